This design comes from an exercise in tuning for small area and a short achievable clock period on the open sky130 flow, not from production work.
Where RTL was checked, it was by simulation tests only, not by an equivalence proof against the original.
Runs are listed by start time; runs that overlapped did not see each other's results, and the first one shown may already differ from the original design.
The series may have gaps, and a smaller design here may also do less where the tests do not look.
No functional check of the RTL was part of run 4.

File: design.v
`timescale 1ns/1ps
module DW01_csa(a, b, c, ci, carry, sum, co);
parameter width = 8;
input [width-1:0] a, b, c;
input ci;
output [width-1:0] carry, sum;
output co;
wire [width-1:0] maj;
assign sum = a ^ b ^ c;
assign maj = (a & b) | (a & c) | (b & c);
assign carry = {maj[width-2:0], ci};
assign co = maj[width-1];
endmodule
`timescale 1ns/1ps
module Dadda_tree(
    inst_a, inst_b, 
    part_prod1, part_prod2
);
input [23:0] inst_a, inst_b;
output [49:0] part_prod1, part_prod2;
wire [47:0] prod;
assign prod = inst_a * inst_b;                       
assign part_prod1 = {2'b0, prod};
assign part_prod2 = 50'b0;
endmodule
`timescale 1ns/1ps
module DP4_pipe_stage1(
    mode, clk, reset,
    a, b, c, d, e, f, g, h,
    part_prod0_0_reg, part_prod0_1_reg, 
    part_prod1_0_reg, part_prod1_1_reg, 
    part_prod2_0_reg, part_prod2_1_reg, 
    part_prod3_0_reg, part_prod3_1_reg,
    sign_ab_reg, sign_cd_reg, sign_ef_reg, sign_gh_reg,
    exp_DP4_reg, shift_ab_reg, shift_cd_reg, shift_ef_reg, shift_gh_reg
) ;
input mode, clk, reset;
input [31:0] a, b, c, d, e, f, g, h;
output reg sign_ab_reg, sign_cd_reg, sign_ef_reg, sign_gh_reg;
output reg [7:0] exp_DP4_reg, shift_ab_reg, shift_cd_reg, shift_ef_reg, shift_gh_reg;
output reg signed [49:0] part_prod0_0_reg, part_prod0_1_reg, part_prod1_0_reg, part_prod1_1_reg, part_prod2_0_reg, part_prod2_1_reg, part_prod3_0_reg, part_prod3_1_reg;
wire sign_ab, sign_cd, sign_ef, sign_gh;
reg [7:0] _exp_DP4, shift_ab, shift_cd, shift_ef, shift_gh;
wire signed [49:0] part_prod0_0, part_prod0_1, part_prod1_0, part_prod1_1, part_prod2_0, part_prod2_1, part_prod3_0, part_prod3_1;
wire [1:0] uns0_0, uns0_1, uns1_0, uns1_1, uns2_0, uns2_1, uns3_0, uns3_1;
wire [7:0] exp_ab, exp_cd, exp_ef, exp_gh;
wire [7:0] diff_ab_cd, diff_cd_ef, diff_ef_gh, diff_gh_ab, diff_ab_ef, diff_cd_gh;
wire signed [7:0] _diff_ab_cd, _diff_cd_ef, _diff_ef_gh, _diff_gh_ab, _diff_ab_ef, _diff_cd_gh;
wire signed [7:0] diff_ab_cd_, diff_cd_ef_, diff_ef_gh_, diff_gh_ab_, diff_ab_ef_, diff_cd_gh_;
wire [23:0] mantissa_A, mantissa_B, mantissa_C, mantissa_D, mantissa_E, mantissa_F, mantissa_G, mantissa_H;
wire [7:0] exp_DP4, _exp_DP4_;
assign mantissa_A = (mode) ? {1'b1, a[22:0]} : {1'b1, a[9:0], 13'b0};       
assign mantissa_B = (mode) ? {1'b1, b[22:0]} : {1'b1, b[9:0], 13'b0};
assign mantissa_C = (mode) ? {1'b1, c[22:0]} : {1'b1, c[9:0], 13'b0};
assign mantissa_D = (mode) ? {1'b1, d[22:0]} : {1'b1, d[9:0], 13'b0};
assign mantissa_E = (mode) ? {1'b1, e[22:0]} : {1'b1, e[9:0], 13'b0};
assign mantissa_F = (mode) ? {1'b1, f[22:0]} : {1'b1, f[9:0], 13'b0};
assign mantissa_G = (mode) ? {1'b1, g[22:0]} : {1'b1, g[9:0], 13'b0};
assign mantissa_H = (mode) ? {1'b1, h[22:0]} : {1'b1, h[9:0], 13'b0};
Dadda_tree D0(
    mantissa_A, mantissa_B, 
    part_prod0_0, part_prod0_1
);
Dadda_tree D1(
    mantissa_C, mantissa_D, 
    part_prod1_0, part_prod1_1
);
Dadda_tree D2(
    mantissa_E, mantissa_F, 
    part_prod2_0, part_prod2_1
);
Dadda_tree D3(
    mantissa_G, mantissa_H, 
    part_prod3_0, part_prod3_1
);
assign sign_ab = (mode) ? (a[31] ^ b[31]) : (a[15] ^ b[15]);
assign sign_cd = (mode) ? (c[31] ^ d[31]) : (c[15] ^ d[15]);
assign sign_ef = (mode) ? (e[31] ^ f[31]) : (e[15] ^ f[15]);
assign sign_gh = (mode) ? (g[31] ^ h[31]) : (g[15] ^ h[15]);
assign exp_ab = (mode) ? (a[30:23] + b[30:23] - 127) : (a[14:10] + b[14:10] - 15);
assign exp_cd = (mode) ? (c[30:23] + d[30:23] - 127) : (c[14:10] + d[14:10] - 15);
assign exp_ef = (mode) ? (e[30:23] + f[30:23] - 127) : (e[14:10] + f[14:10] - 15);
assign exp_gh = (mode) ? (g[30:23] + h[30:23] - 127) : (g[14:10] + h[14:10] - 15);
assign _diff_ab_cd = exp_ab - exp_cd;
assign diff_ab_cd_ = exp_cd - exp_ab;
assign _diff_cd_ef = exp_cd - exp_ef;
assign diff_cd_ef_ = exp_ef - exp_cd;
assign _diff_ef_gh = exp_ef - exp_gh;
assign diff_ef_gh_ = exp_gh - exp_ef;
assign _diff_gh_ab = exp_gh - exp_ab;
assign diff_gh_ab_ = exp_ab - exp_gh;
assign _diff_ab_ef = exp_ab - exp_ef;
assign diff_ab_ef_ = exp_ef - exp_ab;
assign _diff_cd_gh = exp_cd - exp_gh;
assign diff_cd_gh_ = exp_gh - exp_cd;
assign diff_ab_cd = (_diff_ab_cd[7]) ? diff_ab_cd_ : _diff_ab_cd;
assign diff_cd_ef = (_diff_cd_ef[7]) ? diff_cd_ef_ : _diff_cd_ef;
assign diff_ef_gh = (_diff_ef_gh[7]) ? diff_ef_gh_ : _diff_ef_gh;
assign diff_gh_ab = (_diff_gh_ab[7]) ? diff_gh_ab_ : _diff_gh_ab;
assign diff_ab_ef = (_diff_ab_ef[7]) ? diff_ab_ef_ : _diff_ab_ef;
assign diff_cd_gh = (_diff_cd_gh[7]) ? diff_cd_gh_ : _diff_cd_gh;
assign comp_ab_cd = (_diff_ab_cd >= 0) ? 1 : 0;
assign comp_cd_ef = (_diff_cd_ef >= 0) ? 1 : 0;
assign comp_ef_gh = (_diff_ef_gh >= 0) ? 1 : 0;
assign comp_gh_ab = (_diff_gh_ab >= 0) ? 1 : 0;
assign comp_ab_ef = (_diff_ab_ef >= 0) ? 1 : 0;
assign comp_cd_gh = (_diff_cd_gh >= 0) ? 1 : 0;
always @(*) begin
    casex({comp_ab_cd, comp_cd_ef, comp_ef_gh, comp_gh_ab, comp_ab_ef, comp_cd_gh})
        6'b0001_xx: _exp_DP4 <= exp_gh;
        6'b0010_xx: _exp_DP4 <= exp_ef;
        6'b0011_xx: _exp_DP4 <= exp_ef;
        6'b0100_xx: _exp_DP4 <= exp_cd;
        6'b0101_x0: _exp_DP4 <= exp_gh;
        6'b0101_x1: _exp_DP4 <= exp_cd;
        6'b0110_xx: _exp_DP4 <= exp_cd;
        6'b0111_xx: _exp_DP4 <= exp_cd;
        6'b1000_xx: _exp_DP4 <= exp_ab;
        6'b1001_xx: _exp_DP4 <= exp_gh;
        6'b1010_0x: _exp_DP4 <= exp_ef;
        6'b1010_1x: _exp_DP4 <= exp_ab;
        6'b1011_xx: _exp_DP4 <= exp_ef;
        6'b1100_xx: _exp_DP4 <= exp_ab;
        6'b1101_xx: _exp_DP4 <= exp_gh;
        6'b1110_xx: _exp_DP4 <= exp_ab;
        default: _exp_DP4 <= exp_ab;
    endcase
end
assign exp_DP4 = (mode) ? _exp_DP4 : {3'b0, _exp_DP4[4:0]};
always @(*) begin
    casex({comp_ab_cd, comp_cd_ef, comp_ef_gh, comp_gh_ab, comp_ab_ef, comp_cd_gh})
        6'b0001_xx: shift_ab <= diff_gh_ab;
        6'b0010_xx: shift_ab <= diff_ab_ef;
        6'b0011_xx: shift_ab <= diff_ab_ef;
        6'b0100_xx: shift_ab <= diff_ab_cd;
        6'b0101_x0: shift_ab <= diff_gh_ab;
        6'b0101_x1: shift_ab <= diff_ab_cd;
        6'b0110_xx: shift_ab <= diff_ab_cd;
        6'b0111_xx: shift_ab <= diff_ab_cd;
        6'b1000_xx: shift_ab <= 0;
        6'b1001_xx: shift_ab <= diff_gh_ab;
        6'b1010_0x: shift_ab <= diff_ab_ef;
        6'b1010_1x: shift_ab <= 0;
        6'b1011_xx: shift_ab <= diff_ab_ef;
        6'b1100_xx: shift_ab <= 0;
        6'b1101_xx: shift_ab <= diff_gh_ab;
        6'b1110_xx: shift_ab <= 0;
        default: shift_ab <= 0;
    endcase
end
always @(*) begin
    casex({comp_ab_cd, comp_cd_ef, comp_ef_gh, comp_gh_ab, comp_ab_ef, comp_cd_gh})
        6'b0001_xx: shift_cd <= diff_cd_gh;
        6'b0010_xx: shift_cd <= diff_cd_ef;
        6'b0011_xx: shift_cd <= diff_cd_ef;
        6'b0100_xx: shift_cd <= 0;
        6'b0101_x0: shift_cd <= diff_cd_gh;
        6'b0101_x1: shift_cd <= 0;
        6'b0110_xx: shift_cd <= 0;
        6'b0111_xx: shift_cd <= 0;
        6'b1000_xx: shift_cd <= diff_ab_cd;
        6'b1001_xx: shift_cd <= diff_cd_gh;
        6'b1010_0x: shift_cd <= diff_cd_ef;
        6'b1010_1x: shift_cd <= diff_ab_cd;
        6'b1011_xx: shift_cd <= diff_cd_ef;
        6'b1100_xx: shift_cd <= diff_ab_cd;
        6'b1101_xx: shift_cd <= diff_cd_gh;
        6'b1110_xx: shift_cd <= diff_ab_cd;
        default: shift_cd <= 0;
    endcase
end
always @(*) begin
    casex({comp_ab_cd, comp_cd_ef, comp_ef_gh, comp_gh_ab, comp_ab_ef, comp_cd_gh})
        6'b0001_xx: shift_ef <= diff_ef_gh;
        6'b0010_xx: shift_ef <= 0;
        6'b0011_xx: shift_ef <= 0;
        6'b0100_xx: shift_ef <= diff_cd_ef;
        6'b0101_x0: shift_ef <= diff_ef_gh;
        6'b0101_x1: shift_ef <= diff_cd_ef;
        6'b0110_xx: shift_ef <= diff_cd_ef;
        6'b0111_xx: shift_ef <= diff_cd_ef;
        6'b1000_xx: shift_ef <= diff_ab_ef;
        6'b1001_xx: shift_ef <= diff_ef_gh;
        6'b1010_0x: shift_ef <= 0;
        6'b1010_1x: shift_ef <= diff_ab_ef;
        6'b1011_xx: shift_ef <= 0;
        6'b1100_xx: shift_ef <= diff_ab_ef;
        6'b1101_xx: shift_ef <= diff_ef_gh;
        6'b1110_xx: shift_ef <= diff_ab_ef;
        default: shift_ef <= 0;
    endcase
end
always @(*) begin
    casex({comp_ab_cd, comp_cd_ef, comp_ef_gh, comp_gh_ab, comp_ab_ef, comp_cd_gh})
        6'b0001_xx: shift_gh <= 0;
        6'b0010_xx: shift_gh <= diff_ef_gh;
        6'b0011_xx: shift_gh <= diff_ef_gh;
        6'b0100_xx: shift_gh <= diff_cd_gh;
        6'b0101_x0: shift_gh <= 0;
        6'b0101_x1: shift_gh <= diff_cd_gh;
        6'b0110_xx: shift_gh <= diff_cd_gh;
        6'b0111_xx: shift_gh <= diff_cd_gh;
        6'b1000_xx: shift_gh <= diff_gh_ab;
        6'b1001_xx: shift_gh <= 0;
        6'b1010_0x: shift_gh <= diff_ef_gh;
        6'b1010_1x: shift_gh <= diff_gh_ab;
        6'b1011_xx: shift_gh <= diff_ef_gh;
        6'b1100_xx: shift_gh <= diff_gh_ab;
        6'b1101_xx: shift_gh <= 0;
        6'b1110_xx: shift_gh <= diff_gh_ab;
        default: shift_gh <= 0;
    endcase
end
always @(posedge clk or posedge reset) begin
    if(reset) begin
        exp_DP4_reg[7:5] <= 0;
        shift_ab_reg[7:5] <= 0;
        shift_cd_reg[7:5] <= 0;
        shift_ef_reg[7:5] <= 0;
        shift_gh_reg[7:5] <= 0;
        part_prod0_0_reg[24:0] <= 0;
        part_prod0_1_reg[24:0] <= 0;
        part_prod1_0_reg[24:0] <= 0;
        part_prod1_1_reg[24:0] <= 0;
        part_prod2_0_reg[24:0] <= 0;
        part_prod2_1_reg[24:0] <= 0;
        part_prod3_0_reg[24:0] <= 0;
        part_prod3_1_reg[24:0] <= 0;
    end
    else begin     
        exp_DP4_reg[7:5] <= exp_DP4[7:5];
        shift_ab_reg[7:5] <= shift_ab[7:5];
        shift_cd_reg[7:5] <= shift_cd[7:5];
        shift_ef_reg[7:5] <= shift_ef[7:5];
        shift_gh_reg[7:5] <= shift_gh[7:5];
        part_prod0_0_reg[24:0] <= part_prod0_0[24:0];
        part_prod0_1_reg[24:0] <= part_prod0_1[24:0];
        part_prod1_0_reg[24:0] <= part_prod1_0[24:0];
        part_prod1_1_reg[24:0] <= part_prod1_1[24:0];
        part_prod2_0_reg[24:0] <= part_prod2_0[24:0];
        part_prod2_1_reg[24:0] <= part_prod2_1[24:0];
        part_prod3_0_reg[24:0] <= part_prod3_0[24:0];
        part_prod3_1_reg[24:0] <= part_prod3_1[24:0];
    end
end
always @(posedge clk or posedge reset) begin
    if(reset) begin
        sign_ab_reg <= 0;
        sign_cd_reg <= 0;
        sign_ef_reg <= 0;
        sign_gh_reg <= 0;
        exp_DP4_reg[4:0] <= 0;
        shift_ab_reg[4:0] <= 0;
        shift_cd_reg[4:0] <= 0;
        shift_ef_reg[4:0] <= 0;
        shift_gh_reg[4:0] <= 0;
        part_prod0_0_reg[49:25] <= 0;
        part_prod0_1_reg[49:25] <= 0;
        part_prod1_0_reg[49:25] <= 0;
        part_prod1_1_reg[49:25] <= 0;
        part_prod2_0_reg[49:25] <= 0;
        part_prod2_1_reg[49:25] <= 0;
        part_prod3_0_reg[49:25] <= 0;
        part_prod3_1_reg[49:25] <= 0;
    end
    else begin
        sign_ab_reg <= sign_ab;
        sign_cd_reg <= sign_cd;
        sign_ef_reg <= sign_ef;
        sign_gh_reg <= sign_gh;
        exp_DP4_reg[4:0] <= exp_DP4[4:0];
        shift_ab_reg[4:0] <= shift_ab[4:0];
        shift_cd_reg[4:0] <= shift_cd[4:0];
        shift_ef_reg[4:0] <= shift_ef[4:0];
        shift_gh_reg[4:0] <= shift_gh[4:0];
        part_prod0_0_reg[49:25] <= part_prod0_0[49:25];
        part_prod0_1_reg[49:25] <= part_prod0_1[49:25];
        part_prod1_0_reg[49:25] <= part_prod1_0[49:25];
        part_prod1_1_reg[49:25] <= part_prod1_1[49:25];
        part_prod2_0_reg[49:25] <= part_prod2_0[49:25];
        part_prod2_1_reg[49:25] <= part_prod2_1[49:25];
        part_prod3_0_reg[49:25] <= part_prod3_0[49:25];
        part_prod3_1_reg[49:25] <= part_prod3_1[49:25];
    end
end
endmodule
`timescale 1ns/1ps
module DP4_pipe_stage2(
    mode, clk, reset,
    part_prod0_0_reg, part_prod0_1_reg, 
    part_prod1_0_reg, part_prod1_1_reg, 
    part_prod2_0_reg, part_prod2_1_reg, 
    part_prod3_0_reg, part_prod3_1_reg,
    sign_ab_reg, sign_cd_reg, sign_ef_reg, sign_gh_reg,
    exp_DP4_reg, shift_ab_reg, shift_cd_reg, shift_ef_reg, shift_gh_reg,
    exp_DP4_2_reg,
    carry1_1_reg, carry_pos_reg, sum_pos_reg, carry_Neg0_reg, sum_Neg0_reg, carry_Neg1_reg, sum_Neg1_reg
);
input mode, clk, reset;
input sign_ab_reg, sign_cd_reg, sign_ef_reg, sign_gh_reg;
input [7:0] exp_DP4_reg, shift_ab_reg, shift_cd_reg, shift_ef_reg, shift_gh_reg;
input signed [49:0] part_prod0_0_reg, part_prod0_1_reg, part_prod1_0_reg, part_prod1_1_reg, part_prod2_0_reg, part_prod2_1_reg, part_prod3_0_reg, part_prod3_1_reg;
output reg[7:0] exp_DP4_2_reg;
output reg signed [51:0] carry1_1_reg, carry_pos_reg, sum_pos_reg, carry_Neg0_reg, sum_Neg0_reg, carry_Neg1_reg, sum_Neg1_reg;
wire [7:0] exp_DP4_2;
wire signed [51:0] carry1_1, carry_pos, sum_pos, carry_Neg0, sum_Neg0, carry_Neg1, sum_Neg1;
wire signed [49:0] part_prodAB_0, part_prodAB_1, part_prodCD_0, part_prodCD_1, part_prodEF_0, part_prodEF_1, part_prodGH_0, part_prodGH_1;
wire signed [51:0] part_prod0, part_prod1, part_prod2, part_prod3, part_prod4, part_prod5, part_prod6, part_prod7;
wire signed [51:0] carry0_0, sum0_0, carry0_1, sum0_1, carry0_2, sum0_2, carry1_0, sum1_0, sum1_1;
assign exp_DP4_2 = exp_DP4_reg;
assign part_prodAB_0 = part_prod0_0_reg >>> shift_ab_reg;
assign part_prodAB_1 = part_prod0_1_reg >>> shift_ab_reg;
assign part_prodCD_0 = part_prod1_0_reg >>> shift_cd_reg;
assign part_prodCD_1 = part_prod1_1_reg >>> shift_cd_reg;
assign part_prodEF_0 = part_prod2_0_reg >>> shift_ef_reg;
assign part_prodEF_1 = part_prod2_1_reg >>> shift_ef_reg;
assign part_prodGH_0 = part_prod3_0_reg >>> shift_gh_reg;
assign part_prodGH_1 = part_prod3_1_reg >>> shift_gh_reg;
assign part_prod0 = {52{sign_ab_reg}} ^ {{2{part_prodAB_0[49]}}, part_prodAB_0};     
assign part_prod1 = {52{sign_ab_reg}} ^ {{2{part_prodAB_1[49]}}, part_prodAB_1};
assign part_prod2 = {52{sign_cd_reg}} ^ {{2{part_prodCD_0[49]}}, part_prodCD_0};
assign part_prod3 = {52{sign_cd_reg}} ^ {{2{part_prodCD_1[49]}}, part_prodCD_1};
assign part_prod4 = {52{sign_ef_reg}} ^ {{2{part_prodEF_0[49]}}, part_prodEF_0};
assign part_prod5 = {52{sign_ef_reg}} ^ {{2{part_prodEF_1[49]}}, part_prodEF_1};
assign part_prod6 = {52{sign_gh_reg}} ^ {{2{part_prodGH_0[49]}}, part_prodGH_0};
assign part_prod7 = {52{sign_gh_reg}} ^ {{2{part_prodGH_1[49]}}, part_prodGH_1};
DW01_csa #(52) U0_0(                                                   
    .a(part_prod0), .b(part_prod1), .c(part_prod2), .ci(sign_ab_reg),      
    .carry(carry0_0), .sum(sum0_0), .co(cout00)                        
);                                                                     
DW01_csa #(52) U0_1(
    .a(part_prod3), .b(part_prod4), .c(part_prod5), .ci(sign_ab_reg), 
    .carry(carry0_1), .sum(sum0_1), .co(cout01)
);
DW01_csa #(52) U0_2(
    .a(part_prod6), .b(part_prod7), .c({50'b0, sign_cd_reg, 1'b0}), .ci(sign_ef_reg), 
    .carry(carry0_2), .sum(sum0_2), .co(cout02)
);
DW01_csa #(52) U1_0(
    .a(carry0_0), .b(sum0_0), .c(sum0_1), .ci(sign_ef_reg), 
    .carry(carry1_0), .sum(sum1_0), .co(cout10)
);
DW01_csa #(52) U1_1(
    .a(sum0_2), .b(carry0_1), .c(carry0_2), .ci(sign_gh_reg), 
    .carry(carry1_1), .sum(sum1_1), .co(cout11)
);
DW01_csa #(52) C0(
    .a(sum1_0), .b(carry1_0), .c(sum1_1), .ci(sign_gh_reg),
    .carry(carry_pos), .sum(sum_pos), .co(cout_pos)
);
DW01_csa #(52) Neg0_0(
    .a(~carry1_0), .b(~sum1_0), .c(~sum1_1), .ci(~sign_gh_reg),
    .carry(carry_Neg0), .sum(sum_Neg0), .co(_cout_Neg)
);
DW01_csa #(52) Neg0_1(
    .a(~carry1_1), .b(52'd4), .c(52'b0), .ci(1'b0),
    .carry(carry_Neg1), .sum(sum_Neg1), .co(cout_Neg1)
);
always @(posedge clk or posedge reset) begin
    if(reset) begin
        exp_DP4_2_reg[7:5] <= 0;
        carry1_1_reg[24:0] <= 0;
        carry_pos_reg[24:0] <= 0;
        sum_pos_reg[24:0] <= 0;
        carry_Neg0_reg[24:0] <= 0;
        sum_Neg0_reg[24:0] <= 0;
        carry_Neg1_reg[24:0] <= 0;
        sum_Neg1_reg[24:0] <= 0;
    end
    else begin     
        exp_DP4_2_reg[7:5] <= exp_DP4_2[7:5];
        carry1_1_reg[24:0] <= carry1_1[24:0];
        carry_pos_reg[24:0] <= carry_pos[24:0];
        sum_pos_reg[24:0] <= sum_pos[24:0];
        carry_Neg0_reg[24:0] <= carry_Neg0[24:0];
        sum_Neg0_reg[24:0] <= sum_Neg0[24:0];
        carry_Neg1_reg[24:0] <= carry_Neg1[24:0];
        sum_Neg1_reg[24:0] <= sum_Neg1[24:0];
    end
end
always @(posedge clk or posedge reset) begin
    if(reset) begin
        exp_DP4_2_reg[4:0] <= 0;
        carry1_1_reg[51:25] <= 0;
        carry_pos_reg[51:25] <= 0;
        sum_pos_reg[51:25] <= 0;
        carry_Neg0_reg[51:25] <= 0;
        sum_Neg0_reg[51:25] <= 0;
        carry_Neg1_reg[51:25] <= 0;
        sum_Neg1_reg[51:25] <= 0;
    end
    else begin
        exp_DP4_2_reg[4:0] <= exp_DP4_2[4:0];
        carry1_1_reg[51:25] <= carry1_1[51:25];
        carry_pos_reg[51:25] <= carry_pos[51:25];
        sum_pos_reg[51:25] <= sum_pos[51:25];
        carry_Neg0_reg[51:25] <= carry_Neg0[51:25];
        sum_Neg0_reg[51:25] <= sum_Neg0[51:25];
        carry_Neg1_reg[51:25] <= carry_Neg1[51:25];
        sum_Neg1_reg[51:25] <= sum_Neg1[51:25];
    end
end
endmodule
`timescale 1ns/1ps
module DP4_pipe_stage3(
    mode, clk, reset,
    exp_DP4_2_reg,
    carry1_1_reg, carry_pos_reg, sum_pos_reg, carry_Neg0_reg, sum_Neg0_reg, carry_Neg1_reg, sum_Neg1_reg,
    sign_DP4_reg,
    exp_DP4_3_reg,
    mantissa_DP4_reg, 
    LOD_reg
);
input mode, clk, reset;
input [7:0] exp_DP4_2_reg;
input signed [51:0] carry1_1_reg, carry_pos_reg, sum_pos_reg, carry_Neg0_reg, sum_Neg0_reg, carry_Neg1_reg, sum_Neg1_reg;
output reg sign_DP4_reg;
output reg [7:0] exp_DP4_3_reg;
output reg [7:0] LOD_reg;
output reg [51:0] mantissa_DP4_reg;
wire [7:0] exp_DP4_3;
wire [7:0] LOD;
wire [51:0] mantissa_DP4;
wire signed [51:0] carry_f_pos, sum_f_pos, carry_Neg2, sum_Neg2, carry_f_Neg, sum_f_Neg, mantissa_DP4_pos, mantissa_DP4_neg;
integer i, j;
reg [7:0] LOD_pos, LOD_neg;
assign exp_DP4_3 = exp_DP4_2_reg;
DW01_csa #(52) C1(
    .a(carry1_1_reg), .b(carry_pos_reg), .c(sum_pos_reg), .ci(1'b0),
    .carry(carry_f_pos), .sum(sum_f_pos), .co(cout_f_pos)
);
DW01_csa #(52) Neg1_0(
    .a(carry_Neg0_reg), .b(sum_Neg0_reg), .c(carry_Neg1_reg), .ci(1'b0),
    .carry(carry_Neg2), .sum(sum_Neg2), .co(cout_Neg2)
);
DW01_csa #(52) Neg2(
    .a(sum_Neg1_reg), .b(carry_Neg2), .c(sum_Neg2), .ci(1'b0),
    .carry(carry_f_Neg), .sum(sum_f_Neg), .co(cout_f_Neg)
);
assign mantissa_DP4_pos = carry_f_pos + sum_f_pos;
assign mantissa_DP4_neg = carry_f_Neg + sum_f_Neg;
assign sign_DP4 = mantissa_DP4_pos[51];
assign mantissa_DP4 = (sign_DP4) ? mantissa_DP4_neg : mantissa_DP4_pos;
always @(*) begin
    LOD_pos = 51;
    for(i = 0; i <= 51; i = i + 1) begin
        if(mantissa_DP4_pos[i])
            LOD_pos = 51 - i;
    end
end
always @(*) begin
    LOD_neg = 51;
    for(j = 0; j <= 51; j = j + 1) begin
        if(mantissa_DP4_neg[j])
            LOD_neg = 51 - j;
    end
end
assign LOD = (sign_DP4) ? LOD_neg : LOD_pos;
always @(posedge clk or posedge reset) begin
    if(reset) begin
        exp_DP4_3_reg[7:5] <= 0;
        mantissa_DP4_reg[24:0] <= 0;
    end
    else begin     
        exp_DP4_3_reg[7:5] <= exp_DP4_3[7:5];
        mantissa_DP4_reg[24:0] <= mantissa_DP4[24:0];
    end
end
always @(posedge clk or posedge reset) begin
    if(reset) begin
        sign_DP4_reg <= 0;
        exp_DP4_3_reg[4:0] <= 0;
        mantissa_DP4_reg[51:25] <= 0;
        LOD_reg <= 0;
    end
    else begin
        sign_DP4_reg <= sign_DP4;
        exp_DP4_3_reg[4:0] <= exp_DP4_3[4:0];
        mantissa_DP4_reg[51:25] <= mantissa_DP4[51:25];
        LOD_reg <= LOD;
    end
end
endmodule
`timescale 1ns/1ps
module DP4_pipe_stage4(
    mode, clk, reset,
    sign_DP4_reg,
    exp_DP4_3_reg, LOD_reg,
    mantissa_DP4_reg, 
    DP4
);
input mode, clk, reset;
input sign_DP4_reg;
input [7:0] exp_DP4_3_reg, LOD_reg;
input [51:0] mantissa_DP4_reg;
output reg [31:0] DP4;
reg [7:0] exp_DP4_4;
reg [51:0] mantissa_DP4_1;
wire [7:0] LOD, exp_DP4_5;
wire [15:0] DP4_16;
wire [22:0] mantissa_DP4_4;
wire [23:0] mantissa_DP4_2;
wire [24:0] mantissa_DP4_round, mantissa_DP4_3;
wire [31:0] DP4_32;
wire [51:0] mantissa_DP4;
wire [4:0] exp_DP4_16;
wire [9:0] mantissa_DP4_16_3;
wire [10:0] mantissa_DP4_16_1;
wire [11:0] mantissa_DP4_round_16, mantissa_DP4_16_2;
always @(*) begin
    if(LOD_reg < 5) begin
        mantissa_DP4_1 <= mantissa_DP4_reg >> (5 - LOD_reg);
        exp_DP4_4 <= exp_DP4_3_reg + (5 - LOD_reg);
    end
    else begin
        mantissa_DP4_1 <= mantissa_DP4_reg << (LOD_reg - 5);
        exp_DP4_4 <= exp_DP4_3_reg - (LOD_reg - 5);
    end
end
assign mantissa_DP4_2 = mantissa_DP4_1[46:23];               
assign Guard_DP4 = mantissa_DP4_1[22];
assign Round_DP4 = mantissa_DP4_1[21];
assign Sticky_DP4 = |mantissa_DP4_1[20:0];
assign carry_DP4 = ( Guard_DP4 & (Round_DP4 | mantissa_DP4_1[23] | Sticky_DP4) );
assign mantissa_DP4_round = {1'b0, mantissa_DP4_2} + {24'b0, carry_DP4};           
assign mantissa_DP4_3 = (mantissa_DP4_reg[51] | mantissa_DP4_reg[50] | mantissa_DP4_reg[49] | mantissa_DP4_reg[48] | mantissa_DP4_reg[47]) ? mantissa_DP4_round : {1'b0, mantissa_DP4_2};
assign mantissa_DP4_4 = (mantissa_DP4_3[24]) ? (mantissa_DP4_3[23:1]) : mantissa_DP4_3[22:0];
assign exp_DP4_5 = exp_DP4_4 + {7'b0, mantissa_DP4_3[24]};
assign DP4_32 = {sign_DP4_reg, exp_DP4_5, mantissa_DP4_4};
assign mantissa_DP4_16_1 = mantissa_DP4_1[46:36];     
assign Guard_DP4_16 = mantissa_DP4_1[35];
assign Round_DP4_16 = mantissa_DP4_1[34];
assign Sticky_DP4_16 = |mantissa_DP4_1[33:25];           
assign carry_DP4_16 = Guard_DP4_16 & (Round_DP4_16 | mantissa_DP4_1[36] | Sticky_DP4_16);
assign mantissa_DP4_round_16 = {1'b0, mantissa_DP4_16_1} + {11'b0, carry_DP4_16};           
assign mantissa_DP4_16_2 = (mantissa_DP4_reg[51] | mantissa_DP4_reg[50] | mantissa_DP4_reg[49] | mantissa_DP4_reg[48] | mantissa_DP4_reg[47]) ? mantissa_DP4_round_16 : {1'b0, mantissa_DP4_16_1};
assign mantissa_DP4_16_3 = (mantissa_DP4_16_2[11]) ? (mantissa_DP4_16_2[10:1]) : mantissa_DP4_16_2[9:0];
assign exp_DP4_16 = exp_DP4_4[4:0] + {4'b0, mantissa_DP4_16_2[11]};
assign DP4_16 = {sign_DP4_reg, exp_DP4_16, mantissa_DP4_16_3};
always @(posedge clk or posedge reset) begin
    if(reset)
        DP4[31:16] <= 0;
    else if(mode)     
        DP4[31:16] <= DP4_32[31:16];
end
always @(posedge clk or posedge reset) begin
    if(reset)
        DP4[15:0] <= 0;
    else
        DP4[15:0] <= (mode) ? DP4_32[15:0] : DP4_16;
end
endmodule
`timescale 1ns/1ps
module DP4_pipe(
    mode, clk, reset,
    a, b, c, d, e, f, g, h,
    DP4
);
input mode, clk, reset;
input [31:0] a, b, c, d, e, f, g, h;
output [31:0] DP4;
wire sign_ab_reg, sign_cd_reg, sign_ef_reg, sign_gh_reg;
wire [7:0] exp_DP4_reg, shift_ab_reg, shift_cd_reg, shift_ef_reg, shift_gh_reg;
wire signed [49:0] part_prod0_0_reg, part_prod0_1_reg, part_prod1_0_reg, part_prod1_1_reg;
wire signed [49:0] part_prod2_0_reg, part_prod2_1_reg, part_prod3_0_reg, part_prod3_1_reg;
wire [7:0] exp_DP4_2_reg;
wire signed [51:0] carry1_1_reg, carry_pos_reg, sum_pos_reg, carry_Neg0_reg, sum_Neg0_reg, carry_Neg1_reg, sum_Neg1_reg;
wire sign_DP4_reg;
wire [7:0] exp_DP4_3_reg, LOD_reg;
wire [51:0] mantissa_DP4_reg;
DP4_pipe_stage1 S1(
    mode, clk, reset,
    a, b, c, d, e, f, g, h,
    part_prod0_0_reg, part_prod0_1_reg,
    part_prod1_0_reg, part_prod1_1_reg,
    part_prod2_0_reg, part_prod2_1_reg,
    part_prod3_0_reg, part_prod3_1_reg,
    sign_ab_reg, sign_cd_reg, sign_ef_reg, sign_gh_reg,
    exp_DP4_reg, shift_ab_reg, shift_cd_reg, shift_ef_reg, shift_gh_reg
);
DP4_pipe_stage2 S2(
    mode, clk, reset,
    part_prod0_0_reg, part_prod0_1_reg,
    part_prod1_0_reg, part_prod1_1_reg,
    part_prod2_0_reg, part_prod2_1_reg,
    part_prod3_0_reg, part_prod3_1_reg,
    sign_ab_reg, sign_cd_reg, sign_ef_reg, sign_gh_reg,
    exp_DP4_reg, shift_ab_reg, shift_cd_reg, shift_ef_reg, shift_gh_reg,
    exp_DP4_2_reg,
    carry1_1_reg, carry_pos_reg, sum_pos_reg, carry_Neg0_reg, sum_Neg0_reg, carry_Neg1_reg, sum_Neg1_reg
);
DP4_pipe_stage3 S3(
    mode, clk, reset,
    exp_DP4_2_reg,
    carry1_1_reg, carry_pos_reg, sum_pos_reg, carry_Neg0_reg, sum_Neg0_reg, carry_Neg1_reg, sum_Neg1_reg,
    sign_DP4_reg,
    exp_DP4_3_reg,
    mantissa_DP4_reg,
    LOD_reg
);
DP4_pipe_stage4 S4(
    mode, clk, reset,
    sign_DP4_reg,
    exp_DP4_3_reg, LOD_reg,
    mantissa_DP4_reg,
    DP4
);
endmodule
File: run.sh
#!/bin/bash
# synth_recipe.tcl (not shown) runs the flow's synth.tcl, then flattens the netlist and writes it again
# the make line also repeats each setting of config.mk as NAME=value (left out here)
make -C /OpenROAD-flow-scripts/flow DESIGN_CONFIG=/design/flow/config.mk WORK_HOME=/design/flow/orfs CLKGATE_MAP_FILE= SYNTH_SCRIPT=/design/flow/synth_recipe.tcl finish
File: config.mk
export PLATFORM = sky130hd
export DESIGN_NAME = DP4_pipe
export DESIGN_NICKNAME = DP4_pipe
export VERILOG_FILES = /design/flow/design.v
export SDC_FILE = /design/flow/constraint.sdc
export NUM_CORES = 4
export LEC_CHECK = 0
export CAP_MARGIN = 20
export CORE_MARGIN = 2
export CORE_UTILIZATION = 40
export PLACE_DENSITY = 0.6
export SLEW_MARGIN = 20
File: constraint.sdc
create_clock -name core_clock -period 8.8 [get_ports {clk}]
set_input_delay 1.7600 -clock core_clock [delete_from_list [all_inputs] [get_ports {clk}]]
set_output_delay 1.7600 -clock core_clock [all_outputs]
set_load 0.01 [all_outputs]
==> flow_summary.yaml, run 1 <==
sta:
  finalClockSkew_ns: 0.0671
  hold_ws_ns: 0.342
  period_share_pct: 97.3
  setup_viol_count_final: 0
  relSlewSlack_pct: 28.3
  fmax_mhz: 117
  slew_violations: 0
  setup_ws_ns: 0.237
  min_period_ns: 8.56
  tightest_slew_ns: 1.07
  hold_viol_final: 0
  final.setup.tns_ns: 0
yosys:
  ys_async_sr_fraction_pct: 100
  synth.distinct_cells: 111
  avgSynthCellArea_sq_um: 9.05
  synth_enable_flop_cells: 0
  synth_area_sq_um: 135000
  yosys_register_bits: 649
  synth_area_leaders: "fa_1 (33%), dfrtp_1 (12%), ha_1 (9.9%), inv_1 (8.0%), nand2_1 (5.0%)"
  synth_top_area_share_pct: 33.4
  synth_warnings: 30
  syn_inst: 14900
  yosysSeqAreaShare_pct: 12.0
  yosysTopAreaCell: "fa_1"
  ys.flop_type: "dfrtp_1"
grt:
  grt_pass1_wl_um: 683000
  grt_max_degree: 137
  grt_usage_pct: 26.3
  globalRouteOverflowTotal: 0
  grt_pass1_vias: 110000
  antenna_found_initial: 40
setup_path:
  cp_slowest_cell: "fa_1"
  critical_path.most_common_cell: "fa_1"
  worstSetupPathType: "input port to flop"
  critPathMaxStageDelay_ns: 0.56
  crit_fanout: 12
  end_kind: "flop"
  crit_arrival_ns: 9.10
  worstPathRequired_ns: 9.34
  worstSetupStartpointType: "input port"
worst_hold_path:
  min_path_type: "flop to flop"
die:
  fp.dieArea_sq_um: 342000
  ios: 291
  core_sq_um: 336000
  initial_core_util_pct: 40.1
  num_rows: 213
  die_h_um: 585
  die_w_um: 585
detailed_routing:
  met3WireLength_um: 33300
  drt_iter0_drc: 8871
  wl_per_cell_um: 22.0
  m1WireLength_um: 200000
  highest-signal-layer: "met5"
  vias: 108000
  drt_pass1_iterations: 8
  avgViaCountPerCell: 5.28
  wl_um: 450000
  drcViolationCount: 0
  postRouteAntennaNets: 0
  route.met2.wl_um: 200000
final_layout:
  largest_reg_flops: 52
  fill_cells: 32500
  layout.nets: 19400
  syn_to_final_growth_pct: 14.7
  drive_gt1_share_pct: 11.9
  layout_commonest_cell: "inv_1"
  final_cell_mix: "inv_1 (2865), fa_1 (2248), nand2_1 (1805)"
cts:
  clk_latency_ns: 0.72
  tritoncts: "built"
  path_clk_slew_ns: 0.06
  cts_inserted_buffers: 77
  clock_sinks: 649
  clk_path_buf_depth: 3
  cts_hold_buf: 0
  root_buffer: "clkbuf_16"
  cts_max_level: 3
placed_design:
  dp_slack_ns: -0.705
  gp_congestion: 1.01
  portBuffers: 290
  dp_hpwl_um: 384000
run:
  max_cap_violations: 0
run_status:
  status: "complete, no violations"
==> path summary, 6_finish.rpt <==
check | startpoint | endpoint | cells past startpoint | slack [ns]
worst max register to register | S3.LOD_reg[0] | S4.DP4[14] | 21 | 2.17
worst min register to register | S1.exp_DP4_reg[5] | S2.exp_DP4_2_reg[5] | 0 | 0.34
min in group asynchronous | reset | S3.mantissa_DP4_reg[35] | 2 | 1.52
worst min-delay path | S1.exp_DP4_reg[5] | S2.exp_DP4_2_reg[5] | 0 | 0.34
worst max-delay path | b[0] | S1.part_prod0_0_reg[46] | 31 | 0.24
max in group asynchronous | reset | S1.shift_ab_reg[7] | 4 | 5.67
==> what timing repair did <==
| action | CTS | global route |
|---|---|---|
| buffers inserted | 0 | 5 |
| gates resized for setup | 1 | 73 |
| endpoints found under the setup margin | 1 | 39 |
| cloned | 0 | 5 |
| pin swaps | 0 | 12 |
==> through the flow <==
stage / instance area, sq um / instances / utilization, %
floorplan: 135000 / 14900 / -
global placement: 152000 / 20200 / 45.1
detailed placement: 152000 / 20200 / 45.1
CTS: 154000 / 20400 / 45.9
global route: 155000 / 20400 / 46.0
finish: 155000 / 20400 / 46.0
==> cells by family (layout without fill, tap and decap cells) <==
logic type / count (synthesis) / after routing / share of synthesized area, %
simple gates: 4141 / 4141 / 14.4
flops: 649 / 649 / 12.0
compound gates: 1856 / 1856 / 8.90
other cells: 0 / 26 / 0
buf+inv: 3644 / 4608 / 10.3
xor+xnor: 595 / 595 / 3.94
mux: 708 / 708 / 7.12
fa+ha+maj: 3321 / 3321 / 43.3
==> worst max-delay path, delay by kind of cell <==
family / cells / cell delay, ns
fa+ha+maj: 8 / 3.49
simple gates: 2 / 0.39
xor+xnor: 1 / 0.15
compound gates: 11 / 1.95
buf+inv: 9 / 1.35
==> cell type report <==
class	count	area [sq um]	area share, %
diodes	26	65.1	0.0420
clock buffers	91	2080	1.34
clock inverters	46	639	0.413
inverters	2877	10800	6.98
multi-input cells	10600	105000	67.9
flip-flops and latches	649	16300	10.5
well taps	4515	5650	3.65
repair buffers	1594	14100	9.14
==> synth_stat cells (20+ instances only) <==
master	n
a21o_1	149
nor2_1	741
a22oi_1	30
o22a_1	45
o21ai_1	22
o21bai_1	62
xnor2_1	444
a31oi_1	55
clkbuf_1	636
o211ai_1	38
buf_2	27
fa_1	2249
nand3_1	130
o31ai_1	22
o22ai_1	62
a21oi_1	527
o21a_1	61
ha_1	1072
a211o_1	29
mux2_2	103
a211oi_1	104
nor4_1	21
buf_1	75
xor2_1	143
nand2_1	1807
and3_1	734
o21ai_0	405
inv_1	2866
nand2b_1	211
mux2i_1	412
dfrtp_1	649
nor3_1	121
or3_1	41
a21boi_0	20
mux4_2	190
and2_1	141
nor2b_1	66
==> per-layer routing <==
layer | vias to the layer above | global-route usage [%]
met4 | 10 | 8.01
met5 | - | 0.350
met2 | 3839 | 41.0
met1 | 54100 | 37.3
li1 | 49200 | -
met3 | 646 | 4.31
Power of run 1 is not shown: default switching activity piles up to over one toggle a cycle in this logic, so the estimate is an artifact.
## Run 2: large edit since run 1, in outline
design.v: 608 -> 1929 lines; modules unchanged: 0
  DP4_pipe: edited, 55 -> 188 lines
  MUL: new, 332 lines, not shown
  SUM4: new, 164 lines
  ADD48: new, 592 lines, not shown
  ADD52: new, 640 lines, shown in part
  FA: new, 6 lines
  HA: new, 6 lines
  removed: DW01_csa, Dadda_tree, DP4_pipe_stage1, DP4_pipe_stage2, DP4_pipe_stage3, DP4_pipe_stage4
  code outside the modules changed too, not shown
==> module DP4_pipe as of run 2 <==
module DP4_pipe(
    mode, clk, reset,
    a, b, c, d, e, f, g, h,
    DP4
);
input mode, clk, reset;
input [31:0] a, b, c, d, e, f, g, h;
output [31:0] DP4;
function [22:0] man;                  
    input m;
    input [31:0] x;
    man = m ? x[22:0] : {x[9:0], 13'b0};
endfunction
function [7:0] pexp;                  
    input m;
    input [31:0] x, y;
    pexp = m ? (x[30:23] + y[30:23] - 8'd127) : ({3'b0, x[14:10]} + {3'b0, y[14:10]} - 8'd15);
endfunction
function [35:0] booth;                
    input [22:0] y;
    reg [24:0] z;
    integer i;
    begin
        z = {1'b1, y, 1'b0};          
        for (i = 0; i < 12; i = i + 1) begin
            booth[24 + i] = z[2*i+2];
            booth[12 + i] = (z[2*i+2] & ~z[2*i+1] & ~z[2*i]) | (~z[2*i+2] & z[2*i+1] & z[2*i]);
            booth[i]      = z[2*i+1] ^ z[2*i];
        end
    end
endfunction
reg        m1;
reg [22:0] xa1, xc1, xe1, xg1;
reg [35:0] yb1, yd1, yf1, yh1;
reg [7:0]  eab1, ecd1, eef1, egh1;
reg [3:0]  sg1;
always @(posedge clk) begin
    m1 <= mode;
    xa1 <= man(mode, a); yb1 <= booth(man(mode, b));
    xc1 <= man(mode, c); yd1 <= booth(man(mode, d));
    xe1 <= man(mode, e); yf1 <= booth(man(mode, f));
    xg1 <= man(mode, g); yh1 <= booth(man(mode, h));
    eab1 <= pexp(mode, a, b); ecd1 <= pexp(mode, c, d);
    eef1 <= pexp(mode, e, f); egh1 <= pexp(mode, g, h);
    sg1 <= mode ? {a[31]^b[31], c[31]^d[31], e[31]^f[31], g[31]^h[31]}
                : {a[15]^b[15], c[15]^d[15], e[15]^f[15], g[15]^h[15]};
end
wire [47:0] pab, pcd, pef, pgh;
MUL u_mab(xa1, yb1[11:0], yb1[23:12], yb1[35:24], pab);
MUL u_mcd(xc1, yd1[11:0], yd1[23:12], yd1[35:24], pcd);
MUL u_mef(xe1, yf1[11:0], yf1[23:12], yf1[35:24], pef);
MUL u_mgh(xg1, yh1[11:0], yh1[23:12], yh1[35:24], pgh);
wire [7:0] d_ab_cd = eab1 - ecd1, d_cd_ab = ecd1 - eab1;
wire [7:0] d_cd_ef = ecd1 - eef1, d_ef_cd = eef1 - ecd1;
wire [7:0] d_ef_gh = eef1 - egh1, d_gh_ef = egh1 - eef1;
wire [7:0] d_gh_ab = egh1 - eab1, d_ab_gh = eab1 - egh1;
wire [7:0] d_ab_ef = eab1 - eef1, d_ef_ab = eef1 - eab1;
wire [7:0] d_cd_gh = ecd1 - egh1, d_gh_cd = egh1 - ecd1;
wire [7:0] x_ab_cd = d_ab_cd[7] ? d_cd_ab : d_ab_cd;
wire [7:0] x_cd_ef = d_cd_ef[7] ? d_ef_cd : d_cd_ef;
wire [7:0] x_ef_gh = d_ef_gh[7] ? d_gh_ef : d_ef_gh;
wire [7:0] x_gh_ab = d_gh_ab[7] ? d_ab_gh : d_gh_ab;
wire [7:0] x_ab_ef = d_ab_ef[7] ? d_ef_ab : d_ab_ef;
wire [7:0] x_cd_gh = d_cd_gh[7] ? d_gh_cd : d_cd_gh;
wire [5:0] cmp = {~d_ab_cd[7], ~d_cd_ef[7], ~d_ef_gh[7], ~d_gh_ab[7], ~d_ab_ef[7], ~d_cd_gh[7]};
reg [7:0] emax, s_ab, s_cd, s_ef, s_gh;
always @(*) begin
    casex (cmp)
        6'b0001_xx: begin emax = egh1; s_ab = x_gh_ab; s_cd = x_cd_gh; s_ef = x_ef_gh; s_gh = 0; end
        6'b0010_xx: begin emax = eef1; s_ab = x_ab_ef; s_cd = x_cd_ef; s_ef = 0; s_gh = x_ef_gh; end
        6'b0011_xx: begin emax = eef1; s_ab = x_ab_ef; s_cd = x_cd_ef; s_ef = 0; s_gh = x_ef_gh; end
        6'b0100_xx: begin emax = ecd1; s_ab = x_ab_cd; s_cd = 0; s_ef = x_cd_ef; s_gh = x_cd_gh; end
        6'b0101_x0: begin emax = egh1; s_ab = x_gh_ab; s_cd = x_cd_gh; s_ef = x_ef_gh; s_gh = 0; end
        6'b0101_x1: begin emax = ecd1; s_ab = x_ab_cd; s_cd = 0; s_ef = x_cd_ef; s_gh = x_cd_gh; end
        6'b0110_xx: begin emax = ecd1; s_ab = x_ab_cd; s_cd = 0; s_ef = x_cd_ef; s_gh = x_cd_gh; end
        6'b0111_xx: begin emax = ecd1; s_ab = x_ab_cd; s_cd = 0; s_ef = x_cd_ef; s_gh = x_cd_gh; end
        6'b1000_xx: begin emax = eab1; s_ab = 0; s_cd = x_ab_cd; s_ef = x_ab_ef; s_gh = x_gh_ab; end
        6'b1001_xx: begin emax = egh1; s_ab = x_gh_ab; s_cd = x_cd_gh; s_ef = x_ef_gh; s_gh = 0; end
        6'b1010_0x: begin emax = eef1; s_ab = x_ab_ef; s_cd = x_cd_ef; s_ef = 0; s_gh = x_ef_gh; end
        6'b1010_1x: begin emax = eab1; s_ab = 0; s_cd = x_ab_cd; s_ef = x_ab_ef; s_gh = x_gh_ab; end
        6'b1011_xx: begin emax = eef1; s_ab = x_ab_ef; s_cd = x_cd_ef; s_ef = 0; s_gh = x_ef_gh; end
        6'b1100_xx: begin emax = eab1; s_ab = 0; s_cd = x_ab_cd; s_ef = x_ab_ef; s_gh = x_gh_ab; end
        6'b1101_xx: begin emax = egh1; s_ab = x_gh_ab; s_cd = x_cd_gh; s_ef = x_ef_gh; s_gh = 0; end
        6'b1110_xx: begin emax = eab1; s_ab = 0; s_cd = x_ab_cd; s_ef = x_ab_ef; s_gh = x_gh_ab; end
        default:    begin emax = eab1; s_ab = 0; s_cd = 0; s_ef = 0; s_gh = 0; end
    endcase
end
function [5:0] clamp;
    input [7:0] s;
    clamp = (s[7:6] != 2'b0) ? 6'h3f : s[5:0];
endfunction
reg        m2;
reg [47:0] pab2, pcd2, pef2, pgh2;
reg [5:0]  sab2, scd2, sef2, sgh2;
reg [7:0]  e2;
reg [3:0]  sg2;
always @(posedge clk) begin
    m2 <= m1;
    pab2 <= pab; pcd2 <= pcd; pef2 <= pef; pgh2 <= pgh;
    sab2 <= clamp(s_ab); scd2 <= clamp(s_cd); sef2 <= clamp(s_ef); sgh2 <= clamp(s_gh);
    e2 <= m1 ? emax : {3'b0, emax[4:0]};
    sg2 <= sg1;
end
function [47:0] rsh48;                
    input [47:0] v;
    input [5:0] s;
    reg [47:0] t;
    begin
        t = s[5] ? {32'b0, v[47:32]} : v;
        t = s[4] ? {16'b0, t[47:16]} : t;
        t = s[3] ? { 8'b0, t[47:8]}  : t;
        t = s[2] ? { 4'b0, t[47:4]}  : t;
        t = s[1] ? { 2'b0, t[47:2]}  : t;
        rsh48 = s[0] ? { 1'b0, t[47:1]}  : t;
    end
endfunction
wire [51:0] tab = {52{sg2[3]}} ^ {4'b0, rsh48(pab2, sab2)};
wire [51:0] tcd = {52{sg2[2]}} ^ {4'b0, rsh48(pcd2, scd2)};
wire [51:0] tef = {52{sg2[1]}} ^ {4'b0, rsh48(pef2, sef2)};
wire [51:0] tgh = {52{sg2[0]}} ^ {4'b0, rsh48(pgh2, sgh2)};
wire [51:0] sx, sy, ssum;
SUM4  u_sum(tab, tcd, tef, tgh, sg2, sx, sy);
ADD52 u_add(sx, sy, 1'b0, ssum);
reg        m3;
reg [51:0] s3;
reg [7:0]  e3;
always @(posedge clk) begin
    m3 <= m2;
    s3 <= ssum;
    e3 <= e2;
end
wire        neg = s3[51];
wire [49:0] u   = s3[49:0] ^ {50{neg}};
wire [49:0] mg  = u + {48'b0, neg, 1'b0};
wire        rsh = |mg[49:47];
wire [1:0]  k   = mg[49] ? 2'd3 : (mg[48] ? 2'd2 : 2'd1);
wire [23:0] mr  = mg[49] ? mg[49:26] : (mg[48] ? mg[48:25] : mg[47:24]);
wire        g32 = mg[49] ? mg[25] : (mg[48] ? mg[24] : mg[23]);
wire        r32 = mg[49] ? mg[24] : (mg[48] ? mg[23] : mg[22]);
wire        t32 = mg[49] ? |mg[23:3] : (mg[48] ? |mg[22:2] : |mg[21:1]);
wire        g16 = mg[49] ? mg[38] : (mg[48] ? mg[37] : mg[36]);
wire        r16 = mg[49] ? mg[37] : (mg[48] ? mg[36] : mg[35]);
wire        t16 = mg[49] ? |mg[36:28] : (mg[48] ? |mg[35:27] : |mg[34:26]);
wire        c32 = g32 & (r32 | mr[0] | t32);
wire        c16 = g16 & (r16 | mr[13] | t16);
reg  [5:0]  lz;
integer i;
always @(*) begin
    lz = 6'd46;
    for (i = 0; i <= 46; i = i + 1)
        if (mg[i]) lz = 6'd46 - i;
end
function [46:0] lsh47;                
    input [46:0] v;
    input [5:0] s;
    reg [46:0] t;
    begin
        t = s[5] ? {v[14:0], 32'b0} : v;
        t = s[4] ? {t[30:0], 16'b0} : t;
        t = s[3] ? {t[38:0],  8'b0} : t;
        t = s[2] ? {t[42:0],  4'b0} : t;
        t = s[1] ? {t[44:0],  2'b0} : t;
        lsh47 = s[0] ? {t[45:0],  1'b0} : t;
    end
endfunction
wire [46:0] ml = lsh47(mg[46:0], lz);
reg        m4, sgn4, up4;
reg [23:0] n4;
reg [7:0]  e4;
always @(posedge clk or posedge reset) begin
    if (reset) begin
        m4 <= 1'b0; sgn4 <= 1'b0; up4 <= 1'b0; n4 <= 24'b0; e4 <= 8'b0;
    end else begin
        m4 <= m3;
        sgn4 <= neg;
        up4 <= rsh & (m3 ? c32 : c16);
        n4 <= rsh ? mr : ml[46:23];
        e4 <= rsh ? e3 + {6'b0, k} : e3 - {2'b0, lz};
    end
end
wire [24:0] r32v = {1'b0, n4} + {24'b0, up4};
wire [22:0] f32  = r32v[24] ? r32v[23:1] : r32v[22:0];
wire [7:0]  x32  = e4 + {7'b0, r32v[24]};
wire [11:0] r16v = {1'b0, n4[23:13]} + {11'b0, up4};
wire [9:0]  f16  = r16v[11] ? r16v[10:1] : r16v[9:0];
wire [4:0]  x16  = e4[4:0] + {4'b0, r16v[11]};
assign DP4 = m4 ? {sgn4, x32, f32} : {16'b0, sgn4, x16, f16};
endmodule
==> module SUM4 as of run 2 <==
module SUM4(t0, t1, t2, t3, ng, x, y);
input [51:0] t0, t1, t2, t3;
input [3:0] ng;
output [51:0] x, y;
wire qs1, qc2; FA u_qs1(t0[0], t1[0], t2[0], qs1, qc2);
wire qs3, qc4; FA u_qs3(t3[0], ng[0], ng[1], qs3, qc4);
wire qs5, qc6; FA u_qs5(t0[1], t1[1], t2[1], qs5, qc6);
wire qs7, qc8; HA u_qs7(t0[2], t1[2], qs7, qc8);
wire qs9, qc10; HA u_qs9(t0[3], t1[3], qs9, qc10);
wire qs11, qc12; HA u_qs11(t0[4], t1[4], qs11, qc12);
wire qs13, qc14; HA u_qs13(t0[5], t1[5], qs13, qc14);
wire qs15, qc16; HA u_qs15(t0[6], t1[6], qs15, qc16);
wire qs17, qc18; HA u_qs17(t0[7], t1[7], qs17, qc18);
wire qs19, qc20; HA u_qs19(t0[8], t1[8], qs19, qc20);
wire qs21, qc22; HA u_qs21(t0[9], t1[9], qs21, qc22);
wire qs23, qc24; HA u_qs23(t0[10], t1[10], qs23, qc24);
wire qs25, qc26; HA u_qs25(t0[11], t1[11], qs25, qc26);
wire qs27, qc28; HA u_qs27(t0[12], t1[12], qs27, qc28);
wire qs29, qc30; HA u_qs29(t0[13], t1[13], qs29, qc30);
wire qs31, qc32; HA u_qs31(t0[14], t1[14], qs31, qc32);
wire qs33, qc34; HA u_qs33(t0[15], t1[15], qs33, qc34);
wire qs35, qc36; HA u_qs35(t0[16], t1[16], qs35, qc36);
wire qs37, qc38; HA u_qs37(t0[17], t1[17], qs37, qc38);
wire qs39, qc40; HA u_qs39(t0[18], t1[18], qs39, qc40);
wire qs41, qc42; HA u_qs41(t0[19], t1[19], qs41, qc42);
wire qs43, qc44; HA u_qs43(t0[20], t1[20], qs43, qc44);
wire qs45, qc46; HA u_qs45(t0[21], t1[21], qs45, qc46);
wire qs47, qc48; HA u_qs47(t0[22], t1[22], qs47, qc48);
wire qs49, qc50; HA u_qs49(t0[23], t1[23], qs49, qc50);
wire qs51, qc52; HA u_qs51(t0[24], t1[24], qs51, qc52);
wire qs53, qc54; HA u_qs53(t0[25], t1[25], qs53, qc54);
wire qs55, qc56; HA u_qs55(t0[26], t1[26], qs55, qc56);
wire qs57, qc58; HA u_qs57(t0[27], t1[27], qs57, qc58);
wire qs59, qc60; HA u_qs59(t0[28], t1[28], qs59, qc60);
wire qs61, qc62; HA u_qs61(t0[29], t1[29], qs61, qc62);
wire qs63, qc64; HA u_qs63(t0[30], t1[30], qs63, qc64);
wire qs65, qc66; HA u_qs65(t0[31], t1[31], qs65, qc66);
wire qs67, qc68; HA u_qs67(t0[32], t1[32], qs67, qc68);
wire qs69, qc70; HA u_qs69(t0[33], t1[33], qs69, qc70);
wire qs71, qc72; HA u_qs71(t0[34], t1[34], qs71, qc72);
wire qs73, qc74; HA u_qs73(t0[35], t1[35], qs73, qc74);
wire qs75, qc76; HA u_qs75(t0[36], t1[36], qs75, qc76);
wire qs77, qc78; HA u_qs77(t0[37], t1[37], qs77, qc78);
wire qs79, qc80; HA u_qs79(t0[38], t1[38], qs79, qc80);
wire qs81, qc82; HA u_qs81(t0[39], t1[39], qs81, qc82);
wire qs83, qc84; HA u_qs83(t0[40], t1[40], qs83, qc84);
wire qs85, qc86; HA u_qs85(t0[41], t1[41], qs85, qc86);
wire qs87, qc88; HA u_qs87(t0[42], t1[42], qs87, qc88);
wire qs89, qc90; HA u_qs89(t0[43], t1[43], qs89, qc90);
wire qs91, qc92; HA u_qs91(t0[44], t1[44], qs91, qc92);
wire qs93, qc94; HA u_qs93(t0[45], t1[45], qs93, qc94);
wire qs95, qc96; HA u_qs95(t0[46], t1[46], qs95, qc96);
wire qs97, qc98; HA u_qs97(t0[47], t1[47], qs97, qc98);
wire qs99, qc100; HA u_qs99(t0[48], t1[48], qs99, qc100);
wire qs101, qc102; HA u_qs101(t0[49], t1[49], qs101, qc102);
wire qs103, qc104; HA u_qs103(t0[50], t1[50], qs103, qc104);
wire qs105, qc106; HA u_qs105(t0[51], t1[51], qs105, qc106);
wire qs107, qc108; HA u_qs107(ng[2], ng[3], qs107, qc108);
wire qs109, qc110; FA u_qs109(t3[1], qc2, qc4, qs109, qc110);
wire qs111, qc112; FA u_qs111(t2[2], t3[2], qc6, qs111, qc112);
wire qs113, qc114; FA u_qs113(t2[3], t3[3], qc8, qs113, qc114);
wire qs115, qc116; FA u_qs115(t2[4], t3[4], qc10, qs115, qc116);
wire qs117, qc118; FA u_qs117(t2[5], t3[5], qc12, qs117, qc118);
wire qs119, qc120; FA u_qs119(t2[6], t3[6], qc14, qs119, qc120);
wire qs121, qc122; FA u_qs121(t2[7], t3[7], qc16, qs121, qc122);
wire qs123, qc124; FA u_qs123(t2[8], t3[8], qc18, qs123, qc124);
wire qs125, qc126; FA u_qs125(t2[9], t3[9], qc20, qs125, qc126);
wire qs127, qc128; FA u_qs127(t2[10], t3[10], qc22, qs127, qc128);
wire qs129, qc130; FA u_qs129(t2[11], t3[11], qc24, qs129, qc130);
wire qs131, qc132; FA u_qs131(t2[12], t3[12], qc26, qs131, qc132);
wire qs133, qc134; FA u_qs133(t2[13], t3[13], qc28, qs133, qc134);
wire qs135, qc136; FA u_qs135(t2[14], t3[14], qc30, qs135, qc136);
wire qs137, qc138; FA u_qs137(t2[15], t3[15], qc32, qs137, qc138);
wire qs139, qc140; FA u_qs139(t2[16], t3[16], qc34, qs139, qc140);
wire qs141, qc142; FA u_qs141(t2[17], t3[17], qc36, qs141, qc142);
wire qs143, qc144; FA u_qs143(t2[18], t3[18], qc38, qs143, qc144);
wire qs145, qc146; FA u_qs145(t2[19], t3[19], qc40, qs145, qc146);
wire qs147, qc148; FA u_qs147(t2[20], t3[20], qc42, qs147, qc148);
wire qs149, qc150; FA u_qs149(t2[21], t3[21], qc44, qs149, qc150);
wire qs151, qc152; FA u_qs151(t2[22], t3[22], qc46, qs151, qc152);
wire qs153, qc154; FA u_qs153(t2[23], t3[23], qc48, qs153, qc154);
wire qs155, qc156; FA u_qs155(t2[24], t3[24], qc50, qs155, qc156);
wire qs157, qc158; FA u_qs157(t2[25], t3[25], qc52, qs157, qc158);
wire qs159, qc160; FA u_qs159(t2[26], t3[26], qc54, qs159, qc160);
wire qs161, qc162; FA u_qs161(t2[27], t3[27], qc56, qs161, qc162);
wire qs163, qc164; FA u_qs163(t2[28], t3[28], qc58, qs163, qc164);
wire qs165, qc166; FA u_qs165(t2[29], t3[29], qc60, qs165, qc166);
wire qs167, qc168; FA u_qs167(t2[30], t3[30], qc62, qs167, qc168);
wire qs169, qc170; FA u_qs169(t2[31], t3[31], qc64, qs169, qc170);
wire qs171, qc172; FA u_qs171(t2[32], t3[32], qc66, qs171, qc172);
wire qs173, qc174; FA u_qs173(t2[33], t3[33], qc68, qs173, qc174);
wire qs175, qc176; FA u_qs175(t2[34], t3[34], qc70, qs175, qc176);
wire qs177, qc178; FA u_qs177(t2[35], t3[35], qc72, qs177, qc178);
wire qs179, qc180; FA u_qs179(t2[36], t3[36], qc74, qs179, qc180);
wire qs181, qc182; FA u_qs181(t2[37], t3[37], qc76, qs181, qc182);
wire qs183, qc184; FA u_qs183(t2[38], t3[38], qc78, qs183, qc184);
wire qs185, qc186; FA u_qs185(t2[39], t3[39], qc80, qs185, qc186);
wire qs187, qc188; FA u_qs187(t2[40], t3[40], qc82, qs187, qc188);
wire qs189, qc190; FA u_qs189(t2[41], t3[41], qc84, qs189, qc190);
wire qs191, qc192; FA u_qs191(t2[42], t3[42], qc86, qs191, qc192);
wire qs193, qc194; FA u_qs193(t2[43], t3[43], qc88, qs193, qc194);
wire qs195, qc196; FA u_qs195(t2[44], t3[44], qc90, qs195, qc196);
wire qs197, qc198; FA u_qs197(t2[45], t3[45], qc92, qs197, qc198);
wire qs199, qc200; FA u_qs199(t2[46], t3[46], qc94, qs199, qc200);
wire qs201, qc202; FA u_qs201(t2[47], t3[47], qc96, qs201, qc202);
wire qs203, qc204; FA u_qs203(t2[48], t3[48], qc98, qs203, qc204);
wire qs205, qc206; FA u_qs205(t2[49], t3[49], qc100, qs205, qc206);
wire qs207, qc208; FA u_qs207(t2[50], t3[50], qc102, qs207, qc208);
wire qs209, qc210; FA u_qs209(t2[51], t3[51], qc104, qs209, qc210);
wire qs211, qc212; HA u_qs211(qs1, qs3, qs211, qc212);
wire qs213, qc214; FA u_qs213(qs5, qc108, qs109, qs213, qc214);
wire qs215, qc216; FA u_qs215(qs7, qc110, qs111, qs215, qc216);
wire qs217, qc218; FA u_qs217(qs9, qc112, qs113, qs217, qc218);
wire qs219, qc220; FA u_qs219(qs11, qc114, qs115, qs219, qc220);
wire qs221, qc222; FA u_qs221(qs13, qc116, qs117, qs221, qc222);
wire qs223, qc224; FA u_qs223(qs15, qc118, qs119, qs223, qc224);
wire qs225, qc226; FA u_qs225(qs17, qc120, qs121, qs225, qc226);
wire qs227, qc228; FA u_qs227(qs19, qc122, qs123, qs227, qc228);
wire qs229, qc230; FA u_qs229(qs21, qc124, qs125, qs229, qc230);
wire qs231, qc232; FA u_qs231(qs23, qc126, qs127, qs231, qc232);
wire qs233, qc234; FA u_qs233(qs25, qc128, qs129, qs233, qc234);
wire qs235, qc236; FA u_qs235(qs27, qc130, qs131, qs235, qc236);
wire qs237, qc238; FA u_qs237(qs29, qc132, qs133, qs237, qc238);
wire qs239, qc240; FA u_qs239(qs31, qc134, qs135, qs239, qc240);
wire qs241, qc242; FA u_qs241(qs33, qc136, qs137, qs241, qc242);
wire qs243, qc244; FA u_qs243(qs35, qc138, qs139, qs243, qc244);
wire qs245, qc246; FA u_qs245(qs37, qc140, qs141, qs245, qc246);
wire qs247, qc248; FA u_qs247(qs39, qc142, qs143, qs247, qc248);
wire qs249, qc250; FA u_qs249(qs41, qc144, qs145, qs249, qc250);
wire qs251, qc252; FA u_qs251(qs43, qc146, qs147, qs251, qc252);
wire qs253, qc254; FA u_qs253(qs45, qc148, qs149, qs253, qc254);
wire qs255, qc256; FA u_qs255(qs47, qc150, qs151, qs255, qc256);
wire qs257, qc258; FA u_qs257(qs49, qc152, qs153, qs257, qc258);
wire qs259, qc260; FA u_qs259(qs51, qc154, qs155, qs259, qc260);
wire qs261, qc262; FA u_qs261(qs53, qc156, qs157, qs261, qc262);
wire qs263, qc264; FA u_qs263(qs55, qc158, qs159, qs263, qc264);
wire qs265, qc266; FA u_qs265(qs57, qc160, qs161, qs265, qc266);
wire qs267, qc268; FA u_qs267(qs59, qc162, qs163, qs267, qc268);
wire qs269, qc270; FA u_qs269(qs61, qc164, qs165, qs269, qc270);
wire qs271, qc272; FA u_qs271(qs63, qc166, qs167, qs271, qc272);
wire qs273, qc274; FA u_qs273(qs65, qc168, qs169, qs273, qc274);
wire qs275, qc276; FA u_qs275(qs67, qc170, qs171, qs275, qc276);
wire qs277, qc278; FA u_qs277(qs69, qc172, qs173, qs277, qc278);
wire qs279, qc280; FA u_qs279(qs71, qc174, qs175, qs279, qc280);
wire qs281, qc282; FA u_qs281(qs73, qc176, qs177, qs281, qc282);
wire qs283, qc284; FA u_qs283(qs75, qc178, qs179, qs283, qc284);
wire qs285, qc286; FA u_qs285(qs77, qc180, qs181, qs285, qc286);
wire qs287, qc288; FA u_qs287(qs79, qc182, qs183, qs287, qc288);
wire qs289, qc290; FA u_qs289(qs81, qc184, qs185, qs289, qc290);
wire qs291, qc292; FA u_qs291(qs83, qc186, qs187, qs291, qc292);
wire qs293, qc294; FA u_qs293(qs85, qc188, qs189, qs293, qc294);
wire qs295, qc296; FA u_qs295(qs87, qc190, qs191, qs295, qc296);
wire qs297, qc298; FA u_qs297(qs89, qc192, qs193, qs297, qc298);
wire qs299, qc300; FA u_qs299(qs91, qc194, qs195, qs299, qc300);
wire qs301, qc302; FA u_qs301(qs93, qc196, qs197, qs301, qc302);
wire qs303, qc304; FA u_qs303(qs95, qc198, qs199, qs303, qc304);
wire qs305, qc306; FA u_qs305(qs97, qc200, qs201, qs305, qc306);
wire qs307, qc308; FA u_qs307(qs99, qc202, qs203, qs307, qc308);
wire qs309, qc310; FA u_qs309(qs101, qc204, qs205, qs309, qc310);
wire qs311, qc312; FA u_qs311(qs103, qc206, qs207, qs311, qc312);
wire qs313, qc314; FA u_qs313(qs105, qc208, qs209, qs313, qc314);
assign x = {qc312, qc310, qc308, qc306, qc304, qc302, qc300, qc298, qc296, qc294, qc292, qc290, qc288, qc286, qc284, qc282, qc280, qc278, qc276, qc274, qc272, qc270, qc268, qc266, qc264, qc262, qc260, qc258, qc256, qc254, qc252, qc250, qc248, qc246, qc244, qc242, qc240, qc238, qc236, qc234, qc232, qc230, qc228, qc226, qc224, qc222, qc220, qc218, qc216, qc214, qc212, qs107};
assign y = {qs313, qs311, qs309, qs307, qs305, qs303, qs301, qs299, qs297, qs295, qs293, qs291, qs289, qs287, qs285, qs283, qs281, qs279, qs277, qs275, qs273, qs271, qs269, qs267, qs265, qs263, qs261, qs259, qs257, qs255, qs253, qs251, qs249, qs247, qs245, qs243, qs241, qs239, qs237, qs235, qs233, qs231, qs229, qs227, qs225, qs223, qs221, qs219, qs217, qs215, qs213, qs211};
endmodule
==> module ADD52 as of run 2, first 52 of 640 lines <==
module ADD52(a, b, ci, y);
input [51:0] a, b;
input ci;
output [51:0] y;
wire [51:0] p = a ^ b;
wire [51:0] g0 = a & b;
wire [51:0] G0 = {g0[51:1], g0[0] | (p[0] & ci)};
wire [51:0] P0 = p;
wire [51:0] G1, P1;
assign G1[0] = G0[0];
assign P1[0] = P0[0];
assign G1[1] = G0[1] | (P0[1] & G0[0]);
assign P1[1] = P0[1] & P0[0];
assign G1[2] = G0[2] | (P0[2] & G0[1]);
assign P1[2] = P0[2] & P0[1];
assign G1[3] = G0[3] | (P0[3] & G0[2]);
assign P1[3] = P0[3] & P0[2];
assign G1[4] = G0[4] | (P0[4] & G0[3]);
assign P1[4] = P0[4] & P0[3];
assign G1[5] = G0[5] | (P0[5] & G0[4]);
assign P1[5] = P0[5] & P0[4];
assign G1[6] = G0[6] | (P0[6] & G0[5]);
assign P1[6] = P0[6] & P0[5];
assign G1[7] = G0[7] | (P0[7] & G0[6]);
assign P1[7] = P0[7] & P0[6];
assign G1[8] = G0[8] | (P0[8] & G0[7]);
assign P1[8] = P0[8] & P0[7];
assign G1[9] = G0[9] | (P0[9] & G0[8]);
assign P1[9] = P0[9] & P0[8];
assign G1[10] = G0[10] | (P0[10] & G0[9]);
assign P1[10] = P0[10] & P0[9];
assign G1[11] = G0[11] | (P0[11] & G0[10]);
assign P1[11] = P0[11] & P0[10];
assign G1[12] = G0[12] | (P0[12] & G0[11]);
assign P1[12] = P0[12] & P0[11];
assign G1[13] = G0[13] | (P0[13] & G0[12]);
assign P1[13] = P0[13] & P0[12];
assign G1[14] = G0[14] | (P0[14] & G0[13]);
assign P1[14] = P0[14] & P0[13];
assign G1[15] = G0[15] | (P0[15] & G0[14]);
assign P1[15] = P0[15] & P0[14];
assign G1[16] = G0[16] | (P0[16] & G0[15]);
assign P1[16] = P0[16] & P0[15];
assign G1[17] = G0[17] | (P0[17] & G0[16]);
assign P1[17] = P0[17] & P0[16];
assign G1[18] = G0[18] | (P0[18] & G0[17]);
assign P1[18] = P0[18] & P0[17];
assign G1[19] = G0[19] | (P0[19] & G0[18]);
assign P1[19] = P0[19] & P0[18];
assign G1[20] = G0[20] | (P0[20] & G0[19]);
assign P1[20] = P0[20] & P0[19];
assign G1[21] = G0[21] | (P0[21] & G0[20]);
==> module FA as of run 2 <==
module FA(a, b, c, s, co);
input a, b, c;
output s, co;
assign s = a ^ b ^ c;
assign co = (a & b) | (a & c) | (b & c);
endmodule
==> module HA as of run 2 <==
module HA(a, b, s, co);
input a, b;
output s, co;
assign s = a ^ b;
assign co = a & b;
endmodule
--- a/config.mk
+++ b/config.mk
@@ -11,2 +11,4 @@
 export PLACE_DENSITY = 0.6
 export SLEW_MARGIN = 20
+export SYNTH_HIERARCHICAL = 1
+export SYNTH_MINIMUM_KEEP_SIZE = 0
==> run 2 against run 1 <==
Largest cell class unchanged. Die area is 22% lower. Fmax up 18%. Still clean on timing, DRC and antenna. Highest routed layer unchanged. Count of clock-buffer cells in the layout rose by 4. Final cell count is 29% lower. Sequential cell count down 56. First-iteration DRC count grew 8.7%. Clock skew decreased by 0.025 ns.
==> flow_summary.yaml, run 2 <==
detailed_routing:
  met3WireLength_um: 32500
  drcViolationCount: 0
  highest-signal-layer: "met5"
  wl_per_cell_um: 25.5
  route.met2.wl_um: 165000
  drt_iter0_drc: 9641
  wl_um: 369000
  m1WireLength_um: 157000
  avgViaCountPerCell: 6.09
  drt_pass1_iterations: 10
  vias: 88300
  postRouteAntennaNets: 0
setup_path:
  path_cells: "buf_4 > nor3b_1 > nand3b_1 > a2111oi_1 > nand3_1 > xnor2_1 > o21ai_0 > a21o_1 > a21o_1 > a2111oi_0 > or2_2 > inv_1 > ha_1 > a21o_1 > ha_1 > a21o_1 > a21oi_1 > o21bai_1 > a21oi_1 > o21bai_1 > a21oi_1 > xor2_1 > xnor2_1"
  end_kind: "flop"
  worstSetupStartpointType: "flop"
  worstSetupPathType: "flop to flop"
  crit_arrival_ns: 7.85
  rr_worst_depth: 23
  worstPathRequired_ns: 9.41
  critPathMaxStageDelay_ns: 0.89
  critical_path.most_common_cell: "a21o_1"
  crit_fanout: 49
  cp_slowest_cell: "a2111oi_1"
sta:
  fmax_mhz: 138
  min_period_ns: 7.25
  setup_viol_count_final: 0
  hold_ws_ns: 0.326
  hold_viol_final: 0
  finalClockSkew_ns: 0.0421
  rsz0062_at_grt: "no"
  tightest_slew_ns: 1.23
  slew_violations: 0
  final.setup.tns_ns: 0
  period_share_pct: 82.4
  relSlewSlack_pct: 17.7
die:
  core_sq_um: 260000
  num_rows: 187
  ios: 291
  fp.dieArea_sq_um: 266000
  die_h_um: 516
  initial_core_util_pct: 40.3
  die_w_um: 516
yosys:
  avgSynthCellArea_sq_um: 9.34
  synth_area_sq_um: 105000
  syn_inst: 11200
  synth_warnings: 7
worst_hold_path:
  min_path_type: "flop to flop"
  whs_path_depth: 0
final_layout:
  layout_commonest_cell: "xnor2_1"
  final_cell_mix: "xnor2_1 (1470), fa_1 (1192), a22oi_1 (1077)"
  fill_cells: 25400
  largest_reg_flops: 51
  drive_gt1_share_pct: 6.55
  layout.nets: 13000
  syn_to_final_growth_pct: 6.00
grt:
  grt_usage_pct: 26.8
  grt_max_degree: 106
  grt_pass1_vias: 90300
  antenna_found_initial: 15
  globalRouteOverflowTotal: 0
  grt_pass1_wl_um: 557000
cts:
  tritoncts: "built"
  cts-resized-gates: 0
  cts_max_level: 3
  clk_latency_ns: 0.73
  cts_inserted_buffers: 72
  post_cts.repair.setup_buffers: 0
  root_buffer: "clkbuf_16"
  cts_hold_buf: 0
  path_clk_slew_ns: 0.06
  clk_path_buf_depth: 3
  clock_sinks: 593
placed_design:
  gp_congestion: 0.944
  portBuffers: 290
  dp_hpwl_um: 276000
run:
  max_cap_violations: 0
run_status:
  status: "complete, no violations"
==> run 2: through the flow <==
step	cell area [sq um]	utilization (%)	cells	worst slack [ns]
5_1_grt	111000	42.7	14500	0.959
6_report	111000	42.7	14500	1.55
2_1_floorplan	105000	-	11300	1.37
3_3_place_gp	109000	41.8	14400	1.65
3_5_place_dp	109000	41.8	14400	1.60
4_1_cts	111000	42.7	14500	1.59
==> run 2: worst paths after layout <==
check / from / slack, ns / endpoint
setup / recovery: s3[51] / 1.55 / e4[7]
hold / removal: sg1[0] / 0.33 / sg2[0]
setup reg to reg: s3[51] / 1.55 / e4[7]
hold reg to reg: sg1[0] / 0.33 / sg2[0]
max in group asynchronous: reset / 6.94 / e4[6]
min in group asynchronous: reset / 1.49 / n4[23]
==> run 2: layer usage <==
layer / up-vias / GRT usage (%)
li1: 38900 / -
met1: 43900 / 36.5
met2: 4533 / 42.1
met3: 934 / 5.00
met4: 8 / 10.0
met5: - / 0
==> run 2: critical path: cells and delay by family (launching register included) <==
kind	cells	cell delay (ns)
compound gates	12	3.11
simple gates	4	1.15
xor+xnor	3	1.12
flops	1	0.66
fa+ha+maj	2	0.57
buf+inv	2	0.49
==> run 2: cell type report <==
class	count	area, sq um	share of cell area [%]
Multi-Input combinational cell	9397	86000	77.4
Sequential cell	593	12100	10.9
Timing Repair Buffer	578	5070	4.56
Tap cell	3496	4370	3.93
Clock buffer	95	2010	1.81
Inverter	295	1110	0.996
Clock inverter	36	488	0.439
Antenna cell	3	7.51	0.00675
Power of run 2 is left out for the same reason.
--- run 3: outline of the changes from run 2 ---
design.v: 1929 -> 2011 lines; modules unchanged: 2
  DP4_pipe: edited, 188 -> 192 lines
  MUL: edited, 332 -> 330 lines, shown in part
  SUM4: edited, 164 -> 113 lines
  ADD48: edited, 592 -> 592 lines, not shown
  ADD52: edited, 640 -> 640 lines, not shown
  LZC64: new, 131 lines
==> module DP4_pipe, changes in run 3 <==
@@ -120,17 +120,19 @@
 wire [51:0] tgh = {52{sg2[0]}} ^ {4'b0, rsh48(pgh2, sgh2)};
 wire [51:0] sx, sy, ssum;
-SUM4  u_sum(tab, tcd, tef, tgh, sg2, sx, sy);
-ADD52 u_add(sx, sy, 1'b0, ssum);
-reg        m3;
+SUM4  u_sum(tab, tcd, tef, tgh, sg2[3:2], sx, sy);
+ADD52 u_add(sx, sy, sg2[1], ssum);
+reg        m3, c3;
 reg [51:0] s3;
 reg [7:0]  e3;
 always @(posedge clk) begin
     m3 <= m2;
+    c3 <= sg2[0];
     s3 <= ssum;
     e3 <= e2;
 end
 wire        neg = s3[51];
+wire        zfix = c3 & (&s3);
 wire [49:0] u   = s3[49:0] ^ {50{neg}};
-wire [49:0] mg  = u + {48'b0, neg, 1'b0};
+wire [49:0] mg  = u + {48'b0, neg & ~c3, c3};
 wire        rsh = |mg[49:47];
 wire [1:0]  k   = mg[49] ? 2'd3 : (mg[48] ? 2'd2 : 2'd1);
@@ -144,11 +146,6 @@
 wire        c32 = g32 & (r32 | mr[0] | t32);
 wire        c16 = g16 & (r16 | mr[13] | t16);
-reg  [5:0]  lz;
-integer i;
-always @(*) begin
-    lz = 6'd46;
-    for (i = 0; i <= 46; i = i + 1)
-        if (mg[i]) lz = 6'd46 - i;
-end
+wire [5:0]  lz;                       
+LZC64 u_lzc({mg[46:1], 1'b1, 17'b0}, lz);
 function [46:0] lsh47;                
     input [46:0] v;
@@ -165,24 +162,31 @@
 endfunction
 wire [46:0] ml = lsh47(mg[46:0], lz);
-reg        m4, sgn4, up4;
+reg        m4, sgn4, up4, rsh4;
 reg [23:0] n4;
 reg [7:0]  e4;
+reg [5:0]  lz4;
+reg [1:0]  k4;
 always @(posedge clk or posedge reset) begin
     if (reset) begin
-        m4 <= 1'b0; sgn4 <= 1'b0; up4 <= 1'b0; n4 <= 24'b0; e4 <= 8'b0;
+        m4 <= 1'b0; sgn4 <= 1'b0; up4 <= 1'b0; rsh4 <= 1'b0;
+        n4 <= 24'b0; e4 <= 8'b0; lz4 <= 6'b0; k4 <= 2'b0;
     end else begin
         m4 <= m3;
-        sgn4 <= neg;
-        up4 <= rsh & (m3 ? c32 : c16);
-        n4 <= rsh ? mr : ml[46:23];
-        e4 <= rsh ? e3 + {6'b0, k} : e3 - {2'b0, lz};
+        e4 <= e3;
+        sgn4 <= neg & ~zfix;
+        up4 <= rsh & ~zfix & (m3 ? c32 : c16);
+        rsh4 <= rsh & ~zfix;
+        k4 <= k;
+        lz4 <= zfix ? 6'd46 : lz;
+        n4 <= zfix ? 24'b0 : (rsh ? mr : ml[46:23]);
     end
 end
+wire [7:0]  ex  = rsh4 ? e4 + {6'b0, k4} : e4 - {2'b0, lz4};
 wire [24:0] r32v = {1'b0, n4} + {24'b0, up4};
 wire [22:0] f32  = r32v[24] ? r32v[23:1] : r32v[22:0];
-wire [7:0]  x32  = e4 + {7'b0, r32v[24]};
+wire [7:0]  x32  = ex + {7'b0, r32v[24]};
 wire [11:0] r16v = {1'b0, n4[23:13]} + {11'b0, up4};
 wire [9:0]  f16  = r16v[11] ? r16v[10:1] : r16v[9:0];
-wire [4:0]  x16  = e4[4:0] + {4'b0, r16v[11]};
+wire [4:0]  x16  = ex[4:0] + {4'b0, r16v[11]};
 assign DP4 = m4 ? {sgn4, x32, f32} : {16'b0, sgn4, x16, f16};
 endmodule
==> module MUL as of run 3, first 36 of 330 lines <==
module MUL(x, one, two, neg, p);
input [22:0] x;
input [11:0] one, two, neg;
output [47:0] p;
wire [24:0] xx = {1'b0, 1'b1, x};
wire [25:0] xs = {xx, 1'b0};    
wire [24:0] pp0 = ((xx & {25{one[0]}}) | (xs[24:0] & {25{two[0]}})) ^ {25{neg[0]}};
wire sn0 = ~neg[0];
wire [24:0] pp1 = ((xx & {25{one[1]}}) | (xs[24:0] & {25{two[1]}})) ^ {25{neg[1]}};
wire sn1 = ~neg[1];
wire [24:0] pp2 = ((xx & {25{one[2]}}) | (xs[24:0] & {25{two[2]}})) ^ {25{neg[2]}};
wire sn2 = ~neg[2];
wire [24:0] pp3 = ((xx & {25{one[3]}}) | (xs[24:0] & {25{two[3]}})) ^ {25{neg[3]}};
wire sn3 = ~neg[3];
wire [24:0] pp4 = ((xx & {25{one[4]}}) | (xs[24:0] & {25{two[4]}})) ^ {25{neg[4]}};
wire sn4 = ~neg[4];
wire [24:0] pp5 = ((xx & {25{one[5]}}) | (xs[24:0] & {25{two[5]}})) ^ {25{neg[5]}};
wire sn5 = ~neg[5];
wire [24:0] pp6 = ((xx & {25{one[6]}}) | (xs[24:0] & {25{two[6]}})) ^ {25{neg[6]}};
wire sn6 = ~neg[6];
wire [24:0] pp7 = ((xx & {25{one[7]}}) | (xs[24:0] & {25{two[7]}})) ^ {25{neg[7]}};
wire sn7 = ~neg[7];
wire [24:0] pp8 = ((xx & {25{one[8]}}) | (xs[24:0] & {25{two[8]}})) ^ {25{neg[8]}};
wire sn8 = ~neg[8];
wire [24:0] pp9 = ((xx & {25{one[9]}}) | (xs[24:0] & {25{two[9]}})) ^ {25{neg[9]}};
wire sn9 = ~neg[9];
wire [24:0] pp10 = ((xx & {25{one[10]}}) | (xs[24:0] & {25{two[10]}})) ^ {25{neg[10]}};
wire sn10 = ~neg[10];
wire [24:0] pp11 = ((xx & {25{one[11]}}) | (xs[24:0] & {25{two[11]}})) ^ {25{neg[11]}};
wire sn11 = ~neg[11];
wire ms1, mc2; HA u_ms1(pp0[16], pp1[14], ms1, mc2);
wire ms3, mc4; HA u_ms3(pp0[17], pp1[15], ms3, mc4);
wire ms5, mc6; FA u_ms5(pp0[18], pp1[16], pp2[14], ms5, mc6);
wire ms7, mc8; HA u_ms7(pp3[12], pp4[10], ms7, mc8);
wire ms9, mc10; FA u_ms9(pp0[19], pp1[17], pp2[15], ms9, mc10);
wire ms11, mc12; HA u_ms11(pp3[13], pp4[11], ms11, mc12);
==> module SUM4 as of run 3 <==
module SUM4(t0, t1, t2, t3, ng, x, y);
input [51:0] t0, t1, t2, t3;
input [1:0] ng;
output [51:0] x, y;
wire [51:0] a; wire [52:0] b; wire [52:0] c;
assign b[0] = ng[1];
assign c[0] = ng[0];
FA u1_0(t0[0], t1[0], t2[0], a[0], b[1]);
FA u1_1(t0[1], t1[1], t2[1], a[1], b[2]);
FA u1_2(t0[2], t1[2], t2[2], a[2], b[3]);
FA u1_3(t0[3], t1[3], t2[3], a[3], b[4]);
FA u1_4(t0[4], t1[4], t2[4], a[4], b[5]);
FA u1_5(t0[5], t1[5], t2[5], a[5], b[6]);
FA u1_6(t0[6], t1[6], t2[6], a[6], b[7]);
FA u1_7(t0[7], t1[7], t2[7], a[7], b[8]);
FA u1_8(t0[8], t1[8], t2[8], a[8], b[9]);
FA u1_9(t0[9], t1[9], t2[9], a[9], b[10]);
FA u1_10(t0[10], t1[10], t2[10], a[10], b[11]);
FA u1_11(t0[11], t1[11], t2[11], a[11], b[12]);
FA u1_12(t0[12], t1[12], t2[12], a[12], b[13]);
FA u1_13(t0[13], t1[13], t2[13], a[13], b[14]);
FA u1_14(t0[14], t1[14], t2[14], a[14], b[15]);
FA u1_15(t0[15], t1[15], t2[15], a[15], b[16]);
FA u1_16(t0[16], t1[16], t2[16], a[16], b[17]);
FA u1_17(t0[17], t1[17], t2[17], a[17], b[18]);
FA u1_18(t0[18], t1[18], t2[18], a[18], b[19]);
FA u1_19(t0[19], t1[19], t2[19], a[19], b[20]);
FA u1_20(t0[20], t1[20], t2[20], a[20], b[21]);
FA u1_21(t0[21], t1[21], t2[21], a[21], b[22]);
FA u1_22(t0[22], t1[22], t2[22], a[22], b[23]);
FA u1_23(t0[23], t1[23], t2[23], a[23], b[24]);
FA u1_24(t0[24], t1[24], t2[24], a[24], b[25]);
FA u1_25(t0[25], t1[25], t2[25], a[25], b[26]);
FA u1_26(t0[26], t1[26], t2[26], a[26], b[27]);
FA u1_27(t0[27], t1[27], t2[27], a[27], b[28]);
FA u1_28(t0[28], t1[28], t2[28], a[28], b[29]);
FA u1_29(t0[29], t1[29], t2[29], a[29], b[30]);
FA u1_30(t0[30], t1[30], t2[30], a[30], b[31]);
FA u1_31(t0[31], t1[31], t2[31], a[31], b[32]);
FA u1_32(t0[32], t1[32], t2[32], a[32], b[33]);
FA u1_33(t0[33], t1[33], t2[33], a[33], b[34]);
FA u1_34(t0[34], t1[34], t2[34], a[34], b[35]);
FA u1_35(t0[35], t1[35], t2[35], a[35], b[36]);
FA u1_36(t0[36], t1[36], t2[36], a[36], b[37]);
FA u1_37(t0[37], t1[37], t2[37], a[37], b[38]);
FA u1_38(t0[38], t1[38], t2[38], a[38], b[39]);
FA u1_39(t0[39], t1[39], t2[39], a[39], b[40]);
FA u1_40(t0[40], t1[40], t2[40], a[40], b[41]);
FA u1_41(t0[41], t1[41], t2[41], a[41], b[42]);
FA u1_42(t0[42], t1[42], t2[42], a[42], b[43]);
FA u1_43(t0[43], t1[43], t2[43], a[43], b[44]);
FA u1_44(t0[44], t1[44], t2[44], a[44], b[45]);
FA u1_45(t0[45], t1[45], t2[45], a[45], b[46]);
FA u1_46(t0[46], t1[46], t2[46], a[46], b[47]);
FA u1_47(t0[47], t1[47], t2[47], a[47], b[48]);
FA u1_48(t0[48], t1[48], t2[48], a[48], b[49]);
FA u1_49(t0[49], t1[49], t2[49], a[49], b[50]);
FA u1_50(t0[50], t1[50], t2[50], a[50], b[51]);
FA u1_51(t0[51], t1[51], t2[51], a[51], b[52]);
FA u2_0(a[0], b[0], t3[0], x[0], c[1]);
FA u2_1(a[1], b[1], t3[1], x[1], c[2]);
FA u2_2(a[2], b[2], t3[2], x[2], c[3]);
FA u2_3(a[3], b[3], t3[3], x[3], c[4]);
FA u2_4(a[4], b[4], t3[4], x[4], c[5]);
FA u2_5(a[5], b[5], t3[5], x[5], c[6]);
FA u2_6(a[6], b[6], t3[6], x[6], c[7]);
FA u2_7(a[7], b[7], t3[7], x[7], c[8]);
FA u2_8(a[8], b[8], t3[8], x[8], c[9]);
FA u2_9(a[9], b[9], t3[9], x[9], c[10]);
FA u2_10(a[10], b[10], t3[10], x[10], c[11]);
FA u2_11(a[11], b[11], t3[11], x[11], c[12]);
FA u2_12(a[12], b[12], t3[12], x[12], c[13]);
FA u2_13(a[13], b[13], t3[13], x[13], c[14]);
FA u2_14(a[14], b[14], t3[14], x[14], c[15]);
FA u2_15(a[15], b[15], t3[15], x[15], c[16]);
FA u2_16(a[16], b[16], t3[16], x[16], c[17]);
FA u2_17(a[17], b[17], t3[17], x[17], c[18]);
FA u2_18(a[18], b[18], t3[18], x[18], c[19]);
FA u2_19(a[19], b[19], t3[19], x[19], c[20]);
FA u2_20(a[20], b[20], t3[20], x[20], c[21]);
FA u2_21(a[21], b[21], t3[21], x[21], c[22]);
FA u2_22(a[22], b[22], t3[22], x[22], c[23]);
FA u2_23(a[23], b[23], t3[23], x[23], c[24]);
FA u2_24(a[24], b[24], t3[24], x[24], c[25]);
FA u2_25(a[25], b[25], t3[25], x[25], c[26]);
FA u2_26(a[26], b[26], t3[26], x[26], c[27]);
FA u2_27(a[27], b[27], t3[27], x[27], c[28]);
FA u2_28(a[28], b[28], t3[28], x[28], c[29]);
FA u2_29(a[29], b[29], t3[29], x[29], c[30]);
FA u2_30(a[30], b[30], t3[30], x[30], c[31]);
FA u2_31(a[31], b[31], t3[31], x[31], c[32]);
FA u2_32(a[32], b[32], t3[32], x[32], c[33]);
FA u2_33(a[33], b[33], t3[33], x[33], c[34]);
FA u2_34(a[34], b[34], t3[34], x[34], c[35]);
FA u2_35(a[35], b[35], t3[35], x[35], c[36]);
FA u2_36(a[36], b[36], t3[36], x[36], c[37]);
FA u2_37(a[37], b[37], t3[37], x[37], c[38]);
FA u2_38(a[38], b[38], t3[38], x[38], c[39]);
FA u2_39(a[39], b[39], t3[39], x[39], c[40]);
FA u2_40(a[40], b[40], t3[40], x[40], c[41]);
FA u2_41(a[41], b[41], t3[41], x[41], c[42]);
FA u2_42(a[42], b[42], t3[42], x[42], c[43]);
FA u2_43(a[43], b[43], t3[43], x[43], c[44]);
FA u2_44(a[44], b[44], t3[44], x[44], c[45]);
FA u2_45(a[45], b[45], t3[45], x[45], c[46]);
FA u2_46(a[46], b[46], t3[46], x[46], c[47]);
FA u2_47(a[47], b[47], t3[47], x[47], c[48]);
FA u2_48(a[48], b[48], t3[48], x[48], c[49]);
FA u2_49(a[49], b[49], t3[49], x[49], c[50]);
FA u2_50(a[50], b[50], t3[50], x[50], c[51]);
FA u2_51(a[51], b[51], t3[51], x[51], c[52]);
assign y = c[51:0];
endmodule
==> module LZC64 as of run 3 <==
module LZC64(x, z);
input [63:0] x;
output [5:0] z;
wire v0_0 = x[1] | x[0];
wire [0:0] c0_0 = ~x[1];
wire v0_1 = x[3] | x[2];
wire [0:0] c0_1 = ~x[3];
wire v0_2 = x[5] | x[4];
wire [0:0] c0_2 = ~x[5];
wire v0_3 = x[7] | x[6];
wire [0:0] c0_3 = ~x[7];
wire v0_4 = x[9] | x[8];
wire [0:0] c0_4 = ~x[9];
wire v0_5 = x[11] | x[10];
wire [0:0] c0_5 = ~x[11];
wire v0_6 = x[13] | x[12];
wire [0:0] c0_6 = ~x[13];
wire v0_7 = x[15] | x[14];
wire [0:0] c0_7 = ~x[15];
wire v0_8 = x[17] | x[16];
wire [0:0] c0_8 = ~x[17];
wire v0_9 = x[19] | x[18];
wire [0:0] c0_9 = ~x[19];
wire v0_10 = x[21] | x[20];
wire [0:0] c0_10 = ~x[21];
wire v0_11 = x[23] | x[22];
wire [0:0] c0_11 = ~x[23];
wire v0_12 = x[25] | x[24];
wire [0:0] c0_12 = ~x[25];
wire v0_13 = x[27] | x[26];
wire [0:0] c0_13 = ~x[27];
wire v0_14 = x[29] | x[28];
wire [0:0] c0_14 = ~x[29];
wire v0_15 = x[31] | x[30];
wire [0:0] c0_15 = ~x[31];
wire v0_16 = x[33] | x[32];
wire [0:0] c0_16 = ~x[33];
wire v0_17 = x[35] | x[34];
wire [0:0] c0_17 = ~x[35];
wire v0_18 = x[37] | x[36];
wire [0:0] c0_18 = ~x[37];
wire v0_19 = x[39] | x[38];
wire [0:0] c0_19 = ~x[39];
wire v0_20 = x[41] | x[40];
wire [0:0] c0_20 = ~x[41];
wire v0_21 = x[43] | x[42];
wire [0:0] c0_21 = ~x[43];
wire v0_22 = x[45] | x[44];
wire [0:0] c0_22 = ~x[45];
wire v0_23 = x[47] | x[46];
wire [0:0] c0_23 = ~x[47];
wire v0_24 = x[49] | x[48];
wire [0:0] c0_24 = ~x[49];
wire v0_25 = x[51] | x[50];
wire [0:0] c0_25 = ~x[51];
wire v0_26 = x[53] | x[52];
wire [0:0] c0_26 = ~x[53];
wire v0_27 = x[55] | x[54];
wire [0:0] c0_27 = ~x[55];
wire v0_28 = x[57] | x[56];
wire [0:0] c0_28 = ~x[57];
wire v0_29 = x[59] | x[58];
wire [0:0] c0_29 = ~x[59];
wire v0_30 = x[61] | x[60];
wire [0:0] c0_30 = ~x[61];
wire v0_31 = x[63] | x[62];
wire [0:0] c0_31 = ~x[63];
wire v1_0 = v0_1 | v0_0;
wire [1:0] c1_0 = v0_1 ? {1'b0, c0_1} : {1'b1, c0_0};
wire v1_1 = v0_3 | v0_2;
wire [1:0] c1_1 = v0_3 ? {1'b0, c0_3} : {1'b1, c0_2};
wire v1_2 = v0_5 | v0_4;
wire [1:0] c1_2 = v0_5 ? {1'b0, c0_5} : {1'b1, c0_4};
wire v1_3 = v0_7 | v0_6;
wire [1:0] c1_3 = v0_7 ? {1'b0, c0_7} : {1'b1, c0_6};
wire v1_4 = v0_9 | v0_8;
wire [1:0] c1_4 = v0_9 ? {1'b0, c0_9} : {1'b1, c0_8};
wire v1_5 = v0_11 | v0_10;
wire [1:0] c1_5 = v0_11 ? {1'b0, c0_11} : {1'b1, c0_10};
wire v1_6 = v0_13 | v0_12;
wire [1:0] c1_6 = v0_13 ? {1'b0, c0_13} : {1'b1, c0_12};
wire v1_7 = v0_15 | v0_14;
wire [1:0] c1_7 = v0_15 ? {1'b0, c0_15} : {1'b1, c0_14};
wire v1_8 = v0_17 | v0_16;
wire [1:0] c1_8 = v0_17 ? {1'b0, c0_17} : {1'b1, c0_16};
wire v1_9 = v0_19 | v0_18;
wire [1:0] c1_9 = v0_19 ? {1'b0, c0_19} : {1'b1, c0_18};
wire v1_10 = v0_21 | v0_20;
wire [1:0] c1_10 = v0_21 ? {1'b0, c0_21} : {1'b1, c0_20};
wire v1_11 = v0_23 | v0_22;
wire [1:0] c1_11 = v0_23 ? {1'b0, c0_23} : {1'b1, c0_22};
wire v1_12 = v0_25 | v0_24;
wire [1:0] c1_12 = v0_25 ? {1'b0, c0_25} : {1'b1, c0_24};
wire v1_13 = v0_27 | v0_26;
wire [1:0] c1_13 = v0_27 ? {1'b0, c0_27} : {1'b1, c0_26};
wire v1_14 = v0_29 | v0_28;
wire [1:0] c1_14 = v0_29 ? {1'b0, c0_29} : {1'b1, c0_28};
wire v1_15 = v0_31 | v0_30;
wire [1:0] c1_15 = v0_31 ? {1'b0, c0_31} : {1'b1, c0_30};
wire v2_0 = v1_1 | v1_0;
wire [2:0] c2_0 = v1_1 ? {1'b0, c1_1} : {1'b1, c1_0};
wire v2_1 = v1_3 | v1_2;
wire [2:0] c2_1 = v1_3 ? {1'b0, c1_3} : {1'b1, c1_2};
wire v2_2 = v1_5 | v1_4;
wire [2:0] c2_2 = v1_5 ? {1'b0, c1_5} : {1'b1, c1_4};
wire v2_3 = v1_7 | v1_6;
wire [2:0] c2_3 = v1_7 ? {1'b0, c1_7} : {1'b1, c1_6};
wire v2_4 = v1_9 | v1_8;
wire [2:0] c2_4 = v1_9 ? {1'b0, c1_9} : {1'b1, c1_8};
wire v2_5 = v1_11 | v1_10;
wire [2:0] c2_5 = v1_11 ? {1'b0, c1_11} : {1'b1, c1_10};
wire v2_6 = v1_13 | v1_12;
wire [2:0] c2_6 = v1_13 ? {1'b0, c1_13} : {1'b1, c1_12};
wire v2_7 = v1_15 | v1_14;
wire [2:0] c2_7 = v1_15 ? {1'b0, c1_15} : {1'b1, c1_14};
wire v3_0 = v2_1 | v2_0;
wire [3:0] c3_0 = v2_1 ? {1'b0, c2_1} : {1'b1, c2_0};
wire v3_1 = v2_3 | v2_2;
wire [3:0] c3_1 = v2_3 ? {1'b0, c2_3} : {1'b1, c2_2};
wire v3_2 = v2_5 | v2_4;
wire [3:0] c3_2 = v2_5 ? {1'b0, c2_5} : {1'b1, c2_4};
wire v3_3 = v2_7 | v2_6;
wire [3:0] c3_3 = v2_7 ? {1'b0, c2_7} : {1'b1, c2_6};
wire v4_0 = v3_1 | v3_0;
wire [4:0] c4_0 = v3_1 ? {1'b0, c3_1} : {1'b1, c3_0};
wire v4_1 = v3_3 | v3_2;
wire [4:0] c4_1 = v3_3 ? {1'b0, c3_3} : {1'b1, c3_2};
wire v5_0 = v4_1 | v4_0;
wire [5:0] c5_0 = v4_1 ? {1'b0, c4_1} : {1'b1, c4_0};
assign z = c5_0;
endmodule
--- a/config.mk
+++ b/config.mk
@@ -10,4 +10,5 @@
 export CORE_UTILIZATION = 40
 export PLACE_DENSITY = 0.6
+export SETUP_SLACK_MARGIN = 5.0
 export SLEW_MARGIN = 20
 export SYNTH_HIERARCHICAL = 1
==> run 3 against run 2 <==
Still clean. First-iteration DRC count up 4.2%. Global-route usage up 4.2 points. Clock skew up 0.0045 ns. Synthesized area down 3.0%. Via count up 5.4%. Core utilization up 9.8 points. Setup slack better by 1.7 ns. Critical path depth down 5. Register-to-register slack better by 1.7 ns. Sequential cell count up 11. Wire length up 13%. Non-clock buffer count up 1093. Critical endpoint is now pab2[38].
==> flow_summary.yaml, run 3 <==
yosys:
  syn_inst: 10700
  avgSynthCellArea_sq_um: 9.48
  synth_commonest_cells: "xnor2_1 (1471), fa_1 (1217), a22oi_1 (1078)"
  yosysMostFrequentCell: "xnor2_1"
  synth_enable_flop_cells: 0
  synth_area_sq_um: 102000
  synth_warnings: 7
  synth.distinct_cells: 135
  synth_area_leaders: "fa_1 (24%), xnor2_1 (13%), dfxtp_1 (11%), a22oi_1 (8.0%), ha_1 (6.8%)"
  yosysTopAreaCell: "fa_1"
  synth_top_area_share_pct: 24.0
  ys_async_sr_fraction_pct: 7.28
  ys.flop_type: "dfxtp_1"
  yosysSeqAreaShare_pct: 12.1
  yosys_register_bits: 604
setup_path:
  worstPathRequired_ns: 9.44
  end_kind: "flop"
  crit_fanout: 12
  crit_arrival_ns: 6.16
  worstSetupStartpointType: "flop"
  worstSetupPathType: "flop to flop"
detailed_routing:
  avgViaCountPerCell: 6.16
  wl_um: 418000
  postRouteAntennaNets: 0
  drcViolationCount: 0
  drt_iter0_drc: 10000
  drt_pass1_iterations: 10
  vias: 93100
  wl_per_cell_um: 27.7
die:
  fp.dieArea_sq_um: 258000
  core_sq_um: 253000
  die_h_um: 508
  initial_core_util_pct: 40.1
  num_rows: 185
  die_w_um: 508
  ios: 291
worst_hold_path:
  min_path_type: "flop to flop"
final_layout:
  layout.nets: 13700
  seqCellArea_sq_um: 13100
  multi_input_comb_area_sq_um: 93100
  layout_commonest_cell: "xnor2_1"
  fill_cells: 22100
  largest_reg_flops: 52
  syn_to_final_growth_pct: 31.0
  drive_gt1_share_pct: 30.5
  final_cell_mix: "xnor2_1 (1275), fa_1 (1011), a22oi_1 (833)"
grt:
  grt_usage_pct: 31.0
  grt_pass1_vias: 94800
  grt_pass1_wl_um: 610000
  grt_max_degree: 131
  globalRouteOverflowTotal: 0
  antenna_found_initial: 24
cts:
  clock_sinks: 604
  tritoncts: "built"
  path_clk_slew_ns: 0.07
  clk_latency_ns: 0.77
  cts_inserted_buffers: 79
  clk_path_buf_depth: 3
  root_buffer: "clkbuf_16"
  cts_max_level: 3
sta:
  setup_viol_count_final: 0
  slew_violations: 0
  setup_ws_ns: 3.29
  fmax_mhz: 181
  hold_viol_final: 0
  relSlewSlack_pct: 23.2
  final.setup.tns_ns: 0
  rsz0062_at_grt: "yes"
  tightest_slew_ns: 1.15
  finalClockSkew_ns: 0.0466
  period_share_pct: 62.7
  min_period_ns: 5.51
placed_design:
  gp_congestion: 0.952
  portBuffers: 290
  dp_slack_ns: 1.74
  dp_hpwl_um: 259000
run:
  max_cap_violations: 0
run_status:
  status: "complete, no violations"
## run 3: what timing repair did
| action | in CTS | in global routing |
|---|---|---|
| resized for setup | 1582 | 623 |
| buffers inserted | 876 | 275 |
| gates cloned | 47 | 4 |
| endpoints found under the setup margin | 312 | 300 |
| hold buffers | 0 | 0 |
| endpoints found under the hold margin | 0 | 0 |
| pin swaps | 520 | 468 |
## run 3: critical path, stage by stage, from the launching register on
cell and delay [ns]:
dfxtp_4 0.38, buf_12 0.16, a22oi_2 0.34, xnor2_2 0.19, fa_1 0.48, fa_2 0.38, fa_1 0.48, fa_1 0.52
fa_2 0.49, ha_4 0.30, and4_4 0.23, and4_1 0.20, inv_2 0.06, a2111oi_4 0.26, buf_4 0.20, nor2_4 0.07
o31ai_4 0.33, a31oi_1 0.17, xnor2_1 0.16
## run 3: stage by stage
stage	area, sq um	cells	hold WS (ns)	utilization [%]
finish	133000	15100	0.329	52.6
global route	133000	15100	0.339	52.6
CTS	128000	14800	0.329	50.4
detailed placement	109000	13700	0.313	42.9
global placement	109000	13700	0.318	42.9
floorplan	108000	10800	0.310	-
## run 3: cell type report
| cell class | instances | share of cell area, % |
|---|---|---|
| Multi-Input combinational cell | 8934 | 69.9 |
| Timing Repair Buffer | 1671 | 14.0 |
| Sequential cell | 604 | 9.84 |
| Tap cell | 3366 | 3.16 |
| Clock buffer | 95 | 1.59 |
| Inverter | 366 | 1.09 |
| Clock inverter | 46 | 0.387 |
| Antenna cell | 28 | 0.0526 |
## run 3: worst paths after layout
kind                       endpoint  slack (ns)    from  depth (start not counted)
setup / recovery           pab2[38]        3.29  yb1[6]                         18
hold / removal                   m3        0.33      m2                          0
setup reg to reg           pab2[38]        3.29  yb1[6]                         18
hold reg to reg                  m3        0.33      m2                          0
max in group asynchronous        m4        6.90   reset                          3
min in group asynchronous     n4[8]        1.47   reset                          3
## run 3: logic make-up after synthesis
family,after synthesis,synth area share [%]
buffers and inverters,1291,6.71
other,10,0.0369
adders and majority gates,1768,30.7
muxes,673,7.07
and+or+nand+nor,1916,9.36
AOI/OAI and AO/OA,2674,18.5
xor gates and xnor gates,1791,15.5
DFF,604,12.1
## run 3: modules after synthesis, one instance, submodules excluded
module    copies in the design  flops+latches
DP4_pipe                     1            604
MUL                          4              0
ADD52                        1              0
ADD48                        4              0
LZC64                        1              0
SUM4                         1              0
FA                        1160              0
HA                         128              0
## run 3: per-layer routing
layer  routed length (um)  track usage (%)  up-vias
li1                     -                -    39500
met1               162000             39.1    46300
met2               187000             48.7     5618
met3                41500             7.91     1585
met4                27200             16.2       22
met5                  275                0        -
Power of run 3 is left out for the same reason.
==> inputs of run 4 (changes only) <==
--- a/design.v
+++ b/design.v
@@ -149,20 +149,18 @@
 wire [5:0]  lz;                       
 LZC64 u_lzc({mg[46:1], 1'b1, 17'b0}, lz);
-function [46:0] lsh47;                
+function [46:0] lsh47h;
     input [46:0] v;
-    input [5:0] s;
+    input [2:0] s;
     reg [46:0] t;
     begin
-        t = s[5] ? {v[14:0], 32'b0} : v;
-        t = s[4] ? {t[30:0], 16'b0} : t;
-        t = s[3] ? {t[38:0],  8'b0} : t;
-        t = s[2] ? {t[42:0],  4'b0} : t;
-        t = s[1] ? {t[44:0],  2'b0} : t;
-        lsh47 = s[0] ? {t[45:0],  1'b0} : t;
+        t = s[2] ? {v[14:0], 32'b0} : v;
+        t = s[1] ? {t[30:0], 16'b0} : t;
+        lsh47h = s[0] ? {t[38:0],  8'b0} : t;
     end
 endfunction
-wire [46:0] ml = lsh47(mg[46:0], lz);
+wire [46:0] mh = lsh47h(mg[46:0], lz[5:3]);
 reg        m4, sgn4, up4, rsh4;
-reg [23:0] n4;
+reg [30:0] h4;                        
+reg [2:0]  lzl4;
 reg [7:0]  e4;
 reg [5:0]  lz4;
@@ -171,5 +169,5 @@
     if (reset) begin
         m4 <= 1'b0; sgn4 <= 1'b0; up4 <= 1'b0; rsh4 <= 1'b0;
-        n4 <= 24'b0; e4 <= 8'b0; lz4 <= 6'b0; k4 <= 2'b0;
+        h4 <= 31'b0; lzl4 <= 3'b0; e4 <= 8'b0; lz4 <= 6'b0; k4 <= 2'b0;
     end else begin
         m4 <= m3;
@@ -180,7 +178,20 @@
         k4 <= k;
         lz4 <= zfix ? 6'd46 : lz;
-        n4 <= zfix ? 24'b0 : (rsh ? mr : ml[46:23]);
+        lzl4 <= (rsh | zfix) ? 3'b0 : lz[2:0];
+        h4 <= zfix ? 31'b0 : (rsh ? {mr, 7'b0} : mh[46:16]);
     end
 end
+function [23:0] lsh31l;               
+    input [30:0] v;
+    input [2:0] s;
+    reg [30:0] t;
+    begin
+        t = s[2] ? {v[26:0], 4'b0} : v;
+        t = s[1] ? {t[28:0], 2'b0} : t;
+        t = s[0] ? {t[29:0], 1'b0} : t;
+        lsh31l = t[30:7];
+    end
+endfunction
+wire [23:0] n4  = lsh31l(h4, lzl4);
 wire [7:0]  ex  = rsh4 ? e4 + {6'b0, k4} : e4 - {2'b0, lz4};
 wire [24:0] r32v = {1'b0, n4} + {24'b0, up4};
==> run 4 against run 3 <==
Still clean. Fmax decreased by 3.5%. Core utilization decreased by 0.30 points. Worst hold slack got worse by 0.0042 ns. Critical path depth unchanged. Synthesized area decreased by 0.63%. Non-clock buffer count decreased by 117. Critical endpoint is now DP4[29].
==> flow_summary.yaml, run 4 <==
cts:
  root_buffer: "clkbuf_16"
  tritoncts: "built"
  clk_latency_ns: 0.76
  clk_path_buf_depth: 3
  clock_sinks: 614
  cts_inserted_buffers: 76
  cts_hold_buf: 0
  path_clk_slew_ns: 0.07
  cts_max_level: 3
setup_path:
  critPathMaxStageDelay_ns: 0.47
  critical_path.most_common_cell: "buf_4"
  crit_fanout: 6
  cp_top_family: "buffers and inverters"
  cp_slowest_cell: "dfrtp_2"
  worstSetupStartpointType: "flop"
  worstPathRequired_ns: 7.04
  path_cells: "buf_12 > buf_4 > buf_4 > buf_4 > mux2i_4 > a21oi_4 > nand3_1 > a21oi_4 > buf_4 > nand4_1 > inv_2 > ha_4 > buf_4 > ha_4 > nand4_1 > xnor2_1 > and2_1 > buf_2"
  crit_arrival_ns: 3.95
  end_kind: "primary output"
  worstSetupPathType: "flop to primary output"
  crit_buf_inv: 8
yosys:
  synth.distinct_cells: 117
  ys_async_sr_fraction_pct: 8.79
  synth_warnings: 7
  yosysTopAreaCell: "fa_1"
  synth_top_area_share_pct: 24.1
  yosysMostFrequentCell: "xnor2_1"
  yosysSeqAreaShare_pct: 12.4
  ys.flop_type: "dfxtp_1"
  syn_inst: 10600
  avgSynthCellArea_sq_um: 9.50
  synth_area_sq_um: 101000
  synth_area_leaders: "fa_1 (24%), xnor2_1 (13%), dfxtp_1 (11%), a22oi_1 (8.0%), ha_1 (6.8%)"
  yosys_register_bits: 614
  synth_commonest_cells: "xnor2_1 (1474), fa_1 (1217), a22oi_1 (1074)"
  synth_enable_flop_cells: 0
detailed_routing:
  vias: 91500
  postRouteAntennaNets: 0
  drt_iter0_drc: 10100
  drt_pass1_iterations: 10
  drcViolationCount: 0
  wl_um: 417000
  avgViaCountPerCell: 6.15
  wl_per_cell_um: 28.0
sta:
  slew_violations: 0
  final.setup.tns_ns: 0
  relSlewSlack_pct: 26.8
  fmax_mhz: 175
  rsz0062_at_grt: "yes"
  finalClockSkew_ns: 0.0648
  setup_ws_ns: 3.09
  min_period_ns: 5.71
  hold_viol_final: 0
  setup_viol_count_final: 0
  period_share_pct: 64.9
  tightest_slew_ns: 1.10
final_layout:
  fill_cells: 22000
  syn_to_final_growth_pct: 30.0
  final_cell_mix: "xnor2_1 (1278), fa_1 (1007), a22oi_1 (826)"
  layout_commonest_cell: "xnor2_1"
  drive_gt1_share_pct: 30.0
  largest_reg_flops: 52
  layout.nets: 13500
  seqCellArea_sq_um: 13300
  fin_util_pct: 52.3
  multi_input_comb_area_sq_um: 92000
die:
  ios: 291
  fp.dieArea_sq_um: 257000
  initial_core_util_pct: 40.2
  num_rows: 184
  die_h_um: 507
  die_w_um: 507
  core_sq_um: 251000
run:
  max_cap_violations: 0
grt:
  grt_pass1_vias: 93000
  grt_usage_pct: 30.9
  grt_pass1_wl_um: 605000
  antenna_found_initial: 14
  grt_max_degree: 131
  globalRouteOverflowTotal: 0
run_status:
  status: "complete, no violations"
placed_design:
  dp_slack_ns: 1.98
  dp_hpwl_um: 260000
  portBuffers: 290
  gp_congestion: 0.955
worst_hold_path:
  min_path_type: "flop to flop"
[run 4: changes by cell type in the layout (fill, tap and decap cells not counted), sizes merged, moves of 13 or more]
cell / previous run / this run
nor3: 100 / 85
buf: 1371 / 1260
bufbuf: 37 / 22
nand2: 517 / 553
a21oi: 496 / 528
nand3: 181 / 161
clkinv: 29 / 13
diode: 28 / 3
inv: 363 / 376
clkbuf: 100 / 117
a222oi: 16 / 0
[run 4: layout make-up]
type,instances,share of cell area [%]
repair inverters,1,0.00381
well taps,3348,3.19
clock buffers,103,1.66
inverters,377,1.14
multi-input cells,8851,70.0
flip-flops and latches,614,10.1
repair buffers,1554,13.6
diodes,3,0.00571
clock inverters,31,0.316
[run 4: repair_timing]
action	4_1_cts	5_1_grt
setup endpoints to repair	325	316
gates resized for setup	1438	679
pin swaps	500	450
buffers inserted	793	242
cloned	43	12
[run 4: logic make-up after synthesis]
family | count (synthesis) | share of synthesized area, %
compound gates | 2606 | 17.9
xor+xnor | 1795 | 15.6
fa+ha+maj | 1768 | 30.9
buf+inv | 1280 | 6.73
flops | 614 | 12.4
mux | 688 | 7.39
other cells | 10 | 0.0371
simple gates | 1883 | 9.04
[run 4: Yosys stat by module, one instance, submodules excluded, a selection]
module    cell area (sq um)  times used  flops+latches
SUM4                    390           1              0
ADD52                  2530           1              0
MUL                    5680           4              0
DP4_pipe              41700           1            614
HA                     12.5         128              0
LZC64                   698           1              0
FA                     20.0        1160              0
[run 4: worst paths after layout]
check	startpoint	end	slack, ns	cells after the start
max in group asynchronous	reset	lzl4[0]	6.72	3
worst max register to register	xg1[8]	pgh2[27]	3.30	16
worst min register to register	sg1[3]	sg2[3]	0.32	0
min in group asynchronous	reset	h4[12]	1.54	3
worst min-delay path	sg1[3]	sg2[3]	0.32	0
worst max-delay path	lzl4[1]	DP4[29]	3.09	18
[run 4: through the flow]
step,instance area [sq um],hold slack [ns],instances
after floorplan,107000,0.310,10700
after global placement,108000,0.317,13700
after detailed placement,108000,0.315,13700
after CTS,126000,0.327,14600
after global routing,131000,0.328,14900
final,131000,0.324,14900
[run 4: layer usage]
layer | vias to the layer above | GRT usage [%] | wire length (um) | part of all wire, %
li1 | 38700 | - | - | -
met1 | 45600 | 40.6 | 166000 | 40
met2 | 5647 | 47.2 | 183000 | 44
met3 | 1458 | 8.31 | 44500 | 11
met4 | 4 | 14.3 | 23100 | 5.5
met5 | - | 0 | 25 | 0.0060
Power of run 4 is left out for the same reason.
==> inputs of run 5 (changes only) <==
--- a/design.v
+++ b/design.v
@@ -149,18 +149,20 @@
 wire [5:0]  lz;                       
 LZC64 u_lzc({mg[46:1], 1'b1, 17'b0}, lz);
-function [46:0] lsh47h;
+function [46:0] lsh47;                
     input [46:0] v;
-    input [2:0] s;
+    input [5:0] s;
     reg [46:0] t;
     begin
-        t = s[2] ? {v[14:0], 32'b0} : v;
-        t = s[1] ? {t[30:0], 16'b0} : t;
-        lsh47h = s[0] ? {t[38:0],  8'b0} : t;
+        t = s[5] ? {v[14:0], 32'b0} : v;
+        t = s[4] ? {t[30:0], 16'b0} : t;
+        t = s[3] ? {t[38:0],  8'b0} : t;
+        t = s[2] ? {t[42:0],  4'b0} : t;
+        t = s[1] ? {t[44:0],  2'b0} : t;
+        lsh47 = s[0] ? {t[45:0],  1'b0} : t;
     end
 endfunction
-wire [46:0] mh = lsh47h(mg[46:0], lz[5:3]);
+wire [46:0] ml = lsh47(mg[46:0], lz);
 reg        m4, sgn4, up4, rsh4;
-reg [30:0] h4;                        
-reg [2:0]  lzl4;
+reg [23:0] n4;
 reg [7:0]  e4;
 reg [5:0]  lz4;
@@ -169,5 +171,5 @@
     if (reset) begin
         m4 <= 1'b0; sgn4 <= 1'b0; up4 <= 1'b0; rsh4 <= 1'b0;
-        h4 <= 31'b0; lzl4 <= 3'b0; e4 <= 8'b0; lz4 <= 6'b0; k4 <= 2'b0;
+        n4 <= 24'b0; e4 <= 8'b0; lz4 <= 6'b0; k4 <= 2'b0;
     end else begin
         m4 <= m3;
@@ -178,20 +180,7 @@
         k4 <= k;
         lz4 <= zfix ? 6'd46 : lz;
-        lzl4 <= (rsh | zfix) ? 3'b0 : lz[2:0];
-        h4 <= zfix ? 31'b0 : (rsh ? {mr, 7'b0} : mh[46:16]);
+        n4 <= zfix ? 24'b0 : (rsh ? mr : ml[46:23]);
     end
 end
-function [23:0] lsh31l;               
-    input [30:0] v;
-    input [2:0] s;
-    reg [30:0] t;
-    begin
-        t = s[2] ? {v[26:0], 4'b0} : v;
-        t = s[1] ? {t[28:0], 2'b0} : t;
-        t = s[0] ? {t[29:0], 1'b0} : t;
-        lsh31l = t[30:7];
-    end
-endfunction
-wire [23:0] n4  = lsh31l(h4, lzl4);
 wire [7:0]  ex  = rsh4 ? e4 + {6'b0, k4} : e4 - {2'b0, lz4};
 wire [24:0] r32v = {1'b0, n4} + {24'b0, up4};
--- a/config.mk
+++ b/config.mk
@@ -10,5 +10,5 @@
 export CORE_UTILIZATION = 40
 export PLACE_DENSITY = 0.6
-export SETUP_SLACK_MARGIN = 5.0
+export SETUP_SLACK_MARGIN = 3.5
 export SLEW_MARGIN = 20
 export SYNTH_HIERARCHICAL = 1
==> run 5 against run 4 <==
Count of clock-buffer cells in the layout shrank 11. Still clean on timing, DRC and antenna. Setup slack gained 0.086 ns. Fmax grew 1.5%. Sequential share of layout area is essentially flat. Clock skew shrank 0.019 ns. Non-clock buffer count shrank 182. Final cell count shrank 0.48%. Wire length shrank 4.7%. Core utilization shrank 1.7 points.
==> flow_summary.yaml, run 5 <==
setup_path:
  crit_arrival_ns: 6.26
  worstSetupStartpointType: "flop"
  r2r-end: "pab2[27]"
  rr_startpoint: "yb1[17]"
  r2r_slack_ns: 3.17
  rr_worst_depth: 19
  crit_start: "yb1[17]"
  crit_fanout: 11
  cp_slowest_cell: "fa_1"
  cp_top_family: "adder cells"
  critical_path.most_common_cell: "fa_1"
  end_kind: "flop"
  critical_path.endpoint: "pab2[27]"
  critPathMaxStageDelay_ns: 0.56
  worstPathRequired_ns: 9.44
  cp_num_cells: 19
  path_cells: "buf_8 > a22oi_2 > xnor2_1 > fa_1 > fa_2 > fa_2 > fa_1 > fa_1 > ha_4 > and4_4 > and4_1 > inv_2 > buf_4 > buf_6 > a211oi_4 > o21a_1 > o21a_1 > or4b_4 > o2111ai_4"
  crit_buf_inv: 4
  worstSetupPathType: "flop to flop"
run:
  max_cap_violations: 0
cts:
  path_clk_slew_ns: 0.06
  root_buffer: "clkbuf_16"
  clock_sinks: 604
  cts_inserted_buffers: 77
  clk_path_buf_depth: 3
  clk_latency_ns: 0.76
  cts_max_level: 3
  tritoncts: "built"
die:
  num_rows: 185
  die_h_um: 508
  die_w_um: 508
  ios: 291
  fp.dieArea_sq_um: 258000
  initial_core_util_pct: 40.1
  core_sq_um: 253000
final_layout:
  largest_reg_flops: 52
  final_cells: 14800
  syn_to_final_growth_pct: 25.9
  fin_util_pct: 50.5
  layout.nets: 13400
  layout_commonest_cell: "xnor2_1"
  drive_gt1_share_pct: 24.9
  final_cell_mix: "xnor2_1 (1361), fa_1 (1023), a22oi_1 (842)"
yosys:
  synth_enable_flop_cells: 0
  ys.flop_type: "dfxtp_1"
  yosysSeqAreaShare_pct: 12.1
  avgSynthCellArea_sq_um: 9.48
  synth_commonest_cells: "xnor2_1 (1471), fa_1 (1217), a22oi_1 (1078)"
  yosysTopAreaCell: "fa_1"
  synth.distinct_cells: 135
  synth_area_sq_um: 102000
  syn_inst: 10700
  ys_async_sr_fraction_pct: 7.28
  yosysMostFrequentCell: "xnor2_1"
  synth_warnings: 7
  synth_area_leaders: "fa_1 (24%), xnor2_1 (13%), dfxtp_1 (11%), a22oi_1 (8.0%), ha_1 (6.8%)"
  synth_top_area_share_pct: 24.0
  yosys_register_bits: 604
sta:
  final.setup.tns_ns: 0
  period_share_pct: 64.0
  hold_viol_final: 0
  finalClockSkew_ns: 0.0460
  relSlewSlack_pct: 4.77
  tightest_slew_ns: 1.39
  min_period_ns: 5.63
  rsz0062_at_grt: "yes"
  slew_violations: 0
  fmax_mhz: 178
  setup_viol_count_final: 0
  hold_ws_ns: 0.324
grt:
  globalRouteOverflowTotal: 0
  grt_max_degree: 124
  antenna_found_initial: 11
  grt_pass1_vias: 91600
  grt_usage_pct: 28.8
  grt_pass1_wl_um: 576000
placed_design:
  gp_congestion: 0.983
  dp_hpwl_um: 262000
  dpl.cell_count: 13900
  portBuffers: 290
detailed_routing:
  wl_per_cell_um: 26.8
  postRouteAntennaNets: 0
  drcViolationCount: 0
  drt_pass1_iterations: 7
  drt_iter0_drc: 10100
  wl_um: 398000
  vias: 90800
  avgViaCountPerCell: 6.13
run_status:
  status: "complete, no violations"
worst_hold_path:
  min_path_type: "flop to flop"
-- run 5: cell count changes after synthesis, moves of 10 or more --
cell      previous run  this run
a21oi_1            524       494
a222oi_1             0        16
clkbuf_1           229       256
dfrtp_1             54        44
inv_1              366       354
mux4_2              36        26
nand2_1            549       515
nand3_1            160       178
nor2_1             527       517
nor3_1              79        90
-- run 5: worst min-delay path by stage --
stage,startpoint,slack [ns],end,depth (start not counted)
2_1_floorplan,e2[0],0.31,e3[0],0
3_3_place_gp,e2[5],0.31,e3[5],0
3_5_place_dp,sg1[3],0.31,sg2[3],0
4_1_cts,sg1[3],0.33,sg2[3],0
5_1_grt,e3[3],0.33,e4[3],0
6_report,sg1[3],0.32,sg2[3],0
-- run 5: final cells by class --
cell class              count  area, sq um
diodes                     28         70.1
clock buffers              92         2070
clock inverters            49          669
fillers                 22500       125000
inverters                 366         1450
multi-input cells        8933        90100
flip-flops and latches    604        13000
well taps                3366         4210
repair buffers           1372        16500
repair inverters            1         7.51
-- run 5: repair_timing --
action,in CTS,in global routing
hold buffers,0,0
endpoints found under the hold margin,0,0
buffers inserted,448,235
gates resized for setup,1454,932
endpoints found under the setup margin,239,193
pin swaps,486,506
cloned,63,40
-- run 5: Yosys stat by module (local to each module, per instance) --
| module | area (sq um) | flops+latches | copies in the design |
|---|---|---|---|
| ADD48 | 2050 | 0 | 4 |
| ADD52 | 2530 | 0 | 1 |
| DP4_pipe | 42300 | 604 | 1 |
| FA | 20.0 | 0 | 1160 |
| HA | 12.5 | 0 | 128 |
| LZC64 | 698 | 0 | 1 |
| MUL | 5680 | 0 | 4 |
| SUM4 | 390 | 0 | 1 |
-- run 5: kinds of logic (layout without fill, tap and decap cells) --
group                      Yosys count  in the layout  synth area share [%]
AOI/OAI and AO/OA                 2674           2674                  18.5
and+or+nand+nor                   1916           1918                  9.36
xor gates and xnor gates          1791           1791                  15.5
adders and majority gates         1768           1768                  30.7
buffers and inverters             1291           1880                  6.71
muxes                              673            673                  7.07
DFF                                604            604                  12.1
other                               10            137                0.0369
-- run 5: metal layers --
layer	GRT usage, %	wire length [um]	vias to the layer above
li1	-	-	38900
met1	37.4	156000	44900
met2	44.9	176000	5489
met3	6.66	40700	1416
met4	14.7	24700	4
met5	0	30	-
-- run 5: stage by stage --
step / setup WS, ns / cell area, sq um
finish: 3.17 / 128000
global route: 3.04 / 128000
CTS: 3.33 / 121000
detailed placement: 1.84 / 106000
global placement: 1.91 / 106000
floorplan: 3.09 / 102000
Power of run 5 is left out for the same reason.
==> inputs of run 6 (changes only) <==
--- a/design.v
+++ b/design.v
@@ -122,18 +122,22 @@
 wire [51:0] sx, sy, ssum;
 SUM4  u_sum(tab, tcd, tef, tgh, sg2[3:2], sx, sy);
-ADD52 u_add(sx, sy, sg2[1], ssum);
-reg        m3, c3;
+ADD52 u_add(sx, sy, ssum);
+reg        m3;
+reg [1:0]  c3;
 reg [51:0] s3;
 reg [7:0]  e3;
 always @(posedge clk) begin
     m3 <= m2;
-    c3 <= sg2[0];
+    c3 <= {sg2[1] & sg2[0], sg2[1] ^ sg2[0]};
     s3 <= ssum;
     e3 <= e2;
 end
 wire        neg = s3[51];
-wire        zfix = c3 & (&s3);
+wire        all1 = &s3[51:1];
+wire        zfix = all1 & (s3[0] ? (c3 != 2'd0) : c3[1]);    
+wire        tone = all1 & s3[0] & c3[1];                      
 wire [49:0] u   = s3[49:0] ^ {50{neg}};
-wire [49:0] mg  = u + {48'b0, neg & ~c3, c3};
+wire [1:0]  inc = neg ? (2'd2 - c3) : c3;
+wire [49:0] mg  = u + {48'b0, inc};
 wire        rsh = |mg[49:47];
 wire [1:0]  k   = mg[49] ? 2'd3 : (mg[48] ? 2'd2 : 2'd1);
@@ -149,20 +153,18 @@
 wire [5:0]  lz;                       
 LZC64 u_lzc({mg[46:1], 1'b1, 17'b0}, lz);
-function [46:0] lsh47;                
+function [46:0] lsh47h;
     input [46:0] v;
-    input [5:0] s;
+    input [2:0] s;
     reg [46:0] t;
     begin
-        t = s[5] ? {v[14:0], 32'b0} : v;
-        t = s[4] ? {t[30:0], 16'b0} : t;
-        t = s[3] ? {t[38:0],  8'b0} : t;
-        t = s[2] ? {t[42:0],  4'b0} : t;
-        t = s[1] ? {t[44:0],  2'b0} : t;
-        lsh47 = s[0] ? {t[45:0],  1'b0} : t;
+        t = s[2] ? {v[14:0], 32'b0} : v;
+        t = s[1] ? {t[30:0], 16'b0} : t;
+        lsh47h = s[0] ? {t[38:0],  8'b0} : t;
     end
 endfunction
-wire [46:0] ml = lsh47(mg[46:0], lz);
+wire [46:0] mh = lsh47h(mg[46:0], lz[5:3]);
 reg        m4, sgn4, up4, rsh4;
-reg [23:0] n4;
+reg [30:0] h4;                        
+reg [2:0]  lzl4;
 reg [7:0]  e4;
 reg [5:0]  lz4;
@@ -171,5 +173,5 @@
     if (reset) begin
         m4 <= 1'b0; sgn4 <= 1'b0; up4 <= 1'b0; rsh4 <= 1'b0;
-        n4 <= 24'b0; e4 <= 8'b0; lz4 <= 6'b0; k4 <= 2'b0;
+        h4 <= 31'b0; lzl4 <= 3'b0; e4 <= 8'b0; lz4 <= 6'b0; k4 <= 2'b0;
     end else begin
         m4 <= m3;
@@ -180,7 +182,20 @@
         k4 <= k;
         lz4 <= zfix ? 6'd46 : lz;
-        n4 <= zfix ? 24'b0 : (rsh ? mr : ml[46:23]);
+        lzl4 <= (rsh | zfix) ? 3'b0 : lz[2:0];
+        h4 <= zfix ? {tone, 30'b0} : (rsh ? {mr, 7'b0} : mh[46:16]);
     end
 end
+function [23:0] lsh31l;               
+    input [30:0] v;
+    input [2:0] s;
+    reg [30:0] t;
+    begin
+        t = s[2] ? {v[26:0], 4'b0} : v;
+        t = s[1] ? {t[28:0], 2'b0} : t;
+        t = s[0] ? {t[29:0], 1'b0} : t;
+        lsh31l = t[30:7];
+    end
+endfunction
+wire [23:0] n4  = lsh31l(h4, lzl4);
 wire [7:0]  ex  = rsh4 ? e4 + {6'b0, k4} : e4 - {2'b0, lz4};
 wire [24:0] r32v = {1'b0, n4} + {24'b0, up4};
@@ -520,5 +535,5 @@
 wire [47:0] r0 = {mc590, mc588, mc586, mc584, mc582, mc580, mc578, mc576, mc574, mc572, mc570, mc568, mc566, mc564, mc562, mc560, mc558, mc556, mc554, mc552, mc550, mc548, mc546, mc544, mc542, mc540, mc538, mc536, mc534, mc532, mc530, mc528, mc526, mc524, mc522, mc520, mc518, mc516, mc514, mc512, mc510, mc508, mc506, mc504, mc502, neg[1], pp0[1], pp0[0]};
 wire [47:0] r1 = {ms591, ms589, ms587, ms585, ms583, ms581, ms579, ms577, ms575, ms573, ms571, ms569, ms567, ms565, ms563, ms561, ms559, ms557, ms555, ms553, ms551, ms549, ms547, ms545, ms543, ms541, ms539, ms537, ms535, ms533, ms531, ms529, ms527, ms525, ms523, ms521, ms519, ms517, ms515, ms513, ms511, ms509, ms507, ms505, ms503, ms501, 1'b0, neg[0]};
-ADD48 u_add(r0, r1, 1'b0, p);
+ADD48 u_add(r0, r1, p);
 endmodule
 module SUM4(t0, t1, t2, t3, ng, x, y);
@@ -635,11 +650,10 @@
 assign y = c[51:0];
 endmodule
-module ADD48(a, b, ci, y);
+module ADD48(a, b, y);
 input [47:0] a, b;
-input ci;
 output [47:0] y;
 wire [47:0] p = a ^ b;
 wire [47:0] g0 = a & b;
-wire [47:0] G0 = {g0[47:1], g0[0] | (p[0] & ci)};
+wire [47:0] G0 = g0;
 wire [47:0] P0 = p;
 wire [47:0] G1, P1;
@@ -1225,13 +1239,12 @@
 assign G6[47] = G5[47] | (P5[47] & G5[31]);
 assign P6[47] = P5[47] & P5[31];
-assign y = p ^ {G6[46:0], ci};
+assign y = p ^ {G6[46:0], 1'b0};
 endmodule
-module ADD52(a, b, ci, y);
+module ADD52(a, b, y);
 input [51:0] a, b;
-input ci;
 output [51:0] y;
 wire [51:0] p = a ^ b;
 wire [51:0] g0 = a & b;
-wire [51:0] G0 = {g0[51:1], g0[0] | (p[0] & ci)};
+wire [51:0] G0 = g0;
 wire [51:0] P0 = p;
 wire [51:0] G1, P1;
@@ -1865,5 +1878,5 @@
 assign G6[51] = G5[51] | (P5[51] & G5[31]);
 assign P6[51] = P5[51] & P5[31];
-assign y = p ^ {G6[50:0], ci};
+assign y = p ^ {G6[50:0], 1'b0};
 endmodule
 module FA(a, b, c, s, co);
--- a/config.mk
+++ b/config.mk
@@ -8,7 +8,7 @@
 export CAP_MARGIN = 20
 export CORE_MARGIN = 2
-export CORE_UTILIZATION = 40
-export PLACE_DENSITY = 0.6
-export SETUP_SLACK_MARGIN = 3.5
+export CORE_UTILIZATION = 60
+export PLACE_DENSITY = 0.75
+export SETUP_SLACK_MARGIN = 3.2
 export SLEW_MARGIN = 20
 export SYNTH_HIERARCHICAL = 1
==> run 6 against run 5 <==
Final cell count decreased by 12%. Worst hold slack improved by 0.0031 ns. Fmax fell by 8.5%. Count of clock-buffer cells in the layout decreased by 7. Critical endpoint is now DP4[30]. Critical path depth increased by 3. Synthesized area shrank 2.0%. Global-route usage up 11 points. Clock skew rose by 0.014 ns. Setup slack worse by 0.52 ns.
==> flow_summary.yaml, run 6 <==
grt:
  antenna_found_initial: 27
  met2_usage_pct: 60.9
  met1_usage_pct: 51.7
  grt_usage_pct: 39.9
  gr-usage-met3_pct: 10.2
  grt_max_degree: 73
  grt_pass1_vias: 87300
  globalRouteOverflowTotal: 0
  grt_pass1_wl_um: 522000
  top_usage_layer: "met2"
yosys:
  syn_inst: 10400
  yosysMostFrequentCell: "xnor2_1"
  synth.distinct_cells: 113
  yosys.area_share.simple_pct: 8.30
  synthAdderAreaFrac_pct: 31.3
  synth_xor_area_share_pct: 16.0
  synth_area_sq_um: 99700
  synth_area_leaders: "fa_1 (24%), xnor2_1 (13%), dfxtp_1 (11%), a22oi_1 (8.1%), ha_1 (7.0%)"
  yosysSeqAreaShare_pct: 12.6
  yosysTopAreaCell: "fa_1"
  avgSynthCellArea_sq_um: 9.56
  synth_commonest_cells: "xnor2_1 (1474), fa_1 (1212), a22oi_1 (1071)"
  synth_compound_area_share_pct: 17.1
  yosys_register_bits: 615
  synthMuxAreaShare_pct: 8.04
  synth_top_area_share_pct: 24.3
  ys.flop_type: "dfxtp_1"
  synth_enable_flop_cells: 0
  synth_warnings: 7
  ys_async_sr_fraction_pct: 8.78
  synth_top_family_by_area: "adder cells"
detailed_routing:
  drt_pass1_iterations: 17
  vias: 90100
  avgViaCountPerCell: 6.92
  drt_iter0_drc: 12600
  drcViolationCount: 0
  wl_per_cell_um: 29.3
  postRouteAntennaNets: 0
  wl_um: 382000
setup_path:
  crit_arrival_ns: 4.39
  cp_slowest_cell: "dfrtp_2"
  rr_startpoint: "xg1[2]"
  worstSetupStartpointType: "flop"
  r2r_slack_ns: 2.88
  cp_top_family: "simple AND/OR/NAND/NOR gates"
  crit_fanout: 5
  end_kind: "primary output"
  worstSetupPathType: "flop to primary output"
  rr_worst_depth: 19
  worstPathRequired_ns: 7.04
  critPathMaxStageDelay_ns: 0.47
  path_cells: "buf_12 > mux2i_2 > mux2i_1 > nand2_1 > nand2_2 > ha_4 > ha_4 > nand2_2 > a211o_1 > or2_4 > nor4b_4 > nand3_2 > inv_2 > nand2_4 > inv_4 > ha_4 > and2_4 > and3_4 > nand3_2 > xnor2_1 > nor2b_1 > buf_2"
  crit_buf_inv: 4
  critical_path.most_common_cell: "ha_4"
  r2r-end: "pgh2[38]"
sta:
  setup_ws_ns: 2.65
  fmax_mhz: 163
  final.setup.tns_ns: 0
  rsz0062_at_grt: "yes"
  tightest_slew_ns: 1.20
  hold_viol_final: 0
  finalClockSkew_ns: 0.0598
  period_share_pct: 69.9
  min_period_ns: 6.15
  slew_violations: 0
  relSlewSlack_pct: 19.8
  setup_viol_count_final: 0
placed_design:
  gp_congestion: 0.989
  dp_slack_ns: 1.95
  dp_hpwl_um: 241000
  portBuffers: 290
cts:
  clock_sinks: 615
  clk_latency_ns: 0.78
  cts_max_level: 3
  cts_inserted_buffers: 76
  path_clk_slew_ns: 0.06
  cts_hold_buf: 0
  tritoncts: "built"
  root_buffer: "clkbuf_16"
  clk_path_buf_depth: 3
run:
  max_cap_violations: 0
final_layout:
  syn_to_final_growth_pct: 18.4
  final_cell_mix: "xnor2_1 (1413), fa_1 (1110), a22oi_1 (935)"
  layout.nets: 12800
  largest_reg_flops: 52
  drive_gt1_share_pct: 18.9
  layout_commonest_cell: "xnor2_1"
die:
  initial_core_util_pct: 60.4
  die_w_um: 412
  core_sq_um: 165000
  num_rows: 149
  die_h_um: 412
  ios: 291
  fp.dieArea_sq_um: 169000
worst_hold_path:
  min_path_type: "flop to flop"
  min_from: "sg1[0]"
  whs_path_depth: 0
  hold_end: "sg2[0]"
run_status:
  status: "complete, no violations"
run 6: changes by cell type after synthesis, sizes merged, moves of 19 or more:
cell | previous run | this run
o21ai | 343 | 375
o21a | 45 | 26
nand3 | 181 | 125
nor3 | 100 | 71
inv | 361 | 335
xor2 | 316 | 348
o31ai | 36 | 13
a21o | 105 | 130
clkbuf | 309 | 258
mux2i | 542 | 584
o2111ai | 20 | 1
a211oi | 97 | 59
a2111oi | 36 | 9
run 6: layer usage:
metal | part of all wire (%) | vias up | wire length, um
met5 | 0.095 | - | 362
met4 | 7.8 | 28 | 29600
met3 | 13 | 2288 | 51100
met2 | 43 | 7194 | 163000
met1 | 36 | 43700 | 137000
li1 | - | 36900 | -
run 6: worst max-delay path by stage:
| stage | from | to | slack (ns) | depth (start not counted) |
|---|---|---|---|---|
| 6_report | lzl4[1] | DP4[30] | 2.65 | 22 |
| 5_1_grt | lzl4[1] | DP4[30] | 2.49 | 22 |
| 4_1_cts | lzl4[1] | DP4[30] | 2.62 | 22 |
| 3_5_place_dp | s3[51] | h4[4] | 1.95 | 20 |
| 3_3_place_gp | lzl4[2] | DP4[30] | 2.04 | 21 |
| 2_1_floorplan | s3[51] | h4[29] | 3.16 | 32 |
run 6: repair_timing:
action,in CTS,in global routing
setup endpoints to repair,227,184
resized for setup,936,911
pin swaps,76,400
setup buffers,163,199
cloned,31,63
endpoints found under the hold margin,0,0
run 6: layout make-up:
type | count | area, sq um
Timing Repair Buffer | 1029 | 12700
Antenna cell | 7 | 17.5
Clock buffer | 85 | 1990
Inverter | 336 | 1290
Multi-Input combinational cell | 8694 | 85300
Sequential cell | 615 | 13200
Clock inverter | 55 | 762
Timing Repair inverter | 1 | 5.00
Fill cell | 11400 | 46900
Tap cell | 2189 | 2740
run 6: per-module statistics from Yosys (local to each module, per instance):
module	flip-flops and latches	cells
FA	0	1
ADD48	0	239
DP4_pipe	615	4798
ADD52	0	292
MUL	0	732
LZC64	0	117
SUM4	0	52
HA	0	1
run 6: cell families after synthesis:
| logic type | after synthesis |
|---|---|
| xor+xnor | 1823 |
| fa+ha+maj | 1770 |
| buf+inv | 1219 |
| flops | 615 |
| other cells | 10 |
| simple gates | 1733 |
| compound gates | 2519 |
| mux | 742 |
run 6: per-stage QoR:
step                      utilization [%]  hold slack, ns  instances  cell area, sq um
after detailed placement             62.3           0.312      12400            103000
after CTS                            67.1           0.326      12700            111000
after global routing                 71.6           0.331      13000            118000
final                                71.6           0.327      13000            118000
after floorplan                         -           0.310      10500            100000
after global placement               62.3           0.313      12400            103000
Power of run 6 is left out for the same reason.
==> inputs of run 7 (changes only) <==
--- a/design.v
+++ b/design.v
@@ -164,5 +164,5 @@
 endfunction
 wire [46:0] mh = lsh47h(mg[46:0], lz[5:3]);
-reg        m4, sgn4, up4, rsh4;
+reg        m4, sgn4, up4;
 reg [30:0] h4;                        
 reg [2:0]  lzl4;
@@ -170,16 +170,17 @@
 reg [5:0]  lz4;
 reg [1:0]  k4;
+reg        rsh4;
 always @(posedge clk or posedge reset) begin
     if (reset) begin
-        m4 <= 1'b0; sgn4 <= 1'b0; up4 <= 1'b0; rsh4 <= 1'b0;
-        h4 <= 31'b0; lzl4 <= 3'b0; e4 <= 8'b0; lz4 <= 6'b0; k4 <= 2'b0;
+        m4 <= 1'b0; sgn4 <= 1'b0; up4 <= 1'b0;
+        h4 <= 31'b0; lzl4 <= 3'b0; e4 <= 8'b0; lz4 <= 6'b0; k4 <= 2'b0; rsh4 <= 1'b0;
     end else begin
         m4 <= m3;
         e4 <= e3;
-        sgn4 <= neg & ~zfix;
-        up4 <= rsh & ~zfix & (m3 ? c32 : c16);
         rsh4 <= rsh & ~zfix;
         k4 <= k;
         lz4 <= zfix ? 6'd46 : lz;
+        sgn4 <= neg & ~zfix;
+        up4 <= rsh & ~zfix & (m3 ? c32 : c16);
         lzl4 <= (rsh | zfix) ? 3'b0 : lz[2:0];
         h4 <= zfix ? {tone, 30'b0} : (rsh ? {mr, 7'b0} : mh[46:16]);
@@ -198,11 +199,11 @@
 endfunction
 wire [23:0] n4  = lsh31l(h4, lzl4);
-wire [7:0]  ex  = rsh4 ? e4 + {6'b0, k4} : e4 - {2'b0, lz4};
-wire [24:0] r32v = {1'b0, n4} + {24'b0, up4};
-wire [22:0] f32  = r32v[24] ? r32v[23:1] : r32v[22:0];
-wire [7:0]  x32  = ex + {7'b0, r32v[24]};
-wire [11:0] r16v = {1'b0, n4[23:13]} + {11'b0, up4};
-wire [9:0]  f16  = r16v[11] ? r16v[10:1] : r16v[9:0];
-wire [4:0]  x16  = ex[4:0] + {4'b0, r16v[11]};
+wire [7:0]  ex   = rsh4 ? e4 + {6'b0, k4} : e4 - {2'b0, lz4};
+wire        o32  = up4 & (&h4[29:7]);
+wire [22:0] f32  = up4 ? h4[29:7] + 23'd1 : n4[22:0];
+wire [7:0]  x32  = ex + {7'b0, o32};
+wire        o16  = up4 & (&h4[29:20]);
+wire [9:0]  f16  = up4 ? h4[29:20] + 10'd1 : n4[22:13];
+wire [4:0]  x16  = ex[4:0] + {4'b0, o16};
 assign DP4 = m4 ? {sgn4, x32, f32} : {16'b0, sgn4, x16, f16};
 endmodule
--- a/config.mk
+++ b/config.mk
@@ -8,7 +8,7 @@
 export CAP_MARGIN = 20
 export CORE_MARGIN = 2
-export CORE_UTILIZATION = 60
-export PLACE_DENSITY = 0.75
-export SETUP_SLACK_MARGIN = 3.2
+export CORE_UTILIZATION = 40
+export PLACE_DENSITY = 0.6
+export SETUP_SLACK_MARGIN = 3.0
 export SLEW_MARGIN = 20
 export SYNTH_HIERARCHICAL = 1
==> run 7 against run 6 <==
Still clean on timing, DRC and antenna. Register-to-register slack better by 0.20 ns. Synthesized cell count is 0.21% lower. Wire length down 2.3%. Setup slack better by 0.43 ns. Die area rose by 49%. Critical endpoint is now s3[46]. Largest cell class unchanged.
==> flow_summary.yaml, run 7 <==
final_layout:
  layout.nets: 12600
  syn_to_final_growth_pct: 15.3
  fill_cells: 23400
  fin_util_pct: 46.3
  largest_reg_flops: 52
  final_cell_mix: "xnor2_1 (1446), fa_1 (1173), a22oi_1 (1035)"
  layout_commonest_cell: "xnor2_1"
  drive_gt1_share_pct: 13.8
yosys:
  synth_enable_flop_cells: 0
  avgSynthCellArea_sq_um: 9.57
  synth_area_sq_um: 99600
  synth_commonest_cells: "xnor2_1 (1480), fa_1 (1212), a22oi_1 (1088)"
  synth_warnings: 7
  ys.flop_type: "dfxtp_1"
  ys_async_sr_fraction_pct: 8.63
  synth.distinct_cells: 115
  yosys_register_bits: 614
  yosysMostFrequentCell: "xnor2_1"
  syn_inst: 10400
  synth_top_area_share_pct: 24.4
  yosysSeqAreaShare_pct: 12.6
  yosysTopAreaCell: "fa_1"
  synth_area_leaders: "fa_1 (24%), xnor2_1 (13%), dfxtp_1 (11%), a22oi_1 (8.2%), ha_1 (7.0%)"
die:
  core_sq_um: 248000
  die_h_um: 503
  ios: 291
  die_w_um: 503
  num_rows: 183
  initial_core_util_pct: 40.1
  fp.dieArea_sq_um: 253000
setup_path:
  crit_fanout: 6
  crit_arrival_ns: 6.32
  worstPathRequired_ns: 9.40
  worstSetupStartpointType: "flop"
  end_kind: "flop"
  worstSetupPathType: "flop to flop"
run_status:
  status: "complete, no violations"
grt:
  grt_max_degree: 127
  grt_pass1_vias: 84800
  grt_pass1_wl_um: 534000
  antenna_found_initial: 16
  globalRouteOverflowTotal: 0
  grt_usage_pct: 27.4
detailed_routing:
  vias: 84500
  wl_um: 373000
  postRouteAntennaNets: 0
  wl_per_cell_um: 26.7
  drt_iter0_drc: 9356
  drt_pass1_iterations: 7
  drcViolationCount: 0
  avgViaCountPerCell: 6.05
sta:
  rsz0062_at_grt: "yes"
  period_share_pct: 65.0
  finalClockSkew_ns: 0.0465
  tightest_slew_ns: 1.12
  hold_ws_ns: 0.327
  min_period_ns: 5.72
  hold_viol_final: 0
  relSlewSlack_pct: 25.2
  fmax_mhz: 175
  final.setup.tns_ns: 0
  setup_viol_count_final: 0
  slew_violations: 0
cts:
  cts_inserted_buffers: 80
  cts_max_level: 3
  path_clk_slew_ns: 0.07
  clk_path_buf_depth: 3
  tritoncts: "built"
  clock_sinks: 614
  clk_latency_ns: 0.74
  cts_hold_buf: 0
  root_buffer: "clkbuf_16"
run:
  max_cap_violations: 0
placed_design:
  portBuffers: 290
  dp_hpwl_um: 261000
  gp_congestion: 0.961
worst_hold_path:
  min_path_type: "flop to flop"
-- run 7: changes by cell type after synthesis, sizes merged, moves of 17 or more --
cell and delta:
nand2 -38, nor2 -19, clkbuf +25, nand4 +23
nor3 +21, mux2i -20, nand3 +20, a211oi +30
a22oi +17
-- run 7: routing by layer --
| layer | routed length, um | vias to the layer above | GRT usage [%] |
|---|---|---|---|
| met5 | 69 | - | 0.114 |
| met4 | 16500 | 10 | 11.0 |
| met3 | 36400 | 984 | 5.28 |
| met2 | 166000 | 4896 | 43.3 |
| met1 | 153000 | 42100 | 36.8 |
| li1 | - | 36500 | - |
-- run 7: stage by stage --
stage	area, sq um	instances	worst slack (ns)
2_1_floorplan	100000	10500	3.00
3_3_place_gp	104000	13500	2.16
3_5_place_dp	104000	13500	2.10
4_1_cts	109000	13700	2.90
5_1_grt	115000	14000	2.84
6_report	115000	14000	3.08
-- run 7: critical path: stages (launching register included) --
cell	delay [ns]
dfxtp_4	0.39
buf_6	0.14
buf_4	0.13
nor2b_2	0.28
nand2_1	0.08
o21ai_0	0.08
o21ai_0	0.14
mux2i_1	0.31
mux2i_1	0.16
mux2i_1	0.28
xor2_2	0.27
fa_1	0.50
fa_1	0.55
ha_4	0.31
nand4_1	0.21
a211oi_4	0.33
o2111ai_4	0.22
a211oi_4	0.38
o21ai_4	0.13
o31ai_4	0.36
a2111o_1	0.21
o311ai_2	0.09
-- run 7: path summary, 6_finish.rpt --
path	from	endpoint	slack, ns	depth (start not counted)
max	sef2[4]	s3[46]	3.08	21
min	e3[3]	e4[3]	0.33	0
max reg2reg	sef2[4]	s3[46]	3.08	21
min reg2reg	e3[3]	e4[3]	0.33	0
max in group asynchronous	reset	h4[10]	6.73	3
min in group asynchronous	reset	h4[8]	1.57	3
-- run 7: cells by family after synthesis --
family                   count (synthesis)  share of synthesized area (%)
flip-flops                             614                           12.6
AND/OR/NAND/NOR                       1708                           8.31
multiplexers                           713                           7.69
other                                   10                         0.0377
buffers and inverters                 1225                           6.60
adder cells (fa/ha/maj)               1768                           31.3
AO/OA/AOI/OAI                         2547                           17.4
XOR/XNOR                              1824                           16.1
-- run 7: layout make-up --
| cell class | count | area [sq um] | area share (%) |
|---|---|---|---|
| Antenna cell | 3 | 7.51 | 0.00654 |
| Clock buffer | 93 | 2130 | 1.86 |
| Clock inverter | 51 | 743 | 0.647 |
| Inverter | 326 | 1240 | 1.08 |
| Multi-Input combinational cell | 8667 | 82900 | 72.2 |
| Sequential cell | 614 | 13100 | 11.4 |
| Tap cell | 3330 | 4170 | 3.63 |
| Timing Repair Buffer | 890 | 10500 | 9.11 |
-- run 7: what timing repair did --
action,in CTS,in global routing
endpoints found under the setup margin,177,140
gates cloned,1,47
pin swaps,9,178
gates resized for setup,419,695
setup buffers,50,209
-- run 7: Yosys stat by module, one instance, submodules excluded --
| module | cells | times used | flip-flops and latches |
|---|---|---|---|
| DP4_pipe | 4776 | 1 | 614 |
| MUL | 732 | 4 | 0 |
| ADD52 | 292 | 1 | 0 |
| ADD48 | 239 | 4 | 0 |
| LZC64 | 117 | 1 | 0 |
| SUM4 | 52 | 1 | 0 |
| FA | 1 | 1160 | 0 |
| HA | 1 | 128 | 0 |
Power of run 7 is left out for the same reason.
==> inputs of run 8 (changes only) <==
==> design.v: back to that of run 2 <==
==> run 8 against run 7 <==
Critical path type unchanged. Count of clock-buffer cells in the layout grew 5. Critical path depth is 2 higher. Final cell count rose by 5.3%. Via count increased by 6.3%. Register-to-register slack worse by 0.03 ns. Sequential share of layout area down 0.80 points. Sequential cell count decreased by 21.
==> flow_summary.yaml, run 8 <==
cts:
  cts_inserted_buffers: 73
  clk_path_buf_depth: 3
  tritoncts: "built"
  root_buffer: "clkbuf_16"
  clock_sinks: 593
  clk_latency_ns: 0.74
  cts_max_level: 3
  path_clk_slew_ns: 0.06
  cts_hold_buf: 0
worst_hold_path:
  min_from: "sg1[0]"
  min_path_type: "flop to flop"
  hold_end: "sg2[0]"
  whs_path_depth: 0
setup_path:
  rr_startpoint: "sab2[5]"
  rr_worst_depth: 23
  r2r-end: "s3[48]"
  crit_fanout: 13
  worstSetupPathType: "flop to flop"
  crit_arrival_ns: 6.37
  end_kind: "flop"
  worstPathRequired_ns: 9.42
  worstSetupStartpointType: "flop"
  r2r_slack_ns: 3.05
die:
  num_rows: 187
  ios: 291
  fp.dieArea_sq_um: 266000
  initial_core_util_pct: 40.3
  die_h_um: 516
  core_sq_um: 260000
  die_w_um: 516
detailed_routing:
  wl_per_cell_um: 25.1
  wl_um: 369000
  avgViaCountPerCell: 6.10
  drcViolationCount: 0
  drt_pass1_iterations: 9
  postRouteAntennaNets: 0
  vias: 89800
  drt_iter0_drc: 9960
grt:
  grt_pass1_vias: 91100
  grt_max_degree: 128
  grt_usage_pct: 26.7
  globalRouteOverflowTotal: 0
  antenna_found_initial: 10
  grt_pass1_wl_um: 557000
yosys:
  syn_inst: 11200
  synth_area_sq_um: 105000
  synth_warnings: 7
  avgSynthCellArea_sq_um: 9.34
sta:
  finalClockSkew_ns: 0.0364
  rsz0062_at_grt: "yes"
  setup_viol_count_final: 0
  period_share_pct: 65.3
  fmax_mhz: 174
  relSlewSlack_pct: 17.8
  min_period_ns: 5.75
  final.setup.tns_ns: 0
  setup_ws_ns: 3.05
  slew_violations: 0
  hold_viol_final: 0
  tightest_slew_ns: 1.23
placed_design:
  dp_slack_ns: 1.46
  dpl.cell_count: 14400
  dp_hpwl_um: 267000
  portBuffers: 290
  gp_congestion: 0.948
run_status:
  status: "complete, no violations"
final_layout:
  layout.nets: 13200
  final_cells: 14700
  largest_reg_flops: 51
  syn_to_final_growth_pct: 11.4
  final_cell_mix: "xnor2_1 (1456), fa_1 (1184), a22oi_1 (1075)"
  layout_commonest_cell: "xnor2_1"
  drive_gt1_share_pct: 11.9
run:
  max_cap_violations: 0
run 8: metrics by stage:
step | utilization, % | area [sq um] | hold WS (ns)
after floorplan | - | 105000 | 0.310
after global placement | 41.8 | 109000 | 0.317
after detailed placement | 41.8 | 109000 | 0.318
after CTS | 43.6 | 113000 | 0.331
after global routing | 44.9 | 117000 | 0.335
final | 44.9 | 117000 | 0.327
run 8: how the worst max path moves through the flow:
stage                       start  endpoint  slack (ns)  cells after the start
final                     sab2[5]    s3[48]        3.05                     23
after global routing      sef2[4]    s3[48]        2.81                     23
after CTS                 sef2[5]    s3[48]        2.90                     23
after detailed placement  sab2[4]    s3[48]        1.46                     21
after global placement    sab2[4]    s3[48]        1.62                     21
after floorplan            s3[51]     e4[7]        2.59                     36
run 8: layout make-up:
class	instances	area, sq um
flip-flops and latches	593	12400
well taps	3496	4370
clock inverters	35	449
multi-input cells	9400	88000
inverters	295	1110
repair buffers	793	8440
fillers	24900	143000
clock buffers	98	2080
diodes	6	15.0
run 8: critical path, cell delays in order (launching register included):
cell and delay, ns:
dfxtp_4 0.38, buf_12 0.16, nor2b_4 0.15, buf_4 0.14, a21oi_1 0.20, nand2_1 0.08, o21ai_0 0.09, mux2i_1 0.13
mux4_2 0.51, xor2_2 0.21, fa_2 0.43, fa_1 0.49, fa_1 0.58, inv_1 0.06, fa_2 0.37, nor2b_4 0.16
o31ai_4 0.08, a21oi_2 0.20, a22oi_2 0.11, a21oi_2 0.24, a21oi_2 0.13, o21a_1 0.20, or3_1 0.36, o211ai_1 0.18
run 8: what timing repair did:
item | CTS | global route
gates resized for setup | 351 | 499
gates cloned | 12 | 10
pin swaps | 25 | 97
setup endpoints to repair | 179 | 137
setup buffers | 67 | 135
run 8: routing by layer:
layer  vias to the layer above  routed length (um)  GRT usage [%]  share of wire, %
li1                      39400                   -              -                 -
met1                     44400              153000           35.8                41
met2                      5033              167000           41.9                45
met3                       978               34000           5.31               9.2
met4                         4               15800           11.0               4.3
met5                         -                  33              0            0.0089
Power of run 8 is left out for the same reason.
==> inputs of run 9 (changes only) <==
==> design.v: back to that of run 7 <==
--- a/config.mk
+++ b/config.mk
@@ -10,5 +10,5 @@
 export CORE_UTILIZATION = 40
 export PLACE_DENSITY = 0.6
-export SETUP_SLACK_MARGIN = 3.0
+export SETUP_SLACK_MARGIN = 3.3
 export SLEW_MARGIN = 20
 export SYNTH_HIERARCHICAL = 1
==> run 9 against run 8 <==
Count of clock-buffer cells in the layout down 2. Wire length up 3.7%. Synthesized cell count down 7.3%. Critical path depth down 4. Sequential cell count up 21. Register-to-register slack better by 0.10 ns. Die area down 4.9%. Core utilization up 3.3 points. Final cell count down 3.8%. First-iteration DRC count down 4.6%. Global-route usage up 2.1 points. Via count down 4.4%. Critical endpoint is now pgh2[38].
==> flow_summary.yaml, run 9 <==
run_status:
  status: "complete, no violations"
setup_path:
  crit_fanout: 7
  rr_worst_depth: 19
  worstPathRequired_ns: 9.48
  end_kind: "flop"
  critical_path.most_common_cell: "fa_2"
  worstSetupStartpointType: "flop"
  worstSetupPathType: "flop to flop"
  cp_top_family: "adder cells"
  path_cells: "buf_12 > buf_6 > a22oi_2 > xnor2_2 > fa_2 > fa_2 > fa_2 > fa_1 > fa_2 > ha_4 > nand2_1 > nand2_1 > a21o_2 > a221o_1 > nor3_4 > a21oi_4 > a221o_2 > a21oi_2 > xnor2_1"
  critPathMaxStageDelay_ns: 0.58
  cp_slowest_cell: "fa_2"
  crit_buf_inv: 2
  rr_startpoint: "yh1[18]"
  r2r-end: "pgh2[38]"
  r2r_slack_ns: 3.15
  crit_arrival_ns: 6.32
worst_hold_path:
  min_from: "sg1[2]"
  hold_end: "sg2[2]"
  whs_path_depth: 0
  min_path_type: "flop to flop"
yosys:
  synth_top_family_by_area: "adder cells"
  synth_area_leaders: "fa_1 (24%), xnor2_1 (13%), dfxtp_1 (11%), a22oi_1 (8.2%), ha_1 (7.0%)"
  synthMuxAreaShare_pct: 7.69
  synth_xor_area_share_pct: 16.1
  yosys.area_share.simple_pct: 8.31
  avgSynthCellArea_sq_um: 9.57
  synth.distinct_cells: 115
  synth_enable_flop_cells: 0
  ys_async_sr_fraction_pct: 8.63
  synth_commonest_cells: "xnor2_1 (1480), fa_1 (1212), a22oi_1 (1088)"
  yosysSeqAreaShare_pct: 12.6
  synth_area_sq_um: 99600
  yosysTopAreaCell: "fa_1"
  synth_compound_area_share_pct: 17.4
  syn_inst: 10400
  synth_top_area_share_pct: 24.4
  yosys_register_bits: 614
  synth_warnings: 7
  yosysMostFrequentCell: "xnor2_1"
  synthAdderAreaFrac_pct: 31.3
  ys.flop_type: "dfxtp_1"
cts:
  tritoncts: "built"
  root_buffer: "clkbuf_16"
  path_clk_slew_ns: 0.07
  clk_path_buf_depth: 3
  cts_inserted_buffers: 81
  clk_latency_ns: 0.76
  clock_sinks: 614
  cts_max_level: 3
detailed_routing:
  postRouteAntennaNets: 0
  drt_pass1_iterations: 7
  avgViaCountPerCell: 6.07
  vias: 85900
  drt_iter0_drc: 9504
  wl_per_cell_um: 27.1
  wl_um: 383000
  drcViolationCount: 0
run:
  max_cap_violations: 0
sta:
  fmax_mhz: 177
  relSlewSlack_pct: 17.1
  hold_viol_final: 0
  setup_viol_count_final: 0
  tightest_slew_ns: 1.24
  rsz0062_at_grt: "yes"
  finalClockSkew_ns: 0.0421
  min_period_ns: 5.65
  period_share_pct: 64.2
  final.setup.tns_ns: 0
  slew_violations: 0
final_layout:
  drive_gt1_share_pct: 19.3
  largest_reg_flops: 52
  layout_commonest_cell: "xnor2_1"
  layout.nets: 12800
  final_cell_mix: "xnor2_1 (1402), fa_1 (1070), a22oi_1 (953)"
  syn_to_final_growth_pct: 20.2
placed_design:
  dp_hpwl_um: 262000
  gp_congestion: 0.957
  portBuffers: 290
grt:
  grt_pass1_vias: 86800
  antenna_found_initial: 16
  grt_max_degree: 142
  gr-usage-met3_pct: 5.74
  met1_usage_pct: 38.6
  globalRouteOverflowTotal: 0
  grt_usage_pct: 28.8
  grt_pass1_wl_um: 558000
  met2_usage_pct: 45.3
  top_usage_layer: "met2"
die:
  die_w_um: 503
  fp.dieArea_sq_um: 253000
  die_h_um: 503
  initial_core_util_pct: 40.1
  ios: 291
  num_rows: 183
  core_sq_um: 248000
## run 9: cells by family (layout without fill, tap and decap cells)
kind of cell,Yosys count,count (layout)
mux,713,713
xor+xnor,1824,1824
buf+inv,1225,1536
compound gates,2547,2547
fa+ha+maj,1768,1768
flops,614,614
other cells,10,113
simple gates,1708,1708
## run 9: per-stage QoR
step / instance area [sq um] / worst slack (ns) / util [%] / hold slack, ns / std cells
2_1_floorplan: 100000 / 3.30 / - / 0.310 / 10500
6_report: 120000 / 3.15 / 48.3 / 0.327 / 14200
4_1_cts: 115000 / 3.19 / 46.3 / 0.328 / 14000
5_1_grt: 120000 / 3.00 / 48.3 / 0.332 / 14100
3_3_place_gp: 104000 / 1.68 / 41.9 / 0.316 / 13500
3_5_place_dp: 104000 / 1.77 / 41.9 / 0.316 / 13500
## run 9: timing repair
item / in CTS / in global routing
endpoints found under the setup margin: 218 / 168
hold buffers: 0 / 0
gates resized for setup: 1070 / 654
setup buffers: 258 / 137
cloned: 52 / 27
pin swaps: 198 / 318
## run 9: per-module statistics from Yosys, one instance, submodules excluded
module    area [sq um]  times used
ADD48             1870           4
HA                12.5         128
ADD52             2260           1
LZC64              698           1
DP4_pipe         41300           1
SUM4               390           1
MUL               5680           4
FA                20.0        1160
## run 9: per-layer routing
layer,wire (um),part of all wire [%]
met4,18400,4.8
met2,171000,45
met5,138,0.036
met1,156000,41
met3,37200,9.7
## run 9: worst register-to-register path, delay by kind of cell (launching register included)
family / cells / cell delay, ns
fa+ha+maj: 6 / 2.62
simple gates: 3 / 0.49
compound gates: 6 / 1.47
buf+inv: 2 / 0.32
flops: 1 / 0.37
xor+xnor: 2 / 0.27
## run 9: worst max path at each step
stage	startpoint	end	slack (ns)	cells past startpoint
5_1_grt	xc1[17]	pcd2[47]	3.00	19
4_1_cts	xc1[18]	pcd2[38]	3.19	18
6_report	yh1[18]	pgh2[38]	3.15	19
2_1_floorplan	sef2[4]	s3[47]	3.30	24
3_5_place_dp	s3[51]	h4[19]	1.77	17
3_3_place_gp	s3[51]	h4[19]	1.68	17
## run 9: layout make-up
cell class,instances,area [sq um]
Inverter,326,1250
Timing Repair inverter,1,7.51
Tap cell,3330,4170
Clock buffer,96,2190
Fill cell,22800,128000
Sequential cell,614,13300
Clock inverter,53,632
Antenna cell,8,20.0
Timing Repair Buffer,1060,13100
Multi-Input combinational cell,8665,85100
Power of run 9 is left out for the same reason.
==> inputs of run 10 (changes only) <==
--- a/config.mk
+++ b/config.mk
@@ -6,10 +6,10 @@
 export NUM_CORES = 4
 export LEC_CHECK = 0
-export CAP_MARGIN = 20
+export CAP_MARGIN = 0
 export CORE_MARGIN = 2
 export CORE_UTILIZATION = 40
 export PLACE_DENSITY = 0.6
-export SETUP_SLACK_MARGIN = 3.3
-export SLEW_MARGIN = 20
+export SETUP_SLACK_MARGIN = 3.0
+export SLEW_MARGIN = 0
 export SYNTH_HIERARCHICAL = 1
 export SYNTH_MINIMUM_KEEP_SIZE = 0
==> run 10 against run 9 <==
Fmax is 1.9% lower. Critical path depth stayed put. Register-to-register slack worse by 0.11 ns. Highest routed layer unchanged. Synthesized cell count stayed put. Critical path type unchanged. Clock skew is 0.010 ns higher. Via count is 2.2% lower. Worst hold slack worse by 0.0022 ns. Sequential share of layout area is 0.42 points higher. Global-route usage is 1.4 points lower. Core utilization is 2.4 points lower. Final cell count is 1.4% lower. Design area is 5.0% lower. Largest cell class unchanged.
==> flow_summary.yaml, run 10 <==
die:
  die_w_um: 503
  initial_core_util_pct: 40.1
  num_rows: 183
  ios: 291
  fp.dieArea_sq_um: 253000
  core_sq_um: 248000
  die_h_um: 503
setup_path:
  critPathMaxStageDelay_ns: 0.58
  worstSetupPathType: "flop to flop"
  rr_worst_depth: 19
  end_kind: "flop"
  crit_arrival_ns: 6.44
  rr_startpoint: "yb1[19]"
  worstSetupStartpointType: "flop"
  r2r_slack_ns: 3.04
  cp_top_family: "adder cells"
  path_cells: "buf_12 > a22oi_1 > xnor2_1 > fa_1 > fa_2 > fa_1 > fa_1 > fa_1 > ha_4 > a21o_1 > a21o_1 > a21o_1 > a221o_1 > nor3_4 > buf_6 > a21oi_4 > a221o_2 > a21oi_2 > xnor2_1"
  critical_path.most_common_cell: "fa_1"
  crit_buf_inv: 2
  crit_fanout: 12
  worstPathRequired_ns: 9.48
  cp_slowest_cell: "fa_1"
  r2r-end: "pab2[38]"
yosys:
  synth_enable_flop_cells: 0
  avgSynthCellArea_sq_um: 9.57
  synth_warnings: 7
  synthAdderAreaFrac_pct: 31.3
  synth_compound_area_share_pct: 17.4
  ys.flop_type: "dfxtp_1"
  synth_top_family_by_area: "adder cells"
  synthMuxAreaShare_pct: 7.69
  yosysSeqAreaShare_pct: 12.6
  synth.distinct_cells: 115
  yosysMostFrequentCell: "xnor2_1"
  yosysTopAreaCell: "fa_1"
  synth_top_area_share_pct: 24.4
  yosys_register_bits: 614
  synth_area_sq_um: 99600
  synth_area_leaders: "fa_1 (24%), xnor2_1 (13%), dfxtp_1 (11%), a22oi_1 (8.2%), ha_1 (7.0%)"
  ys_async_sr_fraction_pct: 8.63
  syn_inst: 10400
  synth_xor_area_share_pct: 16.1
  yosys.area_share.simple_pct: 8.31
  synth_commonest_cells: "xnor2_1 (1480), fa_1 (1212), a22oi_1 (1088)"
sta:
  min_period_ns: 5.76
  tightest_slew_ns: 1.18
  relSlewSlack_pct: 21.2
  finalClockSkew_ns: 0.0521
  rsz0062_at_grt: "yes"
  period_share_pct: 65.4
  fmax_mhz: 174
  hold_viol_final: 0
  slew_violations: 0
  final.setup.tns_ns: 0
  setup_viol_count_final: 0
detailed_routing:
  wl_per_cell_um: 26.5
  drt_pass1_iterations: 8
  postRouteAntennaNets: 0
  avgViaCountPerCell: 6.02
  drt_iter0_drc: 9208
  wl_um: 369000
  drcViolationCount: 0
  vias: 84000
grt:
  grt_max_degree: 127
  globalRouteOverflowTotal: 0
  grt_usage_pct: 27.5
  grt_pass1_vias: 84800
  grt_pass1_wl_um: 535000
  antenna_found_initial: 10
run_status:
  status: "complete, no violations"
final_layout:
  fill_cells: 23500
  syn_to_final_growth_pct: 14.2
  layout.nets: 12600
  largest_reg_flops: 52
  final_cell_mix: "xnor2_1 (1448), fa_1 (1186), a22oi_1 (1057)"
  layout_commonest_cell: "xnor2_1"
  drive_gt1_share_pct: 13.3
worst_hold_path:
  min_path_type: "flop to flop"
  hold_end: "e4[7]"
  whs_path_depth: 0
  min_from: "e3[7]"
placed_design:
  dp_hpwl_um: 261000
  gp_congestion: 0.961
  portBuffers: 290
cts:
  clk_path_buf_depth: 3
  root_buffer: "clkbuf_16"
  path_clk_slew_ns: 0.06
  cts_max_level: 3
  clock_sinks: 614
  clk_latency_ns: 0.77
  tritoncts: "built"
  cts_inserted_buffers: 82
run:
  max_cap_violations: 0
-- run 10: cell count changes in the layout (fill, tap and decap cells not counted), sizes merged --
cell | previous run | this run
buf | 694 | 536
dlymetal6s2s | 1 | 3
dlygate4sd2 | 1 | 0
bufbuf | 48 | 0
clkdlybuf4s50 | 284 | 286
bufinv | 8 | 4
inv | 332 | 343
clkbuf | 128 | 139
diode | 8 | 6
nor2b | 72 | 74
clkinvlp | 13 | 6
-- run 10: logic make-up (layout without fill, tap and decap cells) --
logic type / after synthesis / after routing
other cells: 10 / 111
mux: 713 / 713
buf+inv: 1225 / 1344
flops: 614 / 614
xor+xnor: 1824 / 1824
fa+ha+maj: 1768 / 1768
simple gates: 1708 / 1710
compound gates: 2547 / 2547
-- run 10: modules after synthesis, one instance, submodules excluded --
module | cell area, sq um | copies in the design | cells inside | flip-flops and latches
HA | 12.5 | 128 | 1 | 0
SUM4 | 390 | 1 | 52 | 0
ADD48 | 1870 | 4 | 239 | 0
FA | 20.0 | 1160 | 1 | 0
MUL | 5680 | 4 | 732 | 0
DP4_pipe | 41300 | 1 | 4776 | 614
ADD52 | 2260 | 1 | 292 | 0
LZC64 | 698 | 1 | 117 | 0
-- run 10: metrics by stage --
step | worst slack [ns] | hold slack (ns) | utilization [%] | cells | cell area (sq um)
final | 3.04 | 0.324 | 45.9 | 14000 | 114000
after global routing | 2.90 | 0.331 | 45.9 | 14000 | 114000
after CTS | 2.92 | 0.325 | 43.7 | 13700 | 109000
after detailed placement | 2.12 | 0.313 | 41.9 | 13500 | 104000
after global placement | 2.16 | 0.313 | 41.9 | 13500 | 104000
after floorplan | 3.00 | 0.310 | - | 10500 | 100000
-- run 10: cell type report --
class / count / area, sq um / share of cell area (%)
Tap cell: 3330 / 4170 / 3.66
Sequential cell: 614 / 13100 / 11.5
Clock inverter: 54 / 568 / 0.499
Antenna cell: 6 / 15.0 / 0.0132
Timing Repair Buffer: 865 / 9840 / 8.64
Clock buffer: 99 / 2200 / 1.93
Inverter: 326 / 1240 / 1.09
Multi-Input combinational cell: 8667 / 82700 / 72.7
-- run 10: repair_timing --
action,4_1_cts,5_1_grt
hold buffers,0,0
pin swaps,12,124
cloned,0,36
setup endpoints to repair,177,146
buffers inserted,54,193
gates resized for setup,410,654
-- run 10: per-layer routing --
layer  GRT usage (%)  share of wire, %  up-vias
li1                -                 -    36500
met1            37.1                42    41800
met2            43.5                45     4819
met3            5.07               9.2      912
met4            10.7               4.1        2
met5               0            0.0035        -
-- run 10: worst max path at each step --
stage                     startpoint  endpoint  depth (start not counted)
after floorplan              scd2[3]    s3[46]                         22
after global placement       scd2[5]    s3[31]                         21
after detailed placement     sef2[5]    s3[29]                         20
after CTS                    yd1[26]  pcd2[38]                         17
after global routing         yd1[15]  pcd2[38]                         19
final                        yb1[19]  pab2[38]                         19
Power of run 10 is left out for the same reason.
==> inputs of run 11 (changes only) <==
--- a/config.mk
+++ b/config.mk
@@ -10,5 +10,5 @@
 export CORE_UTILIZATION = 40
 export PLACE_DENSITY = 0.6
-export SETUP_SLACK_MARGIN = 3.0
+export SETUP_SLACK_MARGIN = 2.8
 export SLEW_MARGIN = 0
 export SYNTH_HIERARCHICAL = 1
==> run 11 against run 10 <==
Via count decreased by 1.8%. Setup slack worse by 0.15 ns. Critical endpoint is now pcd2[38]. Highest routed layer is now met4. Still clean on timing, DRC and antenna. Synthesized cell count unchanged. Clock skew fell by 0.0088 ns. Final cell count down 1.4%. Non-clock buffer count fell by 197. Global-route usage shrank 0.14 points.
==> flow_summary.yaml, run 11 <==
run_status:
  status: "complete, no violations"
sta:
  rsz0062_at_grt: "yes"
  slew_violations: 0
  min_period_ns: 5.91
  fmax_mhz: 169
  period_share_pct: 67.2
  finalClockSkew_ns: 0.0433
  hold_viol_final: 0
  relSlewSlack_pct: 21.0
  tightest_slew_ns: 1.18
  final.setup.tns_ns: 0
  setup_viol_count_final: 0
die:
  fp.dieArea_sq_um: 253000
  num_rows: 183
  die_h_um: 503
  core_sq_um: 248000
  initial_core_util_pct: 40.1
  ios: 291
  die_w_um: 503
setup_path:
  rr_worst_depth: 17
  crit_arrival_ns: 6.56
  r2r_slack_ns: 2.89
  end_kind: "flop"
  critPathMaxStageDelay_ns: 0.57
  cp_num_cells: 17
  critical_path.most_common_cell: "fa_1"
  crit_fanout: 15
  worstSetupPathType: "flop to flop"
  cp_slowest_cell: "fa_1"
  crit_buf_inv: 1
  worstPathRequired_ns: 9.45
  cp_top_family: "adder cells"
  r2r-end: "pcd2[38]"
  rr_startpoint: "xc1[8]"
  worstSetupStartpointType: "flop"
  path_cells: "buf_4 > a22oi_1 > xnor2_1 > fa_1 > fa_1 > fa_1 > fa_1 > fa_1 > ha_1 > and3_1 > a21boi_0 > a221o_1 > nor3_4 > a21oi_2 > a221o_2 > a21oi_2 > xnor2_1"
final_layout:
  fill_cells: 23900
  largest_reg_flops: 52
  final_cell_mix: "xnor2_1 (1464), fa_1 (1212), a22oi_1 (1088)"
  layout_commonest_cell: "xnor2_1"
  syn_to_final_growth_pct: 10.2
  drive_gt1_share_pct: 9.73
  layout.nets: 12400
run:
  max_cap_violations: 0
yosys:
  synth_area_leaders: "fa_1 (24%), xnor2_1 (13%), dfxtp_1 (11%), a22oi_1 (8.2%), ha_1 (7.0%)"
  synth.distinct_cells: 115
  synth_area_sq_um: 99600
  synth_commonest_cells: "xnor2_1 (1480), fa_1 (1212), a22oi_1 (1088)"
  yosysMostFrequentCell: "xnor2_1"
  synth_top_area_share_pct: 24.4
  ys.flop_type: "dfxtp_1"
  yosysTopAreaCell: "fa_1"
  yosysSeqAreaShare_pct: 12.6
  avgSynthCellArea_sq_um: 9.57
  syn_inst: 10400
  synth_warnings: 7
  synth_enable_flop_cells: 0
  yosys_register_bits: 614
  ys_async_sr_fraction_pct: 8.63
grt:
  top_usage_layer: "met2"
  grt_max_degree: 142
  met2_usage_pct: 43.4
  gr-usage-met3_pct: 5.17
  grt_pass1_vias: 84800
  grt_pass1_wl_um: 533000
  met1_usage_pct: 36.6
  grt_usage_pct: 27.3
  antenna_found_initial: 6
  globalRouteOverflowTotal: 0
cts:
  root_buffer: "clkbuf_16"
  tritoncts: "built"
  path_clk_slew_ns: 0.06
  cts_inserted_buffers: 83
  clock_sinks: 614
  clk_latency_ns: 0.76
  clk_path_buf_depth: 3
  cts_max_level: 3
placed_design:
  gp_congestion: 0.953
  portBuffers: 290
  dp_hpwl_um: 260000
worst_hold_path:
  hold_end: "sg2[3]"
  min_from: "sg1[3]"
  whs_path_depth: 0
  min_path_type: "flop to flop"
detailed_routing:
  wl_per_cell_um: 26.0
  wl_um: 358000
  drt_pass1_iterations: 7
  vias: 82500
  avgViaCountPerCell: 5.99
  drt_iter0_drc: 8514
  postRouteAntennaNets: 0
  drcViolationCount: 0
run 11: cell counts after synthesis:
No cell type changed its count.
run 11: kinds of logic after synthesis:
family | Yosys count | synth area share [%]
adder cells (fa/ha/maj) | 1768 | 31.3
buffers and inverters | 1225 | 6.60
XOR/XNOR | 1824 | 16.1
AO/OA/AOI/OAI | 2547 | 17.4
other | 10 | 0.0377
multiplexers | 713 | 7.69
flip-flops | 614 | 12.6
AND/OR/NAND/NOR | 1708 | 8.31
run 11: per-stage QoR:
step	setup slack, ns	hold WS, ns	utilization [%]	cells	area (sq um)
floorplan	2.83	0.310	-	10500	100000
global placement	1.98	0.312	41.9	13500	104000
detailed placement	2.09	0.314	41.9	13500	104000
CTS	2.75	0.326	43.3	13700	107000
global route	2.74	0.332	44.3	13800	110000
finish	2.89	0.328	44.3	13800	110000
run 11: routing by layer:
metal	share of wire [%]	up-vias	wire length [um]
met5	0	-	0
met3	9.1	914	32700
met4	4.4	0	15600
met2	45	4501	162000
met1	41	41000	148000
li1	-	36100	-
run 11: modules after synthesis (local to each module, per instance):
module    times used  flip-flops and latches  cells inside
SUM4               1                       0            52
HA               128                       0             1
FA              1160                       0             1
DP4_pipe           1                     614          4776
MUL                4                       0           732
ADD48              4                       0           239
LZC64              1                       0           117
ADD52              1                       0           292
run 11: what timing repair did:
action / 4_1_cts / 5_1_grt
setup endpoints to repair: 152 / 117
buffers inserted: 6 / 70
pin swaps: 2 / 18
gates resized for setup: 215 / 366
hold buffers: 0 / 0
gates cloned: 1 / 13
run 11: layout make-up:
type                       count  area [sq um]  area share (%)
clock inverter                51           632           0.575
timing repair inverter         1          7.51         0.00684
sequential                   614         13000            11.8
antenna                        2          5.00         0.00456
clock buffer                 101          2290            2.08
tap                         3330          4170            3.79
multi-input combinational   8667         81600            74.3
timing repair buffer         668          6910            6.30
inverter                     326          1250            1.14
run 11: how the worst max path moves through the flow:
stage	from	endpoint	slack (ns)
finish	xc1[8]	pcd2[38]	2.89
global route	lz4[0]	DP4[30]	2.74
CTS	xg1[1]	pgh2[38]	2.75
detailed placement	s3[51]	h4[21]	2.09
global placement	s3[51]	h4[21]	1.98
floorplan	s3[51]	h4[9]	2.83
run 11: worst register-to-register path: stages, from the launching register on:
cell and delay (ns):
dfxtp_4 0.53, buf_4 0.34, a22oi_1 0.15, xnor2_1 0.17, fa_1 0.57, fa_1 0.46
fa_1 0.42, fa_1 0.55, fa_1 0.42, ha_1 0.33, and3_1 0.19, a21boi_0 0.13
a221o_1 0.37, nor3_4 0.32, a21oi_2 0.14, a221o_2 0.42, a21oi_2 0.18, xnor2_1 0.15
Power of run 11 is left out for the same reason.
==> inputs of run 12 (changes only) <==
--- a/config.mk
+++ b/config.mk
@@ -8,7 +8,7 @@
 export CAP_MARGIN = 0
 export CORE_MARGIN = 2
-export CORE_UTILIZATION = 40
-export PLACE_DENSITY = 0.6
-export SETUP_SLACK_MARGIN = 2.8
+export CORE_UTILIZATION = 48
+export PLACE_DENSITY = 0.65
+export SETUP_SLACK_MARGIN = 3.0
 export SLEW_MARGIN = 0
 export SYNTH_HIERARCHICAL = 1
==> run 12 against run 11 <==
Core utilization increased by 10 points. Clock skew decreased by 0.0063 ns. Via count increased by 2.5%. Sequential share of layout area decreased by 0.14 points. Largest cell class unchanged. Highest routed layer is now met5.
==> flow_summary.yaml, run 12 <==
run_status:
  status: "complete, no violations"
detailed_routing:
  drt_iter0_drc: 10100
  vias: 84600
  avgViaCountPerCell: 6.37
  drt_pass1_iterations: 8
  drcViolationCount: 0
  postRouteAntennaNets: 0
  wl_um: 355000
  wl_per_cell_um: 26.7
setup_path:
  crit_buf_inv: 1
  crit_fanout: 13
  worstPathRequired_ns: 9.45
  critical_path.most_common_cell: "fa_1"
  cp_top_family: "adder cells"
  path_cells: "buf_12 > a22oi_1 > xnor2_1 > fa_1 > fa_1 > fa_1 > fa_1 > fa_1 > ha_4 > a21o_1 > a21o_1 > a21o_1 > a221o_1 > nor3_4 > a21oi_4 > a221o_2 > a21oi_2 > xnor2_1"
  worstSetupStartpointType: "flop"
  end_kind: "flop"
  critPathMaxStageDelay_ns: 0.57
  cp_slowest_cell: "fa_1"
  worstSetupPathType: "flop to flop"
  crit_arrival_ns: 6.46
yosys:
  ys.flop_type: "dfxtp_1"
  yosys_register_bits: 614
  synth_area_leaders: "fa_1 (24%), xnor2_1 (13%), dfxtp_1 (11%), a22oi_1 (8.2%), ha_1 (7.0%)"
  synth_warnings: 7
  synth.distinct_cells: 115
  avgSynthCellArea_sq_um: 9.57
  synth_top_area_share_pct: 24.4
  synth_commonest_cells: "xnor2_1 (1480), fa_1 (1212), a22oi_1 (1088)"
  synth_enable_flop_cells: 0
  synth_area_sq_um: 99600
  syn_inst: 10400
  yosysMostFrequentCell: "xnor2_1"
  yosysTopAreaCell: "fa_1"
  yosysSeqAreaShare_pct: 12.6
  ys_async_sr_fraction_pct: 8.63
cts:
  clk_latency_ns: 0.73
  clock_sinks: 614
  cts_max_level: 3
  tritoncts: "built"
  path_clk_slew_ns: 0.06
  root_buffer: "clkbuf_16"
  clk_path_buf_depth: 3
  cts_inserted_buffers: 77
final_layout:
  fill_cells: 18300
  layout.nets: 12500
  final_cells: 13300
  drive_gt1_share_pct: 12.7
  fin_util_pct: 54.3
  largest_reg_flops: 52
  multi_input_comb_area_sq_um: 82500
  final_cell_mix: "xnor2_1 (1444), fa_1 (1190), a22oi_1 (1054)"
  seqCellArea_sq_um: 13100
  layout_commonest_cell: "xnor2_1"
  syn_to_final_growth_pct: 12.7
  num_antenna_cells: 0
sta:
  tightest_slew_ns: 1.20
  fmax_mhz: 172
  setup_viol_count_final: 0
  slew_violations: 0
  rsz0062_at_grt: "yes"
  min_period_ns: 5.81
  final.setup.tns_ns: 0
  relSlewSlack_pct: 19.0
  hold_viol_final: 0
  hold_ws_ns: 0.326
  period_share_pct: 66.0
  finalClockSkew_ns: 0.0371
die:
  initial_core_util_pct: 48.2
  die_w_um: 460
  die_h_um: 460
  core_sq_um: 207000
  ios: 291
  fp.dieArea_sq_um: 211000
  num_rows: 167
grt:
  grt_pass1_vias: 84600
  grt_pass1_wl_um: 519000
  grt_max_degree: 124
  globalRouteOverflowTotal: 0
  antenna_found_initial: 12
  grt_usage_pct: 31.6
worst_hold_path:
  min_path_type: "flop to flop"
placed_design:
  dp_hpwl_um: 249000
  gp_congestion: 0.991
  dpl.cell_count: 12900
  portBuffers: 290
run:
  max_cap_violations: 0
==> run 12: cell counts after synthesis <==
Identical to the previous run, type by type.
==> run 12: repair_timing <==
item | in CTS | in global routing
cloned | 1 | 39
pin swaps | 10 | 125
endpoints found under the hold margin | 0 | 0
buffers inserted | 40 | 183
resized for setup | 392 | 618
endpoints found under the setup margin | 162 | 129
hold buffers | 0 | 0
==> run 12: metrics by stage <==
step | setup slack, ns | area (sq um)
after floorplan | 3.00 | 100000
after global placement | 2.24 | 103000
after detailed placement | 2.07 | 103000
after CTS | 2.95 | 107000
after global routing | 2.88 | 112000
final | 2.99 | 112000
==> run 12: modules after synthesis (local to each module, per instance) <==
module / times used / flops+latches / cell area (sq um) / cells
SUM4: 1 / 0 / 390 / 52
DP4_pipe: 1 / 614 / 41300 / 4776
ADD52: 1 / 0 / 2260 / 292
FA: 1160 / 0 / 20.0 / 1
ADD48: 4 / 0 / 1870 / 239
MUL: 4 / 0 / 5680 / 732
HA: 128 / 0 / 12.5 / 1
LZC64: 1 / 0 / 698 / 117
==> run 12: kinds of logic (layout without fill, tap and decap cells) <==
family | after synthesis | count (layout) | share of synthesized area [%]
mux | 713 | 713 | 7.69
simple gates | 1708 | 1710 | 8.31
flops | 614 | 614 | 12.6
fa+ha+maj | 1768 | 1768 | 31.3
compound gates | 2547 | 2547 | 17.4
buf+inv | 1225 | 1293 | 6.60
xor+xnor | 1824 | 1824 | 16.1
other cells | 10 | 105 | 0.0377
==> run 12: final cells by class <==
type / instances / area share, %
Inverter: 326 / 1.10
Clock buffer: 93 / 1.85
Tap cell: 2704 / 3.01
Multi-Input combinational cell: 8667 / 73.5
Timing Repair Buffer: 825 / 8.40
Timing Repair inverter: 1 / 0.00669
Sequential cell: 614 / 11.7
Clock inverter: 48 / 0.439
==> run 12: worst reg2reg max path: cells and delay by family (launching register included) <==
family          cells  cell delay [ns]
simple gates        1             0.37
flops               1             0.38
compound gates      8             1.82
buf+inv             1             0.17
fa+ha+maj           6             2.65
xor+xnor            2             0.35
==> run 12: path summary, 6_finish.rpt <==
path / from / to / slack [ns] / cells past startpoint
min in group asynchronous: reset / h4[9] / 1.57 / 3
max in group asynchronous: reset / h4[20] / 6.73 / 3
min reg2reg: m2 / m3 / 0.33 / 0
max: xc1[22] / pcd2[38] / 2.99 / 18
min: m2 / m3 / 0.33 / 0
max reg2reg: xc1[22] / pcd2[38] / 2.99 / 18
==> run 12: per-layer routing <==
layer | GRT usage (%) | vias up | wire [um]
met5 | 0.184 | - | 89
met4 | 13.8 | 12 | 18300
met2 | 49.6 | 5282 | 157000
met1 | 42.3 | 41700 | 142000
met3 | 6.36 | 1235 | 36900
li1 | - | 36400 | -
Power of run 12 is left out for the same reason.
==> inputs of run 13 (changes only) <==
--- a/config.mk
+++ b/config.mk
@@ -8,7 +8,7 @@
 export CAP_MARGIN = 0
 export CORE_MARGIN = 2
-export CORE_UTILIZATION = 48
-export PLACE_DENSITY = 0.65
-export SETUP_SLACK_MARGIN = 3.0
+export CORE_UTILIZATION = 40
+export PLACE_DENSITY = 0.6
+export SETUP_SLACK_MARGIN = 2.4
 export SLEW_MARGIN = 0
 export SYNTH_HIERARCHICAL = 1
==> run 13 against run 12 <==
Sequential share of layout area up 0.19 points. Design area down 4.4%. Global-route usage down 4.5 points. Clock skew down 0.0084 ns. Core utilization down 11 points. Die area up 20%. Still clean. Worst hold slack worse by 0.0018 ns. Sequential cell count unchanged. First-iteration DRC count down 24%.
==> flow_summary.yaml, run 13 <==
run_status:
  status: "complete, no violations"
final_layout:
  final_cell_mix: "xnor2_1 (1475), fa_1 (1212), a22oi_1 (1088)"
  largest_reg_flops: 52
  syn_to_final_growth_pct: 7.75
  drive_gt1_share_pct: 8.15
  fill_cells: 24200
  seqCellArea_sq_um: 12800
  layout.nets: 12300
  layout_commonest_cell: "xnor2_1"
  multi_input_comb_area_sq_um: 81000
detailed_routing:
  drcViolationCount: 0
  wl_per_cell_um: 25.6
  drt_pass1_iterations: 6
  vias: 81200
  postRouteAntennaNets: 0
  met3WireLength_um: 28400
  wl_um: 350000
  drt_iter0_drc: 7660
  m1WireLength_um: 151000
  route.met2.wl_um: 157000
  avgViaCountPerCell: 5.93
  highest-signal-layer: "met5"
sta:
  finalClockSkew_ns: 0.0287
  period_share_pct: 71.9
  min_period_ns: 6.32
  hold_ws_ns: 0.324
  setup_ws_ns: 2.48
  relSlewSlack_pct: 22.8
  tightest_slew_ns: 1.15
  fmax_mhz: 158
  hold_viol_final: 0
  rsz0062_at_grt: "yes"
  slew_violations: 0
  final.setup.tns_ns: 0
  setup_viol_count_final: 0
yosys:
  syn_inst: 10400
  yosysTopAreaCell: "fa_1"
  synth_enable_flop_cells: 0
  yosys_register_bits: 614
  avgSynthCellArea_sq_um: 9.57
  synth_commonest_cells: "xnor2_1 (1480), fa_1 (1212), a22oi_1 (1088)"
  yosysMostFrequentCell: "xnor2_1"
  synth_top_area_share_pct: 24.4
  ys_async_sr_fraction_pct: 8.63
  ys.flop_type: "dfxtp_1"
  yosysSeqAreaShare_pct: 12.6
  synth_warnings: 7
  synth.distinct_cells: 115
  synth_area_leaders: "fa_1 (24%), xnor2_1 (13%), dfxtp_1 (11%), a22oi_1 (8.2%), ha_1 (7.0%)"
  synth_area_sq_um: 99600
setup_path:
  worstSetupPathType: "flop to flop"
  critPathMaxStageDelay_ns: 0.89
  cp_top_family: "adder cells"
  worstSetupStartpointType: "flop"
  crit_fanout: 18
  crit_buf_inv: 1
  critical_path.most_common_cell: "fa_1"
  crit_arrival_ns: 6.95
  cp_slowest_cell: "dfxtp_1"
  path_cells: "buf_4 > xnor2_1 > fa_1 > fa_1 > fa_1 > fa_1 > ha_1 > a21oi_1 > nand2_1 > a221oi_1 > nand2_1 > a21o_1 > a211oi_1 > o31ai_1 > a21oi_1 > xnor2_1"
  worstPathRequired_ns: 9.43
  end_kind: "flop"
die:
  die_w_um: 503
  die_h_um: 503
  core_sq_um: 248000
  ios: 291
  num_rows: 183
  fp.dieArea_sq_um: 253000
  initial_core_util_pct: 40.1
grt:
  grt_max_degree: 95
  grt_usage_pct: 27.1
  grt_pass1_vias: 84000
  antenna_found_initial: 7
  grt_pass1_wl_um: 529000
  globalRouteOverflowTotal: 0
cts:
  clk_path_buf_depth: 3
  cts_max_level: 3
  root_buffer: "clkbuf_16"
  clock_sinks: 614
  path_clk_slew_ns: 0.06
  clk_latency_ns: 0.73
  cts_inserted_buffers: 82
  tritoncts: "built"
worst_hold_path:
  min_path_type: "flop to flop"
placed_design:
  dp_slack_ns: 1.99
  gp_congestion: 0.953
  dp_hpwl_um: 261000
  portBuffers: 290
run:
  max_cap_violations: 0
-- run 13: cell counts after synthesis --
No cell type changed its count.
-- run 13: worst reg2reg max path, stage by stage, from the launching register on --
cell	delay, ns
dfxtp_1	0.89
buf_4	0.48
xnor2_1	0.21
fa_1	0.48
fa_1	0.44
fa_1	0.54
fa_1	0.44
ha_1	0.37
a21oi_1	0.17
nand2_1	0.07
a221oi_1	0.55
nand2_1	0.33
a21o_1	0.30
a211oi_1	0.35
o31ai_1	0.18
a21oi_1	0.23
xnor2_1	0.19
-- run 13: kinds of logic (layout without fill, tap and decap cells) --
logic type	after synthesis	count (layout)	synth area share, %
fa+ha+maj	1768	1768	31.3
xor+xnor	1824	1824	16.1
other cells	10	107	0.0377
compound gates	2547	2547	17.4
buf+inv	1225	1078	6.60
simple gates	1708	1708	8.31
mux	713	713	7.69
flops	614	614	12.6
-- run 13: metrics by stage --
stage                     instance area (sq um)  std cells  utilization [%]
after CTS                                107000      13700             43.1
final                                    107000      13700             43.3
after global placement                   104000      13500             41.9
after global routing                     107000      13700             43.3
after floorplan                          100000      10500                -
after detailed placement                 104000      13500             41.9
-- run 13: timing repair --
action,CTS,global route
hold endpoints to repair,0,0
setup buffers,2,10
hold buffers,0,0
gates resized for setup,44,121
gates cloned,0,2
endpoints found under the setup margin,70,124
pin swaps,0,2
-- run 13: area by class of cell --
type	instances	share of cell area [%]
diodes	2	0.00466
inverters	326	1.15
repair buffers	599	4.94
multi-input cells	8665	75.5
flip-flops and latches	614	11.9
clock buffers	107	2.17
well taps	3330	3.88
clock inverters	44	0.494
repair inverters	2	0.00932
-- run 13: worst paths after layout --
check	from	to	slack, ns	depth (start not counted)
min	sg1[3]	sg2[3]	0.32	0
max reg2reg	yf1[25]	pef2[31]	2.48	16
min reg2reg	sg1[3]	sg2[3]	0.32	0
max	yf1[25]	pef2[31]	2.48	16
max in group asynchronous	reset	sgn4	6.79	3
min in group asynchronous	reset	h4[2]	1.54	3
-- run 13: per-module statistics from Yosys, one instance, submodules excluded --
module | flops+latches | area (sq um) | times used | cells inside
MUL | 0 | 5680 | 4 | 732
LZC64 | 0 | 698 | 1 | 117
DP4_pipe | 614 | 41300 | 1 | 4776
SUM4 | 0 | 390 | 1 | 52
ADD52 | 0 | 2260 | 1 | 292
HA | 0 | 12.5 | 128 | 1
FA | 0 | 20.0 | 1160 | 1
ADD48 | 0 | 1870 | 4 | 239
-- run 13: per-layer routing --
metal / vias up / track usage [%]
met5: - / 0
met4: 2 / 10.5
met3: 780 / 4.51
met2: 4071 / 42.5
met1: 40400 / 37.2
li1: 35900 / -
Power of run 13 is left out for the same reason.
==> inputs of run 14 (changes only) <==
--- a/config.mk
+++ b/config.mk
@@ -10,5 +10,5 @@
 export CORE_UTILIZATION = 40
 export PLACE_DENSITY = 0.6
-export SETUP_SLACK_MARGIN = 2.4
+export SETUP_SLACK_MARGIN = 2.6
 export SLEW_MARGIN = 0
 export SYNTH_HIERARCHICAL = 1
==> run 14 against run 13 <==
Still clean. Via count rose by 0.24%. Non-clock buffer count rose by 11. Wire length rose by 0.19%. Critical endpoint unchanged.
==> flow_summary.yaml, run 14 <==
die:
  die_w_um: 503
  core_sq_um: 248000
  die_h_um: 503
  num_rows: 183
  fp.dieArea_sq_um: 253000
  initial_core_util_pct: 40.1
  ios: 291
cts:
  path_clk_slew_ns: 0.06
  cts_max_level: 3
  cts_inserted_buffers: 82
  clock_sinks: 614
  root_buffer: "clkbuf_16"
  tritoncts: "built"
  clk_latency_ns: 0.74
  cts_hold_buf: 0
  clk_path_buf_depth: 3
yosys:
  yosysTopAreaCell: "fa_1"
  synth_warnings: 7
  synth_enable_flop_cells: 0
  synth_area_leaders: "fa_1 (24%), xnor2_1 (13%), dfxtp_1 (11%), a22oi_1 (8.2%), ha_1 (7.0%)"
  avgSynthCellArea_sq_um: 9.57
  syn_inst: 10400
  yosys_register_bits: 614
  ys_async_sr_fraction_pct: 8.63
  synth.distinct_cells: 115
  ys.flop_type: "dfxtp_1"
  synth_area_sq_um: 99600
  yosysMostFrequentCell: "xnor2_1"
  yosysSeqAreaShare_pct: 12.6
  synth_top_area_share_pct: 24.4
  synth_commonest_cells: "xnor2_1 (1480), fa_1 (1212), a22oi_1 (1088)"
sta:
  tightest_slew_ns: 1.16
  fmax_mhz: 165
  slew_violations: 0
  finalClockSkew_ns: 0.0326
  period_share_pct: 68.8
  rsz0062_at_grt: "yes"
  setup_viol_count_final: 0
  final.setup.tns_ns: 0
  relSlewSlack_pct: 22.0
  hold_viol_final: 0
  min_period_ns: 6.06
run:
  max_cap_violations: 0
grt:
  grt_usage_pct: 27.1
  globalRouteOverflowTotal: 0
  grt_max_degree: 95
  grt_pass1_vias: 84000
  grt_pass1_wl_um: 529000
  antenna_found_initial: 7
setup_path:
  rr_startpoint: "yf1[25]"
  end_kind: "flop"
  worstSetupPathType: "flop to flop"
  r2r_slack_ns: 2.74
  crit_arrival_ns: 6.68
  worstPathRequired_ns: 9.43
  rr_worst_depth: 16
  worstSetupStartpointType: "flop"
  crit_fanout: 18
  r2r-end: "pef2[31]"
placed_design:
  dp_hpwl_um: 261000
  gp_congestion: 0.953
  portBuffers: 290
detailed_routing:
  vias: 81400
  drt_pass1_iterations: 9
  drcViolationCount: 0
  wl_per_cell_um: 25.6
  wl_um: 351000
  postRouteAntennaNets: 0
  drt_iter0_drc: 7868
  avgViaCountPerCell: 5.94
worst_hold_path:
  whs_path_depth: 0
  min_from: "sg1[3]"
  min_path_type: "flop to flop"
  hold_end: "sg2[3]"
final_layout:
  drive_gt1_share_pct: 8.54
  layout_commonest_cell: "xnor2_1"
  multi_input_comb_area_sq_um: 81100
  seqCellArea_sq_um: 12900
  syn_to_final_growth_pct: 8.29
  layout.nets: 12300
  fill_cells: 24200
  final_cell_mix: "xnor2_1 (1473), fa_1 (1212), a22oi_1 (1088)"
  largest_reg_flops: 52
run_status:
  status: "complete, no violations"
run 14: worst max path at each step:
stage / slack, ns / startpoint / to
after global routing: 2.55 / xa1[15] / pab2[47]
after global placement: 1.98 / s3[51] / h4[28]
after detailed placement: 1.99 / sef2[4] / s3[29]
after CTS: 2.60 / s3[51] / h4[26]
after floorplan: 2.76 / s3[51] / h4[18]
final: 2.74 / yf1[25] / pef2[31]
run 14: logic make-up after synthesis:
family	count (synthesis)	synth area share [%]
xor gates and xnor gates	1824	16.1
and+or+nand+nor	1708	8.31
muxes	713	7.69
adders and majority gates	1768	31.3
buffers and inverters	1225	6.60
AOI/OAI and AO/OA	2547	17.4
other	10	0.0377
DFF	614	12.6
run 14: timing repair:
action	in CTS	in global routing
cloned	1	1
pin swaps	1	3
resized for setup	128	169
endpoints found under the setup margin	125	122
buffers inserted	4	19
run 14: area by class of cell:
class,instances,area share (%)
sequential,614,12.0
antenna,4,0.00928
multi-input combinational,8665,75.2
clock buffer,107,2.16
timing repair buffer,610,5.16
inverter,326,1.15
clock inverter,44,0.492
tap,3330,3.86
timing repair inverter,2,0.0116
run 14: Yosys stat by module (local to each module, per instance):
module	flops+latches	cells inside	copies in the design	area, sq um
DP4_pipe	614	4776	1	41300
MUL	0	732	4	5680
ADD52	0	292	1	2260
ADD48	0	239	4	1870
LZC64	0	117	1	698
SUM4	0	52	1	390
FA	0	1	1160	20.0
HA	0	1	128	12.5
run 14: worst max-delay path, cell delays in order (launching register included):
cell and delay [ns]:
dfxtp_2 0.62, buf_4 0.42, xnor2_1 0.20, fa_1 0.48, fa_1 0.44, fa_1 0.54
fa_1 0.44, ha_1 0.37, a21oi_1 0.17, nand2_1 0.07, a221oi_1 0.60, nand2_1 0.34
a21o_1 0.31, a211oi_1 0.34, o31ai_1 0.18, a21oi_1 0.23, xnor2_1 0.19
run 14: stage by stage:
step / hold WS (ns) / setup slack (ns) / instances / util [%] / cell area (sq um)
2_1_floorplan: 0.310 / 2.76 / 10500 / - / 100000
3_3_place_gp: 0.312 / 1.98 / 13500 / 41.9 / 104000
3_5_place_dp: 0.313 / 1.99 / 13500 / 41.9 / 104000
4_1_cts: 0.324 / 2.60 / 13700 / 43.2 / 107000
5_1_grt: 0.330 / 2.55 / 13700 / 43.5 / 108000
6_report: 0.326 / 2.74 / 13700 / 43.5 / 108000
run 14: routing by layer:
metal  share of wire [%]  GRT usage (%)  vias up
li1                    -              -    36000
met4                 3.9           10.6        2
met3                 8.0           4.51      799
met2                  45           42.5     4029
met5              0.0037              0        -
met1                  43           37.2    40600
Power of run 14 is left out for the same reason.

port drivers added, routing unchanged:
The results above use ideal ports. As a check the final layouts listed here were re-extracted and re-timed, cells and wires unchanged. Step 1, drivers: a clkbuf_16 drives clk and a buf_2 each remaining input, both assumed. Step 2 moves the port delays by t, midway between the first and last clock arrival at a register: inputs arrive t later, outputs are due t later. That takes back most of the time a late clock gives input paths. a / b / c = ideal / step 1 / step 2; a / b = the first two.
run | t, ns | setup WS [ns] | hold WS [ns]
run 1 | 0.780 | 0.237 / 0.134 / -0.646 | 0.342 / 0.342 / 0.342
run 2 | 0.790 | 1.551 / 1.551 / 1.551 | 0.326 / 0.326 / 0.326
run 3 | 0.845 | 3.286 / 3.286 / 3.286 | 0.329 / 0.329 / 0.329
run 4 | 0.840 | 3.086 / 2.979 / 3.296 | 0.324 / 0.324 / 0.324
run 5 | 0.845 | 3.172 / 3.172 / 3.172 | 0.324 / 0.324 / 0.324
run 6 | 0.836 | 2.652 / 2.559 / 2.881 | 0.327 / 0.327 / 0.327
run 7 | 0.827 | 3.077 / 3.077 / 3.077 | 0.327 / 0.327 / 0.327
run 8 | 0.806 | 3.050 / 3.050 / 3.050 | 0.327 / 0.327 / 0.327
run 9 | 0.849 | 3.154 / 3.154 / 3.154 | 0.327 / 0.327 / 0.327
run 10 | 0.833 | 3.044 / 3.044 / 3.044 | 0.324 / 0.324 / 0.324
run 11 | 0.840 | 2.890 / 2.841 / 2.890 | 0.328 / 0.328 / 0.328
run 12 | 0.803 | 2.990 / 2.990 / 2.990 | 0.326 / 0.326 / 0.326
run 13 | 0.827 | 2.477 / 2.477 / 2.477 | 0.324 / 0.324 / 0.324
run 14 | 0.827 | 2.742 / 2.742 / 2.742 | 0.326 / 0.326 / 0.326
Met with ideal ports but missed after step 2: setup timing in run 1. The setup slack of run 1, which loses most, moves by -0.103 ns with the drivers and by -0.883 ns with both steps.
